What follows belongs to an exercise in optimizing a design on an open flow for small area and a short achievable clock period; a production flow would make more cautious choices.
Where RTL was checked, it was by simulation tests only, not by an equivalence proof against the original.
Order is by start time. A run may have started before the one above it ended, and the first run may already hold edits.
Not every run is shown, and edits may drop behaviour that the tests do not exercise.
Only the layout flow was run in runs 5 to 7; the RTL was not checked for function there.
Power is estimated from default activity; no workload was simulated. No driver is modelled on the clock port, so clocking that relies on it looks cheaper here than on a real chip.

<file path="flow/design.v">
module STREAM_REG(ready_out, valid_out, data_out, ready_in, valid_in, data_in, clk, rst_n);
	input clk, rst_n;
	input ready_in, valid_in;
	input [DATA_WIDTH-1:0] data_in;
	output ready_out, valid_out;
	output reg [DATA_WIDTH-1:0] data_out;
	parameter DATA_WIDTH = 26;
	reg data_valid, ready_in_d;
	always@(posedge clk) begin
		if (~rst_n) begin
			data_out <= 1'b0;
			data_valid <= 0;
			ready_in_d <= 0;
			end
		else begin
			ready_in_d <= ready_in;
			if (valid_in & (~data_valid | ready_in_d)) begin
				data_out <= data_in;
				data_valid <= 1;
				end
			else if (ready_in_d) begin
				data_valid <= 0;
				end
			end
	end
	assign ready_out = (~data_valid & ~valid_in) | ready_in;
	assign valid_out = ready_in_d & data_valid;
endmodule
module MSG_FIFO (
	clock,
	data,
	rdreq,
	sclr,
	wrreq,
	empty,
	q,
	usedw);
	parameter DEPTH = 32;
	parameter AW = 5;
	input	  clock;
	input	[31:0]  data;
	input	  rdreq;
	input	  sclr;
	input	  wrreq;
	output	  empty;
	output	[31:0]  q;
	output	[7:0]  usedw;
	reg [31:0] mem [0:DEPTH-1];
	reg [AW-1:0] rd_ptr, wr_ptr;
	reg [7:0] count;
	wire full = (count == DEPTH);
	wire do_rd = rdreq & (count != 0);
	wire do_wr = wrreq & ~full;
	assign empty = (count == 0);
	assign q = empty ? 32'h0 : mem[rd_ptr];
	assign usedw = count;
	always @(posedge clock) begin
		if (do_wr) mem[wr_ptr] <= data;
	end
	always @(posedge clock) begin
		if (sclr) begin
			rd_ptr <= {AW{1'b0}};
			wr_ptr <= {AW{1'b0}};
			count <= 8'h0;
		end
		else begin
			if (do_rd) rd_ptr <= rd_ptr + 1'b1;
			if (do_wr) wr_ptr <= wr_ptr + 1'b1;
			count <= count + {7'h0, do_wr} - {7'h0, do_rd};
		end
	end
endmodule
module  RGB_2_HSV(
	input                         clk,
	input                         rst,
	input	     [7:0]            rgb_r,
	input	     [7:0]            rgb_g,
	input	     [7:0]            rgb_b,
	output reg 	 [8:0] 			  hsv_h,
	output reg   [7:0] 			  hsv_s,
	output reg   [7:0] 			  hsv_v
);
reg [13:0] top_60;
reg [7:0] top, max, min, max_min, hsv_s_m, max_n, division;
reg [2:0] rgb_se, rgb_se_n;
wire r_g, r_b, g_b;
assign r_g = (rgb_r > rgb_g)? 1'b1:1'b0;
assign r_b = (rgb_r > rgb_b)? 1'b1:1'b0;
assign g_b = (rgb_g > rgb_b)? 1'b1:1'b0;
always @ (posedge clk)
begin
	if (!rst)
	begin
		max <= 8'd0;
		min <= 8'd0;
		top <= 8'd0;
		rgb_se <= 3'b010;
	end
	else
	begin
	case ({r_g,r_b,g_b})
	3'b000:
			begin 
			max <= rgb_b;
			min <= rgb_r;
			top <= rgb_g - rgb_r; 
			rgb_se <= 3'b000;
			end
	3'b001:
			begin 
			max <= rgb_g;
			min <= rgb_r;
			top <= rgb_b - rgb_r; 
			rgb_se <= 3'b001;
			end
	3'b011:
			begin 
			max <= rgb_g;
			min <= rgb_b;
			top <= rgb_r - rgb_b; 
			rgb_se <= 3'b011;
			end
	3'b100:
			begin 
			max <= rgb_b;
			min <= rgb_g;
			top <= rgb_r - rgb_g; 
			rgb_se <= 3'b100;
			end
	3'b110:
			begin 
			max <= rgb_r;
			min <= rgb_g;
			top <= rgb_b - rgb_g; 
			rgb_se <= 3'b110;
			end
	3'b111:
			begin 
			max <= rgb_r;
			min <= rgb_b;
			top <= rgb_g - rgb_b; 
			rgb_se <= 3'b111;
			end
	default
			begin
			max <= 8'd0;
			min <= 8'd0;
			top <= 8'd0;
			rgb_se <= 3'b010;
			end
	endcase
end
end
always @ (posedge clk)
begin
	if (!rst)
		begin
		top_60 <= 14'd0;
		rgb_se_n <= 3'b010;
		max_min <= 8'd0;
		max_n <= 8'd0;
		end
	else
		begin
		top_60 <= {top,6'b000000} - {top,2'b00}; 
		rgb_se_n <= rgb_se;
		max_min <= max - min;
		max_n <= max;
		end
end
always @ (*)
begin
	division = (max_min > 8'd0) ? top_60 / max_min : 8'd240; 
end
always @ (posedge clk)
begin
	if (!rst)
		hsv_h <= 9'd0;
	else
	begin
	case (rgb_se_n)
	3'b000:
			hsv_h <= 9'd240 - division; 
	3'b001:
			hsv_h <= 9'd120 + division; 
	3'b011:
			hsv_h <= 9'd120 - division; 
	3'b100:
			hsv_h <= 9'd240 + division; 
	3'b110:
			hsv_h <= 9'd360 - division; 
	3'b111:
			hsv_h <= division; 
	default
			hsv_h <= 9'd0;
	endcase
end
end
always @ (*)
begin
	hsv_s_m = (max_n > 8'd0)? (((max_min == max_n) ? 8'd255 : {max_min[7:0],8'b00000000} / max_n)) : 8'd0;
end
always@(posedge clk)
begin
	if (!rst)
      hsv_s <= 8'd0;
	else
	hsv_s <= hsv_s_m;
end
always@(posedge clk)
begin
  if (!rst)
  hsv_v <= 8'd0;
  else
  hsv_v <= max_n;
 end
endmodule
module PIXEL_PROC(
    input               clk,
    input               rst,
    input       [23:0]  pixel_in,                
    output reg  [2:0]   pixel_classification     
);
wire [7:0]   red, green, blue;
assign {red,green,blue} = pixel_in;
wire [8:0] hsv_h;
wire [7:0] hsv_s, hsv_v;
always @(*) begin
    if((hsv_h < 27 | hsv_h > 359) &  hsv_s>68 & hsv_v>24) begin
        pixel_classification <= 3'h1;
    end
    else if((hsv_h > 68 & hsv_h < 79) & hsv_s>57 & hsv_v>65) begin
        pixel_classification <= 3'h2;
    end
    else if((hsv_h > 137 & hsv_h < 170) & hsv_s>54 & hsv_v>23) begin
        pixel_classification <= 3'h3;
    end
    else if((hsv_h > 187 & hsv_h < 241) & hsv_s>35 & hsv_v>1) begin
        pixel_classification <= 3'h4;
    end
    else if((hsv_h > 0 & hsv_h < 31) & hsv_s>30 & hsv_v>58) begin
        pixel_classification <= 3'h5;
    end
    else begin
        pixel_classification <= 3'h0;
    end
end
RGB_2_HSV rgb_2_hsv(
    .clk(clk),
    .rst(rst),
    .rgb_r(red),
    .rgb_g(green),
    .rgb_b(blue),
    .hsv_h(hsv_h),
    .hsv_s(hsv_s),
    .hsv_v(hsv_v)
);
endmodule
module AVER_FILTER(
	input                         clk,
	input                         rst,
    input                         valid,
	input 					      packet_video,
	input	     [7:0]            r_in,
	input	     [7:0]            g_in,
	input	     [7:0]            b_in,
    input        [10:0]           x_in,
    input        [10:0]           y_in,
	output reg   [7:0] 			  r_out,
	output reg   [7:0] 			  g_out,
	output reg   [7:0] 			  b_out
);
reg [23:0] prev_pixel [1:0];
always @(posedge clk) begin
	if (~rst) begin
		prev_pixel[1] <= 24'h0;
		prev_pixel[0] <= 24'h0;
		{r_out,g_out,b_out} <= 24'h0;
	end
	else if (~packet_video) begin
		r_out <= r_in;
		g_out <= g_in;
		b_out <= b_in;
	end
	else if(valid) begin
		prev_pixel[1] <= prev_pixel[0];
		prev_pixel[0] <= {r_in,g_in,b_in};
		if (x_in==0 || x_in==1) begin
			{r_out,g_out,b_out} <= 24'b0;
		end
		else begin
			r_out <= ( r_in + prev_pixel[0][23:16] + prev_pixel[1][23:16] ) / 3;
			g_out <= ( g_in + prev_pixel[0][15:8] + prev_pixel[1][15:8] ) / 3;
			b_out <= ( b_in + prev_pixel[0][7:0] + prev_pixel[1][7:0] ) / 3;
		end
	end
end
endmodule
module EEE_IMGPROC(
	clk,
	reset_n,
	s_chipselect,
	s_read,
	s_write,
	s_readdata,
	s_writedata,
	s_address,
	sink_data,
	sink_valid,
	sink_ready,
	sink_sop,
	sink_eop,
	source_data,
	source_valid,
	source_ready,
	source_sop,
	source_eop,
	mode
);
input	clk;
input	reset_n;
input							s_chipselect;
input							s_read;
input							s_write;
output	reg	[31:0]				s_readdata;
input	[31:0]					s_writedata;
input	[2:0]					s_address;
input	[23:0]            		sink_data;
input							sink_valid;
output							sink_ready;
input							sink_sop;
input							sink_eop;
output	[23:0]			  	   	source_data;
output							source_valid;
input							source_ready;
output							source_sop;
output							source_eop;
input                         	mode;
parameter IMAGE_W = 11'd640;
parameter IMAGE_H = 11'd480;
parameter MESSAGE_BUF_MAX = 32;
parameter MSG_INTERVAL = 20;
parameter BB_COL_DEFAULT = 24'h00ff00;
wire [7:0]   red, green, blue; 						 
wire [7:0]   red_out, green_out, blue_out;			 
wire         sop, eop, in_valid, out_ready;			 
wire [23:0] classifier_input_pixel;					 
assign classifier_input_pixel = filtered_image;		 
wire [2:0] pixel_classification;
assign {red_out, green_out, blue_out} = (mode & ~sop & packet_video) ? overlayed_image : {red,green,blue};
reg [10:0] x, y;
reg packet_video;
always@(posedge clk) begin
	if (~reset_n) begin
		x <= 11'h0;
		y <= 11'h0;
		packet_video <= 1'b0;
	end
	else if (sop) begin
		x <= 11'h0;
		y <= 11'h0;
		packet_video <= (blue[3:0] == 3'h0);
	end
	else if (in_valid) begin
		if (x == IMAGE_W-1) begin
			x <= 11'h0;
			y <= y + 11'h1;
		end
		else begin
			x <= x + 11'h1;
		end
	end
end
PIXEL_PROC pixel_proc(
	.clk(clk),
	.rst(reset_n),
	.pixel_in(classifier_input_pixel),
	.pixel_classification(pixel_classification)
);
wire [23:0] filtered_image;
AVER_FILTER af(
	.clk(clk),
	.rst(reset_n),
	.valid(in_valid),
	.packet_video(packet_video),
	.r_in(red),
	.g_in(green),
	.b_in(blue),
	.x_in(x),
	.y_in(y),
	.r_out(filtered_image[7:0]),
	.g_out(filtered_image[15:8]),
	.b_out(filtered_image[23:16])
);
reg [23:0] colorised_image;
always@(*) begin
	case(pixel_classification)
		3'h0: begin
			colorised_image=24'h000000;
		end
		3'h1: begin
			colorised_image=24'hff0000;
		end
		3'h2: begin
			colorised_image=24'hffff00;
		end
		3'h3: begin
			colorised_image=24'h00ff00;
		end
		3'h4: begin
			colorised_image=24'h0000ff;
		end
		3'h5: begin
			colorised_image=24'hff00ff;
		end
		default: begin
			colorised_image=24'h000000;
		end
	endcase
end
reg [23:0] overlayed_image;
always@(*) begin
	if((x == left_yellow) | (x == right_yellow) | (y == top_yellow) | (y == bottom_yellow)) begin
		overlayed_image <= 24'hffff00;
	end
	else if((x == left_green) | (x == right_green) | (y == top_green) | (y == bottom_green)) begin
		overlayed_image <= 24'h00ff00;
	end
	else if((x == left_blue) | (x == right_blue) | (y == top_blue) | (y == bottom_blue)) begin
		overlayed_image <= 24'h0000ff;
	end
	else if((x == left_pink) | (x == right_pink) | (y == top_pink) | (y == bottom_pink)) begin
		overlayed_image <= 24'hff00ff;
	end
	else if((x == left_red) | (x == right_red) | (y == top_red) | (y == bottom_red)) begin
		overlayed_image <= 24'hff0000;
	end
	else begin
		overlayed_image <= colorised_image;
	end
end
reg [10:0] x_min_red, 		y_min_red, 		x_max_red, 		y_max_red;
reg [10:0] x_min_yellow, 	y_min_yellow, 	x_max_yellow, 	y_max_yellow;
reg [10:0] x_min_green, 	y_min_green, 	x_max_green, 	y_max_green;
reg [10:0] x_min_blue, 		y_min_blue, 	x_max_blue, 	y_max_blue;
reg [10:0] x_min_pink, 		y_min_pink, 	x_max_pink, 	y_max_pink;
always@(posedge clk) begin
	case(pixel_classification)
		3'h1: begin	 
			if (x < x_min_red) x_min_red <= x;
			if (x > x_max_red) x_max_red <= x;
			if (y < y_min_red) y_min_red <= y;
			y_max_red <= y;
		end
		3'h2: begin	 
			if (x < x_min_yellow) x_min_yellow <= x;
			if (x > x_max_yellow) x_max_yellow <= x;
			if (y < y_min_yellow) y_min_yellow <= y;
			y_max_yellow <= y;
		end
		3'h3: begin  
			if (x < x_min_green) x_min_green <= x;
			if (x > x_max_green) x_max_green <= x;
			if (y < y_min_green) y_min_green <= y;
			y_max_green <= y;
		end
		3'h4: begin  
			if (x < x_min_blue) x_min_blue <= x;
			if (x > x_max_blue) x_max_blue <= x;
			if (y < y_min_blue) y_min_blue <= y;
			y_max_blue <= y;
		end
		3'h5: begin  
			if (x < x_min_pink) x_min_pink <= x;
			if (x > x_max_pink) x_max_pink <= x;
			if (y < y_min_pink) y_min_pink <= y;
			y_max_pink <= y;
		end
	endcase
	if (~reset_n | (sop & in_valid)) begin
		{x_min_red,x_min_yellow,x_min_green,x_min_blue,x_min_pink} <= IMAGE_W-11'h1;
		{x_max_red,x_max_yellow,x_max_green,x_max_blue,x_max_pink} <= 0;
		{y_min_red,y_min_yellow,y_min_green,y_min_blue,y_min_pink} <= IMAGE_H-11'h1;
		{y_max_red,y_max_yellow,y_max_green,y_max_blue,y_max_pink} <= 0;
	end
end
reg [3:0] msg_state;
reg [10:0] left_red, right_red, top_red, bottom_red;
reg [10:0] left_yellow, right_yellow, top_yellow, bottom_yellow;
reg [10:0] left_green, right_green, top_green, bottom_green;
reg [10:0] left_blue, right_blue, top_blue, bottom_blue;
reg [10:0] left_pink, right_pink, top_pink, bottom_pink;
reg [7:0] frame_count;
always@(posedge clk) begin
	if (~reset_n) begin
		{left_red,right_red,top_red,bottom_red} <= 44'h0;
		{left_yellow,right_yellow,top_yellow,bottom_yellow} <= 44'h0;
		{left_green,right_green,top_green,bottom_green} <= 44'h0;
		{left_blue,right_blue,top_blue,bottom_blue} <= 44'h0;
		{left_pink,right_pink,top_pink,bottom_pink} <= 44'h0;
		frame_count <= 8'h0;
		msg_state <= 4'h0;
	end
	else begin
	if (eop & in_valid & packet_video) begin   
		left_red <= x_min_red;
		right_red <= x_max_red;
		top_red <= y_min_red;
		bottom_red <= y_max_red;
		left_yellow <= x_min_yellow;
		right_yellow <= x_max_yellow;
		top_yellow <= y_min_yellow;
		bottom_yellow <= y_max_yellow;
		left_green <= x_min_green;
		right_green <= x_max_green;
		top_green <= y_min_green;
		bottom_green <= y_max_green;
		left_blue <= x_min_blue;
		right_blue <= x_max_blue;
		top_blue <= y_min_blue;
		bottom_blue <= y_max_blue;
		left_pink <= x_min_pink;
		right_pink <= x_max_pink;
		top_pink <= y_min_pink;
		bottom_pink <= y_max_pink;
		frame_count <= frame_count - 1;
		if (frame_count == 0 && msg_buf_size <= MESSAGE_BUF_MAX - 15) begin
			msg_state <= 4'h1;
			frame_count <= MSG_INTERVAL-1;
		end
	end
	if (msg_state != 4'h0) msg_state <= msg_state + 4'b1;
	end
end
reg [31:0] msg_buf_in;
wire [31:0] msg_buf_out;
reg msg_buf_wr;
wire msg_buf_rd, msg_buf_flush;
wire [7:0] msg_buf_size;
wire msg_buf_empty;
parameter R_BOX_MSG_ID = 32'hffff0001;
parameter Y_BOX_MSG_ID = 32'hffff0002;
parameter G_BOX_MSG_ID = 32'hffff0003;
parameter B_BOX_MSG_ID = 32'hffff0004;
parameter P_BOX_MSG_ID = 32'hffff0005;
always@(*) begin	 
	case(msg_state)
		4'h0: begin
			msg_buf_in = {28'b0,msg_state};
			msg_buf_wr = 1'b0;
		end
		4'h1: begin
			msg_buf_in = R_BOX_MSG_ID;	 
			msg_buf_wr = 1'b1;
		end
		4'h2: begin
			msg_buf_in = {5'b0, left_red, 5'b0, right_red};
			msg_buf_wr = 1'b1;
		end
		4'h3: begin
			msg_buf_in = {5'b0, top_red, 5'b0, bottom_red};
			msg_buf_wr = 1'b1;
		end
		4'h4: begin
			msg_buf_in = Y_BOX_MSG_ID;	 
			msg_buf_wr = 1'b1;
		end
		4'h5: begin
			msg_buf_in = {5'b0, left_yellow, 5'b0, right_yellow};
			msg_buf_wr = 1'b1;
		end
		4'h6: begin
			msg_buf_in = {5'b0, top_yellow, 5'b0, bottom_yellow};
			msg_buf_wr = 1'b1;
		end
		4'h7: begin
			msg_buf_in = G_BOX_MSG_ID;	 
			msg_buf_wr = 1'b1;
		end
		4'h8: begin
			msg_buf_in = {5'b0, left_green, 5'b0, right_green};
			msg_buf_wr = 1'b1;
		end
		4'h9: begin
			msg_buf_in = {5'b0, top_green, 5'b0, bottom_green};
			msg_buf_wr = 1'b1;
		end
		4'ha: begin
			msg_buf_in = B_BOX_MSG_ID;	 
			msg_buf_wr = 1'b1;
		end
		4'hb: begin
			msg_buf_in = {5'b0, left_blue, 5'b0, right_blue};
			msg_buf_wr = 1'b1;
		end
		4'hc: begin
			msg_buf_in = {5'b0, top_blue, 5'b0, bottom_blue};
			msg_buf_wr = 1'b1;
		end
		4'hd: begin
			msg_buf_in = P_BOX_MSG_ID;	 
			msg_buf_wr = 1'b1;
		end
		4'he: begin
			msg_buf_in = {5'b0, left_pink, 5'b0, right_pink};
			msg_buf_wr = 1'b1;
		end
		4'hf: begin
			msg_buf_in = {5'b0, top_pink, 5'b0, bottom_pink};
			msg_buf_wr = 1'b1;
		end
	endcase
end
MSG_FIFO #(.DEPTH(MESSAGE_BUF_MAX), .AW($clog2(MESSAGE_BUF_MAX))) MSG_FIFO_inst (
	.clock (clk),
	.data (msg_buf_in),
	.rdreq (msg_buf_rd),
	.sclr (~reset_n | msg_buf_flush),
	.wrreq (msg_buf_wr),
	.q (msg_buf_out),
	.usedw (msg_buf_size),
	.empty (msg_buf_empty)
);
STREAM_REG #(.DATA_WIDTH(26)) in_reg (
	.clk(clk),
	.rst_n(reset_n),
	.ready_out(sink_ready),
	.valid_out(in_valid),
	.data_out({red,green,blue,sop,eop}),
	.ready_in(out_ready),
	.valid_in(sink_valid),
	.data_in({sink_data,sink_sop,sink_eop})
);
STREAM_REG #(.DATA_WIDTH(26)) out_reg (
	.clk(clk),
	.rst_n(reset_n),
	.ready_out(out_ready),
	.valid_out(source_valid),
	.data_out({source_data,source_sop,source_eop}),
	.ready_in(source_ready),
	.valid_in(in_valid),
	.data_in({red_out, green_out, blue_out, sop, eop})
);
reg [7:0]   reg_status;
reg	[23:0]	bb_col;
always @ (posedge clk)
begin
	if (~reset_n)
	begin
		reg_status <= 8'b0;
		bb_col <= BB_COL_DEFAULT;
	end
	else begin
		if(s_chipselect & s_write) begin
		   if      (s_address == 0)	reg_status <= s_writedata[7:0];
		   if      (s_address == 3)	bb_col <= s_writedata[23:0];
		end
	end
end
assign msg_buf_flush = (s_chipselect & s_write & (s_address == 0) & s_writedata[4]);
reg read_d;  
always @ (posedge clk)
begin
   if (~reset_n) begin
	   s_readdata <= {32'b0};
		read_d <= 1'b0;
	end
	else if (s_chipselect & s_read) begin
		if   (s_address == 0) s_readdata <= {16'b0,msg_buf_size,reg_status};
		if   (s_address == 1) s_readdata <= {msg_buf_out};
		if   (s_address == 2) s_readdata <= 32'h1234EEE2;
		if   (s_address == 3) s_readdata <= {8'h0, bb_col};
	end
	read_d <= s_read;
end
assign msg_buf_rd = s_chipselect & s_read & ~read_d & ~msg_buf_empty & (s_address == 1);
endmodule
</file>
<file path="flow/run.sh">
#!/bin/bash
# synth_recipe.tcl (not shown) runs the flow's synth.tcl, then flattens the netlist and writes it again
# the make line also repeats each setting of config.mk as NAME=value (left out here)
make -C /OpenROAD-flow-scripts/flow DESIGN_CONFIG=/design/flow/config.mk WORK_HOME=/design/flow/orfs CLKGATE_MAP_FILE= SYNTH_SCRIPT=/design/flow/synth_recipe.tcl finish
</file>
<file path="flow/config.mk">
export PLATFORM = sky130hd
export DESIGN_NAME = EEE_IMGPROC
export DESIGN_NICKNAME = EEE_IMGPROC
export VERILOG_FILES = /design/flow/design.v
export SDC_FILE = /design/flow/constraint.sdc
export NUM_CORES = 4
export LEC_CHECK = 0
export CAP_MARGIN = 20
export CORE_MARGIN = 2
export CORE_UTILIZATION = 40
export SLEW_MARGIN = 20
</file>
<file path="flow/constraint.sdc">
create_clock -name core_clock -period 30.0 [get_ports {clk}]
set_input_delay 6.0000 -clock core_clock [delete_from_list [all_inputs] [get_ports {clk}]]
set_output_delay 6.0000 -clock core_clock [all_outputs]
set_load 0.01 [all_outputs]
</file>
==> results.tsv, run 1 <==
stage	metric	value	unit
run_status	outcome	complete, no violations	
job	cap_violations	0	
die	die_w	453	um
die	dieArea	205000	um2
logic_synthesis	syn_nets	8252	
die	ios	129	
worst_setup_path	crit_slowest_cell	or3b_2	
logic_synthesis	ys_async_sr_fraction	0	
grt	grt_pass1_wl	355000	um
route	wl_per_cell	21.8	um
die	core	200000	um2
timing	period_share	0.933	
logic_synthesis	synth_area_per_cell	10.5	um2
grt	grt_pass1_vias	59277	
cts	worstSkewPairLatency	0.83	ns
die	start_util	0.403	
route	drcViolationCount	0	
timing	fin_crit	27.98	ns
worst_setup_path	critical-path-max-stage-delay	0.46	ns
timing	slew_headroom	0.247	
grt	grt_usage	0.223	
finish	layout.cells.most_common	nand2_1	
cts	clk_path_buf_depth	3	
finish	regArea	37600	um2
logic_synthesis	yosys.cell_types.count	114	
placement	port_buffers	120	
grt	antenna_found_initial	6	
timing	grt_setup_unrepaired	false	
die	die_h	453	um
route	totalWireLength	231000	um
logic_synthesis	synth.area.top_cells	edfxtp_1 27%, dfxtp_1 19%, ha_1 7.3%, mux4_2 6.5%, nand2_1 4.2%	
worst_setup_path	cp_common_cell	o21a_1	
cts	root_buffer	clkbuf_16	
worst_setup_path	arrival	28.60	ns
worst_setup_path	critPathLaunchType	flip-flop	
finish	layout-drive-gt1-share	0.116	
logic_synthesis	synth_edf_count	736	
logic_synthesis	synth_cells	7698	
logic_synthesis	synth_warnings	7	
route	viasPerCell	5.60	
cts	hold_buffers	0	
timing	clock_skew	0.0520	ns
cts	cts_made_buffers	167	
worst_setup_path	r2r_slack	2.02	ns
logic_synthesis	yosysTopAreaCell	edfxtp_1	
logic_synthesis	synth_seq_cells	1507	
worst_hold_path	hold_class	flip-flop to flip-flop	
timing	tightestPinTransition	1.12	ns
worst_setup_path	critical_path.max_fanout	17	
logic_synthesis	synth_top_area_frac	0.274	
grt	overflow	0	
timing	slew_viol_final	0	
die	rows	164	
finish	syn_to_final_growth	13.4	%
route	drtIter0Drc	4599	
worst_setup_path	path_class	flip-flop to flip-flop	
logic_synthesis	syn-cell-area	80700	um2
cts	cts_max_level	4	
timing	finalSetupViolCount	0	
logic_synthesis	ys.flop_type	dfxtp_1	
finish	fillerInstances	18373	
grt	grt_max_degree	181	
finish	mostFrequentLayoutCells	906 x nand2_1, 756 x dfxtp_1, 736 x edfxtp_1	
cts	cts_sinks	1507	
route	vias	59298	
logic_synthesis	ys_seq_area_frac	0.465	
finish	multi_input_area	40800	um2
timing	fmax	35.7	MHz
placement	gp_congestion	0.875	
cts	cts_tree	yes	
timing	fin_tns_setup	0	ns
finish	fin_nets	8346	
worst_setup_path	required	30.63	ns
timing	finalHoldViolCount	0	
worst_setup_path	endpoint_kind	flip-flop	
placement	dpl.hpwl	154000	um
route	first_pass_iters	8	
route	ant_nets	0	
cts	path_clk_slew	0.06	ns
timing	worst_hold_slack	0.453	ns
## registers in the layout, summed over array words and instances, names as in the netlist, 12 cells and up, named ones only
signal,cells
MSG_FIFO_inst.mem,736
af.prev_pixel,48
bb_col,24
in_reg.data_out,26
out_reg.data_out,26
pixel_proc.rgb_2_hsv.top_60,12
s_readdata,29
## metal layers
metal  global-route usage  up-vias  share of wire
li1                     -    28093              -
met1                0.292    29310           0.43
met2                0.376     1527           0.48
met3               0.0313      364          0.054
met4               0.0785        4          0.033
met5                    0        -       0.000091
## worst paths after layout
check,startpoint,endpoint,cells after the start
max,pixel_proc.rgb_2_hsv.max_n[5]$_SDFF_PN0_,pixel_proc.rgb_2_hsv.hsv_s[0]$_SDFF_PN0_,132
min,x[1]$_SDFFE_PP0P_,x[1]$_SDFFE_PP0P_,2
max reg2reg,pixel_proc.rgb_2_hsv.max_n[5]$_SDFF_PN0_,pixel_proc.rgb_2_hsv.hsv_s[0]$_SDFF_PN0_,132
min reg2reg,x[1]$_SDFFE_PP0P_,x[1]$_SDFFE_PP0P_,2
## worst max-delay path, delay by kind of cell, from the launching register on
| family | cells | cell delay (ns) |
|---|---|---|
| compound gates | 69 | 13.30 |
| simple gates | 35 | 6.68 |
| fa+ha+maj | 15 | 4.74 |
| mux | 4 | 1.37 |
| buf+inv | 9 | 1.27 |
| flops | 1 | 0.41 |
## cell type report
class | instances | share of cell area
repair buffers | 334 | 0.0312
clock inverters | 78 | 0.0102
clock buffers | 234 | 0.0509
diodes | 2 | 0.0000547
inverters | 345 | 0.0142
multi-input cells | 5437 | 0.446
flip-flops and latches | 1507 | 0.411
well taps | 2656 | 0.0363
## cell usage after synthesis (all sizes together) (30+ instances only)
cell type  count
xor2         118
o21ai        271
nand3        103
and2          72
a21oi        342
clkbuf       336
nand2b        87
mux2          48
or3           34
a22o          36
or2           30
mux4         231
o21a         108
xnor2        304
nor2         600
a22oi         63
dfxtp        771
o211ai        47
edfxtp       736
nor3         142
nor2b        117
a31oi         36
nand4         99
nor4          34
nand2        910
o31ai         44
inv          344
a221oi        47
a21boi       355
a21o         124
o21bai        32
mux2i        250
buf           73
ha           470
## cell families after synthesis
kind of cell	Yosys count	synth area share
fa+ha+maj	490	0.0773
mux	529	0.102
xor+xnor	422	0.0458
simple gates	2317	0.132
flops	1507	0.465
compound gates	1679	0.142
buf+inv	754	0.0355
## metrics by stage
stage	utilization	instances	instance area, um2	worst slack, ns
detailed placement	0.427	10266	85500	0.0387
floorplan	-	7698	80700	1.69
global placement	0.427	10264	85500	0.202
finish	0.457	10593	91500	2.02
global route	0.457	10593	91500	0.0165
CTS	0.455	10578	91100	0.118
## timing repair
action / 4_1_cts / 5_1_grt
buffers inserted: 0 / 12
resized for setup: 1 / 46
pin swaps: 0 / 8
setup endpoints to repair: 1 / 11
Power of run 1 is left out: the tool's default activity adds up to more than one toggle a clock period on the data nets, which glitch-free logic cannot reach.
==> run 2: changes to the inputs <==
==> flow/design.v (replaced) <==
module STREAM_REG(ready_out, valid_out, data_out, ready_in, valid_in, data_in, clk, rst_n);
	input clk, rst_n;
	input ready_in, valid_in;
	input [DATA_WIDTH-1:0] data_in;
	output ready_out, valid_out;
	output reg [DATA_WIDTH-1:0] data_out;
	parameter DATA_WIDTH = 26;
	reg data_valid, ready_in_d;
	always@(posedge clk) begin
		if (~rst_n) begin
			data_out <= 1'b0;
			data_valid <= 0;
			ready_in_d <= 0;
			end
		else begin
			ready_in_d <= ready_in;
			if (valid_in & (~data_valid | ready_in_d)) begin
				data_out <= data_in;
				data_valid <= 1;
				end
			else if (ready_in_d) begin
				data_valid <= 0;
				end
			end
	end
	assign ready_out = (~data_valid & ~valid_in) | ready_in;
	assign valid_out = ready_in_d & data_valid;
endmodule
module MSG_FIFO (
	clock,
	sclr,
	wpos,
	right,
	bottom,
	left_pink,
	top_pink,
	rdreq,
	empty,
	q,
	usedw);
	input         clock;
	input         sclr;
	input  [3:0]  wpos;
	input  [9:0]  right;
	input  [10:0] bottom;
	input  [9:0]  left_pink;
	input  [10:0] top_pink;
	input         rdreq;
	output        empty;
	output [31:0] q;
	output [5:0]  usedw;
	reg [9:0]  rmem [0:10];
	reg [10:0] bmem [0:10];
	reg [9:0]  lmem [0:2];
	reg [10:0] tmem [0:2];
	reg [3:0] rw, rr, bw, br;
	reg [1:0] lw, lr, tw, tr;
	reg [3:0] hpos;
	reg [5:0] count;
	function [1:0] kind;
		input [3:0] p;
		case (p)
			4'd2, 4'd5, 4'd8, 4'd11, 4'd14: kind = 2'd1;
			4'd3, 4'd6, 4'd9, 4'd12, 4'd15: kind = 2'd2;
			default:                        kind = 2'd0;
		endcase
	endfunction
	function [2:0] msg_id;
		input [3:0] p;
		case (p)
			4'd1:    msg_id = 3'd1;
			4'd4:    msg_id = 3'd2;
			4'd7:    msg_id = 3'd3;
			4'd10:   msg_id = 3'd4;
			default: msg_id = 3'd5;
		endcase
	endfunction
	function [3:0] inc11;
		input [3:0] p;
		inc11 = (p == 4'd10) ? 4'd0 : p + 4'd1;
	endfunction
	function [1:0] inc3;
		input [1:0] p;
		inc3 = (p == 2'd2) ? 2'd0 : p + 2'd1;
	endfunction
	wire [1:0] wkind = kind(wpos);
	wire [1:0] hkind = kind(hpos);
	wire wpink = (wpos == 4'd14) | (wpos == 4'd15);
	wire hpink = (hpos == 4'd14) | (hpos == 4'd15);
	wire full = (count == 6'd32);
	assign empty = (count == 6'd0);
	wire do_rd = rdreq & ~empty;
	wire do_wr = (wpos != 4'd0) & ~full;
	wire wr_r = do_wr & (wkind == 2'd1);
	wire wr_b = do_wr & (wkind == 2'd2);
	wire rd_r = do_rd & (hkind == 2'd1);
	wire rd_b = do_rd & (hkind == 2'd2);
	wire [9:0]  lo_x = rmem[rr];
	wire [10:0] lo_y = bmem[br];
	wire [9:0]  hi_x = hpink ? lmem[lr] : 10'h0;
	wire [10:0] hi_y = hpink ? tmem[tr] : 11'h0;
	assign q = empty ? 32'h0 :
	           (hkind == 2'd1) ? {6'b0, hi_x, 6'b0, lo_x} :
	           (hkind == 2'd2) ? {5'b0, hi_y, 5'b0, lo_y} :
	           {16'hFFFF, 13'b0, msg_id(hpos)};
	assign usedw = count;
	always @(posedge clock) begin
		if (wr_r) rmem[rw] <= right;
		if (wr_b) bmem[bw] <= bottom;
		if (wr_r & wpink) lmem[lw] <= left_pink;
		if (wr_b & wpink) tmem[tw] <= top_pink;
	end
	always @(posedge clock) begin
		if (sclr) begin
			rw <= 4'd0;
			rr <= 4'd0;
			bw <= 4'd0;
			br <= 4'd0;
			lw <= 2'd0;
			lr <= 2'd0;
			tw <= 2'd0;
			tr <= 2'd0;
			count <= 6'h0;
		end
		else begin
			if (wr_r) rw <= inc11(rw);
			if (wr_b) bw <= inc11(bw);
			if (rd_r) rr <= inc11(rr);
			if (rd_b) br <= inc11(br);
			if (wr_r & wpink) lw <= inc3(lw);
			if (wr_b & wpink) tw <= inc3(tw);
			if (rd_r & hpink) lr <= inc3(lr);
			if (rd_b & hpink) tr <= inc3(tr);
			count <= count + {5'h0, do_wr} - {5'h0, do_rd};
		end
	end
	always @(posedge clock) begin
		if (empty) hpos <= wpos;
		else if (do_rd) hpos <= (hpos == 4'd15) ? 4'd1 : hpos + 4'd1;
	end
endmodule
module PIXEL_PROC(
    input       [7:0]   red,
    input       [7:0]   green,
    input       [7:0]   blue,
    output reg  [2:0]   pixel_classification     
);
wire r_g = red > green;
wire r_b = red > blue;
wire g_b = green > blue;
reg [7:0] mx, mn, md;
always @(*) begin
    case ({r_g, r_b, g_b})
    3'b000:  begin mx = blue;  mn = red;   md = green; end
    3'b001:  begin mx = green; mn = red;   md = blue;  end
    3'b011:  begin mx = green; mn = blue;  md = red;   end
    3'b100:  begin mx = blue;  mn = green; md = red;   end
    3'b110:  begin mx = red;   mn = green; md = blue;  end
    default: begin mx = red;   mn = blue;  md = green; end    
    endcase
end
wire [7:0] t = md - mn;     
wire [7:0] m = mx - mn;     
wire [15:0] T = {8'b0, t};
wire [15:0] M = {8'b0, m};
wire [15:0] X = {8'b0, mx};
wire q_le26 = T * 20 < M * 9;       
wire q_eq0  = T * 60 < M;           
wire q_ge42 = T * 10 >= M * 7;      
wire q_le51 = T * 15 < M * 13;      
wire q_ge18 = T * 10 >= M * 3;      
wire q_le49 = T * 6 < M * 5;        
wire q_le52 = T * 60 < M * 53;      
wire q_ge1  = ~q_eq0;
wire q_le30 = T * 60 < M * 31;      
wire s_gt68 = M * 256 >= X * 69;
wire s_gt57 = M * 128 >= X * 29;
wire s_gt54 = M * 256 >= X * 55;
wire s_gt35 = M * 64 >= X * 9;
wire s_gt30 = M * 256 >= X * 31;
wire sec111 = r_g & r_b & g_b;
wire sec110 = r_g & r_b & ~g_b;
wire sec100 = r_g & ~r_b & ~g_b;
wire sec011 = ~r_g & r_b & g_b;
wire sec001 = ~r_g & ~r_b & g_b;
wire sec000 = ~r_g & ~r_b & ~g_b;
wire is_red    = ((sec111 & q_le26) | (sec110 & q_eq0)) & s_gt68 & (mx > 8'd24);
wire is_yellow = sec011 & q_ge42 & q_le51 & s_gt57 & (mx > 8'd65);
wire is_green  = sec001 & q_ge18 & q_le49 & s_gt54 & (mx > 8'd23);
wire is_blue   = ((sec000 & q_le52) | (sec100 & q_eq0)) & s_gt35 & (mx > 8'd1);
wire is_pink   = sec111 & q_ge1 & q_le30 & s_gt30 & (mx > 8'd58);
always @(*) begin
    if (is_red)         pixel_classification = 3'h1;
    else if (is_yellow) pixel_classification = 3'h2;
    else if (is_green)  pixel_classification = 3'h3;
    else if (is_blue)   pixel_classification = 3'h4;
    else if (is_pink)   pixel_classification = 3'h5;
    else                pixel_classification = 3'h0;
end
endmodule
module AVER_FILTER(
	input                         clk,
	input                         rst,
	input                         valid,
	input                         packet_video,
	input        [7:0]            r_in,
	input        [7:0]            g_in,
	input        [7:0]            b_in,
	input                         x_lt2,
	output reg   [2:0]            class_out
);
reg [23:0] prev_pixel [1:0];
wire [9:0] r_sum = r_in + prev_pixel[0][23:16] + prev_pixel[1][23:16];
wire [9:0] g_sum = g_in + prev_pixel[0][15:8]  + prev_pixel[1][15:8];
wire [9:0] b_sum = b_in + prev_pixel[0][7:0]   + prev_pixel[1][7:0];
wire [20:0] r_m = r_sum * 11'd683;
wire [20:0] g_m = g_sum * 11'd683;
wire [20:0] b_m = b_sum * 11'd683;
wire [7:0] r_avg = r_m[18:11];
wire [7:0] g_avg = g_m[18:11];
wire [7:0] b_avg = b_m[18:11];
wire [7:0] c_red   = packet_video ? b_avg : b_in;
wire [7:0] c_green = packet_video ? g_avg : g_in;
wire [7:0] c_blue  = packet_video ? r_avg : r_in;
wire [2:0] cls;
PIXEL_PROC pp(
	.red(c_red),
	.green(c_green),
	.blue(c_blue),
	.pixel_classification(cls)
);
always @(posedge clk) begin
	if (~rst) begin
		prev_pixel[1] <= 24'h0;
		prev_pixel[0] <= 24'h0;
		class_out <= 3'h0;
	end
	else if (~packet_video) begin
		class_out <= cls;
	end
	else if (valid) begin
		prev_pixel[1] <= prev_pixel[0];
		prev_pixel[0] <= {r_in, g_in, b_in};
		class_out <= x_lt2 ? 3'h0 : cls;
	end
end
endmodule
module EEE_IMGPROC(
	clk,
	reset_n,
	s_chipselect,
	s_read,
	s_write,
	s_readdata,
	s_writedata,
	s_address,
	sink_data,
	sink_valid,
	sink_ready,
	sink_sop,
	sink_eop,
	source_data,
	source_valid,
	source_ready,
	source_sop,
	source_eop,
	mode
);
input	clk;
input	reset_n;
input							s_chipselect;
input							s_read;
input							s_write;
output	reg	[31:0]				s_readdata;
input	[31:0]					s_writedata;
input	[2:0]					s_address;
input	[23:0]            		sink_data;
input							sink_valid;
output							sink_ready;
input							sink_sop;
input							sink_eop;
output	[23:0]			  	   	source_data;
output							source_valid;
input							source_ready;
output							source_sop;
output							source_eop;
input                         	mode;
parameter IMAGE_W = 10'd640;
parameter IMAGE_H = 11'd480;
parameter MESSAGE_BUF_MAX = 32;
parameter MSG_INTERVAL = 20;
parameter BB_COL_DEFAULT = 24'h00ff00;
wire [7:0]   red, green, blue;		 
wire         sop, eop, in_valid, out_ready;
reg [9:0]  x;
reg [10:0] y;
reg packet_video;
always@(posedge clk) begin
	if (~reset_n) begin
		x <= 10'h0;
		y <= 11'h0;
		packet_video <= 1'b0;
	end
	else if (sop) begin
		x <= 10'h0;
		y <= 11'h0;
		packet_video <= (blue[3:0] == 4'h0);
	end
	else if (in_valid) begin
		if (x == IMAGE_W-1) begin
			x <= 10'h0;
			y <= y + 11'h1;
		end
		else begin
			x <= x + 10'h1;
		end
	end
end
wire [2:0] class_f;
reg  [2:0] class_d1, class_d2, pixel_classification;
AVER_FILTER af(
	.clk(clk),
	.rst(reset_n),
	.valid(in_valid),
	.packet_video(packet_video),
	.r_in(red),
	.g_in(green),
	.b_in(blue),
	.x_lt2(x[9:1] == 9'h0),
	.class_out(class_f)
);
always @(posedge clk) begin
	if (~reset_n) begin
		class_d1 <= 3'h0;
		class_d2 <= 3'h0;
		pixel_classification <= 3'h0;
	end
	else begin
		class_d1 <= class_f;
		class_d2 <= class_d1;
		pixel_classification <= class_d2;
	end
end
wire c_red    = (pixel_classification == 3'h1);
wire c_yellow = (pixel_classification == 3'h2);
wire c_green  = (pixel_classification == 3'h3);
wire c_blue   = (pixel_classification == 3'h4);
wire c_pink   = (pixel_classification == 3'h5);
reg [9:0]  x_max_red, x_max_yellow, x_max_green, x_max_blue, x_max_pink, x_min_pink;
reg [10:0] y_max_red, y_max_yellow, y_max_green, y_max_blue, y_max_pink, y_min_pink;
wire box_clear = ~reset_n | (sop & in_valid);
always@(posedge clk) begin
	if (box_clear) begin
		{x_max_red,x_max_yellow,x_max_green,x_max_blue,x_max_pink} <= 0;
		{y_max_red,y_max_yellow,y_max_green,y_max_blue,y_max_pink} <= 0;
		x_min_pink <= IMAGE_W-10'h1;
		y_min_pink <= IMAGE_H-11'h1;
	end
	else begin
		if (c_red) begin
			if (x > x_max_red) x_max_red <= x;
			y_max_red <= y;
		end
		if (c_yellow) begin
			if (x > x_max_yellow) x_max_yellow <= x;
			y_max_yellow <= y;
		end
		if (c_green) begin
			if (x > x_max_green) x_max_green <= x;
			y_max_green <= y;
		end
		if (c_blue) begin
			if (x > x_max_blue) x_max_blue <= x;
			y_max_blue <= y;
		end
		if (c_pink) begin
			if (x < x_min_pink) x_min_pink <= x;
			if (x > x_max_pink) x_max_pink <= x;
			if (y < y_min_pink) y_min_pink <= y;
			y_max_pink <= y;
		end
	end
end
reg [9:0]  right_red, right_yellow, right_green, right_blue, right_pink, left_pink;
reg [10:0] bottom_red, bottom_yellow, bottom_green, bottom_blue, bottom_pink, top_pink;
reg [3:0] msg_state;
reg [7:0] frame_count;
wire [5:0] msg_buf_size;
wire frame_end = eop & in_valid & packet_video;
always@(posedge clk) begin
	if (~reset_n) begin
		{right_red,right_yellow,right_green,right_blue,right_pink,left_pink} <= 60'h0;
		{bottom_red,bottom_yellow,bottom_green,bottom_blue,bottom_pink,top_pink} <= 66'h0;
	end
	else if (frame_end) begin
		right_red <= x_max_red;       bottom_red <= y_max_red;
		right_yellow <= x_max_yellow; bottom_yellow <= y_max_yellow;
		right_green <= x_max_green;   bottom_green <= y_max_green;
		right_blue <= x_max_blue;     bottom_blue <= y_max_blue;
		right_pink <= x_max_pink;     bottom_pink <= y_max_pink;
		left_pink <= x_min_pink;      top_pink <= y_min_pink;
	end
end
always@(posedge clk) begin
	if (~reset_n) begin
		frame_count <= 8'h0;
		msg_state <= 4'h0;
	end
	else begin
		if (frame_end) begin
			frame_count <= frame_count - 8'h1;
			if (frame_count == 8'h0 && msg_buf_size <= MESSAGE_BUF_MAX - 15) begin
				msg_state <= 4'h1;
				frame_count <= MSG_INTERVAL-1;
			end
		end
		if (msg_state != 4'h0) msg_state <= msg_state + 4'h1;
	end
end
reg [9:0]  msg_right;
reg [10:0] msg_bottom;
always @(*) begin
	case (msg_state)
		4'd1, 4'd2, 4'd3:    begin msg_right = right_red;    msg_bottom = bottom_red;    end
		4'd4, 4'd5, 4'd6:    begin msg_right = right_yellow; msg_bottom = bottom_yellow; end
		4'd7, 4'd8, 4'd9:    begin msg_right = right_green;  msg_bottom = bottom_green;  end
		4'd10, 4'd11, 4'd12: begin msg_right = right_blue;   msg_bottom = bottom_blue;   end
		default:             begin msg_right = right_pink;   msg_bottom = bottom_pink;   end
	endcase
end
wire [31:0] msg_buf_out;
wire msg_buf_rd, msg_buf_flush, msg_buf_empty;
MSG_FIFO MSG_FIFO_inst (
	.clock (clk),
	.sclr (~reset_n | msg_buf_flush),
	.wpos (msg_state),
	.right (msg_right),
	.bottom (msg_bottom),
	.left_pink (left_pink),
	.top_pink (top_pink),
	.rdreq (msg_buf_rd),
	.empty (msg_buf_empty),
	.q (msg_buf_out),
	.usedw (msg_buf_size)
);
wire x0 = (x == 10'h0);
wire y0 = (y == 11'h0);
wire on_yellow = x0 | y0 | (x == right_yellow) | (y == bottom_yellow);
wire on_green  = x0 | y0 | (x == right_green)  | (y == bottom_green);
wire on_blue   = x0 | y0 | (x == right_blue)   | (y == bottom_blue);
wire on_pink   = (x == left_pink) | (x == right_pink) | (y == top_pink) | (y == bottom_pink);
wire on_red    = x0 | y0 | (x == right_red)    | (y == bottom_red);
reg [2:0] ov;	 
always @(*) begin
	if (on_yellow)     ov = 3'b110;
	else if (on_green) ov = 3'b010;
	else if (on_blue)  ov = 3'b001;
	else if (on_pink)  ov = 3'b101;
	else if (on_red)   ov = 3'b100;
	else case (pixel_classification)
		3'h1:    ov = 3'b100;
		3'h2:    ov = 3'b110;
		3'h3:    ov = 3'b010;
		3'h4:    ov = 3'b001;
		3'h5:    ov = 3'b101;
		default: ov = 3'b000;
	endcase
end
wire overlay_on = mode & ~sop & packet_video;
wire [7:0] red_out   = overlay_on ? {8{ov[2]}} : red;
wire [7:0] green_out = overlay_on ? {8{ov[1]}} : green;
wire [7:0] blue_out  = overlay_on ? {8{ov[0]}} : blue;
STREAM_REG #(.DATA_WIDTH(26)) in_reg (
	.clk(clk),
	.rst_n(reset_n),
	.ready_out(sink_ready),
	.valid_out(in_valid),
	.data_out({red,green,blue,sop,eop}),
	.ready_in(out_ready),
	.valid_in(sink_valid),
	.data_in({sink_data,sink_sop,sink_eop})
);
STREAM_REG #(.DATA_WIDTH(26)) out_reg (
	.clk(clk),
	.rst_n(reset_n),
	.ready_out(out_ready),
	.valid_out(source_valid),
	.data_out({source_data,source_sop,source_eop}),
	.ready_in(source_ready),
	.valid_in(in_valid),
	.data_in({red_out, green_out, blue_out, sop, eop})
);
reg [7:0]  reg_status;
reg [23:0] bb_col;
always @ (posedge clk) begin
	if (~reset_n) begin
		reg_status <= 8'b0;
		bb_col <= BB_COL_DEFAULT;
	end
	else if (s_chipselect & s_write) begin
		if (s_address == 3'd0) reg_status <= s_writedata[7:0];
		if (s_address == 3'd3) bb_col <= s_writedata[23:0];
	end
end
assign msg_buf_flush = s_chipselect & s_write & (s_address == 3'd0) & s_writedata[4];
reg read_d;
always @ (posedge clk) begin
	if (~reset_n) begin
		s_readdata <= 32'b0;
	end
	else if (s_chipselect & s_read) begin
		case (s_address)
			3'd0: s_readdata <= {16'b0, 2'b0, msg_buf_size, reg_status};
			3'd1: s_readdata <= msg_buf_out;
			3'd2: s_readdata <= 32'h1234EEE2;
			3'd3: s_readdata <= {8'h0, bb_col};
			default: ;
		endcase
	end
end
always @ (posedge clk) read_d <= s_read;
assign msg_buf_rd = s_chipselect & s_read & ~read_d & ~msg_buf_empty & (s_address == 3'd1);
endmodule
==> run 2 against run 1 <==
Net effect:
- still clean
- maximum frequency grew 48%
- cell count shrank 27%
- critical path depth down 64
- sequential share of layout area fell by 9.8 points
- flip-flop and latch count is 699 lower
- critical path type unchanged
- critical endpoint is now af.class_out[2]$_SDFFE_PN0P_
- cell area decreased by 33%
- non-clock buffer count fell by 115
==> results.tsv, run 2 <==
stage	metric	value	unit
timing	finalHoldViolCount	0	
worst_setup_path	arrival	19.48	ns
cts	cts_setup_buffers	0	
logic_synthesis	syn_nets	6746	
worst_setup_path	critPathTopFamily	adder cells	
grt	antenna_found_initial	4	
finish	layout.cells.most_common	nand2_1	
logic_synthesis	synth.area.top_cells	dfxtp_1 19%, edfxtp_1 16%, ha_1 15%, fa_1 5.3%, nand2_1 5.2%	
logic_synthesis	synth_seq_cells	808	
worst_setup_path	path_class	flip-flop to flip-flop	
route	first_pass_iters	8	
logic_synthesis	synth_warnings	6	
grt	grt_pass1_vias	40460	
logic_synthesis	ys_seq_area_frac	0.347	
logic_synthesis	yosys.cell_count.top_type	nand2_1	
run_status	outcome	complete, no violations	
logic_synthesis	synth_cells	5857	
placement	placed_area	58400	um2
cts	cts_resized	0	
cts	path_clk_slew	0.06	ns
finish	finalNonFillerCells	7748	
logic_synthesis	ys_async_sr_fraction	0	
timing	fin_tns_setup	0	ns
cts	hold_buffers	0	
finish	layout-drive-gt1-share	0.0650	
timing	worst_hold_slack	0.428	ns
worst_setup_path	critical-path-max-stage-delay	0.75	ns
worst_setup_path	crit_buf_inv	8	
cts	worstSkewPairLatency	0.69	ns
route	drtIter0Drc	2917	
cts	cts_made_buffers	83	
worst_setup_path	critical_path.max_fanout	34	
worst_setup_path	crit_slowest_cell	mux2i_1	
finish	final_cell_area	61400	um2
worst_setup_path	critPathLaunchType	flip-flop	
logic_synthesis	synth_top_cells_by_count	766 x nand2_1, 673 x ha_1, 510 x dfxtp_1	
cts	cts_tree	yes	
timing	grt_setup_unrepaired	false	
die	start_util	0.402	
finish	largest-register	MSG_FIFO_inst.bmem	
finish	multi_input_area	33400	um2
route	ant_nets	0	
route	viasPerCell	5.36	
logic_synthesis	ys.flop_type	dfxtp_1	
finish	fin_nets	6772	
logic_synthesis	syn-cell-area	55200	um2
job	cap_violations	0	
finish	largest_reg_flops	121	
placement	port_buffers	120	
cts	cts_sinks	808	
die	die_h	375	um
logic_synthesis	synth_top_area_frac	0.185	
die	die_w	375	um
cts	clk_path_buf_depth	3	
route	wl_per_cell	18.7	um
placement	gp_congestion	0.884	
die	dieArea	141000	um2
logic_synthesis	yosysTopAreaCell	dfxtp_1	
placement	dpl.hpwl	106000	um
route	vias	41519	
worst_setup_path	cp_common_cell	ha_1	
timing	slew_headroom	0.247	
finish	regArea	19200	um2
die	core	137000	um2
timing	slew_viol_final	0	
die	rows	136	
worst_setup_path	required	30.58	ns
finish	top_regs	MSG_FIFO_inst.bmem (121), MSG_FIFO_inst.rmem (110), af.prev_pixel (48)	
grt	overflow	0	
worst_setup_path	endpoint_kind	flip-flop	
timing	fmax	52.9	MHz
cts	cts_max_level	3	
grt	grt_usage	0.204	
logic_synthesis	synth_edf_count	298	
placement	post-place-cells	7592	
grt	grt_pass1_wl	229000	um
worst_hold_path	hold_class	flip-flop to flip-flop	
cts	root_buffer	clkbuf_16	
timing	clock_skew	0.0424	ns
grt	grt_max_degree	126	
finish	syn_to_final_growth	11.2	%
route	drcViolationCount	0	
route	totalWireLength	145000	um
logic_synthesis	synth_area_per_cell	9.42	um2
finish	fillerInstances	13059	
timing	period_share	0.630	
finish	mostFrequentLayoutCells	764 x nand2_1, 673 x ha_1, 507 x dfxtp_1	
timing	fin_crit	18.90	ns
timing	tightestPinTransition	1.12	ns
die	ios	129	
logic_synthesis	yosys.cell_types.count	107	
timing	finalSetupViolCount	0	
[run 2: final cells by class]
class | instances | share of cell area
Antenna cell | 2 | 0.0000816
Clock buffer | 103 | 0.0364
Clock inverter | 51 | 0.0106
Inverter | 463 | 0.0283
Multi-Input combinational cell | 4308 | 0.544
Sequential cell | 808 | 0.312
Tap cell | 1794 | 0.0366
Timing Repair Buffer | 219 | 0.0317
[run 2: logic make-up after synthesis]
| logic type | synth area share |
|---|---|
| flip-flops | 0.347 |
| AO/OA/AOI/OAI | 0.151 |
| adder cells (fa/ha/maj) | 0.208 |
| AND/OR/NAND/NOR | 0.133 |
| XOR/XNOR | 0.0593 |
| buffers and inverters | 0.0514 |
| multiplexers | 0.0498 |
[run 2: routing by layer]
layer,vias to the layer above,GRT usage,wire length (um)
met5,-,0,13
met2,957,0.332,66100
li1,20524,-,-
met1,19856,0.281,67100
met4,2,0.0600,3630
met3,180,0.0279,8250
[run 2: path summary, 6_finish.rpt]
path | start | end | slack [ns] | depth (start not counted)
worst min register to register | class_d1[1]$_SDFF_PN0_ | class_d2[1]$_SDFF_PN0_ | 0.43 | 1
worst max-delay path | in_reg.data_out[2]$_SDFFE_PN0P_ | af.class_out[2]$_SDFFE_PN0P_ | 11.10 | 68
worst min-delay path | class_d1[1]$_SDFF_PN0_ | class_d2[1]$_SDFF_PN0_ | 0.43 | 1
worst max register to register | in_reg.data_out[2]$_SDFFE_PN0P_ | af.class_out[2]$_SDFFE_PN0P_ | 11.10 | 68
[run 2: worst register-to-register path: cells and delay by family (launching register included)]
family	cells	cell delay, ns
adders and majority gates	16	6.14
AOI/OAI and AO/OA	26	5.62
xor gates and xnor gates	7	2.32
and+or+nand+nor	10	1.79
buffers and inverters	8	1.74
muxes	1	0.75
DFF	1	0.48
[run 2: through the flow]
stage          utilization  setup WS [ns]
3_5_place_dp         0.426          11.21
6_report             0.447          11.10
4_1_cts              0.447          11.16
5_1_grt              0.447           9.61
2_1_floorplan            -          14.13
3_3_place_gp         0.426          11.31
Power of run 2 is left out for the same reason.
==> run 3: changes to the inputs <==
--- a/flow/design.v
+++ b/flow/design.v
@@ -79,3 +79,3 @@
 		input [3:0] p;
-		inc11 = (p == 4'd10) ? 4'd0 : p + 4'd1;
+		inc11 = (p == 4'd10) ? 4'd0 : {p[3] ^ (&p[2:0]), p[2] ^ (&p[1:0]), p[1] ^ p[0], ~p[0]};
 	endfunction
@@ -83,3 +83,16 @@
 		input [1:0] p;
-		inc3 = (p == 2'd2) ? 2'd0 : p + 2'd1;
+		inc3 = {p[0], ~p[1] & ~p[0]};
+	endfunction
+	function [5:0] updown6;
+		input [5:0] a;
+		input dn;
+		integer i;
+		reg c;
+		begin
+			c = 1'b1;
+			for (i = 0; i < 6; i = i + 1) begin
+				updown6[i] = a[i] ^ c;
+				c = (a[i] ^ dn) & c;
+			end
+		end
 	endfunction
@@ -133,3 +146,3 @@
 			if (rd_b & hpink) tr <= inc3(tr);
-			count <= count + {5'h0, do_wr} - {5'h0, do_rd};
+			if (do_wr != do_rd) count <= updown6(count, do_rd);
 		end
@@ -138,3 +151,3 @@
 		if (empty) hpos <= wpos;
-		else if (do_rd) hpos <= (hpos == 4'd15) ? 4'd1 : hpos + 4'd1;
+		else if (do_rd) hpos <= (hpos == 4'd15) ? 4'd1 : {hpos[3] ^ (&hpos[2:0]), hpos[2] ^ (&hpos[1:0]), hpos[1] ^ hpos[0], ~hpos[0]};
 	end
@@ -147,5 +160,63 @@
 );
-wire r_g = red > green;
-wire r_b = red > blue;
-wire g_b = green > blue;
+function ge8;     
+    input [7:0] a, b;
+    integer i;
+    reg c;
+    begin
+        c = 1'b1;
+        for (i = 0; i < 8; i = i + 1)
+            c = (a[i] & ~b[i]) | ((a[i] | ~b[i]) & c);
+        ge8 = c;
+    end
+endfunction
+function [7:0] sub8;     
+    input [7:0] a, b;
+    integer i;
+    reg c;
+    begin
+        c = 1'b1;
+        for (i = 0; i < 8; i = i + 1) begin
+            sub8[i] = a[i] ^ ~b[i] ^ c;
+            c = (a[i] & ~b[i]) | ((a[i] | ~b[i]) & c);
+        end
+    end
+endfunction
+function ge16;     
+    input [15:0] a, b;
+    integer i;
+    reg c;
+    begin
+        c = 1'b1;
+        for (i = 0; i < 16; i = i + 1)
+            c = (a[i] & ~b[i]) | ((a[i] | ~b[i]) & c);
+        ge16 = c;
+    end
+endfunction
+function [15:0] add16;
+    input [15:0] a, b;
+    integer i;
+    reg c;
+    begin
+        c = 1'b0;
+        for (i = 0; i < 16; i = i + 1) begin
+            add16[i] = a[i] ^ b[i] ^ c;
+            c = (a[i] & b[i]) | ((a[i] | b[i]) & c);
+        end
+    end
+endfunction
+function [15:0] sub16;
+    input [15:0] a, b;
+    integer i;
+    reg c;
+    begin
+        c = 1'b1;
+        for (i = 0; i < 16; i = i + 1) begin
+            sub16[i] = a[i] ^ ~b[i] ^ c;
+            c = (a[i] & ~b[i]) | ((a[i] | ~b[i]) & c);
+        end
+    end
+endfunction
+wire r_g = ~ge8(green, red);
+wire r_b = ~ge8(blue, red);
+wire g_b = ~ge8(blue, green);
 reg [7:0] mx, mn, md;
@@ -161,21 +232,37 @@
 end
-wire [7:0] t = md - mn;     
-wire [7:0] m = mx - mn;     
-wire [15:0] T = {8'b0, t};
-wire [15:0] M = {8'b0, m};
-wire [15:0] X = {8'b0, mx};
-wire q_le26 = T * 20 < M * 9;       
-wire q_eq0  = T * 60 < M;           
-wire q_ge42 = T * 10 >= M * 7;      
-wire q_le51 = T * 15 < M * 13;      
-wire q_ge18 = T * 10 >= M * 3;      
-wire q_le49 = T * 6 < M * 5;        
-wire q_le52 = T * 60 < M * 53;      
+wire [7:0] t = sub8(md, mn);     
+wire [7:0] m = sub8(mx, mn);     
+wire [15:0] t60 = sub16({2'b0, t, 6'b0}, {6'b0, t, 2'b0});
+reg [7:0] dr;
+reg [8:0] da;
+reg [5:0] q;
+integer k;
+always @(*) begin
+    dr = t60[13:6];
+    for (k = 5; k >= 0; k = k - 1) begin
+        da = {dr, t60[k]};
+        q[k] = da[8] | ge8(da[7:0], m);
+        dr = q[k] ? sub8(da[7:0], m) : da[7:0];
+    end
+end
+wire q_le26 = q <= 6'd26;
+wire q_eq0  = q == 6'd0;
+wire q_ge42 = q >= 6'd42;
+wire q_le51 = q <= 6'd51;
+wire q_ge18 = q >= 6'd18;
+wire q_le49 = q <= 6'd49;
+wire q_le52 = q <= 6'd52;
 wire q_ge1  = ~q_eq0;
-wire q_le30 = T * 60 < M * 31;      
-wire s_gt68 = M * 256 >= X * 69;
-wire s_gt57 = M * 128 >= X * 29;
-wire s_gt54 = M * 256 >= X * 55;
-wire s_gt35 = M * 64 >= X * 9;
-wire s_gt30 = M * 256 >= X * 31;
+wire q_le30 = q <= 6'd30;
+wire [15:0] X = {8'b0, mx};
+wire [15:0] x69 = add16(add16(X << 6, X << 2), X);
+wire [15:0] x29 = sub16(sub16(X << 5, X << 1), X);
+wire [15:0] x55 = sub16(sub16(X << 6, X << 3), X);
+wire [15:0] x9  = add16(X << 3, X);
+wire [15:0] x31 = sub16(X << 5, X);
+wire s_gt68 = ge16({m, 8'b0}, x69);
+wire s_gt57 = ge16({1'b0, m, 7'b0}, x29);     
+wire s_gt54 = ge16({m, 8'b0}, x55);
+wire s_gt35 = ge16({2'b0, m, 6'b0}, x9);      
+wire s_gt30 = ge16({m, 8'b0}, x31);
 wire sec111 = r_g & r_b & g_b;
@@ -209,24 +296,42 @@
 	input                         x_lt2,
-	output reg   [2:0]            class_out
+	output reg   [7:0]            r_out,
+	output reg   [7:0]            g_out,
+	output reg   [7:0]            b_out
 );
 reg [23:0] prev_pixel [1:0];
-wire [9:0] r_sum = r_in + prev_pixel[0][23:16] + prev_pixel[1][23:16];
-wire [9:0] g_sum = g_in + prev_pixel[0][15:8]  + prev_pixel[1][15:8];
-wire [9:0] b_sum = b_in + prev_pixel[0][7:0]   + prev_pixel[1][7:0];
-wire [20:0] r_m = r_sum * 11'd683;
-wire [20:0] g_m = g_sum * 11'd683;
-wire [20:0] b_m = b_sum * 11'd683;
-wire [7:0] r_avg = r_m[18:11];
-wire [7:0] g_avg = g_m[18:11];
-wire [7:0] b_avg = b_m[18:11];
-wire [7:0] c_red   = packet_video ? b_avg : b_in;
-wire [7:0] c_green = packet_video ? g_avg : g_in;
-wire [7:0] c_blue  = packet_video ? r_avg : r_in;
-wire [2:0] cls;
-PIXEL_PROC pp(
-	.red(c_red),
-	.green(c_green),
-	.blue(c_blue),
-	.pixel_classification(cls)
-);
+function [9:0] add3;
+	input [7:0] a, b, c;
+	reg [7:0] sm, cy;
+	reg [9:0] u, v;
+	reg k;
+	integer i;
+	begin
+		sm = a ^ b ^ c;
+		cy = (a & b) | (a & c) | (b & c);
+		u = {2'b0, sm};
+		v = {1'b0, cy, 1'b0};
+		k = 1'b0;
+		for (i = 0; i < 10; i = i + 1) begin
+			add3[i] = u[i] ^ v[i] ^ k;
+			k = (u[i] & v[i]) | ((u[i] | v[i]) & k);
+		end
+	end
+endfunction
+function [7:0] avg3;
+	input [7:0] a, b, c;
+	reg [9:0] s;
+	reg [1:0] r;
+	reg [2:0] v;
+	integer i;
+	begin
+		s = add3(a, b, c);
+		r = 2'd0;
+		avg3 = 8'd0;
+		for (i = 9; i >= 0; i = i - 1) begin
+			v = {r, s[i]};
+			if (i < 8) avg3[i] = (v >= 3'd3);
+			r = (v >= 3'd3) ? v - 3'd3 : v[1:0];
+		end
+	end
+endfunction
 always @(posedge clk) begin
@@ -235,6 +340,8 @@
 		prev_pixel[0] <= 24'h0;
-		class_out <= 3'h0;
+		{r_out,g_out,b_out} <= 24'h0;
 	end
 	else if (~packet_video) begin
-		class_out <= cls;
+		r_out <= r_in;
+		g_out <= g_in;
+		b_out <= b_in;
 	end
@@ -242,4 +349,11 @@
 		prev_pixel[1] <= prev_pixel[0];
-		prev_pixel[0] <= {r_in, g_in, b_in};
-		class_out <= x_lt2 ? 3'h0 : cls;
+		prev_pixel[0] <= {r_in,g_in,b_in};
+		if (x_lt2) begin
+			{r_out,g_out,b_out} <= 24'b0;
+		end
+		else begin
+			r_out <= avg3(r_in, prev_pixel[0][23:16], prev_pixel[1][23:16]);
+			g_out <= avg3(g_in, prev_pixel[0][15:8], prev_pixel[1][15:8]);
+			b_out <= avg3(b_in, prev_pixel[0][7:0], prev_pixel[1][7:0]);
+		end
 	end
@@ -287,2 +401,48 @@
 input                         	mode;
+function lt10;     
+	input [9:0] a, b;
+	integer i;
+	reg c;
+	begin
+		c = 1'b0;
+		for (i = 0; i < 10; i = i + 1)
+			c = (~a[i] & b[i]) | (~(a[i] ^ b[i]) & c);
+		lt10 = c;
+	end
+endfunction
+function lt11;     
+	input [10:0] a, b;
+	integer i;
+	reg c;
+	begin
+		c = 1'b0;
+		for (i = 0; i < 11; i = i + 1)
+			c = (~a[i] & b[i]) | (~(a[i] ^ b[i]) & c);
+		lt11 = c;
+	end
+endfunction
+function [10:0] inc11;
+	input [10:0] a;
+	integer i;
+	reg c;
+	begin
+		c = 1'b1;
+		for (i = 0; i < 11; i = i + 1) begin
+			inc11[i] = a[i] ^ c;
+			c = a[i] & c;
+		end
+	end
+endfunction
+function [7:0] dec8;
+	input [7:0] a;
+	integer i;
+	reg b;
+	begin
+		b = 1'b1;
+		for (i = 0; i < 8; i = i + 1) begin
+			dec8[i] = a[i] ^ b;
+			b = ~a[i] & b;
+		end
+	end
+endfunction
 parameter IMAGE_W = 10'd640;
@@ -311,6 +471,6 @@
 			x <= 10'h0;
-			y <= y + 11'h1;
+			y <= inc11(y);
 		end
 		else begin
-			x <= x + 10'h1;
+			x <= inc11({1'b0, x});
 		end
@@ -318,4 +478,3 @@
 end
-wire [2:0] class_f;
-reg  [2:0] class_d1, class_d2, pixel_classification;
+wire [7:0] f_r, f_g, f_b;
 AVER_FILTER af(
@@ -329,3 +488,13 @@
 	.x_lt2(x[9:1] == 9'h0),
-	.class_out(class_f)
+	.r_out(f_r),
+	.g_out(f_g),
+	.b_out(f_b)
+);
+wire [2:0] class_f;
+reg  [2:0] class_d1, class_d2, pixel_classification;
+PIXEL_PROC pixel_proc(
+	.red(f_b),
+	.green(f_g),
+	.blue(f_r),
+	.pixel_classification(class_f)
 );
@@ -360,3 +529,3 @@
 		if (c_red) begin
-			if (x > x_max_red) x_max_red <= x;
+			if (lt10(x_max_red, x)) x_max_red <= x;
 			y_max_red <= y;
@@ -364,3 +533,3 @@
 		if (c_yellow) begin
-			if (x > x_max_yellow) x_max_yellow <= x;
+			if (lt10(x_max_yellow, x)) x_max_yellow <= x;
 			y_max_yellow <= y;
@@ -368,3 +537,3 @@
 		if (c_green) begin
-			if (x > x_max_green) x_max_green <= x;
+			if (lt10(x_max_green, x)) x_max_green <= x;
 			y_max_green <= y;
@@ -372,3 +541,3 @@
 		if (c_blue) begin
-			if (x > x_max_blue) x_max_blue <= x;
+			if (lt10(x_max_blue, x)) x_max_blue <= x;
 			y_max_blue <= y;
@@ -376,5 +545,5 @@
 		if (c_pink) begin
-			if (x < x_min_pink) x_min_pink <= x;
-			if (x > x_max_pink) x_max_pink <= x;
-			if (y < y_min_pink) y_min_pink <= y;
+			if (lt10(x, x_min_pink)) x_min_pink <= x;
+			if (lt10(x_max_pink, x)) x_max_pink <= x;
+			if (lt11(y, y_min_pink)) y_min_pink <= y;
 			y_max_pink <= y;
@@ -410,4 +579,4 @@
 		if (frame_end) begin
-			frame_count <= frame_count - 8'h1;
-			if (frame_count == 8'h0 && msg_buf_size <= MESSAGE_BUF_MAX - 15) begin
+			frame_count <= dec8(frame_count);
+			if (frame_count == 8'h0 && ~msg_buf_size[5] && (~msg_buf_size[4] || msg_buf_size[3:1] == 3'b000)) begin
 				msg_state <= 4'h1;
@@ -416,3 +585,3 @@
 		end
-		if (msg_state != 4'h0) msg_state <= msg_state + 4'h1;
+		if (msg_state != 4'h0) msg_state <= {msg_state[3] ^ (&msg_state[2:0]), msg_state[2] ^ (&msg_state[1:0]), msg_state[1] ^ msg_state[0], ~msg_state[0]};
 	end
--- a/flow/config.mk
+++ b/flow/config.mk
@@ -7,2 +7,3 @@
 export LEC_CHECK = 0
+export ABC_AREA = 1
 export CAP_MARGIN = 20
==> run 3 against run 2 <==
Net effect:
- synthesized cell count shrank 16%
- cell count down 17%
- highest routed layer unchanged
- largest cell class unchanged
- clock-buffer cell count up 14
- still clean
- worst setup slack got worse by 1.7 ns
==> results.tsv, run 3 <==
stage	metric	value	unit
die	start_util	0.404	
die	die_h	330	um
grt	grt_max_degree	147	
worst_setup_path	endpoint_kind	flip-flop	
logic_synthesis	synth_compound_area_frac	0.181	
route	routed-wl-met2	55100	um
cts	hold_buffers	0	
run_status	outcome	complete, no violations	
logic_synthesis	synthXorXnorAreaFrac	0.0202	
route	routedLengthMet1	52800	um
finish	largest_reg_flops	121	
route	drtIter0Drc	2703	
finish	top_regs	MSG_FIFO_inst.bmem (121), MSG_FIFO_inst.rmem (110), af.prev_pixel (48)	
worst_hold_path	whs_path_depth	2	
route	viasPerCell	5.31	
grt	grt_usage	0.215	
route	ant_nets	0	
worst_setup_path	critPathLaunchType	flip-flop	
worst_setup_path	r2r_slack	9.36	ns
timing	period_share	0.688	
worst_hold_path	hold_start	class_d1[2]$_SDFF_PP0_	
worst_setup_path	cp_common_cell	fa_1	
grt	overflow	0	
grt	grt_pass1_wl	184000	um
worst_setup_path	reg2reg_depth	103	
worst_setup_path	r2r-start	af.g_out[1]$_SDFFE_PN0P_	
logic_synthesis	ys_async_sr_fraction	0	
route	met3_length	6800	um
worst_hold_path	hold_class	flip-flop to flip-flop	
worst_setup_path	critical-path-max-stage-delay	0.51	ns
logic_synthesis	ys_seq_area_frac	0.460	
worst_setup_path	crit_slowest_cell	dfxtp_1	
cts	cts_setup_buffers	0	
cts	root_buffer	clkbuf_16	
logic_synthesis	synth_fa_ha_area_frac	0.117	
timing	slew_headroom	0.318	
cts	worstSkewPairLatency	0.67	ns
logic_synthesis	yosys.cell_types.count	72	
logic_synthesis	synth_seq_cells	829	
logic_synthesis	yosysTopAreaCell	dfxtp_1	
route	first_pass_iters	7	
timing	finalSetupViolCount	0	
route	vias	34045	
logic_synthesis	syn-cell-area	42500	um2
logic_synthesis	synth_warnings	6	
worst_setup_path	required	30.58	ns
die	core	105000	um2
finish	mostFrequentLayoutCells	740 x nand2_1, 530 x dfxtp_1, 523 x o21ai_0	
timing	fin_tns_setup	0	ns
logic_synthesis	yosys.cell_count.top_type	nand2_1	
timing	fin_crit	20.64	ns
cts	cts_max_level	3	
timing	clock_skew	0.0290	ns
placement	gp_congestion	0.873	
cts	path_clk_slew	0.06	ns
logic_synthesis	synth.area.mux_share	0.00182	
grt	antenna_found_initial	6	
timing	grt_setup_unrepaired	false	
die	dieArea	109000	um2
logic_synthesis	yosys.area_share.simple	0.148	
finish	fin_nets	5340	
worst_setup_path	path_class	flip-flop to flip-flop	
worst_setup_path	critical_path.max_fanout	20	
logic_synthesis	ys.flop_type	dfxtp_1	
finish	layout.cells.most_common	nand2_1	
die	die_w	330	um
grt	grt_pass1_vias	32453	
worst_setup_path	arrival	21.22	ns
logic_synthesis	synth_top_family_by_area	compound AO/OA/AOI/OAI gates	
finish	final_util	0.456	
logic_synthesis	synth_edf_count	298	
timing	slew_viol_final	0	
die	rows	119	
timing	finalHoldViolCount	0	
route	top_layer	met5	
logic_synthesis	synth_area_per_cell	8.64	um2
placement	dpl.hpwl	81100	um
timing	fmax	48.5	MHz
cts	cts_made_buffers	88	
die	ios	129	
logic_synthesis	synth_top_cells_by_count	741 x nand2_1, 531 x dfxtp_1, 524 x o21ai_0	
timing	tightestPinTransition	0.997	ns
cts	cts_resized	0	
cts	cts_tree	yes	
finish	diodes	0	
finish	layout-drive-gt1-share	0.0631	
worst_setup_path	r2r_end	class_d1[1]$_SDFF_PP0_	
logic_synthesis	synth.area.top_cells	dfxtp_1 25%, edfxtp_1 21%, nand2_1 6.5%, o21ai_0 6.2%, fa_1 5.9%	
placement	port_buffers	120	
logic_synthesis	synth_top_area_frac	0.250	
finish	syn_to_final_growth	13.1	%
job	cap_violations	0	
finish	largest-register	MSG_FIFO_inst.bmem	
route	drcViolationCount	0	
worst_hold_path	hold_end	class_d2[2]$_SDFF_PN0_	
cts	clk_path_buf_depth	3	
cts	cts_sinks	829	
route	wl_per_cell	18.4	um
logic_synthesis	syn_nets	5315	
route	totalWireLength	118000	um
logic_synthesis	synth_cells	4925	
==> run 3: per-layer routing <==
| layer | up-vias | track usage |
|---|---|---|
| met2 | 874 | 0.350 |
| met5 | - | 0 |
| met3 | 193 | 0.0298 |
| li1 | 16730 | - |
| met1 | 16246 | 0.294 |
| met4 | 2 | 0.0703 |
==> run 3: cell type report <==
class                   count  area [um2]
fillers                 10189       57300
clock inverters            46         589
flip-flops and latches    829       19600
inverters                 556        2090
clock buffers             117        2410
multi-input cells        3291       20000
well taps                1391        1740
repair buffers            184        1710
==> run 3: worst max-delay path by stage <==
stage,from,end,slack [ns]
3_5_place_dp,af.g_out[1]$_SDFFE_PN0P_,class_d1[2]$_SDFF_PP0_,9.33
2_1_floorplan,af.g_out[1]$_SDFFE_PN0P_,class_d1[1]$_SDFF_PP0_,11.47
5_1_grt,af.g_out[1]$_SDFFE_PN0P_,class_d1[1]$_SDFF_PP0_,7.77
3_3_place_gp,af.g_out[1]$_SDFFE_PN0P_,class_d1[2]$_SDFF_PP0_,9.56
4_1_cts,af.g_out[1]$_SDFFE_PN0P_,class_d1[1]$_SDFF_PP0_,9.26
6_report,af.g_out[1]$_SDFFE_PN0P_,class_d1[1]$_SDFF_PP0_,9.36
==> run 3: critical path: cells and delay by family, from the launching register on <==
family | cells | cell delay (ns)
adder cells (fa/ha/maj) | 41 | 13.00
AND/OR/NAND/NOR | 34 | 3.72
AO/OA/AOI/OAI | 9 | 1.80
buffers and inverters | 19 | 1.44
flip-flops | 1 | 0.51
==> run 3: cells by family after synthesis <==
kind of cell	count (synthesis)
XOR/XNOR	98
AND/OR/NAND/NOR	1512
AO/OA/AOI/OAI	1352
adder cells (fa/ha/maj)	322
multiplexers	7
buffers and inverters	805
flip-flops	829
==> run 3: per-stage QoR <==
stage / hold WS, ns / setup slack [ns] / instance area, um2 / cells
final: 0.421 / 9.36 / 48100 / 6414
after CTS: 0.422 / 9.26 / 48100 / 6413
after detailed placement: 0.401 / 9.33 / 45100 / 6250
after floorplan: 0.390 / 11.47 / 42500 / 4925
after global routing: 0.454 / 7.77 / 48100 / 6414
after global placement: 0.409 / 9.56 / 45100 / 6250
Power of run 3 is left out for the same reason.
==> run 4: changes to the inputs <==
--- a/flow/design.v
+++ b/flow/design.v
@@ -234,24 +234,35 @@
 wire [7:0] m = sub8(mx, mn);     
-wire [15:0] t60 = sub16({2'b0, t, 6'b0}, {6'b0, t, 2'b0});
-reg [7:0] dr;
-reg [8:0] da;
-reg [5:0] q;
-integer k;
+wire [15:0] T = {8'b0, t};
+wire [15:0] M = {8'b0, m};
+wire [15:0] t20 = add16(T << 4, T << 2);
+wire [15:0] m9  = add16(M << 3, M);
+wire [15:0] t10 = add16(T << 3, T << 1);
+wire [15:0] m7  = sub16(M << 3, M);
+wire [15:0] t15 = sub16(T << 4, T);
+wire [15:0] m13 = sub16(sub16(M << 4, M << 1), M);
+wire [15:0] m3  = add16(M << 1, M);
+wire [15:0] t6  = add16(T << 2, T << 1);
+wire [15:0] m5  = add16(M << 2, M);
+wire [15:0] t60 = sub16(T << 6, T << 2);
+wire [15:0] m53 = sub16(sub16(sub16(M << 6, M << 3), M << 1), M);
+wire [15:0] m31 = sub16(M << 5, M);
+reg [7:0] t60s;
 always @(*) begin
-    dr = t60[13:6];
-    for (k = 5; k >= 0; k = k - 1) begin
-        da = {dr, t60[k]};
-        q[k] = da[8] | ge8(da[7:0], m);
-        dr = q[k] ? sub8(da[7:0], m) : da[7:0];
-    end
+    case (t[2:0])
+        3'd0:    t60s = 8'd0;
+        3'd1:    t60s = 8'd60;
+        3'd2:    t60s = 8'd120;
+        3'd3:    t60s = 8'd180;
+        default: t60s = 8'd240;
+    endcase
 end
-wire q_le26 = q <= 6'd26;
-wire q_eq0  = q == 6'd0;
-wire q_ge42 = q >= 6'd42;
-wire q_le51 = q <= 6'd51;
-wire q_ge18 = q >= 6'd18;
-wire q_le49 = q <= 6'd49;
-wire q_le52 = q <= 6'd52;
+wire q_eq0  = (t[7:2] == 6'd0 || t == 8'd4) && ~ge8(t60s, m);    
+wire q_le26 = ~ge16(t20, m9);     
+wire q_ge42 = ge16(t10, m7);      
+wire q_le51 = ~ge16(t15, m13);    
+wire q_ge18 = ge16(t10, m3);      
+wire q_le49 = ~ge16(t6, m5);      
+wire q_le52 = ~ge16(t60, m53);    
 wire q_ge1  = ~q_eq0;
-wire q_le30 = q <= 6'd30;
+wire q_le30 = ~ge16(t60, m31);    
 wire [15:0] X = {8'b0, mx};
@@ -337,5 +348,9 @@
 always @(posedge clk) begin
+	if (packet_video & valid) begin
+		prev_pixel[1] <= prev_pixel[0];
+		prev_pixel[0] <= {r_in,g_in,b_in};
+	end
+end
+always @(posedge clk) begin
 	if (~rst) begin
-		prev_pixel[1] <= 24'h0;
-		prev_pixel[0] <= 24'h0;
 		{r_out,g_out,b_out} <= 24'h0;
@@ -348,4 +363,2 @@
 	else if (valid) begin
-		prev_pixel[1] <= prev_pixel[0];
-		prev_pixel[0] <= {r_in,g_in,b_in};
 		if (x_lt2) begin
==> run 4 against run 3 <==
Net effect:
- clock skew grew 0.034 ns
- non-clock buffer count rose by 2
- sequential share of layout area shrank 0.21 points
- largest cell class unchanged
==> results.tsv, run 4 <==
stage	metric	value	unit
run_status	outcome	complete, no violations	
grt	grt_max_degree	190	
logic_synthesis	synth.area.top_cells	edfxtp_1 24%, dfxtp_1 22%, nand2_1 7.2%, ha_1 6.7%, o21ai_0 5.8%	
timing	slew_viol_final	0	
cts	hold_buffers	0	
die	rows	121	
pwr	power_frac_clock	0.199	
route	ant_nets	0	
die	core	109000	um2
grt	grt_pass1_vias	33039	
placement	placed_area	46500	um2
cts	worstSkewPairLatency	0.69	ns
cts	path_clk_slew	0.06	ns
logic_synthesis	syn-cell-area	43900	um2
die	die_h	335	um
finish	final_cell_area	49500	um2
route	first_pass_iters	6	
cts	cts_made_buffers	89	
pwr	power.density	112	nW/um2
finish	fillerInstances	10393	
placement	dpl.hpwl	83900	um
grt	antenna_found_initial	3	
finish	largest-register	MSG_FIFO_inst.bmem	
logic_synthesis	ys.flop_type	dfxtp_1	
timing	setup_slack	16.82	ns
logic_synthesis	synth_edf_count	346	
placement	port_buffers	120	
placement	gp_congestion	0.876	
route	viasPerCell	5.30	
pwr	vdd_ir_drop_max	0.000175	V
finish	mostFrequentLayoutCells	846 x nand2_1, 546 x inv_1, 511 x o21ai_0	
cts	cts_resized	0	
worst_setup_path	path_class	primary input to output pin	
logic_synthesis	yosys.cell_types.count	71	
job	cap_violations	0	
route	totalWireLength	122000	um
route	drtIter0Drc	2769	
grt	grt_pass1_wl	190000	um
pwr	seq_power_share	0.221	
cts	cts_setup_buffers	0	
timing	slew_headroom	0.249	
grt	overflow	0	
worst_setup_path	required	24.00	ns
timing	fin_tns_setup	0	ns
worst_setup_path	endpoint_kind	output pin	
die	start_util	0.404	
finish	fin_nets	5529	
timing	finalSetupViolCount	0	
worst_setup_path	arrival	7.18	ns
pwr	switching_share	0.451	
logic_synthesis	yosys.cell_count.top_type	nand2_1	
finish	layout-drive-gt1-share	0.0607	
finish	top_regs	MSG_FIFO_inst.bmem (121), MSG_FIFO_inst.rmem (110), af.prev_pixel (48)	
worst_setup_path	critPathLaunchType	primary input	
timing	clock_skew	0.0626	ns
pwr	p_leak	20.1	nW
die	die_w	335	um
timing	grt_setup_unrepaired	false	
pwr	p_int	0.00305	W
die	dieArea	113000	um2
route	drcViolationCount	0	
cts	cts_max_level	3	
timing	fin_crit	13.18	ns
finish	largest_reg_flops	121	
logic_synthesis	syn_nets	5497	
pwr	p_comb_frac	0.580	
pwr	switchingPower	0.00251	W
timing	period_share	0.439	
worst_setup_path	r2r-start	af.r_out[3]$_SDFFE_PN0P_	
worst_hold_path	hold_start	class_d1[0]$_SDFF_PN0_	
timing	tightestPinTransition	1.12	ns
cts	cts_sinks	829	
timing	fmax	75.9	MHz
timing	worst_hold_slack	0.389	ns
cts	clk_path_buf_depth	3	
logic_synthesis	synth_top_area_frac	0.236	
logic_synthesis	synth_seq_cells	829	
cts	cts_tree	yes	
finish	layout.cells.most_common	nand2_1	
placement	place_ws	16.82	ns
route	vias	35020	
logic_synthesis	synth_area_per_cell	8.65	um2
logic_synthesis	synth_top_cells_by_count	847 x nand2_1, 549 x inv_1, 513 x o21ai_0	
cts	root_buffer	clkbuf_16	
route	wl_per_cell	18.4	um
grt	grt_usage	0.214	
worst_hold_path	hold_class	flip-flop to flip-flop	
die	ios	129	
logic_synthesis	synth_cells	5079	
worst_setup_path	critical_path.max_fanout	2	
finish	final_util	0.455	
timing	finalHoldViolCount	0	
worst_setup_path	critPathLaunch	source_ready	
logic_synthesis	synth_warnings	6	
finish	syn_to_final_growth	12.8	%
logic_synthesis	ys_async_sr_fraction	0	
logic_synthesis	ys_seq_area_frac	0.457	
logic_synthesis	yosysTopAreaCell	edfxtp_1	
==> run 4: path summary, 6_finish.rpt <==
| path | to | slack [ns] | cells after the start |
|---|---|---|---|
| min reg2reg | class_d2[0]$_SDFF_PN0_ | 0.39 | 2 |
| max | sink_ready | 16.82 | 4 |
| max reg2reg | class_d1[2]$_SDFF_PP0_ | 21.08 | 42 |
| min | class_d2[0]$_SDFF_PN0_ | 0.39 | 2 |
==> run 4: area by class of cell <==
class / instances / area (um2) / share of cell area
inverters: 580 / 2180 / 0.0439
clock inverters: 51 / 508 / 0.0103
multi-input cells: 3425 / 20800 / 0.420
repair buffers: 186 / 1720 / 0.0347
well taps: 1414 / 1770 / 0.0357
diodes: 1 / 2.50 / 0.0000505
clock buffers: 117 / 2490 / 0.0502
flip-flops and latches: 829 / 20100 / 0.405
==> run 4: metrics by stage <==
step,power (W),instances
2_1_floorplan,0.00374,5079
3_3_place_gp,0.00443,6433
3_5_place_dp,0.00446,6433
4_1_cts,0.00559,6601
5_1_grt,0.00612,6603
6_report,0.00557,6603
==> run 4: logic make-up after synthesis <==
kind of cell,Yosys count,synth area share
mux,3,0.000769
buf+inv,825,0.0714
compound gates,1375,0.179
simple gates,1571,0.148
xor+xnor,121,0.0243
flops,829,0.457
fa+ha+maj,355,0.120
==> run 4: critical path, stage by stage <==
cell             delay, ns
clkdlybuf4s50_1       0.49
nor2_1                0.06
o21ai_0               0.07
clkdlybuf4s50_1       0.56
==> run 4: metal layers <==
metal,part of all wire,global-route usage
met5,0.000090,0
met4,0.020,0.0568
met2,0.47,0.352
met3,0.046,0.0244
met1,0.46,0.297
==> run 4: power groups by stage <==
| stage | combinational, W | clock, W | sequential [W] |
|---|---|---|---|
| floorplan | 0.00250 | 0 | 0.00125 |
| global placement | 0.00317 | 0 | 0.00125 |
| detailed placement | 0.00321 | 0 | 0.00126 |
| CTS | 0.00323 | 0.00113 | 0.00123 |
| global route | 0.00371 | 0.00117 | 0.00124 |
| finish | 0.00323 | 0.00111 | 0.00123 |
==> run 5: changes to the inputs <==
--- a/flow/design.v
+++ b/flow/design.v
@@ -55,4 +55,6 @@
 	reg [10:0] tmem [0:2];
-	reg [3:0] rw, rr, bw, br;
-	reg [1:0] lw, lr, tw, tr;
+	reg [3:0] rw, bw;
+	reg [1:0] lw, tw;
+	reg [10:0] rr, br;	 
+	reg [2:0] lr, tr;
 	reg [3:0] hpos;
@@ -110,6 +112,19 @@
 	wire rd_b = do_rd & (hkind == 2'd2);
-	wire [9:0]  lo_x = rmem[rr];
-	wire [10:0] lo_y = bmem[br];
-	wire [9:0]  hi_x = hpink ? lmem[lr] : 10'h0;
-	wire [10:0] hi_y = hpink ? tmem[tr] : 11'h0;
+	reg [9:0]  lo_x, hi_x;
+	reg [10:0] lo_y, hi_y;
+	integer i;
+	always @(*) begin
+		lo_x = 10'h0;
+		lo_y = 11'h0;
+		for (i = 0; i < 11; i = i + 1) begin
+			lo_x = lo_x | (rmem[i] & {10{rr[i]}});
+			lo_y = lo_y | (bmem[i] & {11{br[i]}});
+		end
+		hi_x = 10'h0;
+		hi_y = 11'h0;
+		for (i = 0; i < 3; i = i + 1) begin
+			hi_x = hi_x | (lmem[i] & {10{lr[i] & hpink}});
+			hi_y = hi_y | (tmem[i] & {11{tr[i] & hpink}});
+		end
+	end
 	assign q = empty ? 32'h0 :
@@ -128,9 +143,9 @@
 			rw <= 4'd0;
-			rr <= 4'd0;
+			rr <= 11'd1;
 			bw <= 4'd0;
-			br <= 4'd0;
+			br <= 11'd1;
 			lw <= 2'd0;
-			lr <= 2'd0;
+			lr <= 3'd1;
 			tw <= 2'd0;
-			tr <= 2'd0;
+			tr <= 3'd1;
 			count <= 6'h0;
@@ -140,8 +155,8 @@
 			if (wr_b) bw <= inc11(bw);
-			if (rd_r) rr <= inc11(rr);
-			if (rd_b) br <= inc11(br);
+			if (rd_r) rr <= {rr[9:0], rr[10]};
+			if (rd_b) br <= {br[9:0], br[10]};
 			if (wr_r & wpink) lw <= inc3(lw);
 			if (wr_b & wpink) tw <= inc3(tw);
-			if (rd_r & hpink) lr <= inc3(lr);
-			if (rd_b & hpink) tr <= inc3(tr);
+			if (rd_r & hpink) lr <= {lr[1:0], lr[2]};
+			if (rd_b & hpink) tr <= {tr[1:0], tr[2]};
 			if (do_wr != do_rd) count <= updown6(count, do_rd);
==> flow/flow/run.sh (new file) <==
#!/bin/bash
# Standard layout, with the port buffers made of buf_2 instead of the flow's
# default choice (a slow delay buffer). Each tool's full log is under
# orfs/logs/; make's own output goes to make.log.
set -euo pipefail
bash standard.sh "BUFFER_PORTS_ARGS=-buffer_cell sky130_fd_sc_hd__buf_2" finish > make.log 2>&1
==> flow/standard.sh (new file) <==
#!/bin/bash
# synth_recipe.tcl (not shown) runs the flow's synth.tcl, then flattens the netlist and writes it again
# the make line also repeats each setting of config.mk as NAME=value (left out here)
make -C /OpenROAD-flow-scripts/flow DESIGN_CONFIG=/design/flow/config.mk WORK_HOME=/design/flow/orfs CLKGATE_MAP_FILE= SYNTH_SCRIPT=/design/flow/synth_recipe.tcl "${@:-finish}"
removed: flow/run.sh
==> run 5 against run 4 <==
Net effect:
- flip-flop and latch count up 4
- first-iteration DRC count down 18%
- die area down 1.3%
- clock-buffer cell count up 7
- via count down 2.7%
- maximum frequency up 5.8%
- still clean
- synthesized cell count down 3.5%
- hold slack better by 0.019 ns
- combinational power down 14%
- utilization down 0.49 points
- global-route usage down 0.41 points
==> results.tsv, run 5 <==
stage	metric	value	unit
logic_synthesis	ys.flop_type	dfxtp_1	
grt	grt_pass1_vias	32545	
finish	largest-register	MSG_FIFO_inst.bmem	
worst_setup_path	critical-path-max-stage-delay	0.14	ns
route	drtIter0Drc	2263	
cts	path_clk_slew	0.06	ns
logic_synthesis	synth_top_cells_by_count	852 x nand2_1, 539 x inv_1, 487 x dfxtp_1	
die	start_util	0.404	
finish	largest_reg_flops	121	
route	ant_nets	0	
die	core	107000	um2
timing	clock_skew	0.0561	ns
finish	mostFrequentLayoutCells	851 x nand2_1, 536 x inv_1, 487 x dfxtp_1	
cts	root_buffer	clkbuf_16	
logic_synthesis	synth_warnings	6	
timing	grt_setup_unrepaired	false	
worst_setup_path	critical_path.max_fanout	2	
logic_synthesis	yosys.cell_types.count	71	
worst_setup_path	critPathLaunchType	primary input	
logic_synthesis	ys_seq_area_frac	0.464	
timing	fin_crit	12.46	ns
die	dieArea	111000	um2
route	wl_per_cell	18.3	um
logic_synthesis	synth_area_per_cell	8.85	um2
finish	top_regs	MSG_FIFO_inst.bmem (121), MSG_FIFO_inst.rmem (110), af.prev_pixel (48)	
worst_setup_path	path_class	primary input to output pin	
finish	syn_to_final_growth	11.4	%
timing	period_share	0.415	
route	totalWireLength	118000	um
die	ios	129	
cts	hold_buffers	0	
logic_synthesis	syn-cell-area	43400	um2
route	vias	34090	
route	viasPerCell	5.31	
logic_synthesis	synth_cells	4900	
finish	layout-drive-gt1-share	0.0879	
grt	grt_usage	0.209	
cts	cts_max_level	3	
cts	cts_made_buffers	88	
placement	dpl.hpwl	80900	um
cts	cts_resized	0	
logic_synthesis	synth_edf_count	346	
grt	overflow	0	
worst_setup_path	required	24.00	ns
logic_synthesis	syn_nets	5316	
placement	port_buffers	120	
timing	slew_viol_final	0	
logic_synthesis	yosysTopAreaCell	edfxtp_1	
pwr	p_leak	19.8	nW
logic_synthesis	synth_seq_cells	833	
placement	gp_congestion	0.863	
cts	cts_tree	yes	
logic_synthesis	synth.area.top_cells	edfxtp_1 24%, dfxtp_1 22%, nand2_1 7.4%, ha_1 6.8%, fa_1 5.2%	
worst_setup_path	arrival	6.46	ns
worst_setup_path	crit_buf_inv	2	
pwr	vdd_ir_drop_max	0.000104	V
die	die_h	333	um
grt	antenna_found_initial	0	
finish	layout.cells.most_common	nand2_1	
cts	worstSkewPairLatency	0.68	ns
worst_setup_path	crit_slowest_cell	buf_2	
cts	cts_setup_buffers	0	
worst_setup_path	path_cells	buf_2 > nor2_1 > o21ai_0 > buf_2	
placement	place_ws	17.53	ns
worst_setup_path	cp_common_cell	buf_2	
worst_setup_path	critPathTopFamily	buffers and inverters	
logic_synthesis	ys_async_sr_fraction	0	
die	die_w	333	um
run_status	outcome	complete, no violations	
worst_setup_path	endpoint_kind	output pin	
pwr	power.density	106	nW/um2
logic_synthesis	synth_top_area_frac	0.240	
finish	diodes	0	
die	rows	120	
route	first_pass_iters	6	
timing	finalHoldViolCount	0	
timing	setup_slack	17.54	ns
route	drcViolationCount	0	
grt	grt_max_degree	95	
logic_synthesis	yosys.cell_count.top_type	nand2_1	
timing	fin_tns_setup	0	ns
timing	tightestPinTransition	1.12	ns
job	cap_violations	0	
timing	finalSetupViolCount	0	
grt	grt_pass1_wl	185000	um
timing	fmax	80.3	MHz
cts	clk_path_buf_depth	3	
worst_hold_path	hold_class	flip-flop to flip-flop	
finish	fin_nets	5360	
cts	cts_sinks	833	
timing	slew_headroom	0.250	
## run 5: final cells by class
cell class | instances | area (um2)
Clock inverter | 39 | 477
Timing Repair Buffer | 183 | 1080
Sequential cell | 833 | 20100
Clock buffer | 124 | 2500
Tap cell | 1403 | 1760
Fill cell | 10281 | 59000
Multi-Input combinational cell | 3260 | 20200
Inverter | 578 | 2170
## run 5: path summary, 6_finish.rpt
kind / endpoint / cells after the start / slack [ns] / from
worst max register to register: class_d1[2]$_SDFF_PP0_ / 42 / 21.31 / af.r_out[1]$_SDFFE_PN0P_
worst max-delay path: sink_ready / 4 / 17.54 / source_ready
worst min-delay path: pixel_classification[1]$_SDFF_PN0_ / 2 / 0.41 / class_d2[1]$_SDFF_PN0_
worst min register to register: pixel_classification[1]$_SDFF_PN0_ / 2 / 0.41 / class_d2[1]$_SDFF_PN0_
## run 5: kinds of logic (layout without fill, tap and decap cells)
kind of cell / count (synthesis) / after routing / share of synthesized area
fa+ha+maj: 352 / 352 / 0.121
compound gates: 1243 / 1243 / 0.168
buf+inv: 807 / 924 / 0.0715
flops: 833 / 833 / 0.464
xor+xnor: 117 / 117 / 0.0241
mux: 3 / 3 / 0.000779
simple gates: 1545 / 1545 / 0.150
## run 5: worst min-delay path: stages, from the launching register on
cell	delay, ns
dfxtp_1	0.30
nand2_1	0.04
inv_1	0.04
## run 5: metal layers
metal / up-vias / GRT usage / part of all wire
li1: 16805 / - / -
met1: 16301 / 0.285 / 0.46
met2: 799 / 0.353 / 0.47
met3: 185 / 0.0224 / 0.044
met4: 0 / 0.0577 / 0.024
met5: - / 0 / 0
## run 5: where the power goes
group,internal [W],switching (W)
combinational,0.00106,0.00172
clock,0.000648,0.000474
sequential,0.00121,0.0000248
## run 5: through the flow
stage	total power [W]	util	cell area (um2)	instances	hold WS, ns
final	0.00513	0.450	48300	6420	0.409
after floorplan	0.00343	-	43400	4900	0.390
after CTS	0.00516	0.450	48300	6416	0.408
after global routing	0.00566	0.450	48300	6420	0.435
after global placement	0.00399	0.422	45300	6253	0.394
after detailed placement	0.00402	0.422	45300	6253	0.397
==> run 6: changes to the inputs <==
--- a/flow/config.mk
+++ b/flow/config.mk
@@ -11,2 +11,3 @@
 export CORE_UTILIZATION = 40
+export CTS_BUF_LIST = sky130_fd_sc_hd__clkbuf_4
 export SLEW_MARGIN = 20
==> run 6 against run 5 <==
Net effect:
- still clean on timing, DRC and antenna
- synthesized area did not move
- synthesized cell count unchanged
- combinational power about the same
- clock skew up 0.053 ns
- cell count is 3.8% higher
- power is 2.1% lower
- clock power fell by 9%
==> results.tsv, run 6 <==
stage	metric	value	unit
die	rows	120	
finish	largest_reg_flops	121	
finish	fin_nets	5487	
timing	clock_skew	0.109	ns
route	top_layer	met4	
route	routed-wl-met2	56200	um
die	core	107000	um2
run_status	outcome	complete, no violations	
timing	fin_crit	12.45	ns
worst_setup_path	critPathLaunchType	primary input	
timing	finalHoldViolCount	0	
grt	overflow	0	
logic_synthesis	synth_edf_count	346	
timing	grt_setup_unrepaired	false	
route	met3_length	5810	um
logic_synthesis	yosysTopAreaCell	edfxtp_1	
logic_synthesis	yosys.cell_count.top_type	nand2_1	
logic_synthesis	synth.area.top_cells	edfxtp_1 24%, dfxtp_1 22%, nand2_1 7.4%, ha_1 6.8%, fa_1 5.2%	
route	ant_nets	0	
cts	cts_setup_buffers	0	
finish	layout-drive-gt1-share	0.127	
die	dieArea	111000	um2
finish	largest-register	MSG_FIFO_inst.bmem	
pwr	p_leak	20.1	nW
timing	period_share	0.415	
logic_synthesis	ys.flop_type	dfxtp_1	
timing	slew_headroom	0.251	
placement	post-place-cells	6253	
finish	mostFrequentLayoutCells	851 x nand2_1, 536 x inv_1, 487 x dfxtp_1	
grt	grt_pass1_wl	187000	um
logic_synthesis	synth_warnings	6	
logic_synthesis	syn_nets	5316	
finish	syn_to_final_growth	11.3	%
cts	cts_tree	yes	
route	wl_per_cell	17.8	um
worst_hold_path	hold_class	flip-flop to flip-flop	
die	ios	129	
logic_synthesis	synth_seq_cells	833	
logic_synthesis	ys_seq_area_frac	0.464	
die	start_util	0.404	
logic_synthesis	synth_area_per_cell	8.85	um2
cts	cts_made_buffers	218	
placement	port_buffers	120	
cts	hold_buffers	0	
timing	tightestPinTransition	1.12	ns
route	vias	34742	
worst_setup_path	r2r_slack	21.29	ns
route	drcViolationCount	0	
logic_synthesis	synth_cells	4900	
timing	finalSetupViolCount	0	
route	viasPerCell	5.21	
timing	fin_tns_setup	0	ns
cts	cts_sinks	833	
worst_setup_path	critical_path.max_fanout	2	
logic_synthesis	synth_top_area_frac	0.240	
worst_setup_path	arrival	6.45	ns
route	totalWireLength	119000	um
timing	fmax	80.3	MHz
route	first_pass_iters	6	
pwr	power.density	104	nW/um2
timing	slew_viol_final	0	
job	cap_violations	0	
route	drtIter0Drc	2412	
logic_synthesis	synth_top_cells_by_count	852 x nand2_1, 539 x inv_1, 487 x dfxtp_1	
placement	gp_congestion	0.863	
pwr	vdd_ir_drop_max	0.000104	V
logic_synthesis	yosys.cell_types.count	71	
finish	fillerInstances	10422	
worst_setup_path	required	24.00	ns
cts	worstSkewPairLatency	1.12	ns
finish	top_regs	MSG_FIFO_inst.bmem (121), MSG_FIFO_inst.rmem (110), af.prev_pixel (48)	
worst_setup_path	endpoint_kind	output pin	
grt	grt_usage	0.213	
cts	cts_max_level	4	
route	routedLengthMet1	53900	um
cts	path_clk_slew	0.07	ns
die	die_w	333	um
die	die_h	333	um
cts	clk_path_buf_depth	3	
placement	dpl.hpwl	80900	um
grt	grt_pass1_vias	33773	
cts	root_buffer	clkbuf_4	
logic_synthesis	syn-cell-area	43400	um2
finish	layout.cells.most_common	nand2_1	
finish	finalNonFillerCells	6663	
grt	grt_max_degree	95	
logic_synthesis	ys_async_sr_fraction	0	
worst_setup_path	path_class	primary input to output pin	
cts	cts_resized	0	
grt	antenna_found_initial	2	
run 6: final timing paths:
path                                               start                            endpoint  cells after the start
worst max-delay path                        source_ready                          sink_ready                      4
worst min-delay path              class_d2[2]$_SDFF_PN0_  pixel_classification[2]$_SDFF_PN0_                      2
worst max register to register  af.r_out[1]$_SDFFE_PN0P_              class_d1[2]$_SDFF_PP0_                     42
worst min register to register    class_d2[2]$_SDFF_PN0_  pixel_classification[2]$_SDFF_PN0_                      2
run 6: layout make-up:
| cell class | instances | area, um2 | area share |
|---|---|---|---|
| multi-input combinational | 3260 | 20200 | 0.419 |
| sequential | 833 | 20100 | 0.417 |
| clock buffer | 345 | 2590 | 0.0537 |
| inverter | 578 | 2170 | 0.0450 |
| tap | 1403 | 1760 | 0.0364 |
| timing repair buffer | 180 | 1060 | 0.0219 |
| clock inverter | 58 | 330 | 0.00684 |
| antenna | 6 | 15.0 | 0.000311 |
run 6: critical path, stage by stage:
cell	delay, ns
buf_2	0.10
nor2_1	0.12
o21ai_0	0.09
buf_2	0.14
run 6: kinds of logic (layout without fill, tap and decap cells):
| group | Yosys count | after routing | synth area share |
|---|---|---|---|
| AO/OA/AOI/OAI | 1243 | 1243 | 0.168 |
| AND/OR/NAND/NOR | 1545 | 1545 | 0.150 |
| buffers and inverters | 807 | 1161 | 0.0715 |
| multiplexers | 3 | 3 | 0.000779 |
| adder cells (fa/ha/maj) | 352 | 352 | 0.121 |
| other | 0 | 6 | 0 |
| XOR/XNOR | 117 | 117 | 0.0241 |
| flip-flops | 833 | 833 | 0.464 |
run 6: routing by layer:
metal  up-vias  GRT usage
li1      17212          -
met1     16446      0.281
met2       892      0.356
met3       192     0.0324
met4         0     0.0701
met5         -          0
run 6: per-stage QoR:
| stage | util | hold WS (ns) | worst slack, ns | power, W | cell area, um2 |
|---|---|---|---|---|---|
| 6_report | 0.450 | 0.406 | 17.55 | 0.00503 | 48300 |
| 5_1_grt | 0.450 | 0.429 | 17.46 | 0.00558 | 48300 |
| 4_1_cts | 0.449 | 0.412 | 17.53 | 0.00506 | 48200 |
| 3_5_place_dp | 0.422 | 0.397 | 17.53 | 0.00402 | 45300 |
| 3_3_place_gp | 0.422 | 0.394 | 17.55 | 0.00399 | 45300 |
| 2_1_floorplan | - | 0.390 | 17.73 | 0.00343 | 43400 |
run 6: power breakdown:
group	total (W)	internal (W)	switching [W]
clock network	0.00102	0.000534	0.000483
registers	0.00123	0.00121	0.0000247
logic	0.00278	0.00106	0.00172
==> run 7: changes to the inputs <==
--- a/flow/config.mk
+++ b/flow/config.mk
@@ -11,3 +11,3 @@
 export CORE_UTILIZATION = 40
-export CTS_BUF_LIST = sky130_fd_sc_hd__clkbuf_4
+export CTS_BUF_LIST = sky130_fd_sc_hd__clkbuf_8
 export SLEW_MARGIN = 20
==> run 7 against run 6 <==
Net effect:
- cell count shrank 2.3%
- non-clock buffer count is 2 higher
- synthesized area stayed put
- utilization is 0.22 points lower
- synthesized cell count unchanged
- register-to-register slack improved by 0.04 ns
- sequential power hardly changed
- power down 0.92%
- critical path type unchanged
- critical endpoint unchanged
==> results.tsv, run 7 <==
stage	metric	value	unit
route	drtIter0Drc	2145	
die	rows	120	
logic_synthesis	yosysTopAreaCell	edfxtp_1	
worst_setup_path	r2r_end	class_d1[2]$_SDFF_PP0_	
finish	mostFrequentLayoutCells	851 x nand2_1, 601 x inv_1, 487 x dfxtp_1	
finish	layout-drive-gt1-share	0.0934	
logic_synthesis	yosys.cell_count.top_type	nand2_1	
placement	placed_area	45300	um2
die	dieArea	111000	um2
logic_synthesis	ys_seq_area_frac	0.464	
logic_synthesis	ys_async_sr_fraction	0	
grt	overflow	0	
timing	finalHoldViolCount	0	
route	totalWireLength	118000	um
finish	layout.cells.most_common	nand2_1	
finish	final_cell_area	48000	um2
cts	cts_max_level	4	
worst_hold_path	hold_class	flip-flop to flip-flop	
die	die_w	333	um
worst_setup_path	r2r_slack	21.33	ns
logic_synthesis	ys.flop_type	dfxtp_1	
timing	slew_viol_final	0	
cts	cts_resized	0	
route	drcViolationCount	0	
logic_synthesis	synth_warnings	6	
pwr	p_leak	20.0	nW
timing	fin_crit	12.46	ns
worst_setup_path	arrival	6.46	ns
route	vias	34428	
placement	port_buffers	120	
job	cap_violations	0	
timing	slew_headroom	0.246	
worst_setup_path	reg2reg_depth	42	
logic_synthesis	synth_top_area_frac	0.240	
logic_synthesis	synth_seq_cells	833	
worst_setup_path	required	24.00	ns
die	die_h	333	um
timing	grt_setup_unrepaired	false	
die	ios	129	
worst_setup_path	path_class	primary input to output pin	
placement	dpl.hpwl	80900	um
worst_setup_path	critical_path.max_fanout	2	
cts	root_buffer	clkbuf_8	
worst_setup_path	cp_common_cell	buf_2	
timing	fmax	80.3	MHz
finish	fin_nets	5413	
worst_hold_path	whs_path_depth	2	
grt	grt_max_degree	95	
worst_setup_path	path_cells	buf_2 > nor2_1 > o21ai_0 > buf_2	
timing	fin_tns_setup	0	ns
placement	post-place-cells	6253	
logic_synthesis	synth.area.top_cells	edfxtp_1 24%, dfxtp_1 22%, nand2_1 7.4%, ha_1 6.8%, fa_1 5.2%	
worst_hold_path	hold_start	class_d2[1]$_SDFF_PN0_	
timing	finalSetupViolCount	0	
timing	clock_skew	0.0593	ns
logic_synthesis	synth_edf_count	346	
cts	worstSkewPairLatency	0.83	ns
die	core	107000	um2
grt	grt_pass1_wl	187000	um
die	start_util	0.404	
timing	period_share	0.415	
grt	grt_usage	0.212	
finish	top_regs	MSG_FIFO_inst.bmem (121), MSG_FIFO_inst.rmem (110), af.prev_pixel (48)	
worst_setup_path	r2r-start	af.r_out[1]$_SDFFE_PN0P_	
route	ant_nets	0	
finish	largest-register	MSG_FIFO_inst.bmem	
cts	hold_buffers	0	
grt	antenna_found_initial	2	
logic_synthesis	yosys.cell_types.count	71	
finish	finalNonFillerCells	6510	
cts	clk_path_buf_depth	3	
timing	tightestPinTransition	1.13	ns
worst_hold_path	hold_end	pixel_classification[1]$_SDFF_PN0_	
finish	largest_reg_flops	121	
worst_setup_path	critical-path-max-stage-delay	0.14	ns
worst_setup_path	crit_slowest_cell	buf_2	
finish	syn_to_final_growth	10.7	%
route	first_pass_iters	6	
cts	cts_setup_buffers	0	
cts	cts_made_buffers	142	
route	viasPerCell	5.29	
finish	final_util	0.447	
cts	cts_tree	yes	
pwr	vdd_ir_drop_max	0.000105	V
pwr	power.density	104	nW/um2
logic_synthesis	syn_nets	5316	
grt	grt_pass1_vias	33134	
logic_synthesis	synth_top_cells_by_count	852 x nand2_1, 539 x inv_1, 487 x dfxtp_1	
logic_synthesis	syn-cell-area	43400	um2
placement	gp_congestion	0.863	
run_status	outcome	complete, no violations	
worst_setup_path	critPathLaunchType	primary input	
worst_setup_path	endpoint_kind	output pin	
logic_synthesis	synth_area_per_cell	8.85	um2
route	wl_per_cell	18.2	um
logic_synthesis	synth_cells	4900	
cts	path_clk_slew	0.06	ns
cts	cts_sinks	833	
-- run 7: routing by layer --
layer	up-vias	GRT usage	share of wire	wire [um]
met4	2	0.0668	0.024	2800
met1	16369	0.281	0.45	53400
met5	-	0	0.00014	16
li1	16918	-	-	-
met3	197	0.0320	0.052	6100
met2	942	0.355	0.47	56000
-- run 7: per-stage QoR --
| step | total power (W) | hold WS [ns] | worst slack, ns |
|---|---|---|---|
| final | 0.00498 | 0.407 | 17.54 |
| after global routing | 0.00552 | 0.433 | 17.46 |
| after CTS | 0.00501 | 0.405 | 17.53 |
| after detailed placement | 0.00402 | 0.397 | 17.53 |
| after global placement | 0.00399 | 0.394 | 17.55 |
| after floorplan | 0.00343 | 0.390 | 17.73 |
-- run 7: cell type report --
class / instances / area [um2]
flip-flops and latches: 833 / 20100
clock inverters: 96 / 519
inverters: 578 / 2170
multi-input cells: 3260 / 20200
clock buffers: 157 / 2160
diodes: 1 / 2.50
well taps: 1403 / 1760
fillers: 10372 / 59300
repair buffers: 182 / 1080
-- run 7: kinds of logic (layout without fill, tap and decap cells) --
family | Yosys count | after routing | share of synthesized area
buf+inv | 807 | 1013 | 0.0715
compound gates | 1243 | 1243 | 0.168
mux | 3 | 3 | 0.000779
other cells | 0 | 1 | 0
xor+xnor | 117 | 117 | 0.0241
fa+ha+maj | 352 | 352 | 0.121
simple gates | 1545 | 1545 | 0.150
flops | 833 | 833 | 0.464
-- run 7: critical path, delay by kind of cell --
kind                   cells  cell delay (ns)
buffers and inverters      2             0.24
AND/OR/NAND/NOR            1             0.12
AO/OA/AOI/OAI              1             0.09
-- run 7: worst max-delay path by stage --
| stage | startpoint | end | depth (start not counted) |
|---|---|---|---|
| global placement | source_ready | sink_ready | 4 |
| CTS | source_ready | sink_ready | 4 |
| finish | source_ready | sink_ready | 4 |
| detailed placement | source_ready | sink_ready | 4 |
| floorplan | sink_valid | sink_ready | 1 |
| global route | source_ready | sink_ready | 4 |
-- run 7: where the power goes --
part	internal (W)	switching (W)
registers	0.00121	0.0000247
clock network	0.000501	0.000471
logic	0.00106	0.00172
total	0.00277	0.00221
==> run 8: changes to the inputs <==
--- a/flow/design.v
+++ b/flow/design.v
@@ -436,3 +436,3 @@
 		for (i = 0; i < 10; i = i + 1)
-			c = (~a[i] & b[i]) | (~(a[i] ^ b[i]) & c);
+			c = (~a[i] & b[i]) | ((~a[i] | b[i]) & c);
 		lt10 = c;
@@ -447,3 +447,3 @@
 		for (i = 0; i < 11; i = i + 1)
-			c = (~a[i] & b[i]) | (~(a[i] ^ b[i]) & c);
+			c = (~a[i] & b[i]) | ((~a[i] | b[i]) & c);
 		lt11 = c;
@@ -703,13 +703,18 @@
 reg read_d;
+reg [26:0] rd_low;
+reg rd_msg_id, rd_chip_id;
 always @ (posedge clk) begin
 	if (~reset_n) begin
-		s_readdata <= 32'b0;
-	end
-	else if (s_chipselect & s_read) begin
-		case (s_address)
-			3'd0: s_readdata <= {16'b0, 2'b0, msg_buf_size, reg_status};
-			3'd1: s_readdata <= msg_buf_out;
-			3'd2: s_readdata <= 32'h1234EEE2;
-			3'd3: s_readdata <= {8'h0, bb_col};
-			default: ;
+		rd_low <= 27'b0;
+		rd_msg_id <= 1'b0;
+		rd_chip_id <= 1'b0;
+	end
+	else if (s_chipselect & s_read & ~s_address[2]) begin
+		rd_msg_id <= (s_address[1:0] == 2'd1) & msg_buf_out[31];
+		rd_chip_id <= (s_address[1:0] == 2'd2);
+		case (s_address[1:0])
+			2'd0: rd_low <= {11'b0, 2'b0, msg_buf_size, reg_status};
+			2'd1: rd_low <= msg_buf_out[26:0];
+			2'd2: rd_low <= 27'h234EEE2;
+			2'd3: rd_low <= {3'h0, bb_col};
 		endcase
@@ -717,2 +722,3 @@
 end
+always @(*) s_readdata = {{3{rd_msg_id}}, rd_msg_id | rd_chip_id, rd_msg_id, rd_low};
 always @ (posedge clk) read_d <= s_read;
--- a/flow/config.mk
+++ b/flow/config.mk
@@ -9,5 +9,6 @@
 export CAP_MARGIN = 20
-export CORE_MARGIN = 2
-export CORE_UTILIZATION = 40
-export CTS_BUF_LIST = sky130_fd_sc_hd__clkbuf_8
+export CORE_AREA = 2 2 331.27 331.27
+export CTS_CLUSTER_DIAMETER = 100
+export CTS_CLUSTER_SIZE = 30
+export DIE_AREA = 0 0 333.27 333.27
 export SLEW_MARGIN = 20
==> run 8 against run 7 <==
Net effect:
- hold slack improved by 0.011 ns
- global-route usage down 0.84 points
- maximum frequency shrank 0.13%
- critical path depth unchanged
- critical endpoint unchanged
==> results.tsv, run 8 <==
stage	metric	value	unit
grt	grt_max_degree	97	
cts	cts_made_buffers	34	
cts	cts_sinks	833	
placement	place_ws	17.52	ns
die	die_h	333	um
timing	tightestPinTransition	1.09	ns
logic_synthesis	synth_compound_area_frac	0.171	
logic_synthesis	synth_area_per_cell	8.82	um2
finish	top_regs	MSG_FIFO_inst.bmem (121), MSG_FIFO_inst.rmem (110), af.prev_pixel (48)	
timing	fmax	80.2	MHz
finish	finalNonFillerCells	6227	
logic_synthesis	syn_nets	5182	
worst_setup_path	critical_path.max_fanout	2	
job	cap_violations	0	
worst_hold_path	hold_end	class_d2[1]$_SDFF_PN0_	
finish	layout.cells.most_common	nand2_1	
worst_setup_path	required	24.00	ns
placement	gp_congestion	0.874	
die	ios	129	
grt	grt_usage	0.204	
logic_synthesis	synth_edf_count	346	
die	dieArea	111000	um2
worst_setup_path	r2r-start	af.g_out[0]$_SDFFE_PN0P_	
logic_synthesis	yosys.cell_count.top_type	nand2_1	
logic_synthesis	synth_fa_ha_area_frac	0.104	
timing	period_share	0.416	
route	wl_per_cell	18.5	um
die	core	107000	um2
cts	cts_setup_buffers	0	
logic_synthesis	ys_async_sr_fraction	0	
route	totalWireLength	115000	um
timing	finalHoldViolCount	0	
die	start_util	0.397	
logic_synthesis	synth_seq_cells	833	
placement	placed_area	44500	um2
grt	overflow	0	
timing	finalSetupViolCount	0	
timing	grt_setup_unrepaired	false	
cts	cts_tree	yes	
logic_synthesis	ys_seq_area_frac	0.473	
logic_synthesis	synth_cells	4830	
timing	slew_viol_final	0	
worst_setup_path	path_class	primary input to output pin	
finish	mostFrequentLayoutCells	823 x nand2_1, 487 x dfxtp_1, 478 x o21ai_0	
finish	final_cell_area	45600	um2
placement	port_buffers	120	
logic_synthesis	synthXorXnorAreaFrac	0.0248	
logic_synthesis	synth_warnings	6	
route	viasPerCell	5.36	
timing	slew_headroom	0.270	
worst_hold_path	hold_start	class_d1[1]$_SDFF_PP0_	
route	ant_nets	0	
timing	fin_crit	12.47	ns
route	vias	33370	
worst_setup_path	reg2reg_depth	42	
placement	dpl.hpwl	79900	um
die	rows	120	
logic_synthesis	synth_top_family_by_area	compound AO/OA/AOI/OAI gates	
logic_synthesis	yosysTopAreaCell	edfxtp_1	
finish	layout-drive-gt1-share	0.0688	
die	die_w	333	um
worst_hold_path	whs_path_depth	2	
cts	worstSkewPairLatency	0.64	ns
worst_setup_path	critPathLaunchType	primary input	
worst_setup_path	endpoint_kind	output pin	
finish	largest_reg_flops	121	
cts	path_clk_slew	0.10	ns
logic_synthesis	ys.flop_type	dfxtp_1	
finish	fin_nets	5151	
grt	antenna_found_initial	0	
timing	clock_skew	0.0511	ns
timing	fin_tns_setup	0	ns
logic_synthesis	syn-cell-area	42600	um2
logic_synthesis	synth_top_area_frac	0.244	
worst_setup_path	arrival	6.47	ns
cts	hold_buffers	0	
worst_hold_path	hold_class	flip-flop to flip-flop	
grt	grt_pass1_wl	180000	um
worst_setup_path	r2r_slack	20.23	ns
route	drcViolationCount	0	
cts	cts_max_level	2	
logic_synthesis	yosys.cell_types.count	71	
cts	root_buffer	clkbuf_16	
placement	post-place-cells	6166	
timing	setup_slack	17.53	ns
run_status	outcome	complete, no violations	
cts	cts_resized	0	
finish	syn_to_final_growth	6.93	%
grt	grt_pass1_vias	31335	
worst_setup_path	r2r_end	class_d1[2]$_SDFF_PP0_	
route	drtIter0Drc	2713	
route	first_pass_iters	6	
logic_synthesis	yosys.area_share.simple	0.159	
logic_synthesis	synth.area.mux_share	0.000793	
finish	largest-register	MSG_FIFO_inst.bmem	
logic_synthesis	synth.area.top_cells	edfxtp_1 24%, dfxtp_1 23%, nand2_1 7.3%, o21ai_0 5.6%, fa_1 5.3%	
cts	clk_path_buf_depth	3	
logic_synthesis	synth_top_cells_by_count	824 x nand2_1, 487 x dfxtp_1, 478 x o21ai_0	
[run 8: cell types whose count changed in the layout (fill, tap and decap cells not counted), moves of 23 or more]
cell,previous run,this run
clkbuf_16,0,34
nand2_1,851,823
o21bai_1,26,3
clkbuf_8,157,0
nor2_1,363,444
inv_1,601,477
ha_1,234,170
a21oi_1,405,361
o21ai_0,436,478
[run 8: layout make-up]
type	instances	area, um2
antenna	1	2.50
clock buffer	52	918
clock inverter	8	109
fill	10570	61800
inverter	507	1900
multi-input combinational	3252	19700
sequential	833	20100
tap	1403	1760
timing repair buffer	171	990
[run 8: cells by family (layout without fill, tap and decap cells)]
kind of cell             Yosys count  count (layout)
multiplexers                       3               3
XOR/XNOR                         120             120
AO/OA/AOI/OAI                   1235            1235
AND/OR/NAND/NOR                 1605            1605
buffers and inverters            745             738
adder cells (fa/ha/maj)          289             289
flip-flops                       833             833
other                              0               1
[run 8: worst max path at each step]
stage | start | to | slack, ns
3_5_place_dp | source_ready | sink_ready | 17.52
6_report | source_ready | sink_ready | 17.53
4_1_cts | source_ready | sink_ready | 17.52
5_1_grt | source_ready | sink_ready | 17.50
2_1_floorplan | sink_valid | sink_ready | 17.73
3_3_place_gp | source_ready | sink_ready | 17.54
[run 8: routing by layer]
metal,vias up,routed length [um],GRT usage
li1,16457,-,-
met1,15945,52400,0.279
met2,834,53300,0.337
met3,134,6600,0.0277
met4,0,2820,0.0539
met5,-,0,0
[run 8: per-stage QoR]
step,util,hold slack (ns)
floorplan,-,0.390
global placement,0.415,0.393
detailed placement,0.415,0.398
CTS,0.424,0.422
global route,0.424,0.433
finish,0.424,0.419
[run 8: worst max-delay path, stage by stage]
cell     delay (ns)
buf_2          0.10
nor2_1         0.12
o21ai_0        0.10
buf_2          0.15
Power of run 8 is not shown: the default activity estimate is doubtful for this run.
==> run 9: changes to the inputs <==
==> flow/flow/run.sh (replaced) <==
#!/bin/bash
# Standard layout, with the port buffers made of buf_2 instead of the flow's
# default choice (a slow delay buffer), and clock tree synthesis without
# dummy loads. Each tool's full log is under orfs/logs/; make's own output
# goes to make.log.
set -euo pipefail
bash standard.sh "BUFFER_PORTS_ARGS=-buffer_cell sky130_fd_sc_hd__buf_2" \
  "CTS_ARGS=-sink_clustering_enable -repair_clock_nets -sink_clustering_size 30 -sink_clustering_max_diameter 100 -dont_use_dummy_load" \
  finish > make.log 2>&1
==> run 9 against run 8 <==
Net effect:
- wire length increased by 0.11%
- die area is the same
- clock-buffer cell count down 18
- worst setup slack better by 0.0030 ns
- non-clock buffer count is the same
- sequential share of layout area up 0.17 points
- register-to-register slack got worse by 0.03 ns
- global-route usage about the same
- first-iteration DRC count fell by 1.3%
- via count about the same
- synthesized area is the same
- synthesized cell count unchanged
==> results.tsv, run 9 <==
stage	metric	value	unit
logic_synthesis	synth_seq_cells	833	
timing	fmax	80.2	MHz
grt	grt_pass1_vias	31319	
placement	port_buffers	120	
route	wl_per_cell	18.6	um
route	viasPerCell	5.38	
cts	cts_made_buffers	34	
worst_setup_path	endpoint_kind	output pin	
route	totalWireLength	115000	um
finish	mostFrequentLayoutCells	823 x nand2_1, 487 x dfxtp_1, 478 x o21ai_0	
logic_synthesis	synth.area.top_cells	edfxtp_1 24%, dfxtp_1 23%, nand2_1 7.3%, o21ai_0 5.6%, fa_1 5.3%	
finish	largest-register	MSG_FIFO_inst.bmem	
die	start_util	0.397	
route	drcViolationCount	0	
route	drtIter0Drc	2678	
worst_setup_path	r2r-start	af.g_out[0]$_SDFFE_PN0P_	
grt	grt_pass1_wl	180000	um
finish	fin_nets	5151	
logic_synthesis	synth_top_area_frac	0.244	
timing	finalHoldViolCount	0	
cts	cts_resized	0	
timing	tightestPinTransition	1.10	ns
finish	regArea	20100	um2
timing	slew_viol_final	0	
worst_setup_path	critical_path.max_fanout	2	
placement	dpl.hpwl	79900	um
logic_synthesis	ys_seq_area_frac	0.473	
route	first_pass_iters	6	
cts	path_clk_slew	0.07	ns
timing	slew_headroom	0.259	
finish	layout.cells.most_common	nand2_1	
grt	antenna_found_initial	0	
worst_setup_path	r2r_end	class_d1[2]$_SDFF_PP0_	
worst_hold_path	hold_class	flip-flop to flip-flop	
cts	hold_buffers	0	
finish	layout-drive-gt1-share	0.0680	
timing	finalSetupViolCount	0	
worst_setup_path	critPathLaunch	source_ready	
cts	root_buffer	clkbuf_16	
logic_synthesis	synth_top_cells_by_count	824 x nand2_1, 487 x dfxtp_1, 478 x o21ai_0	
die	core	107000	um2
logic_synthesis	yosysTopAreaCell	edfxtp_1	
worst_setup_path	required	24.00	ns
worst_setup_path	reg2reg_depth	42	
finish	fillerInstances	10583	
logic_synthesis	syn_nets	5182	
cts	cts_sinks	833	
die	rows	120	
job	cap_violations	0	
cts	cts_tree	yes	
grt	grt_usage	0.203	
finish	top_regs	MSG_FIFO_inst.bmem (121), MSG_FIFO_inst.rmem (110), af.prev_pixel (48)	
die	dieArea	111000	um2
finish	multi_input_area	19700	um2
logic_synthesis	syn-cell-area	42600	um2
die	die_h	333	um
logic_synthesis	synth_edf_count	346	
logic_synthesis	yosys.area_share.simple	0.159	
timing	clock_skew	0.112	ns
worst_setup_path	r2r_slack	20.20	ns
worst_setup_path	path_class	primary input to output pin	
logic_synthesis	synth.area.mux_share	0.000793	
placement	gp_congestion	0.874	
logic_synthesis	synth_area_per_cell	8.82	um2
grt	overflow	0	
logic_synthesis	synth_warnings	6	
logic_synthesis	synth_compound_area_frac	0.171	
timing	fin_tns_setup	0	ns
timing	period_share	0.416	
logic_synthesis	synthXorXnorAreaFrac	0.0248	
timing	fin_crit	12.47	ns
cts	cts_setup_buffers	0	
die	die_w	333	um
run_status	outcome	complete, no violations	
worst_setup_path	arrival	6.47	ns
logic_synthesis	synth_cells	4830	
logic_synthesis	synth_top_family_by_area	compound AO/OA/AOI/OAI gates	
die	ios	129	
finish	syn_to_final_growth	6.51	%
route	ant_nets	0	
cts	cts_max_level	2	
logic_synthesis	yosys.cell_count.top_type	nand2_1	
finish	largest_reg_flops	121	
worst_setup_path	cp-endpoint	sink_ready	
logic_synthesis	yosys.cell_types.count	71	
logic_synthesis	ys.flop_type	dfxtp_1	
worst_setup_path	critPathLaunchType	primary input	
cts	worstSkewPairLatency	0.64	ns
logic_synthesis	synth_fa_ha_area_frac	0.104	
logic_synthesis	ys_async_sr_fraction	0	
cts	clk_path_buf_depth	3	
finish	final_util	0.423	
route	vias	33342	
grt	grt_max_degree	97	
timing	grt_setup_unrepaired	false	
run 9: logic make-up after synthesis:
kind of cell / after synthesis
xor+xnor: 120
mux: 3
buf+inv: 745
fa+ha+maj: 289
compound gates: 1235
flops: 833
simple gates: 1605
run 9: worst min path at each step:
stage                      startpoint                                  to  slack (ns)  depth (start not counted)
2_1_floorplan  class_d1[0]$_SDFF_PN0_              class_d2[0]$_SDFF_PN0_        0.39                          2
3_3_place_gp   class_d2[2]$_SDFF_PN0_  pixel_classification[2]$_SDFF_PN0_        0.39                          2
3_5_place_dp   class_d1[1]$_SDFF_PP0_              class_d2[1]$_SDFF_PN0_        0.40                          2
4_1_cts        class_d1[1]$_SDFF_PP0_              class_d2[1]$_SDFF_PN0_        0.42                          2
5_1_grt        class_d2[1]$_SDFF_PN0_  pixel_classification[1]$_SDFF_PN0_        0.43                          2
6_report       class_d1[1]$_SDFF_PP0_              class_d2[1]$_SDFF_PN0_        0.41                          2
run 9: area by class of cell:
class | count | share of cell area
Timing Repair Buffer | 171 | 0.0218
Clock buffer | 34 | 0.0187
Sequential cell | 833 | 0.444
Multi-Input combinational cell | 3252 | 0.435
Tap cell | 1403 | 0.0387
Antenna cell | 1 | 0.0000551
Inverter | 507 | 0.0420
run 9: per-layer routing:
layer  routed length (um)  vias to the layer above  GRT usage
li1                     -                    16427          -
met1                52600                    15934      0.279
met2                53200                      846      0.336
met3                 6510                      135     0.0277
met4                 2850                        0     0.0541
met5                    0                        -          0
run 9: per-stage QoR:
stage / hold WS (ns) / cells / worst slack [ns] / area (um2)
after floorplan: 0.390 / 4830 / 17.73 / 42600
after global placement: 0.393 / 6166 / 17.54 / 44500
after detailed placement: 0.398 / 6166 / 17.52 / 44500
after CTS: 0.417 / 6200 / 17.52 / 45400
after global routing: 0.430 / 6200 / 17.50 / 45400
final: 0.413 / 6201 / 17.53 / 45400
run 9: critical path, cell delays in order:
cell     delay (ns)
buf_2          0.10
nor2_1         0.12
o21ai_0        0.10
buf_2          0.15
Power of run 9 is not shown: the default activity estimate is doubtful for this run.
==> run 10: changes to the inputs <==
--- a/flow/flow/run.sh
+++ b/flow/flow/run.sh
@@ -7,3 +7,3 @@
 bash standard.sh "BUFFER_PORTS_ARGS=-buffer_cell sky130_fd_sc_hd__buf_2" \
-  "CTS_ARGS=-sink_clustering_enable -repair_clock_nets -sink_clustering_size 30 -sink_clustering_max_diameter 100 -dont_use_dummy_load" \
+  "CTS_ARGS=-sink_clustering_enable -repair_clock_nets -sink_clustering_size 22 -sink_clustering_max_diameter 80 -dont_use_dummy_load" \
   finish > make.log 2>&1
--- a/flow/config.mk
+++ b/flow/config.mk
@@ -10,4 +10,4 @@
 export CORE_AREA = 2 2 331.27 331.27
-export CTS_CLUSTER_DIAMETER = 100
-export CTS_CLUSTER_SIZE = 30
+export CTS_CLUSTER_DIAMETER = 80
+export CTS_CLUSTER_SIZE = 22
 export DIE_AREA = 0 0 333.27 333.27
==> run 10 against run 9 <==
Net effect:
- utilization increased by 0.28 points
- wire length increased by 0.37%
- non-clock buffer count unchanged
- via count increased by 0.52%
- clock-buffer cell count increased by 12
- cell area increased by 0.66%
- worst setup slack about the same
- synthesized area unchanged
- synthesized cell count unchanged
- register-to-register slack about the same
- global-route usage increased by 0.065 points
- die area unchanged
- still clean on timing, DRC and antenna
==> results.tsv, run 10 <==
stage	metric	value	unit
die	dieArea	111000	um2
timing	slew_viol_final	0	
worst_setup_path	r2r_slack	20.20	ns
logic_synthesis	ys_seq_area_frac	0.473	
worst_setup_path	critPathTopFamily	buffers and inverters	
logic_synthesis	synth_compound_area_frac	0.171	
timing	period_share	0.416	
worst_setup_path	r2r-start	af.g_out[0]$_SDFFE_PN0P_	
worst_hold_path	hold_class	flip-flop to flip-flop	
placement	dpl.hpwl	79900	um
grt	grt_pass1_wl	181000	um
die	ios	129	
worst_setup_path	cp.depth	4	
worst_hold_path	hold_end	pixel_classification[1]$_SDFF_PN0_	
logic_synthesis	ys_async_sr_fraction	0	
grt	antenna_found_initial	0	
finish	layout-drive-gt1-share	0.0703	
finish	largest-register	MSG_FIFO_inst.bmem	
grt	grt_usage	0.204	
logic_synthesis	synth_edf_count	346	
worst_setup_path	critical_path.max_fanout	2	
finish	fin_nets	5163	
logic_synthesis	yosys.area_share.simple	0.159	
logic_synthesis	synth_area_per_cell	8.82	um2
worst_setup_path	reg2reg_depth	42	
route	ant_nets	0	
cts	cts_resized	0	
logic_synthesis	ys.flop_type	dfxtp_1	
placement	gp_congestion	0.874	
logic_synthesis	synth_top_cells_by_count	824 x nand2_1, 487 x dfxtp_1, 478 x o21ai_0	
logic_synthesis	synth_top_family_by_area	compound AO/OA/AOI/OAI gates	
cts	cts_made_buffers	46	
finish	fillerInstances	10557	
logic_synthesis	syn_nets	5182	
timing	fin_tns_setup	0	ns
cts	clk_path_buf_depth	3	
route	viasPerCell	5.39	
logic_synthesis	syn-cell-area	42600	um2
worst_setup_path	path_cells	buf_2 > nor2_1 > o21ai_0 > buf_2	
timing	fmax	80.2	MHz
cts	cts_max_level	2	
cts	cts_setup_buffers	0	
die	rows	120	
finish	layout.cells.most_common	nand2_1	
finish	mostFrequentLayoutCells	823 x nand2_1, 487 x dfxtp_1, 478 x o21ai_0	
logic_synthesis	yosysTopAreaCell	edfxtp_1	
grt	grt_max_degree	97	
worst_setup_path	crit_slowest_cell	buf_2	
timing	finalHoldViolCount	0	
cts	cts_sinks	833	
route	totalWireLength	116000	um
finish	top_regs	MSG_FIFO_inst.bmem (121), MSG_FIFO_inst.rmem (110), af.prev_pixel (48)	
worst_setup_path	crit_buf_inv	2	
logic_synthesis	synth_seq_cells	833	
timing	fin_crit	12.47	ns
logic_synthesis	synth_fa_ha_area_frac	0.104	
logic_synthesis	yosys.cell_count.top_type	nand2_1	
worst_setup_path	cp_common_cell	buf_2	
logic_synthesis	synth_warnings	6	
timing	finalSetupViolCount	0	
logic_synthesis	synth.area.top_cells	edfxtp_1 24%, dfxtp_1 23%, nand2_1 7.3%, o21ai_0 5.6%, fa_1 5.3%	
job	cap_violations	0	
worst_hold_path	whs_path_depth	2	
worst_setup_path	endpoint_kind	output pin	
logic_synthesis	synthXorXnorAreaFrac	0.0248	
worst_setup_path	critical-path-max-stage-delay	0.15	ns
finish	syn_to_final_growth	7.22	%
worst_setup_path	path_class	primary input to output pin	
placement	port_buffers	120	
logic_synthesis	synth_top_area_frac	0.244	
timing	tightestPinTransition	1.11	ns
route	vias	33514	
timing	grt_setup_unrepaired	false	
worst_setup_path	r2r_end	class_d1[2]$_SDFF_PP0_	
timing	clock_skew	0.114	ns
route	wl_per_cell	18.6	um
placement	placed_area	44500	um2
worst_hold_path	hold_start	class_d2[1]$_SDFF_PN0_	
worst_setup_path	arrival	6.47	ns
cts	path_clk_slew	0.09	ns
route	drtIter0Drc	2727	
die	die_h	333	um
finish	final_cell_area	45700	um2
worst_setup_path	required	24.00	ns
finish	largest_reg_flops	121	
logic_synthesis	yosys.cell_types.count	71	
logic_synthesis	synth.area.mux_share	0.000793	
die	core	107000	um2
cts	cts_tree	yes	
timing	slew_headroom	0.254	
grt	overflow	0	
die	die_w	333	um
logic_synthesis	synth_cells	4830	
die	start_util	0.397	
cts	root_buffer	clkbuf_16	
cts	hold_buffers	0	
grt	grt_pass1_vias	31374	
route	drcViolationCount	0	
route	first_pass_iters	6	
worst_setup_path	critPathLaunchType	primary input	
cts	worstSkewPairLatency	0.65	ns
run_status	outcome	complete, no violations	
[run 10: cell type report]
| class | count | area, um2 | share of cell area |
|---|---|---|---|
| diodes | 1 | 2.50 | 0.0000548 |
| inverters | 507 | 1900 | 0.0417 |
| flip-flops and latches | 833 | 20100 | 0.441 |
| multi-input cells | 3252 | 19700 | 0.432 |
| repair buffers | 171 | 990 | 0.0217 |
| clock buffers | 46 | 1150 | 0.0252 |
| well taps | 1403 | 1760 | 0.0384 |
[run 10: worst register-to-register path, delay by kind of cell, from the launching register on]
kind,cells,cell delay [ns]
xor gates and xnor gates,2,0.44
AOI/OAI and AO/OA,3,0.95
adders and majority gates,14,4.88
buffers and inverters,4,1.21
and+or+nand+nor,19,1.76
DFF,1,0.42
[run 10: how the worst max path moves through the flow]
| stage | startpoint | end |
|---|---|---|
| 5_1_grt | source_ready | sink_ready |
| 3_5_place_dp | source_ready | sink_ready |
| 6_report | source_ready | sink_ready |
| 4_1_cts | source_ready | sink_ready |
| 2_1_floorplan | sink_valid | sink_ready |
| 3_3_place_gp | source_ready | sink_ready |
[run 10: through the flow]
step            util  hold slack, ns  setup WS, ns  instances
2_1_floorplan      -           0.390         17.73       4830
3_3_place_gp   0.415           0.393         17.54       6166
3_5_place_dp   0.415           0.398         17.52       6166
4_1_cts        0.425           0.411         17.52       6212
5_1_grt        0.425           0.419         17.50       6212
6_report       0.426           0.408         17.53       6213
[run 10: kinds of logic (layout without fill, tap and decap cells)]
family | Yosys count | in the layout
and+or+nand+nor | 1605 | 1605
buffers and inverters | 745 | 724
AOI/OAI and AO/OA | 1235 | 1235
DFF | 833 | 833
muxes | 3 | 3
adders and majority gates | 289 | 289
other | 0 | 1
xor gates and xnor gates | 120 | 120
[run 10: metal layers]
metal	vias to the layer above	GRT usage	share of wire
met3	129	0.0272	0.054
li1	16452	-	-
met5	-	0	0
met1	16090	0.281	0.46
met2	843	0.337	0.47
met4	0	0.0536	0.023
Power of run 10 is not shown: the default activity estimate is doubtful for this run.
==> run 11: changes to the inputs <==
==> flow/flow/run.sh (replaced) <==
#!/bin/bash
# Standard synthesis; then OpenROAD's restructure for area on its netlist
# (flow/restructure.tcl, registers untouched; its ABC gets the platform's
# liberty less the don't-use cells, written by flow/filter_lib.py); then the
# standard layout, with
# the port buffers made of buf_2 instead of the flow's default (a slow delay
# buffer) and clock tree synthesis without dummy loads. Each tool's full log:
# orfs/logs/ (ORFS steps), make_synth.log and make.log (make's output),
# filter_lib.log, restructure.log and rmp_abc.log (the area recovery).
set -euo pipefail
bash standard.sh synth > make_synth.log 2>&1
mkdir -p rmp
python3 flow/filter_lib.py "$FLOW_HOME/platforms/sky130hd/lib/sky130_fd_sc_hd__tt_025C_1v80.lib" rmp/lib_no_dont_use.lib > filter_lib.log 2>&1
openroad -no_init -exit flow/restructure.tcl > restructure.log 2>&1
touch orfs/results/sky130hd/EEE_IMGPROC/base/1_synth.sdc
bash standard.sh "BUFFER_PORTS_ARGS=-buffer_cell sky130_fd_sc_hd__buf_2" \
  "CTS_ARGS=-sink_clustering_enable -repair_clock_nets -sink_clustering_size 26 -sink_clustering_max_diameter 90 -dont_use_dummy_load" \
  finish > make.log 2>&1
==> flow/flow/filter_lib.py (new file) <==
# Writes the platform's liberty without the cells the platform marks
# don't-use (lpflow_*, probe*), for restructure's ABC run.
import re, sys
src, dst = sys.argv[1], sys.argv[2]
text = open(src).read()
out = []
pos = 0
drop = re.compile(r'sky130_fd_sc_hd__(lpflow_\w+|probe\w*)$')
for m in re.finditer(r'\n\s*cell\s*\(\s*"?([\w]+)"?\s*\)\s*\{', text):
    if m.start() < pos:
        continue
    if not drop.match(m.group(1)):
        continue
    # find the matching closing brace of this cell group
    i = m.end()
    depth = 1
    while depth:
        c = text[i]
        if c == '{':
            depth += 1
        elif c == '}':
            depth -= 1
        i += 1
    out.append(text[pos:m.start()])
    pos = i
out.append(text[pos:])
open(dst, 'w').write(''.join(out))
==> flow/flow/restructure.tcl (new file) <==
# Area recovery on the standard synthesis's netlist: OpenROAD's restructure
# re-synthesizes the combinational logic between the registers with ABC for
# area. Registers (names and cells) are left as they are.
set P $::env(FLOW_HOME)/platforms/sky130hd
set R orfs/results/sky130hd/EEE_IMGPROC/base
read_lef $P/lef/sky130_fd_sc_hd.tlef
read_lef $P/lef/sky130_fd_sc_hd_merged.lef
read_liberty $P/lib/sky130_fd_sc_hd__tt_025C_1v80.lib
read_db $R/1_synth.odb
read_sdc $R/1_synth.sdc
report_design_area
puts "registers before: [llength [all_registers]]"
restructure -target area -liberty_file rmp/lib_no_dont_use.lib \
  -tielo_port sky130_fd_sc_hd__conb_1/LO -tiehi_port sky130_fd_sc_hd__conb_1/HI \
  -work_dir rmp -abc_logfile rmp_abc.log
report_design_area
puts "registers after: [llength [all_registers]]"
write_db $R/1_synth.odb
--- a/flow/config.mk
+++ b/flow/config.mk
@@ -10,4 +10,4 @@
 export CORE_AREA = 2 2 331.27 331.27
-export CTS_CLUSTER_DIAMETER = 80
-export CTS_CLUSTER_SIZE = 22
+export CTS_CLUSTER_DIAMETER = 90
+export CTS_CLUSTER_SIZE = 26
 export DIE_AREA = 0 0 333.27 333.27
==> run 11 against run 10 <==
Net effect:
- sequential share of layout area rose by 3.0 points
- die area did not move
- clock skew fell by 0.039 ns
- register-to-register slack got worse by 0.19 ns
- largest cell class unchanged
- still clean
- wire length rose by 1.7%
- hold slack improved by 0.031 ns
- critical path type unchanged
==> results.tsv, run 11 <==
stage	metric	value	unit
finish	fillerInstances	10657	
timing	fmax	80.1	MHz
finish	layout-drive-gt1-share	0.0665	
worst_setup_path	crit_slowest_cell	buf_2	
cts	worstSkewPairLatency	0.61	ns
timing	worst_hold_slack	0.439	ns
finish	top_regs	MSG_FIFO_inst.bmem (121), MSG_FIFO_inst.rmem (110), af.prev_pixel (48)	
cts	path_clk_slew	0.09	ns
finish	regArea	20100	um2
die	core	107000	um2
cts	cts_tree	yes	
worst_setup_path	cp_common_cell	buf_2	
route	drtIter0Drc	3572	
timing	slew_viol_final	0	
route	viasPerCell	5.96	
grt	grt_max_degree	113	
finish	finalNonFillerCells	5703	
timing	fin_crit	12.49	ns
placement	port_buffers	120	
cts	clk_path_buf_depth	3	
job	cap_violations	0	
grt	grt_usage	0.204	
timing	fin_tns_setup	0	ns
cts	cts_max_level	2	
cts	cts_sinks	833	
grt	use_met2	0.345	
finish	mostFrequentLayoutCells	487 x dfxtp_1, 478 x o21ai_0, 467 x nor2_1	
worst_setup_path	required	24.00	ns
grt	grt_pass1_vias	31175	
route	wl_per_cell	20.6	um
grt	antenna_found_initial	1	
placement	gp_congestion	0.857	
finish	diodes	0	
route	drcViolationCount	0	
route	first_pass_iters	8	
worst_setup_path	path_cells	buf_2 > a21oi_1 > o21ai_0 > buf_2	
grt	grt_pass1_wl	182000	um
die	rows	120	
placement	dpl.hpwl	79700	um
timing	finalHoldViolCount	0	
worst_setup_path	endpoint_kind	output pin	
grt	globalRouteMet1Util	0.284	
placement	post-place-cells	5661	
cts	cts_made_buffers	38	
worst_setup_path	arrival	6.49	ns
timing	setup_slack	17.51	ns
timing	period_share	0.416	
die	dieArea	111000	um2
finish	fin_nets	4371	
worst_setup_path	critPathLaunchType	primary input	
worst_setup_path	critical_path.max_fanout	2	
timing	grt_setup_unrepaired	false	
logic_synthesis	synth_area_per_cell	9.52	um2
cts	hold_buffers	0	
logic_synthesis	synth_cells	4054	
pwr	vdd_ir_drop_max	0.0000633	V
finish	multi_input_area	16900	um2
placement	place_ws	17.51	ns
worst_setup_path	critical-path-max-stage-delay	0.15	ns
logic_synthesis	syn_nets	4123	
die	ios	129	
pwr	total_power	0.00346	W
finish	layout.cells.most_common	dfxtp_1	
grt	overflow	0	
run_status	outcome	complete, no violations	
timing	finalSetupViolCount	0	
grt	grt_util_met3	0.0197	
logic_synthesis	synth_warnings	6	
route	vias	34008	
logic_synthesis	syn-cell-area	38600	um2
cts	cts_resized	0	
pwr	p_leak	14.5	nW
timing	slew_headroom	0.255	
finish	largest_reg_flops	121	
worst_hold_path	hold_class	flip-flop to flip-flop	
die	die_h	333	um
die	start_util	0.359	
worst_setup_path	path_class	primary input to output pin	
timing	clock_skew	0.0742	ns
grt	busiest_layer	met2	
cts	cts_setup_buffers	0	
finish	syn_to_final_growth	10.9	%
cts	root_buffer	clkbuf_16	
timing	tightestPinTransition	1.12	ns
pwr	power.density	80.9	nW/um2
route	ant_nets	0	
finish	largest-register	MSG_FIFO_inst.bmem	
die	die_w	333	um
route	totalWireLength	118000	um
==> run 11: routing by layer <==
metal	vias up	wire length, um
li1	16379	-
met4	0	2090
met1	16398	53400
met5	-	0
met3	140	6490
met2	1091	55600
==> run 11: report_power, final <==
part           switching (W)  total, W  internal [W]  leakage (nW)
sequential         0.0000154   0.00120       0.00119          7.32
combinational        0.00105   0.00168      0.000627          6.73
clock               0.000349  0.000577      0.000229         0.468
==> run 11: worst paths after layout <==
check	from	endpoint	cells past startpoint	slack, ns
worst max-delay path	source_ready	sink_ready	4	17.51
worst min-delay path	bb_col[19]$_SDFFE_PN0P_	bb_col[19]$_SDFFE_PN0P_	2	0.44
worst max register to register	af.b_out[1]$_SDFFE_PN0P_	class_d1[2]$_SDFF_PP0_	42	20.01
worst min register to register	bb_col[19]$_SDFFE_PN0P_	bb_col[19]$_SDFFE_PN0P_	2	0.44
==> run 11: metrics by stage <==
stage                     cell area (um2)   util
after floorplan                     38600      -
after global placement              41700  0.388
after detailed placement            41700  0.389
after CTS                           42700  0.398
after global routing                42800  0.398
final                               42800  0.398
==> run 11: critical path: cells and delay by family <==
kind,cells,cell delay (ns)
buffers and inverters,2,0.25
AO/OA/AOI/OAI,2,0.24
==> run 11: final cells by class <==
class                   count  share of cell area
repair buffers            212              0.0311
inverters                 439              0.0385
multi-input cells        2778               0.396
well taps                1403              0.0410
flip-flops and latches    833               0.471
clock buffers              38              0.0222
==> run 12: changes to the inputs <==
--- a/flow/config.mk
+++ b/flow/config.mk
@@ -8,3 +8,3 @@
 export ABC_AREA = 1
-export CAP_MARGIN = 20
+export CAP_MARGIN = 0
 export CORE_AREA = 2 2 331.27 331.27
@@ -13,2 +13,2 @@
 export DIE_AREA = 0 0 333.27 333.27
-export SLEW_MARGIN = 20
+export SLEW_MARGIN = 0
==> run 12 against run 11 <==
Net effect:
- flip-flop and latch count is the same
- hold slack gained 0.0014 ns
- worst setup slack about the same
- critical path type unchanged
- still clean
- clock skew up 0.0081 ns
- cell area is 0.25% lower
- non-clock buffer count decreased by 5
- combinational power barely moved
- sequential power hardly changed
- largest cell class unchanged
- clock-buffer cell count unchanged
- power about the same
==> results.tsv, run 12 <==
stage	metric	value	unit
run_status	outcome	complete, no violations	
finish	layout.cells.most_common	dfxtp_1	
pwr	total_power	0.00346	W
timing	tightestPinTransition	1.32	ns
pwr	power.density	81.1	nW/um2
placement	placed_area	41700	um2
die	ios	129	
route	drcViolationCount	0	
timing	fin_tns_setup	0	ns
die	rows	120	
finish	largest-register	MSG_FIFO_inst.bmem	
worst_setup_path	arrival	6.49	ns
die	start_util	0.359	
route	first_pass_iters	9	
cts	worstSkewPairLatency	0.62	ns
timing	grt_setup_unrepaired	false	
cts	cts_sinks	833	
worst_setup_path	required	24.00	ns
cts	cts_resized	0	
grt	grt_usage	0.205	
timing	slew_viol_final	0	
timing	finalHoldViolCount	0	
finish	syn_to_final_growth	10.6	%
logic_synthesis	syn_nets	4123	
timing	fin_crit	12.49	ns
logic_synthesis	synth_area_per_cell	9.52	um2
finish	finalNonFillerCells	5702	
placement	place_ws	17.51	ns
route	drtIter0Drc	3756	
timing	fmax	80.1	MHz
cts	cts_made_buffers	38	
cts	clk_path_buf_depth	3	
job	cap_violations	0	
grt	antenna_found_initial	3	
placement	port_buffers	120	
route	wl_per_cell	20.6	um
die	die_w	333	um
finish	largest_reg_flops	121	
worst_setup_path	critPathLaunchType	primary input	
cts	cts_max_level	2	
finish	fin_nets	4366	
grt	grt_pass1_wl	183000	um
timing	setup_slack	17.51	ns
timing	slew_headroom	0.117	
worst_setup_path	reg2reg_depth	42	
placement	dpl.hpwl	79700	um
timing	finalSetupViolCount	0	
route	ant_nets	0	
route	viasPerCell	5.95	
grt	overflow	0	
worst_hold_path	whs_path_depth	2	
finish	top_regs	MSG_FIFO_inst.bmem (121), MSG_FIFO_inst.rmem (110), af.prev_pixel (48)	
placement	post-place-cells	5660	
die	die_h	333	um
placement	gp_congestion	0.857	
die	dieArea	111000	um2
route	totalWireLength	118000	um
route	vias	33951	
die	core	107000	um2
finish	final_cell_area	42700	um2
timing	clock_skew	0.0824	ns
cts	root_buffer	clkbuf_16	
grt	grt_pass1_vias	31083	
pwr	vdd_ir_drop_max	0.0000596	V
worst_setup_path	endpoint_kind	output pin	
finish	mostFrequentLayoutCells	487 x dfxtp_1, 478 x o21ai_0, 471 x nor2_1	
finish	layout-drive-gt1-share	0.0631	
worst_setup_path	path_class	primary input to output pin	
logic_synthesis	synth_cells	4054	
cts	cts_tree	yes	
logic_synthesis	syn-cell-area	38600	um2
logic_synthesis	synth_warnings	6	
timing	period_share	0.416	
cts	hold_buffers	0	
worst_setup_path	critical_path.max_fanout	2	
cts	path_clk_slew	0.10	ns
grt	grt_max_degree	113	
worst_hold_path	hold_class	flip-flop to flip-flop	
pwr	p_leak	14.5	nW
cts	cts_setup_buffers	0	
-- run 12: cell count changes in the layout (fill, tap and decap cells not counted) --
cell | before | now
o221ai_1 | 56 | 62
nor2_1 | 467 | 471
buf_12 | 1 | 0
nor2_2 | 4 | 0
o221ai_2 | 6 | 0
buf_4 | 90 | 87
buf_16 | 1 | 0
diode_2 | 0 | 4
-- run 12: worst max-delay path, stage by stage --
cell and delay [ns]:
buf_2 0.10, a21oi_1 0.13, o21ai_0 0.11, buf_2 0.15
-- run 12: final cells by class --
cell class              instances  area [um2]
diodes                          4        10.0
well taps                    1403        1760
multi-input cells            2778       16900
repair buffers                207        1260
clock buffers                  38         951
inverters                     439        1650
fillers                     10640       64700
flip-flops and latches        833       20100
-- run 12: final timing paths --
check / start / to / slack, ns
setup reg to reg: af.b_out[1]$_SDFFE_PN0P_ / class_d1[2]$_SDFF_PP0_ / 20.09
hold / removal: bb_col[19]$_SDFFE_PN0P_ / bb_col[19]$_SDFFE_PN0P_ / 0.44
setup / recovery: source_ready / sink_ready / 17.51
hold reg to reg: bb_col[19]$_SDFFE_PN0P_ / bb_col[19]$_SDFFE_PN0P_ / 0.44
-- run 12: power by group --
part	leakage, nW	internal (W)	switching [W]	total, W
clock network	0.468	0.000229	0.000349	0.000577
logic	6.69	0.000627	0.00105	0.00168
registers	7.32	0.00119	0.0000153	0.00120
total	14.5	0.00204	0.00142	0.00346
-- run 12: metrics by stage --
step / util / hold WS [ns]
global placement: 0.388 / 0.426
floorplan: - / 0.414
finish: 0.397 / 0.440
CTS: 0.397 / 0.445
global route: 0.397 / 0.458
detailed placement: 0.388 / 0.431
-- run 12: per-layer routing --
layer	track usage	up-vias	routed length [um]	share of wire
li1	-	16382	-	-
met1	0.284	16301	52900	0.45
met2	0.342	1124	55100	0.47
met3	0.0206	144	6860	0.058
met4	0.0511	0	2720	0.023
met5	0	-	0	0
==> run 13: changes to the inputs <==
--- a/flow/config.mk
+++ b/flow/config.mk
@@ -13,2 +13,3 @@
 export DIE_AREA = 0 0 333.27 333.27
+export GPL_TIMING_DRIVEN = 0
 export SLEW_MARGIN = 0
==> run 13 against run 12 <==
Net effect:
- cell count shrank 0.63%
- maximum frequency shrank 0.86%
- synthesized cell count is the same
- global-route usage shrank 0.25 points
- still clean
- largest power group unchanged
- flip-flop and latch count is the same
- combinational power is essentially flat
- clock power is essentially flat
- register-to-register slack lost 1.3 ns
==> results.tsv, run 13 <==
stage	metric	value	unit
worst_setup_path	path_class	primary input to output pin	
cts	hold_buffers	0	
cts	cts_tree	yes	
timing	finalSetupViolCount	0	
placement	dpl.hpwl	80500	um
die	core	107000	um2
finish	layout-drive-gt1-share	0.0568	
timing	fmax	79.4	MHz
finish	largest_reg_flops	121	
grt	grt_max_degree	134	
placement	port_buffers	120	
die	start_util	0.359	
die	rows	120	
cts	root_buffer	clkbuf_16	
route	ant_nets	0	
finish	syn_to_final_growth	10.6	%
run_status	outcome	complete, no violations	
route	totalWireLength	117000	um
route	first_pass_iters	9	
die	dieArea	111000	um2
route	viasPerCell	5.99	
route	wl_per_cell	20.7	um
worst_setup_path	cp_common_cell	buf_2	
placement	placed_area	41700	um2
logic_synthesis	syn-cell-area	38600	um2
finish	multi_input_area	17000	um2
timing	worst_hold_slack	0.443	ns
pwr	vdd_ir_drop_max	0.0000663	V
worst_setup_path	reg2reg_depth	42	
finish	fin_nets	4331	
timing	fin_tns_setup	0	ns
finish	mostFrequentLayoutCells	487 x dfxtp_1, 477 x o21ai_0, 469 x nor2_1	
finish	fillerInstances	10572	
worst_hold_path	whs_path_depth	2	
placement	gp_congestion	0.879	
finish	final_cell_area	42700	um2
cts	cts_resized	0	
worst_setup_path	r2r_slack	18.84	ns
route	vias	33913	
worst_hold_path	hold_class	flip-flop to flip-flop	
job	cap_violations	0	
worst_setup_path	critical_path.max_fanout	2	
finish	top_regs	MSG_FIFO_inst.bmem (121), MSG_FIFO_inst.rmem (110), af.prev_pixel (48)	
cts	cts_setup_buffers	0	
grt	grt_usage	0.202	
worst_setup_path	critical-path-max-stage-delay	0.17	ns
cts	cts_sinks	833	
finish	layout.cells.most_common	dfxtp_1	
route	drtIter0Drc	3591	
worst_setup_path	path_cells	buf_2 > a21oi_1 > o21ai_0 > buf_2	
die	die_h	333	um
timing	slew_headroom	0.0620	
worst_setup_path	required	24.00	ns
cts	clk_path_buf_depth	3	
worst_hold_path	hold_end	bb_col[22]$_SDFFE_PN0P_	
grt	overflow	0	
grt	antenna_found_initial	3	
pwr	power.density	81.1	nW/um2
logic_synthesis	syn_nets	4123	
cts	worstSkewPairLatency	0.60	ns
cts	cts_made_buffers	38	
worst_setup_path	cp.depth	4	
timing	slew_viol_final	0	
logic_synthesis	synth_cells	4054	
cts	path_clk_slew	0.09	ns
pwr	total_power	0.00346	W
worst_setup_path	crit_buf_inv	2	
timing	finalHoldViolCount	0	
timing	fin_crit	12.60	ns
worst_setup_path	r2r-start	af.g_out[1]$_SDFFE_PN0P_	
worst_setup_path	crit_slowest_cell	buf_2	
worst_setup_path	critPathLaunchType	primary input	
die	die_w	333	um
cts	cts_max_level	2	
timing	tightestPinTransition	1.41	ns
worst_setup_path	arrival	6.60	ns
route	drcViolationCount	0	
timing	clock_skew	0.0637	ns
grt	grt_pass1_vias	31085	
timing	grt_setup_unrepaired	false	
logic_synthesis	synth_warnings	6	
worst_setup_path	critPathTopFamily	compound AO/OA/AOI/OAI gates	
finish	regArea	20100	um2
pwr	p_leak	14.4	nW
worst_setup_path	r2r_end	class_d1[2]$_SDFF_PP0_	
timing	period_share	0.420	
worst_setup_path	endpoint_kind	output pin	
die	ios	129	
grt	grt_pass1_wl	181000	um
worst_hold_path	hold_start	bb_col[22]$_SDFFE_PN0P_	
finish	largest-register	MSG_FIFO_inst.bmem	
logic_synthesis	synth_area_per_cell	9.52	um2
run 13: cell type report:
class                   count  area share
multi-input cells        2778       0.397
clock buffers              38      0.0223
repair buffers            168      0.0281
flip-flops and latches    833       0.472
well taps                1403      0.0411
inverters                 439      0.0388
plain buffers               4    0.000352
diodes                      3    0.000176
run 13: worst max path at each step:
stage	start	to	slack, ns
global placement	reset_n	y_max_pink[10]$_SDFFE_PP0P_	14.68
finish	source_ready	sink_ready	17.40
detailed placement	source_ready	sink_ready	17.44
floorplan	source_ready	sink_ready	17.71
CTS	source_ready	sink_ready	17.43
global route	source_ready	sink_ready	17.37
run 13: through the flow:
stage | setup slack [ns] | cells | utilization
finish | 17.40 | 5666 | 0.398
global route | 17.37 | 5664 | 0.398
CTS | 17.43 | 5662 | 0.397
detailed placement | 17.44 | 5624 | 0.388
global placement | 14.68 | 5577 | 0.381
floorplan | 17.71 | 4054 | -
run 13: worst min-delay path, cell delays in order (launching register included):
cell      delay, ns
dfxtp_1        0.31
clkinv_1       0.04
a21oi_1        0.05
run 13: per-layer routing:
layer	share of wire	track usage	vias to the layer above
met1	0.45	0.283	16319
met2	0.47	0.335	1181
met5	0.00011	0	-
met4	0.021	0.0478	2
li1	-	-	16267
met3	0.061	0.0210	144
run 13: where the power goes:
group	internal [W]	leakage [nW]	switching, W
Combinational	0.000623	6.58	0.00106
Clock	0.000229	0.468	0.000348
Sequential	0.00119	7.32	0.0000153
==> run 14: changes to the inputs <==
--- a/flow/flow/run.sh
+++ b/flow/flow/run.sh
@@ -6,3 +6,5 @@
 # the port buffers made of buf_2 instead of the flow's default (a slow delay
-# buffer) and clock tree synthesis without dummy loads. Each tool's full log:
+# buffer), clock tree synthesis without dummy loads, and timing repair asked
+# for 17.8 ns of setup slack (it then speeds up the path from source_ready
+# and sink_valid to sink_ready, the only one that short of it). Each tool's full log:
 # orfs/logs/ (ORFS steps), make_synth.log and make.log (make's output),
@@ -15,3 +17,3 @@
 touch orfs/results/sky130hd/EEE_IMGPROC/base/1_synth.sdc
-bash standard.sh "BUFFER_PORTS_ARGS=-buffer_cell sky130_fd_sc_hd__buf_2" \
+bash standard.sh "BUFFER_PORTS_ARGS=-buffer_cell sky130_fd_sc_hd__buf_2" "SETUP_SLACK_MARGIN=17.8" \
   "CTS_ARGS=-sink_clustering_enable -repair_clock_nets -sink_clustering_size 26 -sink_clustering_max_diameter 90 -dont_use_dummy_load" \
--- a/flow/config.mk
+++ b/flow/config.mk
@@ -8,3 +8,3 @@
 export ABC_AREA = 1
-export CAP_MARGIN = 0
+export CAP_MARGIN = 20
 export CORE_AREA = 2 2 331.27 331.27
@@ -13,3 +13,2 @@
 export DIE_AREA = 0 0 333.27 333.27
-export GPL_TIMING_DRIVEN = 0
-export SLEW_MARGIN = 0
+export SLEW_MARGIN = 20
==> run 14 against run 13 <==
Net effect:
- still clean
- sequential power about the same
- maximum frequency grew 1.5%
- die area did not move
- synthesized cell count did not move
- via count up 0.25%
- non-clock buffer count rose by 44
- combinational power about the same
- clock-buffer cell count unchanged
- largest cell class unchanged
- largest power group unchanged
==> results.tsv, run 14 <==
stage	metric	value	unit
timing	slew_viol_final	0	
die	rows	120	
route	viasPerCell	5.96	
pwr	power.density	81.0	nW/um2
worst_setup_path	critPathLaunchType	primary input	
timing	period_share	0.414	
worst_setup_path	critPathTopFamily	buffers and inverters	
cts	worstSkewPairLatency	0.62	ns
cts	root_buffer	clkbuf_16	
route	totalWireLength	118000	um
grt	overflow	0	
timing	fin_tns_setup	0	ns
worst_setup_path	critical_path.max_fanout	2	
timing	finalHoldViolCount	0	
cts	clk_path_buf_depth	3	
timing	fin_crit	12.41	ns
finish	layout-drive-gt1-share	0.0688	
finish	final_util	0.399	
route	drtIter0Drc	3472	
pwr	vdd_ir_drop_max	0.0000615	V
grt	grt_max_degree	113	
route	wl_per_cell	20.6	um
finish	largest-register	MSG_FIFO_inst.bmem	
grt	grt_usage	0.204	
route	first_pass_iters	8	
logic_synthesis	syn_nets	4123	
die	die_h	333	um
pwr	p_leak	14.5	nW
finish	top_regs	MSG_FIFO_inst.bmem (121), MSG_FIFO_inst.rmem (110), af.prev_pixel (48)	
finish	fin_nets	4375	
finish	largest_reg_flops	121	
timing	fmax	80.6	MHz
logic_synthesis	synth_warnings	6	
finish	regArea	20100	um2
cts	cts_sinks	833	
grt	grt_pass1_wl	182000	um
job	cap_violations	0	
timing	worst_hold_slack	0.440	ns
timing	slew_headroom	0.247	
route	vias	33999	
die	ios	129	
route	ant_nets	0	
worst_setup_path	path_cells	buf_6 > a21oi_4 > o21ai_2 > buf_2	
die	die_w	333	um
timing	tightestPinTransition	1.13	ns
finish	multi_input_area	17000	um2
timing	clock_skew	0.0717	ns
cts	cts_max_level	2	
cts	hold_buffers	0	
worst_setup_path	path_class	primary input to output pin	
route	drcViolationCount	0	
timing	finalSetupViolCount	0	
die	core	107000	um2
worst_setup_path	crit_slowest_cell	buf_2	
run_status	outcome	complete, no violations	
cts	cts_made_buffers	38	
placement	gp_congestion	0.861	
cts	cts_tree	yes	
finish	layout.cells.most_common	dfxtp_1	
finish	fillerInstances	10635	
timing	grt_setup_unrepaired	true	
placement	dpl.hpwl	79500	um
worst_setup_path	required	24.00	ns
die	dieArea	111000	um2
logic_synthesis	syn-cell-area	38600	um2
die	start_util	0.359	
grt	antenna_found_initial	2	
worst_setup_path	arrival	6.41	ns
worst_hold_path	hold_start	bb_col[16]$_SDFFE_PN0P_	
worst_setup_path	r2r-start	af.g_out[2]$_SDFFE_PN0P_	
logic_synthesis	synth_cells	4054	
worst_hold_path	hold_class	flip-flop to flip-flop	
finish	mostFrequentLayoutCells	487 x dfxtp_1, 477 x o21ai_0, 469 x nor2_1	
grt	grt_pass1_vias	31269	
logic_synthesis	synth_area_per_cell	9.52	um2
worst_setup_path	endpoint_kind	output pin	
worst_setup_path	critical-path-max-stage-delay	0.13	ns
cts	path_clk_slew	0.10	ns
placement	port_buffers	120	
worst_setup_path	crit_buf_inv	2	
worst_setup_path	critPathLaunch	source_ready	
finish	syn_to_final_growth	11.1	%
-- run 14: changes by cell type in the layout (fill, tap and decap cells not counted), moves of 4 or more --
cell and change:
buf_2 -13, buf_1 -4, buf_6 -13, buf_12 -5, o221ai_1 -8, o221ai_2 +8, buf_8 -9, buf_4 +91
-- run 14: metal layers --
layer / wire [um] / track usage
met1: 52700 / 0.283
met2: 55600 / 0.339
met3: 6920 / 0.0227
met4: 2520 / 0.0482
met5: 0 / 0
-- run 14: power breakdown --
part	switching [W]	internal (W)	total, W
Sequential	0.0000151	0.00119	0.00120
Clock	0.000349	0.000229	0.000578
Combinational	0.00106	0.000628	0.00169
-- run 14: worst paths after layout --
kind                             endpoint  slack [ns]  depth (start not counted)
hold reg to reg   bb_col[16]$_SDFFE_PN0P_        0.44                          2
setup / recovery               sink_ready       17.59                          4
setup reg to reg   class_d1[2]$_SDFF_PP0_       20.24                         44
hold / removal    bb_col[16]$_SDFFE_PN0P_        0.44                          2
-- run 14: through the flow --
step	std cells	instance area [um2]	worst slack, ns	power (W)
after CTS	5705	42700	17.60	0.00346
final	5709	42900	17.59	0.00347
after global routing	5708	42800	17.58	0.00374
after global placement	5666	41800	17.57	0.00287
after detailed placement	5666	41800	17.57	0.00289
after floorplan	4054	38600	17.81	0.00250
-- run 14: worst reg2reg max path: cells and delay by family, from the launching register on --
family	cells	cell delay, ns
buffers and inverters	7	1.82
AOI/OAI and AO/OA	22	5.04
and+or+nand+nor	14	2.01
DFF	1	0.51
muxes	1	0.32
-- run 14: repair_timing --
action,in CTS,in global routing
buffers inserted,1,0
gates resized for setup,1,0
setup endpoints to repair,1,1
-- run 14: cell type report --
type                    count  share of cell area
diodes                      2            0.000117
clock buffers              38              0.0222
inverters                 439              0.0385
multi-input cells        2778               0.397
flip-flops and latches    833               0.470
well taps                1403              0.0410
repair buffers            216              0.0316
==> run 15: changes to the inputs <==
--- a/flow/design.v
+++ b/flow/design.v
@@ -548,2 +548,13 @@
 wire box_clear = ~reset_n | (sop & in_valid);
+reg [9:0] x_max_cur;
+always @(*) begin
+	case (pixel_classification)
+		3'h1:    x_max_cur = x_max_red;
+		3'h2:    x_max_cur = x_max_yellow;
+		3'h3:    x_max_cur = x_max_green;
+		3'h4:    x_max_cur = x_max_blue;
+		default: x_max_cur = x_max_pink;
+	endcase
+end
+wire x_gt_max = lt10(x_max_cur, x);
 always@(posedge clk) begin
@@ -557,3 +568,3 @@
 		if (c_red) begin
-			if (lt10(x_max_red, x)) x_max_red <= x;
+			if (x_gt_max) x_max_red <= x;
 			y_max_red <= y;
@@ -561,3 +572,3 @@
 		if (c_yellow) begin
-			if (lt10(x_max_yellow, x)) x_max_yellow <= x;
+			if (x_gt_max) x_max_yellow <= x;
 			y_max_yellow <= y;
@@ -565,3 +576,3 @@
 		if (c_green) begin
-			if (lt10(x_max_green, x)) x_max_green <= x;
+			if (x_gt_max) x_max_green <= x;
 			y_max_green <= y;
@@ -569,3 +580,3 @@
 		if (c_blue) begin
-			if (lt10(x_max_blue, x)) x_max_blue <= x;
+			if (x_gt_max) x_max_blue <= x;
 			y_max_blue <= y;
@@ -574,3 +585,3 @@
 			if (lt10(x, x_min_pink)) x_min_pink <= x;
-			if (lt10(x_max_pink, x)) x_max_pink <= x;
+			if (x_gt_max) x_max_pink <= x;
 			if (lt11(y, y_min_pink)) y_min_pink <= y;
==> run 15 against run 14 <==
Net effect:
- cell area decreased by 0.47%
- critical endpoint unchanged
- still clean on timing, DRC and antenna
- critical path depth unchanged
- flip-flop and latch count stayed put
- via count rose by 0.61%
- clock skew down 0.032 ns
- die area unchanged
- synthesized area is 0.29% lower
- critical path type unchanged
==> results.tsv, run 15 <==
stage	metric	value	unit
run_status	outcome	complete, no violations	
grt	grt_max_degree	102	
worst_setup_path	required	24.00	ns
route	viasPerCell	5.99	
route	drtIter0Drc	3743	
finish	mostFrequentLayoutCells	495 x o21ai_0, 487 x dfxtp_1, 459 x nor2_1	
timing	finalSetupViolCount	0	
route	totalWireLength	119000	um
die	start_util	0.358	
grt	grt_pass1_wl	183000	um
logic_synthesis	synth_warnings	6	
route	first_pass_iters	9	
cts	worstSkewPairLatency	0.61	ns
worst_setup_path	arrival	6.44	ns
finish	largest_reg_flops	121	
logic_synthesis	synth_cells	4066	
cts	root_buffer	clkbuf_16	
route	vias	34207	
logic_synthesis	syn-cell-area	38500	um2
timing	fin_crit	12.44	ns
placement	port_buffers	120	
grt	grt_pass1_vias	31206	
finish	layout.cells.most_common	o21ai_0	
placement	gp_congestion	0.871	
finish	top_regs	MSG_FIFO_inst.bmem (121), MSG_FIFO_inst.rmem (110), af.prev_pixel (48)	
finish	multi_input_area	16800	um2
pwr	vdd_ir_drop_max	0.0000552	V
finish	layout-drive-gt1-share	0.0668	
worst_setup_path	endpoint_kind	output pin	
timing	grt_setup_unrepaired	true	
cts	cts_max_level	2	
worst_setup_path	critical-path-max-stage-delay	0.14	ns
route	wl_per_cell	20.9	um
cts	clk_path_buf_depth	3	
timing	fin_tns_setup	0	ns
pwr	power.density	79.0	nW/um2
die	die_w	333	um
finish	largest-register	MSG_FIFO_inst.bmem	
worst_setup_path	path_cells	buf_6 > a21oi_4 > o21ai_2 > buf_2	
timing	finalHoldViolCount	0	
worst_setup_path	critPathLaunchType	primary input	
timing	period_share	0.415	
die	dieArea	111000	um2
cts	path_clk_slew	0.11	ns
timing	slew_headroom	0.210	
placement	dpl.hpwl	80500	um
worst_setup_path	path_class	primary input to output pin	
finish	syn_to_final_growth	10.9	%
grt	grt_usage	0.205	
placement	place_ws	17.55	ns
timing	slew_viol_final	0	
cts	cts_tree	yes	
logic_synthesis	synth_area_per_cell	9.46	um2
worst_setup_path	crit_slowest_cell	buf_2	
route	ant_nets	0	
worst_hold_path	hold_class	flip-flop to flip-flop	
pwr	p_leak	14.4	nW
cts	cts_made_buffers	38	
timing	tightestPinTransition	1.18	ns
die	core	107000	um2
finish	regArea	20100	um2
logic_synthesis	syn_nets	4135	
die	rows	120	
timing	setup_slack	17.56	ns
pwr	total_power	0.00337	W
finish	fin_nets	4382	
die	die_h	333	um
cts	cts_sinks	833	
die	ios	129	
finish	fillerInstances	10610	
grt	antenna_found_initial	1	
job	cap_violations	0	
timing	clock_skew	0.0399	ns
grt	overflow	0	
timing	fmax	80.4	MHz
worst_setup_path	critical_path.max_fanout	2	
route	drcViolationCount	0	
run 15: through the flow:
step	std cells	instance area (um2)	utilization	hold WS (ns)
global route	5714	42600	0.397	0.460
finish	5715	42600	0.397	0.428
global placement	5669	41600	0.387	0.423
CTS	5708	42600	0.397	0.436
floorplan	4066	38500	-	0.414
detailed placement	5669	41600	0.388	0.429
run 15: timing repair:
item                                    CTS  global route
pin swaps                                 0             0
cloned                                    0             0
gates resized for setup                   2             0
hold buffers                              0             0
setup buffers                             1             1
endpoints found under the setup margin    1             1
run 15: worst max-delay path: cells and delay by family:
kind	cells	cell delay, ns
AO/OA/AOI/OAI	2	0.20
buffers and inverters	2	0.24
run 15: power by group:
| group | switching (W) | leakage, nW | internal [W] | total (W) |
|---|---|---|---|---|
| combinational | 0.00103 | 6.65 | 0.000569 | 0.00160 |
| clock | 0.000348 | 0.468 | 0.000229 | 0.000577 |
| sequential | 0.0000137 | 7.33 | 0.00118 | 0.00120 |
run 15: final timing paths:
kind / startpoint / endpoint / slack (ns) / cells after the start
hold / removal: class_d2[0]$_SDFF_PN0_ / pixel_classification[0]$_SDFF_PN0_ / 0.43 / 1
setup / recovery: source_ready / sink_ready / 17.56 / 4
setup reg to reg: af.g_out[1]$_SDFFE_PN0P_ / class_d1[2]$_SDFF_PP0_ / 19.49 / 46
hold reg to reg: class_d2[0]$_SDFF_PN0_ / pixel_classification[0]$_SDFF_PN0_ / 0.43 / 1
run 15: cell type report:
cell class,instances,area share
sequential,833,0.472
inverter,444,0.0391
multi-input combinational,2785,0.395
timing repair buffer,211,0.0306
clock buffer,38,0.0223
tap,1403,0.0412
antenna,1,0.0000587
run 15: metal layers:
metal	vias up	share of wire	track usage
met5	-	0	0
met4	0	0.025	0.0534
met3	180	0.062	0.0195
met2	1210	0.47	0.343
met1	16438	0.45	0.284
li1	16379	-	-
==> run 16: changes to the inputs <==
--- a/flow/flow/run.sh
+++ b/flow/flow/run.sh
@@ -18,3 +18,3 @@
 bash standard.sh "BUFFER_PORTS_ARGS=-buffer_cell sky130_fd_sc_hd__buf_2" "SETUP_SLACK_MARGIN=17.8" \
-  "CTS_ARGS=-sink_clustering_enable -repair_clock_nets -sink_clustering_size 26 -sink_clustering_max_diameter 90 -dont_use_dummy_load" \
+  "CTS_ARGS=-sink_clustering_enable -repair_clock_nets -sink_clustering_size 30 -sink_clustering_max_diameter 100 -dont_use_dummy_load" \
   finish > make.log 2>&1
--- a/flow/config.mk
+++ b/flow/config.mk
@@ -10,4 +10,4 @@
 export CORE_AREA = 2 2 331.27 331.27
-export CTS_CLUSTER_DIAMETER = 90
-export CTS_CLUSTER_SIZE = 26
+export CTS_CLUSTER_DIAMETER = 100
+export CTS_CLUSTER_SIZE = 30
 export DIE_AREA = 0 0 333.27 333.27
==> run 16 against run 15 <==
Net effect:
- utilization down 0.17 points
- sequential share of layout area up 0.20 points
- critical endpoint unchanged
- first-iteration DRC count fell by 0.83%
- largest power group unchanged
- combinational power is essentially flat
==> results.tsv, run 16 <==
stage	metric	value	unit
pwr	p_int	0.00194	W
worst_setup_path	critPathLaunchType	primary input	
pwr	power.density	78.2	nW/um2
cts	cts_sinks	833	
placement	post-place-cells	5669	
worst_setup_path	critical_path.max_fanout	2	
route	vias	34192	
worst_setup_path	crit_slowest_cell	buf_2	
grt	overflow	0	
grt	grt_usage	0.204	
die	core	107000	um2
timing	fin_tns_setup	0	ns
pwr	power_frac_clock	0.158	
timing	fin_crit	12.44	ns
finish	final_util	0.396	
finish	largest_reg_flops	121	
cts	root_buffer	clkbuf_16	
cts	clk_path_buf_depth	3	
placement	gp_congestion	0.871	
placement	placed_area	41600	um2
timing	slew_headroom	0.221	
timing	fmax	80.4	MHz
worst_hold_path	hold_class	flip-flop to flip-flop	
cts	cts_tree	yes	
route	viasPerCell	5.99	
route	drcViolationCount	0	
timing	period_share	0.415	
timing	finalSetupViolCount	0	
pwr	vdd_ir_drop_max	0.0000554	V
job	cap_violations	0	
logic_synthesis	synth_warnings	6	
finish	layout.cells.most_common	o21ai_0	
route	drtIter0Drc	3712	
route	wl_per_cell	20.9	um
worst_setup_path	critical-path-max-stage-delay	0.14	ns
timing	clock_skew	0.0682	ns
grt	grt_pass1_vias	31119	
die	dieArea	111000	um2
finish	finalNonFillerCells	5706	
worst_setup_path	required	24.00	ns
timing	slew_viol_final	0	
logic_synthesis	synth_area_per_cell	9.46	um2
placement	dpl.hpwl	80500	um
finish	layout-drive-gt1-share	0.0651	
finish	mostFrequentLayoutCells	495 x o21ai_0, 487 x dfxtp_1, 459 x nor2_1	
grt	grt_max_degree	102	
route	ant_nets	0	
placement	place_ws	17.55	ns
die	die_w	333	um
finish	final_cell_area	42500	um2
cts	cts_max_level	1	
worst_setup_path	endpoint_kind	output pin	
worst_setup_path	arrival	6.44	ns
finish	diodes	0	
finish	fin_nets	4374	
cts	path_clk_slew	0.12	ns
route	first_pass_iters	9	
die	ios	129	
logic_synthesis	syn-cell-area	38500	um2
grt	grt_pass1_wl	182000	um
die	die_h	333	um
die	start_util	0.358	
finish	syn_to_final_growth	10.4	%
finish	top_regs	MSG_FIFO_inst.bmem (121), MSG_FIFO_inst.rmem (110), af.prev_pixel (48)	
worst_setup_path	path_cells	buf_6 > a21oi_4 > o21ai_2 > buf_2	
timing	tightestPinTransition	1.17	ns
run_status	outcome	complete, no violations	
route	totalWireLength	119000	um
cts	worstSkewPairLatency	0.68	ns
die	rows	120	
pwr	seq_power_share	0.361	
grt	antenna_found_initial	1	
placement	port_buffers	120	
pwr	p_leak	14.4	nW
worst_setup_path	path_class	primary input to output pin	
timing	grt_setup_unrepaired	true	
pwr	switching_share	0.416	
logic_synthesis	synth_cells	4066	
timing	setup_slack	17.56	ns
finish	largest-register	MSG_FIFO_inst.bmem	
pwr	switchingPower	0.00138	W
timing	finalHoldViolCount	0	
cts	cts_made_buffers	31	
logic_synthesis	syn_nets	4135	
pwr	p_comb_frac	0.481	
run 16: path summary, 6_finish.rpt:
check | from | to | slack, ns | depth (start not counted)
setup / recovery | source_ready | sink_ready | 17.56 | 4
hold / removal | class_d2[0]$_SDFF_PN0_ | pixel_classification[0]$_SDFF_PN0_ | 0.44 | 1
setup reg to reg | af.g_out[1]$_SDFFE_PN0P_ | class_d1[2]$_SDFF_PP0_ | 19.49 | 46
hold reg to reg | class_d2[0]$_SDFF_PN0_ | pixel_classification[0]$_SDFF_PN0_ | 0.44 | 1
run 16: layer usage:
layer,GRT usage,routed length [um],vias up
met2,0.343,55900,1262
met1,0.283,52600,16439
li1,-,-,16343
met4,0.0471,2840,0
met5,0,0,-
met3,0.0185,7740,148
run 16: per-stage QoR:
step | hold WS, ns | total power [W]
2_1_floorplan | 0.414 | 0.00241
3_3_place_gp | 0.423 | 0.00278
3_5_place_dp | 0.429 | 0.00279
4_1_cts | 0.443 | 0.00331
5_1_grt | 0.445 | 0.00357
6_report | 0.437 | 0.00332
run 16: worst max-delay path: cells and delay by family:
family	cells	cell delay (ns)
buffers and inverters	2	0.24
AO/OA/AOI/OAI	2	0.20
run 16: layout make-up:
| cell class | instances | area [um2] |
|---|---|---|
| Clock buffer | 31 | 776 |
| Inverter | 444 | 1670 |
| Fill cell | 10620 | 64900 |
| Timing Repair Buffer | 210 | 1300 |
| Tap cell | 1403 | 1760 |
| Multi-Input combinational cell | 2785 | 16800 |
| Sequential cell | 833 | 20100 |
run 16: what timing repair did:
action	in CTS	in global routing
setup endpoints to repair	1	1
setup buffers	1	1
hold buffers	0	0
gates resized for setup	2	0
run 16: power by group through the flow:
stage / clock (W) / combinational (W) / sequential, W
after global placement: 0 / 0.00155 / 0.00122
after global routing: 0.000569 / 0.00180 / 0.00120
after detailed placement: 0 / 0.00157 / 0.00122
after floorplan: 0 / 0.00119 / 0.00122
after CTS: 0.000536 / 0.00157 / 0.00120
final: 0.000525 / 0.00160 / 0.00120
==> run 17: changes to the inputs <==
--- a/flow/flow/run.sh
+++ b/flow/flow/run.sh
@@ -5,3 +5,3 @@
 # standard layout, with
-# the port buffers made of buf_2 instead of the flow's default (a slow delay
+# the port buffers made of buf_1 instead of the flow's default (a slow delay
 # buffer), clock tree synthesis without dummy loads, and timing repair asked
@@ -17,3 +17,3 @@
 touch orfs/results/sky130hd/EEE_IMGPROC/base/1_synth.sdc
-bash standard.sh "BUFFER_PORTS_ARGS=-buffer_cell sky130_fd_sc_hd__buf_2" "SETUP_SLACK_MARGIN=17.8" \
+bash standard.sh "BUFFER_PORTS_ARGS=-buffer_cell sky130_fd_sc_hd__buf_1" "SETUP_SLACK_MARGIN=17.8" \
   "CTS_ARGS=-sink_clustering_enable -repair_clock_nets -sink_clustering_size 30 -sink_clustering_max_diameter 100 -dont_use_dummy_load" \
==> run 17 against run 16 <==
Net effect:
- die area unchanged
- still clean
- register-to-register slack got worse by 0.43 ns
- cell count about the same
- worst setup slack improved by 0.029 ns
- utilization decreased by 0.12 points
- power about the same
- largest power group unchanged
==> results.tsv, run 17 <==
stage	metric	value	unit
job	cap_violations	0	
route	wl_per_cell	20.9	um
grt	grt_max_degree	122	
finish	mostFrequentLayoutCells	495 x o21ai_0, 487 x dfxtp_1, 460 x nor2_1	
route	drtIter0Drc	3878	
timing	tightestPinTransition	1.09	ns
timing	setup_slack	17.59	ns
die	die_w	333	um
timing	slew_headroom	0.274	
timing	clock_skew	0.0308	ns
placement	port_buffers	120	
logic_synthesis	synth_cells	4066	
cts	cts_made_buffers	31	
worst_setup_path	critical_path.max_fanout	2	
finish	largest-register	MSG_FIFO_inst.bmem	
logic_synthesis	syn-cell-area	38500	um2
die	ios	129	
worst_setup_path	crit_buf_inv	2	
die	dieArea	111000	um2
die	start_util	0.358	
finish	fin_nets	4370	
worst_setup_path	path_cells	buf_6 > a21oi_4 > o21ai_2 > buf_2	
worst_setup_path	arrival	6.41	ns
finish	largest_reg_flops	121	
cts	cts_max_level	1	
worst_setup_path	critical-path-max-stage-delay	0.13	ns
grt	overflow	0	
cts	root_buffer	clkbuf_16	
worst_setup_path	critPathLaunchType	primary input	
die	rows	120	
timing	grt_setup_unrepaired	true	
die	core	107000	um2
logic_synthesis	syn_nets	4135	
route	vias	34133	
timing	slew_viol_final	0	
cts	cts_sinks	833	
logic_synthesis	synth_warnings	6	
placement	place_ws	17.57	ns
timing	fin_crit	12.41	ns
run_status	outcome	complete, no violations	
worst_setup_path	crit_slowest_cell	buf_2	
timing	period_share	0.414	
finish	top_regs	MSG_FIFO_inst.bmem (121), MSG_FIFO_inst.rmem (110), af.prev_pixel (48)	
route	first_pass_iters	9	
worst_setup_path	path_class	primary input to output pin	
placement	dpl.hpwl	80800	um
worst_setup_path	required	24.00	ns
placement	gp_congestion	0.869	
timing	fin_tns_setup	0	ns
grt	grt_usage	0.205	
route	viasPerCell	5.99	
worst_hold_path	hold_class	flip-flop to flip-flop	
grt	grt_pass1_wl	183000	um
cts	worstSkewPairLatency	0.67	ns
finish	layout.cells.most_common	o21ai_0	
timing	fmax	80.6	MHz
grt	grt_pass1_vias	31096	
route	totalWireLength	119000	um
die	die_h	333	um
timing	worst_hold_slack	0.440	ns
pwr	power.density	78.4	nW/um2
route	drcViolationCount	0	
finish	final_util	0.394	
finish	layout-drive-gt1-share	0.0379	
finish	syn_to_final_growth	10.1	%
cts	cts_tree	yes	
route	ant_nets	0	
timing	finalHoldViolCount	0	
worst_setup_path	endpoint_kind	output pin	
cts	clk_path_buf_depth	3	
grt	antenna_found_initial	1	
pwr	p_leak	13.9	nW
timing	finalSetupViolCount	0	
pwr	vdd_ir_drop_max	0.0000538	V
cts	path_clk_slew	0.11	ns
worst_setup_path	critPathTopFamily	buffers and inverters	
logic_synthesis	synth_area_per_cell	9.46	um2
==> run 17: cell types whose count changed in the layout (fill, tap and decap cells not counted), moves of 4 or more <==
cell,previous run,this run
buf_1,0,117
buf_2,118,1
buf_4,88,83
o221ai_1,70,66
o221ai_2,3,7
==> run 17: repair_timing <==
action                                  CTS  global route
endpoints found under the setup margin    1             1
hold buffers                              0             0
hold endpoints to repair                  0             0
setup buffers                             1             0
gates cloned                              0             0
gates resized for setup                   4             0
==> run 17: path summary, 6_finish.rpt <==
| kind | from | end | slack (ns) | depth (start not counted) |
|---|---|---|---|---|
| worst max-delay path | source_ready | sink_ready | 17.59 | 4 |
| worst min-delay path | bb_col[17]$_SDFFE_PN0P_ | bb_col[17]$_SDFFE_PN0P_ | 0.44 | 2 |
| worst max register to register | af.g_out[1]$_SDFFE_PN0P_ | class_d1[2]$_SDFF_PP0_ | 19.06 | 46 |
| worst min register to register | bb_col[17]$_SDFFE_PN0P_ | bb_col[17]$_SDFFE_PN0P_ | 0.44 | 2 |
==> run 17: report_power, final <==
| group | switching (W) | leakage, nW | internal [W] | total [W] |
|---|---|---|---|---|
| clock | 0.000339 | 0.382 | 0.000186 | 0.000525 |
| sequential | 0.0000139 | 7.33 | 0.00118 | 0.00120 |
| combinational | 0.00103 | 6.22 | 0.000567 | 0.00160 |
| total | 0.00138 | 13.9 | 0.00194 | 0.00332 |
==> run 17: final cells by class <==
cell class / instances / area [um2]
Inverter: 444 / 1670
Antenna cell: 1 / 2.50
Multi-Input combinational cell: 2785 / 16900
Tap cell: 1403 / 1760
Timing Repair Buffer: 206 / 1140
Clock buffer: 31 / 776
Sequential cell: 833 / 20100
Fill cell: 10580 / 65000
==> run 17: layer usage <==
| metal | wire, um | vias up | track usage |
|---|---|---|---|
| li1 | - | 16329 | - |
| met1 | 53400 | 16485 | 0.288 |
| met2 | 55400 | 1155 | 0.340 |
| met3 | 7410 | 162 | 0.0205 |
| met4 | 2830 | 2 | 0.0446 |
| met5 | 13 | - | 0 |
==> run 17: through the flow <==
stage               area [um2]  std cells  power [W]
floorplan                38500       4066    0.00241
global placement         41400       5667    0.00277
detailed placement       41500       5668    0.00279
CTS                      42300       5700    0.00330
global route             42300       5702    0.00357
finish                   42300       5703    0.00332
==> run 17: worst reg2reg max path, delay by kind of cell (launching register included) <==
kind                   cells  cell delay (ns)
AO/OA/AOI/OAI             23             4.89
AND/OR/NAND/NOR           15             2.72
buffers and inverters      7             2.33
flip-flops                 1             0.57
multiplexers               1             0.35
==> run 18: changes to the inputs <==
--- a/flow/flow/run.sh
+++ b/flow/flow/run.sh
@@ -18,3 +18,3 @@
 bash standard.sh "BUFFER_PORTS_ARGS=-buffer_cell sky130_fd_sc_hd__buf_1" "SETUP_SLACK_MARGIN=17.8" \
-  "CTS_ARGS=-sink_clustering_enable -repair_clock_nets -sink_clustering_size 30 -sink_clustering_max_diameter 100 -dont_use_dummy_load" \
+  "CTS_ARGS=-sink_clustering_enable -repair_clock_nets -sink_clustering_size 26 -sink_clustering_max_diameter 90 -dont_use_dummy_load" \
   finish > make.log 2>&1
--- a/flow/config.mk
+++ b/flow/config.mk
@@ -10,4 +10,4 @@
 export CORE_AREA = 2 2 331.27 331.27
-export CTS_CLUSTER_DIAMETER = 100
-export CTS_CLUSTER_SIZE = 30
+export CTS_CLUSTER_DIAMETER = 90
+export CTS_CLUSTER_SIZE = 26
 export DIE_AREA = 0 0 333.27 333.27
==> run 18 against run 17 <==
Net effect:
- clock skew is 0.023 ns higher
- register-to-register slack lost 0.02 ns
- combinational power about the same
- first-iteration DRC count up 3.0%
- maximum frequency about the same
- clock-buffer cell count rose by 7
- clock power rose by about 10%
- power increased by 1.5%
- sequential share of layout area decreased by 0.20 points
- utilization increased by 0.17 points
- worst setup slack gained 0.0013 ns
- critical endpoint unchanged
==> results.tsv, run 18 <==
stage	metric	value	unit
placement	gp_congestion	0.869	
cts	path_clk_slew	0.11	ns
pwr	vdd_ir_drop_max	0.0000527	V
worst_setup_path	path_cells	buf_6 > a21oi_4 > o21ai_2 > buf_2	
finish	final_cell_area	42500	um2
finish	top_regs	MSG_FIFO_inst.bmem (121), MSG_FIFO_inst.rmem (110), af.prev_pixel (48)	
placement	dpl.hpwl	80800	um
timing	period_share	0.414	
cts	cts_max_level	2	
finish	multi_input_area	16900	um2
timing	grt_setup_unrepaired	true	
worst_setup_path	reg2reg_depth	46	
route	drtIter0Drc	3994	
timing	finalHoldViolCount	0	
cts	cts_made_buffers	38	
finish	layout.cells.most_common	o21ai_0	
die	ios	129	
grt	grt_max_degree	122	
worst_setup_path	endpoint_kind	output pin	
pwr	switchingPower	0.00139	W
grt	antenna_found_initial	1	
logic_synthesis	syn-cell-area	38500	um2
run_status	outcome	complete, no violations	
route	drcViolationCount	0	
finish	largest_reg_flops	121	
grt	grt_pass1_vias	31130	
pwr	p_int	0.00198	W
pwr	switching_share	0.413	
pwr	total_power	0.00337	W
worst_setup_path	crit_buf_inv	2	
worst_hold_path	hold_class	flip-flop to flip-flop	
route	viasPerCell	5.97	
finish	syn_to_final_growth	10.5	%
die	rows	120	
cts	hold_buffers	0	
worst_setup_path	critPathTopFamily	buffers and inverters	
die	start_util	0.358	
logic_synthesis	syn_nets	4135	
cts	clk_path_buf_depth	3	
route	vias	34109	
cts	cts_tree	yes	
die	core	107000	um2
timing	finalSetupViolCount	0	
timing	worst_hold_slack	0.435	ns
cts	worstSkewPairLatency	0.62	ns
pwr	power_frac_clock	0.171	
finish	fillerInstances	10573	
timing	slew_headroom	0.238	
finish	mostFrequentLayoutCells	495 x o21ai_0, 487 x dfxtp_1, 460 x nor2_1	
worst_hold_path	whs_path_depth	1	
cts	cts_sinks	833	
pwr	p_comb_frac	0.473	
grt	grt_pass1_wl	184000	um
timing	fmax	80.6	MHz
logic_synthesis	synth_area_per_cell	9.46	um2
worst_setup_path	required	24.00	ns
pwr	seq_power_share	0.355	
pwr	p_leak	14.0	nW
die	die_w	333	um
worst_setup_path	r2r_slack	19.04	ns
finish	fin_nets	4377	
logic_synthesis	synth_warnings	6	
worst_setup_path	critical-path-max-stage-delay	0.13	ns
timing	clock_skew	0.0537	ns
timing	fin_tns_setup	0	ns
logic_synthesis	synth_cells	4066	
timing	fin_crit	12.41	ns
finish	layout-drive-gt1-share	0.0395	
cts	root_buffer	clkbuf_16	
placement	placed_area	41500	um2
finish	final_util	0.396	
die	dieArea	111000	um2
worst_setup_path	cp.depth	4	
finish	largest-register	MSG_FIFO_inst.bmem	
grt	grt_usage	0.206	
route	wl_per_cell	20.9	um
pwr	power.density	79.3	nW/um2
worst_setup_path	critPathLaunchType	primary input	
worst_setup_path	crit_slowest_cell	buf_2	
worst_setup_path	path_class	primary input to output pin	
grt	overflow	0	
die	die_h	333	um
worst_setup_path	arrival	6.41	ns
timing	tightestPinTransition	1.14	ns
route	first_pass_iters	11	
placement	port_buffers	120	
finish	regArea	20100	um2
timing	slew_viol_final	0	
route	ant_nets	0	
route	totalWireLength	119000	um
worst_setup_path	critical_path.max_fanout	2	
job	cap_violations	0	
[run 18: area by class of cell]
cell class,count,share of cell area
Timing Repair Buffer,206,0.0267
Clock buffer,38,0.0224
Antenna cell,3,0.000177
Multi-Input combinational cell,2785,0.397
Sequential cell,833,0.474
Inverter,444,0.0392
Tap cell,1403,0.0413
[run 18: power by group through the flow]
stage | combinational [W] | sequential [W] | clock, W
floorplan | 0.00119 | 0.00122 | 0
global placement | 0.00155 | 0.00122 | 0
detailed placement | 0.00156 | 0.00122 | 0
CTS | 0.00157 | 0.00120 | 0.000590
global route | 0.00180 | 0.00120 | 0.000626
finish | 0.00160 | 0.00120 | 0.000578
[run 18: worst reg2reg max path: cells and delay by family (launching register included)]
family                 cells  cell delay (ns)
buffers and inverters      7             2.34
multiplexers               1             0.35
AND/OR/NAND/NOR           15             2.72
flip-flops                 1             0.57
AO/OA/AOI/OAI             23             4.93
[run 18: routing by layer]
layer,up-vias,track usage,routed length [um]
li1,16362,-,-
met4,0,0.0513,2900
met1,16359,0.291,53400
met5,-,0,0
met3,157,0.0197,7540
met2,1231,0.339,55500
[run 18: repair_timing]
action	CTS	global route
setup buffers	1	0
hold endpoints to repair	0	0
resized for setup	4	0
setup endpoints to repair	1	1
[run 18: stage by stage]
step	cells	setup WS [ns]
2_1_floorplan	4066	17.81
3_3_place_gp	5667	17.56
3_5_place_dp	5668	17.57
4_1_cts	5707	17.59
5_1_grt	5709	17.57
6_report	5712	17.59
[run 18: final timing paths]
kind | to | start
worst min-delay path | pixel_classification[1]$_SDFF_PN0_ | class_d2[1]$_SDFF_PN0_
worst max-delay path | sink_ready | source_ready
worst max register to register | class_d1[2]$_SDFF_PP0_ | af.g_out[1]$_SDFFE_PN0P_
worst min register to register | pixel_classification[1]$_SDFF_PN0_ | class_d2[1]$_SDFF_PN0_

[what the ideal ports hide]
How much do the figures lean on ideal ports? The routed layouts below were timed once more, with nothing changed but the port constraints.
Step 1 (the two cells are an assumption about what drives the block):
set clk [get_ports {clk}]
set_driving_cell -lib_cell sky130_fd_sc_hd__clkbuf_16 $clk
set_driving_cell -lib_cell sky130_fd_sc_hd__buf_2 [delete_from_list [all_inputs] $clk]
Step 2 adds t to the input delays and takes it off the output delays; t is the mean of the earliest and latest rising clock arrival at the registers after step 1. Input paths then give back, and output paths get back, about the clock's delay inside the block.
Slacks: no drivers / after step 1 / after step 2; pairs: no drivers / after step 1.
run | t (ns) | slack for setup (ns) | clock arrival spread, ns
run 1 | 0.891 | 2.023 / 2.023 / 2.023 | 0.056 / 0.056
run 2 | 0.746 | 11.100 / 11.100 / 11.100 | 0.047 / 0.048
run 3 | 0.724 | 9.360 / 9.360 / 9.360 | 0.030 / 0.030
run 4 | 0.731 | 16.818 / 16.792 / 16.792 | 0.065 / 0.064
run 5 | 0.724 | 17.542 / 17.522 / 17.522 | 0.058 / 0.057
run 6 | 1.148 | 17.545 / 17.524 / 17.524 | 0.131 / 0.131
run 7 | 0.865 | 17.544 / 17.523 / 17.523 | 0.061 / 0.061
run 8 | 0.681 | 17.527 / 17.506 / 17.506 | 0.053 / 0.053
run 9 | 0.653 | 17.530 / 17.508 / 17.508 | 0.114 / 0.114
run 10 | 0.661 | 17.530 / 17.508 / 17.508 | 0.115 / 0.115
run 11 | 0.647 | 17.510 / 17.490 / 17.490 | 0.092 / 0.092
run 12 | 0.653 | 17.510 / 17.490 / 17.490 | 0.102 / 0.102
run 13 | 0.639 | 17.401 / 17.377 / 17.377 | 0.072 / 0.072
run 14 | 0.651 | 17.592 / 17.554 / 17.554 | 0.078 / 0.079
run 15 | 0.651 | 17.563 / 17.531 / 17.531 | 0.042 / 0.042
run 16 | 0.716 | 17.562 / 17.531 / 17.531 | 0.072 / 0.071
run 17 | 0.715 | 17.591 / 17.559 / 17.559 | 0.034 / 0.034
run 18 | 0.659 | 17.592 / 17.561 / 17.561 | 0.054 / 0.054
After both steps every run listed still meets setup and hold. For run 14, which loses most, drivers alone change the setup slack by -0.038 ns; drivers and shift together by -0.038 ns.
